From an optimization exercise on the open Yosys and OpenROAD flow, aimed at small area; shortcuts taken in it are not production practice.
Function was checked by simulation only, so behaviour that the tests miss may differ from the original.
Runs are listed by start time; runs that overlapped did not see each other's results, and the first one shown may already differ from the original design.
Not every run is shown, and edits may drop behaviour that the tests do not exercise.
In runs 7 to 10 the design's own scripts or RTL, not TritonCTS, make the clock network.
The flow treats the clock pin as an ideal source. Dropping or thinning the clock tree relies on that and would not hold on a real chip.
Power is estimated from default activity; no workload was simulated.

**flow/run.sh**
```bash
#!/bin/bash
# synth_recipe.tcl (not shown) runs the flow's synth.tcl, then flattens the netlist and writes it again
# the make line also repeats each setting of config.mk as NAME=value (left out here)
make -C /OpenROAD-flow-scripts/flow DESIGN_CONFIG=/design/flow/config.mk WORK_HOME=/design/flow/orfs CLKGATE_MAP_FILE= SYNTH_SCRIPT=/design/flow/synth_recipe.tcl finish
```
**flow/design.v**
```verilog
`timescale 1ns / 1ps
module treyVictoryX(winx,occ_player);
  output winx;
  input [8:0] occ_player;
  assign winx = (occ_player[0] & occ_player[1] & occ_player[2])|(occ_player[5] & occ_player[4] & occ_player[3])|(occ_player[6] & occ_player[7] & occ_player[8])|(occ_player[6] & occ_player[0] & occ_player[3])|(occ_player[1] & occ_player[4] & occ_player[7])|(occ_player[5] & occ_player[8] & occ_player[2])|(occ_player[0] & occ_player[4] & occ_player[8])|(occ_player[6] & occ_player[4] & occ_player[2]);
endmodule
module treyVictoryO(wino,occ_square,occ_player);
  output wino;
  input [8:0] occ_square;
  input [8:0] occ_player;
  assign wino = (!occ_player[0] & !occ_player[1] & !occ_player[2] & (occ_square[0] & occ_square[1] & occ_square[2]))|(!occ_player[5] & !occ_player[4] & !occ_player[3] & (occ_square[5] & occ_square[4] & occ_square[3]))|(!occ_player[6] & !occ_player[7] & !occ_player[8] & (occ_square[6] & occ_square[7] & occ_square[8]))|(!occ_player[6] & !occ_player[0] & !occ_player[3] & (occ_square[0] & occ_square[3] & occ_square[6]))|(!occ_player[1] & !occ_player[4] & !occ_player[7] & (occ_square[4] & occ_square[1] & occ_square[7]))|(!occ_player[5] & !occ_player[8] & !occ_player[2] & (occ_square[5] & occ_square[8] & occ_square[2]))|(!occ_player[0] & !occ_player[4] & !occ_player[8] & (occ_square[0] & occ_square[4] & occ_square[8]))|(!occ_player[6] & !occ_player[4] & !occ_player[2] & (occ_square[6] & occ_square[4] & occ_square[2]));
endmodule
module catsGame(cats,occ_square,winx,wino);
  output reg cats;
  input [8:0] occ_square;
  input winx;
  input wino;
  always @(*)begin
    if(occ_square == 9'b111111111 && winx == 1'b0 && wino == 1'b0)begin
       cats <=1'b1;
    end else begin
       cats <= 1'b0;
    end
  end
endmodule
module tictactoe(turnX, turnO, occ_pos, occ_square, occ_player, game_st_ascii, reset, clk, flash_clk, flash_rise, sel_pos, buttonX, buttonO);
  output turnX;
  output turnO;
  output [8:0] occ_pos, occ_square, occ_player;
  output [7:0] game_st_ascii;
  input reset, clk, flash_clk;
  input flash_rise;  
  input [8:0] sel_pos;
  input buttonX, buttonO;
  reg [8:0] occ_square;
  reg [8:0] occ_player;
  reg [3:0] game_state;
  reg [8:0] occ_pos;
  reg [8:0] occ_squarenext;
  reg [8:0] occ_playernext;
  reg [3:0] nx_game_state;
  reg [7:0] game_st_ascii;
  reg [7:0] ascii_next;
  reg nextX;
  reg nextO;
  reg nextV;
  reg counter;
  reg turnX;
  reg turnO;
  reg valid;
  integer a;
  integer b;
  integer i;
  integer j;
  wire winx;
  wire wino;
  wire cat;
  wire wbX;
  wire wbO;
  reg rbX;
  reg rbO;
  wire bO;
  wire bX;
  reg [8:0] r_occ_pos;
  reg trig;
  treyVictoryX treyVictoryX(winx,occ_player);
  treyVictoryO treyVictoryO(wino,occ_square,occ_player);
  catsGame catsGame(cat,occ_square,winx,wino);
  always @(posedge clk) begin
    begin
        game_state <= nx_game_state;
        occ_square <= occ_squarenext;
        occ_player <= occ_playernext;
        game_st_ascii <= ascii_next;
        turnX <= nextX;
        turnO <= nextO;
        valid <= nextV;
	   end
  end
always @(posedge clk)begin
    if(reset)begin
        counter <= 1'b0;
    end else if(flash_rise)begin
        if(counter)begin
            counter <= 1'b0;
        end else begin
            counter <= 1'b1;
        end
    end
end
 always @(*)begin
        occ_pos = 9'b000000000;
        if(game_state != 4'b0101 && game_state != 4'b1010)begin
            if(counter)begin
                occ_pos = occ_square;
            end else begin
                occ_pos = occ_player;
            end
        end
    if(game_state == 4'b0101 || game_state == 4'b1010)begin
    if(!flash_clk)begin
              occ_pos[8:0] = 9'b000000000;
        end
    end
        if(game_state ==4'b0101)begin
      if(flash_clk)begin
            if(occ_player[0] & occ_player[1] & occ_player[2])begin
              occ_pos[8:0] = 9'b000000111;
            end
            if(occ_player[5] & occ_player[4] & occ_player[3])begin
              occ_pos[8:0] = 9'b000111000;
            end
            if(occ_player[6] & occ_player[7] & occ_player[8])begin
              occ_pos[8:0] = 9'b111000000;
            end
            if(occ_player[6] & occ_player[0] & occ_player[3])begin
              occ_pos[8:0] = 9'b001001001;
            end
            if(occ_player[1] & occ_player[4] & occ_player[7])begin
              occ_pos[8:0] = 9'b010010010;
            end
            if(occ_player[5] & occ_player[8] & occ_player[2])begin
              occ_pos[8:0] = 9'b100100100;
            end
            if(occ_player[0] & occ_player[4] & occ_player[8])begin
              occ_pos[8:0] = 9'b100010001;
            end
            if(occ_player[6] & occ_player[4] & occ_player[2])begin
              occ_pos[8:0] = 9'b001010100;
            end
          end 
    end else if(game_state == 4'b1010)begin
      if(flash_clk)begin
            if(!occ_player[0] & !occ_player[1] & !occ_player[2])begin
              occ_pos[8:0] = 9'b000000111;
            end
            if(!occ_player[5] & !occ_player[4] & !occ_player[3])begin
              occ_pos[8:0] = 9'b000111000;
            end
            if(!occ_player[6] & !occ_player[7] & !occ_player[8])begin
              occ_pos[8:0] = 9'b111000000;
            end
            if(!occ_player[6] & !occ_player[0] & !occ_player[3])begin
              occ_pos[8:0] = 9'b001001001;
            end
            if(!occ_player[1] & !occ_player[4] & !occ_player[7])begin
              occ_pos[8:0] = 9'b010010010;
            end
            if(!occ_player[5] & !occ_player[8] & !occ_player[2])begin
              occ_pos[8:0] = 9'b100100100;
            end
            if(!occ_player[0] & !occ_player[4] & !occ_player[8])begin
              occ_pos[8:0] = 9'b100010001;
            end
            if(!occ_player[6] & !occ_player[4] & !occ_player[2])begin
              occ_pos[8:0] = 9'b001010100;
            end
          end 
  end
        end
  always @(posedge clk)begin
      if((nx_game_state == 4'b0001 || nx_game_state == 4'b0010) && (buttonX))begin
        rbX <= 1'b1;
      end
      else begin
        rbX <= 1'b0;
      end
      if((nx_game_state == 4'b0110 || nx_game_state == 4'b0111) && (buttonO))begin
        rbO <= 1'b1;
      end
      else begin
        rbO <= 1'b0;
      end
      end
      assign bO = rbO;
      assign bX = rbX;
  always @(posedge clk) begin
     if (reset == 1) begin
      nx_game_state <= 4'b0000;
	  nextX <= 1'b1;
	  nextO <= 1'b0;
	  nextV <= 1'b1;
	  occ_squarenext <= 9'b000000000;
	  occ_playernext <= 9'b000000000;
    end
	else begin
		case(game_state) 
		  4'b0000: begin
			case (reset)
			  1'b1: begin nx_game_state <= 4'b0000; ascii_next <= 8'b00100000; nextX <= 1'b0; nextO <= 1'b0; nextV <= 1'b0;end
			  1'b0: begin nx_game_state <= 4'b0001; ascii_next <= 8'b00100000; nextX <= 1'b1; nextO <= 1'b0; nextV <= 1'b0;end
			endcase
		  end
		  4'b0001: begin
			case({bX, bO})
			  2'b10: begin 
			   if (((occ_square & sel_pos) != 9'b000000000 )||( sel_pos != 9'b000000001 && sel_pos != 9'b000000010 && sel_pos != 9'b000000100 && sel_pos != 9'b000001000 && sel_pos != 9'b000010000 && sel_pos != 9'b000100000 && sel_pos != 9'b001000000 && sel_pos != 9'b010000000 && sel_pos != 9'b100000000)) begin
				   nx_game_state <= 4'b0011; ascii_next <= 8'b00100000; nextX <= 1'b0; nextO <= 1'b0;nextV <= 1'b0;
			   end
			   else begin
				 nx_game_state <= 4'b0011; ascii_next <= 8'b00100000; nextX <= 1'b0; nextO <= 1'b0; nextV <= 1'b1;
				end
			  end
			  2'b01: begin nx_game_state <= 4'b0010; ascii_next <= 8'b10000000; nextX <= 1'b1; nextO <= 1'b0; nextV <= 1'b1;end
			  2'b00, 2'b11: begin nx_game_state <= 4'b0001; ascii_next <= 8'b00100000; nextX <= 1'b1; nextO <= 1'b0; nextV <= 1'b1;end
			endcase
		  end
		  4'b0010: begin
			case({bX, bO})
			  2'b10: begin 
				if (((occ_square & sel_pos) != 9'b000000000) ||(sel_pos != 9'b000000001 && sel_pos != 9'b000000010 && sel_pos != 9'b000000100 && sel_pos != 9'b000001000 && sel_pos != 9'b000010000 && sel_pos != 9'b000100000 && sel_pos != 9'b001000000 && sel_pos != 9'b010000000 && sel_pos != 9'b100000000)) begin
				  nx_game_state <= 4'b0011; ascii_next <= 8'b00100000; nextX <= 1'b0; nextO <= 1'b0;nextV <= 1'b0;
				end
				else begin
				  nx_game_state <= 4'b0011; ascii_next <= 8'b00100000; nextX <= 1'b0; nextO <= 1'b0; nextV <= 1'b1;
				end
			  end
			  2'b01, 2'b00, 2'b11: begin nx_game_state <= 4'b0010; ascii_next <= 8'b10000000; nextX <= 1'b1; nextO <= 1'b0; nextV <= 1'b1;end
			endcase
		  end
		  4'b0011: begin
			case(valid)
			  1'b1: begin
			    nextX <= 1'b0; nextO <= 1'b0; nextV <= 1'b0;
				nx_game_state <= 4'b0100; ascii_next <= 8'b00100000;
				occ_squarenext <= occ_square | sel_pos;
				occ_playernext <= occ_player | sel_pos;
			  end
			  1'b0: begin nx_game_state <= 4'b0010; ascii_next <= 8'b10000000; nextX <= 1'b1; nextO <= 1'b0; nextV <= 1'b1;end
			endcase
		  end
		  4'b0100: begin
			if (winx) begin
			  nx_game_state <= 4'b0101; ascii_next <= 8'b01000000; nextX <= 1'b0; nextO <= 1'b0; nextV <= 1'b0;
			end
			else if (occ_square == 9'b111111111) begin
			  nx_game_state <= 4'b1011; ascii_next <= 8'b00001000; nextX <= 1'b0; nextO <= 1'b0; nextV <= 1'b1;end
			else
			  begin nx_game_state <= 4'b0110; ascii_next <= 8'b00100000; nextX <= 1'b0; nextO <= 1'b1; nextV <= 1'b0;
   		    end
		  end
		  4'b0101: begin
			ascii_next <= 8'b01000000;
			nx_game_state <= 4'b0101;
			nextX <= 1'b0; nextO <= 1'b0; nextV <= 1'b1;
		  end
		  4'b0110: begin
			case({bO, bX})
			  2'b10: begin  
			   if (((occ_square & sel_pos) != 9'b000000000 ) ||( sel_pos != 9'b000000001 && sel_pos != 9'b000000010 && sel_pos != 9'b000000100 && sel_pos != 9'b000001000 && sel_pos != 9'b000010000 && sel_pos != 9'b000100000 && sel_pos != 9'b001000000 && sel_pos != 9'b010000000 && sel_pos != 9'b100000000)) begin
				  nx_game_state <= 4'b1000; ascii_next <= 8'b00100000; nextX <= 1'b0; nextO <= 1'b0;nextV <= 1'b0;
				end
				else begin
				 nx_game_state <= 4'b1000; ascii_next <= 8'b00100000; nextX <= 1'b0; nextO <= 1'b0; nextV <= 1'b1;
				end
			  end
			  2'b01: begin nx_game_state <= 4'b0111; ascii_next <= 8'b10000000; nextX <= 1'b0; nextO <= 1'b1; nextV <= 1'b1;end
			  2'b00, 2'b11: begin nx_game_state <= 4'b0110; ascii_next <= 8'b00100000; nextX <= 1'b0; nextO <= 1'b1; nextV <= 1'b1;end
			endcase
		  end
		  4'b0111: begin
			case({bO, bX})
			  2'b10: begin 
				if (((occ_square & sel_pos) != 9'b000000000 )||( sel_pos != 9'b000000001 && sel_pos != 9'b000000010 && sel_pos != 9'b000000100 && sel_pos != 9'b000001000 && sel_pos != 9'b000010000 && sel_pos != 9'b000100000 && sel_pos != 9'b001000000 && sel_pos != 9'b010000000 && sel_pos != 9'b100000000)) begin
				  nx_game_state <= 4'b1000; ascii_next <= 8'b00100000; nextX <= 1'b0; nextO <= 1'b0; nextV <= 1'b0;
				end
				else begin
				  nx_game_state <= 4'b1000; ascii_next <= 8'b00100000; nextX <= 1'b0; nextO <= 1'b0; nextV <= 1'b1;
				end
			  end
			  2'b01, 2'b00, 2'b11: begin nx_game_state <= 4'b0111; ascii_next <= 8'b10000000; nextX <= 1'b0; nextO <= 1'b1; end
			endcase
		  end
		  4'b1000: begin
			case(valid)
			  1'b1: begin 
			  nx_game_state <= 4'b1001; ascii_next <= 8'b00100000;
			  occ_squarenext <= (occ_square | sel_pos);
			  nextX <= 1'b0; nextO <= 1'b0; nextV <= 1'b1;
			  end
			  1'b0: begin nx_game_state <= 4'b0111; ascii_next <= 8'b10000000; nextX <= 1'b0; nextO <= 1'b1; nextV <= 1'b1;end
			endcase
		  end
		  4'b1001: begin
			if (wino) begin
			  nx_game_state <= 4'b1010; ascii_next <= 8'b00010000; nextX <= 1'b0; nextO <= 1'b0; nextV <= 1'b1;end
			else if (occ_square == 9'b111111111) begin
			  nx_game_state <= 4'b1011; ascii_next <= 8'b00001000; nextX <= 1'b0; nextO <= 1'b0; nextV <= 1'b1;end
			else  begin
			  nx_game_state <= 4'b0001; ascii_next <= 8'b00100000; nextX <= 1'b1; nextO <= 1'b0; nextV <= 1'b1; end
		  end
		  4'b1010: begin
		    nextX <= 1'b0; nextO <= 1'b0; nextV <= 1'b1;
			ascii_next <= 8'b00010000;
			nx_game_state <= 4'b1010;
		  end
		  4'b1011: begin
		    nextX <= 1'b0; nextO <= 1'b0; nextV <= 1'b1;
			ascii_next <= 8'b00001000;
			nx_game_state <= 4'b1011;
	      end
	    endcase
	end
  end
endmodule
module clock_div(
    input clk,
    input rst,
    input [28:0] speed,  
    output reg new_clk,
    output rise  
    );
    reg [27:0] count;
    assign rise = !rst && ({1'b0, count} == speed) && !new_clk;
    always @ (posedge(clk))
    begin
        if (rst == 1'b1)
        begin 
            count <= 28'b0;   
            new_clk <= 1'b0;            
        end
        else if (count == speed)
        begin
            count <= 28'b0;
            new_clk <= ~new_clk;
        end
        else
        begin
            count <= count + 1'b1;
            new_clk <= new_clk;
        end
    end
endmodule
module Charlieplexer(
   input clk,
   input rst,
   input step,  
   input [35:0] led_array_state,
   output reg [5:0] row,
   output reg [5:0] col,
   output reg emit 
   );
reg [5:0] i;
always @(posedge(clk))
begin
    if(rst) begin
        i = 0;
        row = 6'b000000;
        col = 6'b000000;
        emit = 1'b0;
    end else if(step) begin
    if(i >= 36) begin
        i = 0;
    end
    if(i <= 5)
    begin
        row[5:0] = 6'b000001;    
    end 
    else if(i >=6 && i <= 11)
    begin
        row[5:0] = 6'b000010;
    end 
    else if(i>=12 && i <=17)
    begin
        row[5:0] = 6'b000100;
    end 
    else if(i>=18 && i <=23)
    begin 
        row[5:0] = 6'b001000;
    end 
    else if(i>=23 && i <=29)
    begin
        row[5:0] = 6'b010000;
    end 
    else if(i>=30) 
    begin
        row[5:0] = 6'b100000;
    end
    if(i == 6 || i == 0 || i == 12 ||i == 18 || i == 24 || i == 30) 
    begin
        col[5:0] = 6'b000001;
    end
    else if(i == 7 || i == 1 || i == 13 ||i == 19 || i == 25 || i == 31) 
    begin
        col[5:0] = 6'b000010;
    end
    if(i == 8 || i == 2 || i == 14 ||i == 20 || i == 26 || i == 32) 
    begin
        col[5:0] = 6'b000100;
    end
    if(i == 9 || i == 3 || i == 15 ||i == 21 || i == 27 || i == 33) 
    begin
        col[5:0] = 6'b001000;
    end
    if(i == 10 || i == 4 || i == 16 ||i == 22 || i == 28 || i == 34) 
    begin
        col[5:0] = 6'b010000;
    end
    if(i == 11 || i == 5 || i == 17 ||i == 23 || i == 29 || i == 35) 
    begin
        col[5:0] = 6'b100000;
    end
    if(led_array_state[i])
    begin
        emit = 1'b1;    
    end else 
    begin
        emit = 1'b0;
    end
    i = i+1;
    end
end
endmodule
module buffer_translator(
    input [5:0] row,
    input [5:0] col,
    input emit,
    output reg [6:0] en,
    output reg [6:0] ctrl
);
always @ (*)
begin
if(emit == 1'b1)begin
    en[0] = row[0]|(col[0]&(row[1]|row[2]|row[3]|row[4]|row[5]));
    en[1] = (col[0]&row[0])|row[1]|(col[1]&(row[2]|row[3]|row[4]|row[5]));
    en[2] = (col[1]&(row[0]|row[1]))|row[2]|(col[2]&(row[3]|row[4]|row[5]));
    en[3] = (col[2]&(row[0]|row[1]|row[2]))|row[3]|(col[3]&(row[4]|row[5]));
    en[4] = (col[3]&(row[0]|row[1]|row[2]|row[3]))|row[4]|(col[4]&row[5]);
    en[5] = (col[4]&(row[0]|row[1]|row[2]|row[3]|row[4]))|row[5];
    en[6] = (col[5]&(row[0]|row[1]|row[2]|row[3]|row[4]|row[5]));
    ctrl[0] = ~row[0];
    ctrl[1] = ~row[1];
    ctrl[2] = ~row[2];
    ctrl[3] = ~row[3];
    ctrl[4] = ~row[4];
    ctrl[5] = ~row[5];
    ctrl[6] = col[5];
    end
 else begin
    en[6:0] = 7'b0000000;
    ctrl[6:0] = 7'b0000000; 
end
end
endmodule
module LED_Driver(
    input clk,
    input [8:0] sw,
    input btnC,
    input btnU,
    input btnD,
    output [15:0] led,
    output reg [6:0] seg,
    output [6:0] ja_oe,
    output [6:0] ja_out,
    output reg [3:0] an
    );
    wire sm_clk;
    wire tester_clk;
    wire sm_rise;
    wire tester_rise;
    reg [35:0] led_state;
    clock_div clock_Div(
    .clk(clk),
    .rst(btnC),
    .speed(29'd250000),
    .new_clk(tester_clk),
    .rise(tester_rise)
    );
    clock_div clock_Div2(
    .clk(clk),
    .rst(btnC),
    .speed(29'd2500),
    .new_clk(sm_clk),
    .rise(sm_rise)
    );
    wire x_turn;
    wire o_turn; 
    reg [35:0] grid_state;  
    wire [8:0] occ_position;
    wire [8:0] occ_square;
    wire [8:0] occ_player;
    wire [7:0] game_st_ascii;
    wire [5:0] arr_row;  
    wire [5:0] arr_col;
    wire led_emit;  
    wire [6:0] buffer_en;   
    wire [6:0] buffer_ctrl;
    tictactoe game(
    .turnX(x_turn),
    .turnO(o_turn),
    .occ_pos(occ_position),
    .occ_square(occ_square),
    .occ_player(occ_player),
    .game_st_ascii(game_st_ascii),
    .reset(btnC),
    .clk(clk),
    .flash_clk(tester_clk),
    .flash_rise(tester_rise),
    .sel_pos(sw),
    .buttonX(btnU),
    .buttonO(btnD)
    );
    Charlieplexer Charlie(
    .clk(clk),
    .rst(btnC),
    .step(sm_rise),
    .led_array_state(grid_state),
    .row(arr_row),
    .col(arr_col),
    .emit(led_emit)
    );
    buffer_translator BT(
    .row(arr_row),
    .col(arr_col),
    .emit(led_emit),
    .en(buffer_en),
    .ctrl(buffer_ctrl)
    );
    assign led[8:0] = (sw|occ_position);
    assign led[15] = x_turn;
    assign led[14] = o_turn;
    assign led[13:9] = 5'b00000;
    assign ja_oe = buffer_en;
    assign ja_out = buffer_en & buffer_ctrl;
    always @ (*)
    begin
    if(occ_position[8])begin
        if(occ_player[8])begin
            led_state[35:34] <= 2'b11;
            led_state[29:28] <= 2'b11;
        end else begin
            led_state[35:34] <= 2'b00;
            led_state[29:28] <= 2'b11;
        end 
    end else begin
            led_state[35:34] <= 2'b00;
            led_state[29:28] <= 2'b00;
    end
    if(occ_position[7])begin
        if(occ_player[7])begin
            led_state[33:32] <= 2'b11;
            led_state[27:26] <= 2'b11;
        end else begin
            led_state[33:32] <= 2'b00;
            led_state[27:26] <= 2'b11;
        end
    end else begin
            led_state[33:32] <= 2'b00;
            led_state[27:26] <= 2'b00;
    end
    if(occ_position[6])begin
        if(occ_player[6])begin
            led_state[31:30] <= 2'b11;
            led_state[25:24] <= 2'b11;
        end else begin
            led_state[31:30] <= 2'b00;
            led_state[25:24] <= 2'b11;
        end 
    end else begin
            led_state[31:30] <= 2'b00;
            led_state[25:24] <= 2'b00;
        end
    if(occ_position[5])begin
        if(occ_player[5])begin
            led_state[23:22] <= 2'b11;
            led_state[17:16] <= 2'b11;
        end else begin
            led_state[23:22] <= 2'b00;
            led_state[17:16] <= 2'b11;
        end 
    end else begin
            led_state[23:22] <= 2'b00;
            led_state[17:16] <= 2'b00;
        end
    if(occ_position[4])begin
        if(occ_player[4])begin
            led_state[21:20] <= 2'b11;
            led_state[15:14] <= 2'b11;
        end else begin
            led_state[21:20] <= 2'b00;
            led_state[15:14] <= 2'b11;
        end 
    end else begin
            led_state[21:20] <= 2'b00;
            led_state[15:14] <= 2'b00;
        end
    if(occ_position[3])begin
        if(occ_player[3])begin
            led_state[19:18] <= 2'b11;
            led_state[13:12] <= 2'b11;
        end else begin
            led_state[19:18] <= 2'b00;
            led_state[13:12] <= 2'b11;
        end 
    end else begin
            led_state[19:18] <= 2'b00;
            led_state[13:12] <= 2'b00;
        end 
    if(occ_position[2])begin
        if(occ_player[2])begin
                        led_state[11:10] <= 2'b11;
            led_state[5:4] <= 2'b11;
        end else begin
                        led_state[11:10] <= 2'b00;
            led_state[5:4] <= 2'b11;
        end 
    end else begin
            led_state[11:10] <= 2'b00;
            led_state[5:4] <= 2'b00;
        end
    if(occ_position[1])begin
        if(occ_player[1])begin
            led_state[9:8] <= 2'b11;
            led_state[3:2] <= 2'b11;
        end else begin
            led_state[9:8] <= 2'b00;
            led_state[3:2] <= 2'b11;
        end 
    end else begin
            led_state[9:8] <= 2'b00;
            led_state[3:2] <= 2'b00;
        end       
    if(occ_position[0])begin
        if(occ_player[0])begin
            led_state[7:6] <= 2'b11;
            led_state[1:0] <= 2'b11; 
        end else begin
            led_state[7:6] <= 2'b00;
            led_state[1:0] <= 2'b11; 
        end 
    end else begin
            led_state[7:6] <= 2'b00;
            led_state[1:0] <= 2'b00;
        end
    case(game_st_ascii)
            8'b10000000:
            begin
                seg <= 7'b0000110;
                an <= 4'b1110;
            end
            8'b00100000:
            begin
                seg <= 7'b0101011;
                an <= 4'b1110;
            end
            8'b00010000:
            begin
                seg <= 7'b1000000;
                an <= 4'b1110;
            end
            8'b01000000:
            begin
                seg <= 7'b0001001;
                an <= 4'b1110;
            end
            default:
            begin
                seg <= 7'b1111111;
                an <=4'b1111;
            end
    endcase
        end
    always @ (*)
    begin
        grid_state <= led_state;
    end
endmodule
```
**flow/config.mk**
```make
export PLATFORM = sky130hd
export DESIGN_NAME = LED_Driver
export DESIGN_NICKNAME = LED_Driver
export VERILOG_FILES = /design/flow/design.v
export SDC_FILE = /design/flow/constraint.sdc
export NUM_CORES = 4
export LEC_CHECK = 0
export CAP_MARGIN = 20
export CORE_MARGIN = 2
export CORE_UTILIZATION = 40
export SLEW_MARGIN = 20
```
**flow/constraint.sdc**
```tcl
create_clock -name core_clock -period 5.0 [get_ports {clk}]
set_input_delay 1.0000 -clock core_clock [delete_from_list [all_inputs] [get_ports {clk}]]
set_output_delay 1.0000 -clock core_clock [all_outputs]
set_load 0.01 [all_outputs]
```
==> reports/qor.log, run 1 <==
qor: yosys.synth.yosys.seq_area_share 0.355
qor: yosys.synthDistinctLibCells 86
qor: min_path.hold_depth 0
qor: setup_path.critPathSlowestCell sky130_fd_sc_hd__dfxtp_1
qor: power.clockPowerShare 0.467
qor: cts.tritoncts_clock_tree done
qor: power.powerDensity 313 nW/um^2
qor: min_path.timing.hold.worst_endpoint game.game_st_ascii[5]$_DFF_P_
qor: timing.finalSetupTns 0 ns
qor: timing.final_critical_path_setup_slack 0.654 ns
qor: cells_and_area.layout.cells.most_common sky130_fd_sc_hd__nor2_1
qor: routing.firstDrtPassIters 6
qor: yosys.synth-edff-count 5
qor: setup_path.start_kind register
qor: routing.drt_first_iter_violations 620
qor: timing.layout_worst_path_cycle_share 0.869
qor: routing.route.detailed.drc 0
qor: timing.holdWs 0.348 ns
qor: global_routing.grt_first_pass_wirelength 35100 um
qor: global_routing.number_of_antenna_violations_at_the_first_check_in_global_routing 0
qor: cts.cts.htree.levels 4
qor: min_path.holdCritStartpoint game.ascii_next[5]$_DFFE_PP_
qor: power.internal_portion_of_total_power 2100 uW
qor: timing.final_count_of_pins_violating_max_slew 0
qor: die.initial_utilization 0.410
qor: cells_and_area.area_growth_syn_to_fin 14.2%
qor: setup_path.worst_r2r_endpoint Charlie.col[4]$_SDFFE_PP0P_
qor: die.die-area 21200 um^2
qor: timing.period_minus_slack 4.35 ns
qor: yosys.synth_seq_cells 140
qor: power.leakage 0.00322 uW
qor: setup_path.worst_ep_required_time 4.00 ns
qor: setup_path.regToRegSetupSlack 1.62 ns
qor: run_status.outcome no timing/DRC/antenna violations
qor: cts.clk-insertion-delay-late 0.42 ns
qor: cts.clk_pin_slew 0.06 ns
qor: die.dieWidth 146 um
qor: timing.rsz0062_at_grt no
qor: job.max_cap_violations 0
qor: timing.relSlewSlack 0.316
qor: cells_and_area.diodes 0
qor: die.io-pin-count 54
qor: cts.ctsResizeCount 0
qor: cts.ctsRootBufferMaster sky130_fd_sc_hd__clkbuf_16
qor: global_routing.grt_use_total 0.201
qor: yosys.ys_dominant_reg_cell sky130_fd_sc_hd__dfxtp_1
qor: die.die_y 146 um
qor: timing.fin_skew 0.00944 ns
qor: timing.worstMarginPinSlew 1.02 ns
qor: global_routing.first_global_vias 6748
qor: routing.route.detailed.wl_per_inst 16.5 um
qor: cells_and_area.layout.cells.most_common_list sky130_fd_sc_hd__nor2_1, sky130_fd_sc_hd__dfxtp_1, sky130_fd_sc_hd__nand2_1
qor: die.std_cell_rows 51
qor: yosys.synthesis.area 8030 um^2
qor: min_path.hold_path.class reg -> reg
qor: placed_design.post-place-cells 1267
qor: setup_path.crit_family compound AO/OA/AOI/OAI gates
qor: cts.hold_buffers 0
qor: yosys.yosysWarningCount 6
qor: yosys.syn_avg_cell_area 7.89 um^2
qor: setup_path.crit_fanout 24
qor: yosys.post_synth_inst_count 1017
qor: power.power.share.combinational 0.104
qor: placed_design.detailed_placer_s_ending_hpwl 15000 um
qor: setup_path.worst-setup-path-type reg -> out
qor: setup_path.cp-end-kind output pin
qor: setup_path.critPathBufInv 1
qor: power.seqPwrFrac 0.429
qor: cells_and_area.fillCellCount 1992
qor: yosys.synth-async-reset-ratio 0
qor: timing.endpoints_failing_hold 0
qor: timing.clock.fmax 230 MHz
qor: setup_path.worst_r2r_path_depth 10
qor: routing.num_vias 7275
qor: global_routing.globalRoute.totalOverflow 0
qor: cells_and_area.nets 1047
qor: placed_design.preCtsSetupSlack 1.22 ns
qor: cts.cts.repair_timing.setup_buffer_count 0
qor: die.design.core.area 19600 um^2
qor: cells_and_area.post_route_cells_drive_above_1_share 0.0667
qor: power.ir_drop 212 uV
qor: setup_path.critical-path-max-stage-delay 0.84 ns
qor: cells_and_area.stdcell_count 1299
qor: cts.numCtsBuffers 17
qor: setup_path.cp_cell_sequence o22ai_1, a2111oi_0, nor3_1, o32ai_1, or2_2, clkdlybuf4s50_1
qor: setup_path.worstPathArrival 3.35 ns
qor: timing.timing.final.setup_violations 0
qor: power.power.share.switching 0.268
qor: routing.wirelength 21400 um
qor: routing.avgViaCountPerCell 5.60
qor: routing.ant_nets 0
qor: global_routing.grt_start_max_net_pins 47
qor: cts.clock_tree.buffer_depth 2
qor: placed_design.port_buffers 45
qor: placed_design.place_congestion 0.905
qor: setup_path.r2r-start Charlie.i[1]$_SDFFE_PP0P_
qor: power.p_sw 767 uW
qor: cts.cts.sinks 140
-- synthesized netlist by cell type (all sizes together), types with 13 or more instances --
| master | n | area share |
|---|---|---|
| inv | 33 | 0.015 |
| a211oi | 29 | 0.027 |
| nand2 | 86 | 0.041 |
| nor3 | 28 | 0.018 |
| nand2b | 13 | 0.010 |
| dfxtp | 135 | 0.34 |
| nor2b | 21 | 0.016 |
| ha | 13 | 0.020 |
| and3 | 13 | 0.010 |
| buf | 37 | 0.027 |
| clkbuf | 37 | 0.017 |
| or3 | 19 | 0.016 |
| nor2 | 156 | 0.074 |
| xor2 | 42 | 0.046 |
| a21oi | 37 | 0.023 |
| nand3 | 40 | 0.025 |
| xnor2 | 21 | 0.023 |
| o21ai | 48 | 0.030 |
| nor4 | 15 | 0.012 |
-- sequential cells by signal, summed over array words and instances, names as in the netlist, 6 cells and up --
register             cells
clock_Div2.count        28
Charlie.row              6
game.occ_squarenext      9
Charlie.col              6
game.occ_square          9
clock_Div.count         28
Charlie.i                6
game.occ_playernext      9
game.occ_player          9
-- layout make-up --
cell class                 instances  area (um^2)  area share
multi-input combinational        775         4720       0.515
sequential                       140         2850       0.311
timing repair buffer              53          505      0.0551
clock buffer                      20          478      0.0521
tap                              265          332      0.0362
clock inverter                    12          149      0.0162
inverter                          34          128      0.0139
-- logic make-up (layout without fill, tap and decap cells) --
group	Yosys count	after routing	share of synthesized area
and+or+nand+nor	455	455	0.285
AOI/OAI and AO/OA	224	224	0.194
DFF	140	140	0.355
buffers and inverters	108	119	0.0600
xor gates and xnor gates	63	63	0.0687
adders and majority gates	13	13	0.0203
muxes	12	12	0.0157
other	2	8	0.000936
-- worst register-to-register path: cells and delay by family (launching register included) --
family	cells	cell delay (ns)
AOI/OAI and AO/OA	4	0.89
DFF	1	0.88
adders and majority gates	1	0.27
and+or+nand+nor	3	0.86
muxes	1	0.18
buffers and inverters	1	0.18
-- worst max-delay path by stage --
stage                                           from                          end  cells after the start
after floorplan            Charlie.i[4]$_SDFFE_PP0P_  Charlie.row[3]$_SDFFE_PP0P_                     13
final                     game.occ_player[4]$_DFF_P_                       led[6]                      6
after global placement    game.occ_player[4]$_DFF_P_                       led[6]                      6
after global routing      game.occ_player[4]$_DFF_P_                       led[6]                      6
after detailed placement  game.occ_player[4]$_DFF_P_                       led[4]                      6
after CTS                 game.occ_player[4]$_DFF_P_                       led[6]                      6
-- per-layer routing --
layer	vias up	track usage	wire length (um)
met1	3377	0.271	10100
met4	0	0.0623	417
met3	32	0.0442	1020
met2	223	0.323	9900
li1	3643	-	-
met5	-	0	0
-- per-stage QoR --
stage / power (uW) / utilization / area [um^2]
floorplan: 1450 / - / 8050
global placement: 1550 / 0.436 / 8540
detailed placement: 1550 / 0.436 / 8540
CTS: 2890 / 0.468 / 9170
global route: 2990 / 0.468 / 9170
finish: 2870 / 0.468 / 9170
-- power groups by stage --
stage	combinational, uW	sequential (uW)	clock, uW
floorplan	240	1210	0
global placement	298	1250	0
detailed placement	296	1250	0
CTS	298	1230	1370
global route	332	1240	1420
finish	299	1230	1340
==> run 2, diff against run 1 <==
==> flow/design.v (replaced) <==
`timescale 1ns / 1ps
module LED_Driver(
    input clk,
    input [8:0] sw,
    input btnC,
    input btnU,
    input btnD,
    output [15:0] led,
    output reg [6:0] seg,
    output [6:0] ja_oe,
    output [6:0] ja_out,
    output reg [3:0] an
    );
    wire rst = btnC;
    localparam [17:0] FL_TERM = 18'b111111010011011110;
    reg  [17:0] fl;
    reg         flash;    
    reg         par;      
    wire        fl_tc = (fl == FL_TERM);
    always @(posedge clk) begin
        if (rst | fl_tc) fl <= 18'd0;
        else             fl <= {~fl[16:0], ~(fl[17] ^ fl[6])};
        if (rst) begin
            flash <= 1'b0;
            par   <= 1'b0;
        end else if (fl_tc) begin
            flash <= ~flash;
            if (!flash) par <= ~par;
        end
    end
    localparam [11:0] SC_TERM = 12'b011100100111;
    reg  [11:0] sc;
    reg         sc_clk;
    wire        sc_tc = (sc == SC_TERM);
    wire        step  = !rst && sc_tc && !sc_clk;
    always @(posedge clk) begin
        if (rst | sc_tc) sc <= 12'd0;
        else             sc <= {~sc[10:0], sc[11] ^ sc[0]};
        if (rst)        sc_clk <= 1'b0;
        else if (sc_tc) sc_clk <= ~sc_clk;
    end
    localparam [2:0] S_TURN = 3'b000, S_ERR = 3'b001, S_CHKV_OK = 3'b010,
                     S_CHKV_BAD = 3'b011, S_CHKW = 3'b100, S_WIN = 3'b101,
                     S_START = 3'b110, S_CATS = 3'b111;
    reg  [3:0] gs, nx;
    reg  [8:0] occ_sq_n, occ_pl_n;    
    reg  [8:0] occ_sq, occ_pl;        
    reg        rb;                    
    wire       p  = gs[3];
    wire [2:0] s  = gs[2:0];
    wire onehot = (sw == 9'h001) | (sw == 9'h002) | (sw == 9'h004) |
                  (sw == 9'h008) | (sw == 9'h010) | (sw == 9'h020) |
                  (sw == 9'h040) | (sw == 9'h080) | (sw == 9'h100);
    wire v = onehot && ((occ_sq & sw) == 9'd0);
    wire [8:0] q  = occ_sq;
    wire [8:0] qp = occ_pl;
    wire [8:0] qo = q & ~qp;
    wire winx = (qp[0]&qp[1]&qp[2]) | (qp[5]&qp[4]&qp[3]) | (qp[6]&qp[7]&qp[8]) |
                (qp[6]&qp[0]&qp[3]) | (qp[1]&qp[4]&qp[7]) | (qp[5]&qp[8]&qp[2]) |
                (qp[0]&qp[4]&qp[8]) | (qp[6]&qp[4]&qp[2]);
    wire wino = (qo[0]&qo[1]&qo[2]) | (qo[5]&qo[4]&qo[3]) | (qo[6]&qo[7]&qo[8]) |
                (qo[6]&qo[0]&qo[3]) | (qo[1]&qo[4]&qo[7]) | (qo[5]&qo[8]&qo[2]) |
                (qo[0]&qo[4]&qo[8]) | (qo[6]&qo[4]&qo[2]);
    wire full = &q;
    reg [3:0] nx_d;
    always @(*) begin
        case (s)
            S_TURN, S_ERR: nx_d = rb ? {p, 2'b01, ~v} : gs;
            S_CHKV_OK:     nx_d = {p, S_CHKW};
            S_CHKV_BAD:    nx_d = {p, S_ERR};
            S_CHKW:        nx_d = (p ? wino : winx) ? {p, S_WIN} :
                                  full ? {p, S_CATS} : {~p, S_TURN};
            S_START:       nx_d = {1'b0, S_TURN};
            default:       nx_d = gs;        
        endcase
    end
    wire upd = (s == S_CHKV_OK);
    always @(posedge clk) begin
        gs     <= nx;
        occ_sq <= occ_sq_n;
        occ_pl <= occ_pl_n;
        rb     <= nx[3] ? btnD : btnU;
        if (rst) begin
            nx       <= {1'b0, S_START};
            occ_sq_n <= 9'd0;
            occ_pl_n <= 9'd0;
        end else begin
            nx <= nx_d;
            if (upd)       occ_sq_n <= q | sw;
            if (upd && !p) occ_pl_n <= qp | sw;
        end
    end
    wire turnX = ((s == S_TURN) | (s == S_ERR)) & !p | (s == S_START);
    wire turnO = ((s == S_TURN) | (s == S_ERR)) & p;
    wire [8:0] t = p ? ~qp : qp;
    wire [7:0] m;
    assign m[0] = t[0] & t[1] & t[2];
    assign m[1] = t[5] & t[4] & t[3];
    assign m[2] = t[6] & t[7] & t[8];
    assign m[3] = t[6] & t[0] & t[3];
    assign m[4] = t[1] & t[4] & t[7];
    assign m[5] = t[5] & t[8] & t[2];
    assign m[6] = t[0] & t[4] & t[8];
    assign m[7] = t[6] & t[4] & t[2];
    wire [8:0] line = m[7] ? 9'b001010100 :
                      m[6] ? 9'b100010001 :
                      m[5] ? 9'b100100100 :
                      m[4] ? 9'b010010010 :
                      m[3] ? 9'b001001001 :
                      m[2] ? 9'b111000000 :
                      m[1] ? 9'b000111000 :
                      m[0] ? 9'b000000111 : 9'b000000000;
    wire [8:0] occ_pos = (s == S_WIN) ? (flash ? line : 9'd0)
                                      : (par ? q : qp);
    reg       cl, rl, emit;
    reg [1:0] ch, rh;
    wire [1:0] ch_inc = {ch[0], ~ch[1] & ~ch[0]};
    wire [1:0] rh_inc = {rh[0], ~rh[1] & ~rh[0]};
    wire       c1 = cl & ch[1];           
    wire       n_cl = ~cl;
    wire [1:0] n_ch = cl ? ch_inc : ch;
    wire       n_rl = rl ^ c1;
    wire [1:0] n_rh = (c1 & rl) ? rh_inc : rh;
    wire [8:0] e = occ_pos & (n_rl ? qp : 9'h1ff);
    reg        e_sel;
    always @(*) begin
        case ({n_rh, n_ch})
            4'b0000: e_sel = e[0];
            4'b0001: e_sel = e[1];
            4'b0010: e_sel = e[2];
            4'b0100: e_sel = e[3];
            4'b0101: e_sel = e[4];
            4'b0110: e_sel = e[5];
            4'b1000: e_sel = e[6];
            4'b1001: e_sel = e[7];
            default: e_sel = e[8];
        endcase
    end
    always @(posedge clk) begin
        if (rst) begin
            cl <= 1'b1; ch <= 2'd2; rl <= 1'b1; rh <= 2'd2;
            emit <= 1'b0;
        end else if (step) begin
            cl <= n_cl; ch <= n_ch; rl <= n_rl; rh <= n_rh;
            emit <= e_sel;
        end
    end
    wire [2:0] r = {rh, rl};              
    wire [2:0] c = {ch, cl};
    wire [2:0] colpin = (c < r) ? c : c + 3'd1;
    wire [6:0] rowhot = 7'd1 << r;
    wire [6:0] colhot = 7'd1 << colpin;
    assign ja_oe  = emit ? (rowhot | colhot) : 7'd0;
    assign ja_out = ~rowhot;              
    localparam [2:0] C_NONE = 3'd0, C_E = 3'd1, C_X = 3'd2, C_O = 3'd3, C_CATS = 3'd4;
    reg  [2:0] held;
    reg  [2:0] cls;
    always @(*) begin
        case (s)
            S_ERR:   cls = C_E;
            S_WIN:   cls = p ? C_O : C_X;
            S_CATS:  cls = C_CATS;
            S_START: cls = held;
            default: cls = C_NONE;
        endcase
    end
    always @(posedge clk) held <= cls;
    always @(*) begin
        case (cls)
            C_E:     begin seg = 7'b0000110; an = 4'b1110; end
            C_NONE:  begin seg = 7'b0101011; an = 4'b1110; end
            C_O:     begin seg = 7'b1000000; an = 4'b1110; end
            C_X:     begin seg = 7'b0001001; an = 4'b1110; end
            default: begin seg = 7'b1111111; an = 4'b1111; end
        endcase
    end
    assign led[8:0]  = sw | occ_pos;
    assign led[15]   = turnX;
    assign led[14]   = turnO;
    assign led[13:9] = 5'b00000;
endmodule
==> reports/qor.log, run 2 <==
qor: global_routing.number_of_antenna_violations_at_the_first_check_in_global_routing 0 [unchanged]
qor: yosys.synth-xor-area-share 0.0211 [-0.0476]
qor: timing.endpoints_failing_hold 0 [unchanged]
qor: yosys.portion_of_synthesized_cell_area_occupied_by_the_leading_cell_type 0.386 [+0.0494]
qor: setup_path.cp-end-kind output pin
qor: run_status.outcome no timing/DRC/antenna violations
qor: die.std_cell_rows 39 [-24%]
qor: cts.ctsRootBufferMaster sky130_fd_sc_hd__clkbuf_16
qor: setup_path.crit_fanout 29 [+21%]
qor: routing.avgViaCountPerCell 5.66 [+1.0%]
qor: setup_path.worst-setup-path-type reg -> out
qor: cts.tritoncts_clock_tree done
qor: power.leakage 0.00187 uW [-42%]
qor: timing.finalSetupTns 0 ns [unchanged]
qor: cells_and_area.fillCellCount 1098 [-45%]
qor: yosys.synthDistinctLibCells 76 [-12%]
qor: cells_and_area.nets 578 [-45%]
qor: routing.wirelength 11400 um [-47%]
qor: setup_path.worst_ep_required_time 4.00 ns [about the same]
qor: timing.final_critical_path_setup_slack 0.830 ns [+0.176 ns]
qor: yosys.synth-simple-area-share 0.270 [-0.0153]
qor: yosys.synth_area_leader_cell sky130_fd_sc_hd__dfxtp_1
qor: setup_path.regToRegSetupSlack 2.42 ns [+0.80 ns]
qor: global_routing.grt_first_pass_wirelength 18900 um [-46%]
qor: cts.cts.sinks 88 [-37%]
qor: cells_and_area.diodes 0 [unchanged]
qor: cts.clock_tree.buffer_depth 2 [unchanged]
qor: yosys.synth_top_cells_by_count sky130_fd_sc_hd__nor2_1, sky130_fd_sc_hd__dfxtp_1, sky130_fd_sc_hd__nand2_1, sky130_fd_sc_hd__o21ai_0, sky130_fd_sc_hd__a211oi_1
qor: global_routing.globalRoute.totalOverflow 0 [unchanged]
qor: die.dieWidth 111 um [-24%]
qor: routing.route.detailed.wl_per_inst 16.2 um [-2.0%]
qor: timing.worstMarginPinSlew 0.930 ns [-0.0923 ns]
qor: cts.clk_pin_slew 0.06 ns [about the same]
qor: routing.route.detailed.drc 0 [unchanged]
qor: setup_path.critical-path-max-stage-delay 0.91 ns [+0.07 ns]
qor: timing.clock.fmax 240 MHz [+4.2%]
qor: setup_path.worstSetupStartpoint gs[3]$_DFF_P_
qor: cts.cts.repair_timing.setup_buffer_count 0 [unchanged]
qor: yosys.yosysWarningCount 1 [-5]
qor: setup_path.worst_r2r_endpoint emit$_SDFFE_PP0P_
qor: timing.layout_worst_path_cycle_share 0.834 [-0.0351]
qor: cells_and_area.area_growth_syn_to_fin 14.3% [about the same]
qor: yosys.ys_dominant_reg_cell sky130_fd_sc_hd__dfxtp_1
qor: min_path.holdCritStartpoint nx[1]$_SDFF_PP1_
qor: min_path.hold_depth 0 [unchanged]
qor: cells_and_area.flip_flop_and_latch_area 1760 um^2 [-38%]
qor: setup_path.r2r-start gs[3]$_DFF_P_
qor: yosys.synth_top_family_by_area simple AND/OR/NAND/NOR gates
qor: die.design.core.area 11300 um^2 [-42%]
qor: min_path.timing.hold.worst_endpoint gs[1]$_DFF_P_
qor: cells_and_area.largest_reg_flops 18
qor: setup_path.cp_cell_sequence nor4b_2, o221ai_1, nor4_1, o21bai_1, o211ai_1, or2_2, clkdlybuf4s50_1
qor: placed_design.port_buffers 45 [unchanged]
qor: min_path.hold_path.class reg -> reg
qor: die.die_y 111 um [-24%]
qor: setup_path.critPathBufInv 1 [unchanged]
qor: timing.final_count_of_pins_violating_max_slew 0 [unchanged]
qor: routing.num_vias 4006 [-45%]
qor: cts.clk-insertion-delay-late 0.34 ns [-0.08 ns]
qor: timing.fin_skew 0.0112 ns [+0.00176 ns]
qor: global_routing.first_global_vias 3726 [-45%]
qor: timing.period_minus_slack 4.17 ns [-0.176 ns]
qor: timing.rsz0062_at_grt no
qor: placed_design.place_congestion 0.978 [+8.1%]
qor: global_routing.grt_start_max_net_pins 30 [-36%]
qor: power.powerDensity 354 nW/um^2 [+13%]
qor: yosys.muxShareOfSynthArea 0.0206 [+0.00482]
qor: power.ir_drop 163 uV [-23%]
qor: cells_and_area.top_regs fl: 18 flops, sc: 12 flops
qor: yosys.synth_seq_cells 88 [-37%]
qor: placed_design.preCtsSetupSlack 1.23 ns [+0.00924 ns]
qor: yosys.syn_avg_cell_area 8.39 um^2 [+6.3%]
qor: setup_path.critPathSlowestCell sky130_fd_sc_hd__dfxtp_1
qor: routing.ant_nets 0 [unchanged]
qor: global_routing.grt_use_total 0.189 [-0.0126]
qor: routing.drt_first_iter_violations 279 [-55%]
qor: yosys.synthesis.area 4560 um^2 [-43%]
qor: yosys.synth-async-reset-ratio 0 [unchanged]
qor: yosys.synth-edff-count 0 [-5]
qor: cells_and_area.multi_input_area 2470 um^2 [-48%]
qor: placed_design.detailed_placer_s_ending_hpwl 8130 um [-46%]
qor: cells_and_area.largest-register fl
qor: die.initial_utilization 0.405 [-0.00497]
qor: timing.timing.final.setup_violations 0 [unchanged]
qor: cts.ctsResizeCount 0 [unchanged]
qor: cts.numCtsBuffers 9 [-8]
qor: cts.cts.htree.levels 3 [-1]
qor: yosys.synth.yosys.seq_area_share 0.386 [+0.0307]
qor: yosys.post_synth_inst_count 544 [-47%]
qor: job.max_cap_violations 0 [unchanged]
qor: setup_path.worst_r2r_path_depth 7 [-3]
qor: yosys.synth.area.top_cells sky130_fd_sc_hd__dfxtp_1, sky130_fd_sc_hd__nor2_1, sky130_fd_sc_hd__a211oi_1
qor: yosys.synthMostInstantiatedCell sky130_fd_sc_hd__nor2_1
qor: setup_path.worstPathArrival 3.17 ns [-0.18 ns]
qor: setup_path.start_kind register
qor: timing.relSlewSlack 0.378 [+0.0626]
qor: cells_and_area.post_route_cells_drive_above_1_share 0.0673 [+0.000525]
qor: setup_path.crit_family flip-flops
qor: die.io-pin-count 54 [unchanged]
qor: yosys.synth_adder_area_share 0.0110 [-0.00929]
qor: yosys.post_synthesis_compound_gate_area_fraction 0.213 [+0.0189]
qor: cells_and_area.layout.cells.most_common_list sky130_fd_sc_hd__nor2_1, sky130_fd_sc_hd__dfxtp_1, sky130_fd_sc_hd__clkdlybuf4s50_1
qor: cts.hold_buffers 0 [unchanged]
qor: die.die-area 12300 um^2 [-42%]
qor: routing.firstDrtPassIters 5 [-1]
qor: timing.holdWs 0.330 ns [-0.0178 ns]
qor: cells_and_area.layout.cells.most_common sky130_fd_sc_hd__nor2_1
==> run 2: cell types whose count changed after synthesis, moves of 20 or more <==
| cell | delta |
|---|---|
| sky130_fd_sc_hd__a21oi_1 | -21 |
| sky130_fd_sc_hd__clkbuf_1 | -23 |
| sky130_fd_sc_hd__dfxtp_1 | -47 |
| sky130_fd_sc_hd__nand2_1 | -53 |
| sky130_fd_sc_hd__nand3_1 | -25 |
| sky130_fd_sc_hd__nor2_1 | -60 |
| sky130_fd_sc_hd__o21ai_0 | -20 |
| sky130_fd_sc_hd__xor2_1 | -34 |
==> run 2: cell families after synthesis <==
family / count (synthesis)
buffers and inverters: 65
other: 2
DFF: 88
adders and majority gates: 4
AOI/OAI and AO/OA: 130
and+or+nand+nor: 235
muxes: 9
xor gates and xnor gates: 11
==> run 2: power by group <==
part           internal [uW]  switching [uW]  leakage (uW)
combinational            164             186       0.00101
sequential               777             111      0.000727
clock                    332             274      0.000131
total                   1270             571       0.00187
==> run 2: stage by stage <==
stage,total power [uW],cell area [um^2],cells,utilization
floorplan,1140,4590,550,-
global placement,1240,4950,693,0.439
detailed placement,1250,4950,693,0.439
CTS,1850,5220,708,0.463
global route,1930,5220,708,0.463
finish,1840,5220,708,0.463
==> run 2: cell type report <==
cell class / count / share of cell area
multi-input combinational: 397 / 0.474
sequential: 88 / 0.338
timing repair buffer: 49 / 0.0921
clock buffer: 9 / 0.0432
tap: 143 / 0.0343
inverter: 16 / 0.0115
clock inverter: 6 / 0.00696
==> run 2: worst max-delay path by stage <==
stage / endpoint / cells past startpoint / slack (ns)
6_report: led[2] / 7 / 0.83
5_1_grt: ja_oe[3] / 9 / 0.61
4_1_cts: led[2] / 7 / 0.85
3_5_place_dp: led[2] / 7 / 1.23
3_3_place_gp: led[0] / 7 / 1.28
2_1_floorplan: ja_oe[3] / 9 / 1.90
==> run 2: per-layer routing <==
layer	vias to the layer above	global-route usage	part of all wire
met5	-	0	0
met4	0	0.0750	0.014
met3	11	0.0377	0.062
met2	146	0.282	0.44
li1	1966	-	-
met1	1883	0.267	0.49
==> run 3, diff against run 2 <==
--- a/flow/config.mk
+++ b/flow/config.mk
@@ -5,7 +5,9 @@
 export SDC_FILE = /design/flow/constraint.sdc
 export NUM_CORES = 4
 export LEC_CHECK = 0
+export ABC_AREA = 1
 export CAP_MARGIN = 20
 export CORE_MARGIN = 2
 export CORE_UTILIZATION = 40
+export CTS_BUF_LIST = sky130_fd_sc_hd__clkbuf_8
 export SLEW_MARGIN = 20
==> reports/qor.log, run 3 <==
qor: run_status.outcome no timing/DRC/antenna violations
qor: placed_design.postPlaceCellArea 4810 um^2 [-2.8%]
qor: timing.finalSetupTns 0 ns [unchanged]
qor: timing.rsz0062_at_grt no
qor: yosys.synthMostInstantiatedCell sky130_fd_sc_hd__nand2_1
qor: yosys.synth.yosys.seq_area_share 0.408 [+0.0223]
qor: timing.endpoints_failing_hold 0 [unchanged]
qor: timing.timing.final.setup_violations 0 [unchanged]
qor: routing.ant_nets 0 [unchanged]
qor: cts.ctsResizeCount 0 [unchanged]
qor: setup_path.cp_cell_sequence inv_1, nand2_1, nand2_2, nand2_2, nor2_4, nor2_1, nand3_1, nand2_1, nand2_1, nand2_1, nand2_1, nand3_1, clkdlybuf4s50_1
qor: yosys.yosysWarningCount 1 [unchanged]
qor: die.io-pin-count 54 [unchanged]
qor: cts.hold_buffers 0 [unchanged]
qor: yosys.synthesis.area 4310 um^2 [-5.5%]
qor: cells_and_area.largest-register fl
qor: die.std_cell_rows 37 [-5.1%]
qor: cts.clk_pin_slew 0.10 ns [+0.04 ns]
qor: power.leakage 0.00215 uW [+15%]
qor: setup_path.worst_ep_required_time 4.00 ns [about the same]
qor: routing.num_vias 4077 [+1.8%]
qor: global_routing.grt_start_max_net_pins 24 [-20%]
qor: routing.firstDrtPassIters 6 [+1]
qor: min_path.hold_path.class reg -> reg
qor: cts.cts.sinks 88 [unchanged]
qor: placed_design.port_buffers 45 [unchanged]
qor: yosys.post_synth_inst_count 608 [+12%]
qor: cts.ctsRootBufferMaster sky130_fd_sc_hd__clkbuf_8
qor: setup_path.critPathSlowestCell sky130_fd_sc_hd__dfxtp_1
qor: yosys.synth-async-reset-ratio 0 [unchanged]
qor: global_routing.first_global_vias 3785 [+1.6%]
qor: timing.clock.fmax 250 MHz [+4.2%]
qor: timing.holdWs 0.333 ns [+0.00315 ns]
qor: setup_path.critical-path-max-stage-delay 0.94 ns [+0.03 ns]
qor: die.dieWidth 108 um [-2.7%]
qor: setup_path.cell_seen_most_often_among_critical_path_stages sky130_fd_sc_hd__nand2_1
qor: yosys.ys_dominant_reg_cell sky130_fd_sc_hd__dfxtp_1
qor: yosys.synth-edff-count 0 [unchanged]
qor: routing.avgViaCountPerCell 5.18 [-8.4%]
qor: cells_and_area.area_growth_syn_to_fin 16.2%
qor: cells_and_area.layout.cells.most_common sky130_fd_sc_hd__nand2_1
qor: power.power.total 1560 uW [-16%]
qor: cts.clk-insertion-delay-late 0.37 ns [+0.03 ns]
qor: timing.fin_skew 0.0119 ns [+0.000744 ns]
qor: placed_design.place_congestion 0.949 [-3.0%]
qor: cts.tritoncts_clock_tree done
qor: global_routing.grt_first_pass_wirelength 18500 um [-2.1%]
qor: timing.relSlewSlack 0.293 [-0.0850]
qor: cells_and_area.nets 663 [+15%]
qor: global_routing.globalRoute.totalOverflow 0 [unchanged]
qor: cts.cts.repair_timing.setup_buffer_count 0 [unchanged]
qor: routing.wirelength 11400 um [about the same]
qor: power.seqPwrFrac 0.518 [+0.037]
qor: power.p_sw 505 uW [-12%]
qor: placed_design.detailed_placer_s_ending_hpwl 8830 um [+8.6%]
qor: cells_and_area.top_regs fl: 18 flops, sc: 12 flops
qor: die.design.core.area 10400 um^2 [-7.6%]
qor: power.powerDensity 310 nW/um^2 [-12%]
qor: die.die_y 108 um [-2.7%]
qor: power.internal_portion_of_total_power 1050 uW [-17%]
qor: setup_path.cp-end-kind output pin
qor: routing.route.detailed.wl_per_inst 14.5 um [-10%]
qor: yosys.portion_of_synthesized_cell_area_occupied_by_the_leading_cell_type 0.408 [+0.0223]
qor: yosys.syn_avg_cell_area 7.10 um^2 [-15%]
qor: die.die-area 11600 um^2 [-5.3%]
qor: yosys.synthDistinctLibCells 38 [-50%]
qor: cells_and_area.post_route_cells_drive_above_1_share 0.0722 [+0.00494]
qor: routing.drt_first_iter_violations 290 [+3.9%]
qor: global_routing.grt_use_total 0.205 [+0.0163]
qor: timing.period_minus_slack 4.00 ns [-0.170 ns]
qor: cells_and_area.largest_reg_flops 18 [unchanged]
qor: yosys.synth_seq_cells 88 [unchanged]
qor: job.max_cap_violations 0 [unchanged]
qor: power.ir_drop 177 uV [+8.1%]
qor: cts.numCtsBuffers 9 [unchanged]
qor: routing.route.detailed.drc 0 [unchanged]
qor: timing.layout_worst_path_cycle_share 0.800 [-0.0340]
qor: cts.cts.htree.levels 3 [unchanged]
qor: setup_path.crit_fanout 23 [-21%]
qor: die.initial_utilization 0.414 [+0.00936]
qor: cells_and_area.finalInstanceArea 5010 um^2 [-3.9%]
qor: cells_and_area.layout.cells.most_common_list sky130_fd_sc_hd__nand2_1, sky130_fd_sc_hd__dfxtp_1, sky130_fd_sc_hd__inv_1
qor: yosys.synth.area.top_cells sky130_fd_sc_hd__dfxtp_1, sky130_fd_sc_hd__nand2_1, sky130_fd_sc_hd__inv_1
qor: power.power.share.combinational 0.167 [-0.023]
qor: cells_and_area.diodes 0 [unchanged]
qor: setup_path.start_kind register
qor: yosys.synth_top_cells_by_count sky130_fd_sc_hd__nand2_1, sky130_fd_sc_hd__dfxtp_1, sky130_fd_sc_hd__inv_1, sky130_fd_sc_hd__nor2_1, sky130_fd_sc_hd__o21ai_0
qor: power.clockPowerShare 0.315 [-0.014]
qor: cts.clock_tree.buffer_depth 2 [unchanged]
qor: power.power.share.switching 0.324 [+0.0147]
qor: setup_path.worstPathArrival 3.00 ns [-0.17 ns]
qor: setup_path.worst-setup-path-type reg -> out
qor: timing.worstMarginPinSlew 1.06 ns [+0.126 ns]
qor: global_routing.number_of_antenna_violations_at_the_first_check_in_global_routing 0 [unchanged]
qor: timing.final_count_of_pins_violating_max_slew 0 [unchanged]
qor: yosys.synth_area_leader_cell sky130_fd_sc_hd__dfxtp_1
## run 3: cell types whose count changed after synthesis, moves of 8 or more
cell                       before  now
sky130_fd_sc_hd__inv_1         15   70
sky130_fd_sc_hd__nor2b_1        9    0
sky130_fd_sc_hd__nand2b_1      12    0
sky130_fd_sc_hd__o21ai_0       21   35
sky130_fd_sc_hd__buf_2         11    0
sky130_fd_sc_hd__nor2_1        95   64
sky130_fd_sc_hd__a211oi_1      19    9
sky130_fd_sc_hd__nand3_1       15   34
sky130_fd_sc_hd__a31oi_1        7   15
sky130_fd_sc_hd__a21oi_1       16   25
sky130_fd_sc_hd__nand2_1       32  149
## run 3: cell type report
| type | instances | area [um^2] |
|---|---|---|
| Tap cell | 136 | 170 |
| Fill cell | 1069 | 5400 |
| Clock inverter | 7 | 73.8 |
| Multi-Input combinational cell | 425 | 2140 |
| Timing Repair Buffer | 46 | 458 |
| Clock buffer | 9 | 124 |
| Inverter | 76 | 285 |
| Sequential cell | 88 | 1760 |
## run 3: per-layer routing
layer	up-vias	GRT usage	wire, um
li1	2053	-	-
met1	1894	0.266	5290
met2	115	0.343	5450
met3	15	0.0357	527
met4	0	0.0678	166
met5	-	0	0
## run 3: logic make-up (layout without fill, tap and decap cells)
group                      after synthesis  after routing  synth area share
xor gates and xnor gates                 4              4           0.00812
adders and majority gates                4              4            0.0116
AOI/OAI and AO/OA                      110            110             0.150
buffers and inverters                  101            138             0.101
DFF                                     88             88             0.408
and+or+nand+nor                        298            298             0.316
muxes                                    1              1           0.00261
other                                    2              8           0.00174
## run 3: power by group through the flow
| stage | Combinational [uW] | Sequential, uW | Clock (uW) |
|---|---|---|---|
| floorplan | 189 | 804 | 0 |
| global placement | 257 | 819 | 0 |
| detailed placement | 259 | 821 | 0 |
| CTS | 259 | 805 | 502 |
| global route | 286 | 814 | 535 |
| finish | 260 | 806 | 490 |
## run 3: path summary, 6_finish.rpt
kind	startpoint	to	slack [ns]	cells past startpoint
max reg2reg	gs[3]$_DFF_P_	emit$_SDFFE_PP0P_	2.45	15
min reg2reg	nx[0]$_SDFF_PP0_	gs[0]$_DFF_P_	0.33	0
min	nx[0]$_SDFF_PP0_	gs[0]$_DFF_P_	0.33	0
max	gs[3]$_DFF_P_	led[2]	1.00	13
## run 3: worst max-delay path: cells and delay by family, from the launching register on
| family | cells | cell delay (ns) |
|---|---|---|
| buffers and inverters | 2 | 0.78 |
| DFF | 1 | 0.94 |
| and+or+nand+nor | 11 | 0.89 |
## run 3: per-stage QoR
stage	instances	utilization	worst slack, ns
after floorplan	614	-	2.32
after global placement	771	0.462	1.52
after detailed placement	771	0.462	1.44
after CTS	787	0.481	1.02
after global routing	787	0.481	0.777
final	787	0.481	1.00
==> run 4, diff against run 3 <==
==> flow/flow/run.sh (new file) <==
#!/bin/bash
# Standard ORFS layout with two changes:
#  - synthesis maps the logic with an area-oriented ABC script (flow/abc_min.script);
#    everything else in the standard flow's synthesis script is unchanged;
#  - the port buffers use the smallest buffer cell.
set -euo pipefail
here=$(pwd)
export FLOW_ABC_SCRIPT=$here/flow/abc_min.script
{ echo "source $here/flow/abc_override.tcl"; cat synth_recipe.tcl; } > my_synth.tcl
sed "s#SYNTH_SCRIPT=[^ ]*#SYNTH_SCRIPT=$here/my_synth.tcl#" standard.sh > my_standard.sh
export BUFFER_PORTS_ARGS="-buffer_cell sky130_fd_sc_hd__buf_1"
bash my_standard.sh > standard.log 2>&1
==> flow/flow/abc_min.script (new file) <==
strash
ifraig
scorr
dc2
strash
dch -f
map -a
amap
==> flow/flow/abc_override.tcl (new file) <==
# Replaces the ABC script of ORFS's technology-mapping call with
# flow/abc_min.script and gives ABC the clock period in ps.
proc abc {args} {
  set out {}
  for {set i 0} {$i < [llength $args]} {incr i} {
    set a [lindex $args $i]
    if {$a eq "-script"} {
      incr i
      lappend out -script $::env(FLOW_ABC_SCRIPT)
    } elseif {$a eq "-D"} {
      incr i
      lappend out -D [expr {int($::env(FLOW_PERIOD_NS) * 1000)}]
    } else {
      lappend out $a
    }
  }
  yosys abc {*}$out
}
==> flow/standard.sh (new file) <==
#!/bin/bash
# synth_recipe.tcl (not shown) runs the flow's synth.tcl, then flattens the netlist and writes it again
# the make line also repeats each setting of config.mk as NAME=value (left out here)
make -C /OpenROAD-flow-scripts/flow DESIGN_CONFIG=/design/flow/config.mk WORK_HOME=/design/flow/orfs CLKGATE_MAP_FILE= SYNTH_SCRIPT=/design/flow/synth_recipe.tcl "${@:-finish}"
removed: flow/run.sh
==> reports/qor.log, run 4 <==
qor: run_status.outcome no timing/DRC/antenna violations
qor: routing.ant_nets 0 [unchanged]
qor: cells_and_area.largest-register fl
qor: min_path.hold_path.class reg -> reg
qor: yosys.synth-edff-count 0 [unchanged]
qor: cells_and_area.finalInstanceArea 4370 um^2 [-13%]
qor: timing.layout_worst_path_cycle_share 0.878 [+0.0779]
qor: yosys.ys_dominant_reg_cell sky130_fd_sc_hd__dfxtp_1
qor: setup_path.critPathSlowestCell sky130_fd_sc_hd__dfxtp_1
qor: cts.numCtsBuffers 9 [unchanged]
qor: routing.avgViaCountPerCell 5.47 [+5.6%]
qor: placed_design.postPlaceCellArea 4180 um^2 [-13%]
qor: cts.clk-insertion-delay-late 0.37 ns [about the same]
qor: job.max_cap_violations 0 [unchanged]
qor: die.initial_utilization 0.405 [-0.00932]
qor: yosys.synthesis.area 3900 um^2 [-9.5%]
qor: cells_and_area.layout.cells.most_common sky130_fd_sc_hd__nor2_1
qor: timing.worstMarginPinSlew 0.703 ns [-0.353 ns]
qor: global_routing.number_of_antenna_violations_at_the_first_check_in_global_routing 0 [unchanged]
qor: setup_path.critical_path_cell_count 9 [-4]
qor: cts.ctsResizeCount 0 [unchanged]
qor: power.leakage 0.00148 uW [-31%]
qor: setup_path.critical-path-max-stage-delay 0.64 ns [-0.30 ns]
qor: power.powerDensity 334 nW/um^2 [+7.8%]
qor: global_routing.globalRoute.totalOverflow 0 [unchanged]
qor: setup_path.regToRegSetupSlack 1.19 ns [-1.26 ns]
qor: timing.period_minus_slack 4.39 ns [+0.389 ns]
qor: timing.clock.fmax 228 MHz [-8.9%]
qor: setup_path.worstPathArrival 3.39 ns [+0.39 ns]
qor: setup_path.crit_fanout 14 [-39%]
qor: yosys.portion_of_synthesized_cell_area_occupied_by_the_leading_cell_type 0.451 [+0.0431]
qor: yosys.syn_avg_cell_area 7.96 um^2 [+12%]
qor: yosys.synthMostInstantiatedCell sky130_fd_sc_hd__nor2_1
qor: routing.drt_first_iter_violations 371 [+28%]
qor: timing.finalSetupTns 0 ns [unchanged]
qor: timing.final_count_of_pins_violating_max_slew 0 [unchanged]
qor: power.ir_drop 188 uV [+6.7%]
qor: routing.route.detailed.drc 0 [unchanged]
qor: yosys.synthDistinctLibCells 40 [+5.3%]
qor: timing.relSlewSlack 0.531 [+0.238]
qor: cells_and_area.area_growth_syn_to_fin 12.0%
qor: yosys.post_synth_inst_count 490 [-19%]
qor: routing.route.detailed.wl_per_inst 15.1 um [+4.2%]
qor: die.dieWidth 103 um [-4.7%]
qor: routing.num_vias 3713 [-8.9%]
qor: cts.clock_tree.buffer_depth 2 [unchanged]
qor: cells_and_area.post_route_cells_drive_above_1_share 0.0348 [-0.0374]
qor: die.io-pin-count 54 [unchanged]
qor: yosys.synth_seq_cells 88 [unchanged]
qor: global_routing.grt_start_max_net_pins 23 [-4.2%]
qor: cts.cts.sinks 88 [unchanged]
qor: setup_path.cell_seen_most_often_among_critical_path_stages sky130_fd_sc_hd__or2_0
qor: yosys.synth.area.top_cells sky130_fd_sc_hd__dfxtp_1, sky130_fd_sc_hd__nor2_1, sky130_fd_sc_hd__clkinv_1
qor: placed_design.place_congestion 0.919 [-3.1%]
qor: cells_and_area.diodes 0 [unchanged]
qor: placed_design.detailed_placer_s_ending_hpwl 7770 um [-12%]
qor: timing.rsz0062_at_grt no
qor: routing.wirelength 10300 um [-10%]
qor: die.die_y 103 um [-4.7%]
qor: cells_and_area.nets 558 [-16%]
qor: placed_design.port_buffers 45 [unchanged]
qor: cts.hold_buffers 0 [unchanged]
qor: timing.endpoints_failing_hold 0 [unchanged]
qor: global_routing.grt_use_total 0.202 [-0.00302]
qor: cts.tritoncts_clock_tree done
qor: cts.cts.htree.levels 3 [unchanged]
qor: setup_path.worst_ep_required_time 4.00 ns [about the same]
qor: cts.cts.repair_timing.setup_buffer_count 0 [unchanged]
qor: timing.fin_skew 0.00807 ns [-0.00388 ns]
qor: setup_path.crit_family compound AO/OA/AOI/OAI gates
qor: routing.firstDrtPassIters 5 [-1]
qor: setup_path.cp-end-kind output pin
qor: setup_path.critPathBufInv 2 [unchanged]
qor: global_routing.grt_first_pass_wirelength 16300 um [-12%]
qor: yosys.synth.yosys.seq_area_share 0.451 [+0.0431]
qor: cells_and_area.top_regs fl: 18 flops, sc: 12 flops
qor: yosys.synth-async-reset-ratio 0 [unchanged]
qor: setup_path.worst-setup-path-type reg -> out
qor: cells_and_area.largest_reg_flops 18 [unchanged]
qor: cells_and_area.layout.cells.most_common_list sky130_fd_sc_hd__nor2_1, sky130_fd_sc_hd__dfxtp_1, sky130_fd_sc_hd__clkinv_1
qor: setup_path.start_kind register
qor: global_routing.first_global_vias 3296 [-13%]
qor: die.std_cell_rows 36 [-2.7%]
qor: yosys.yosysWarningCount 1 [unchanged]
qor: setup_path.cp_cell_sequence clkinv_1, a22oi_1, nor3_1, or2_0, nor4_1, a21oi_1, o32ai_1, or2_0, buf_1
qor: setup_path.worst_r2r_path_depth 15 [unchanged]
qor: yosys.synth_area_leader_cell sky130_fd_sc_hd__dfxtp_1
qor: die.die-area 10600 um^2 [-9.2%]
qor: timing.timing.final.setup_violations 0 [unchanged]
qor: yosys.synth_top_cells_by_count sky130_fd_sc_hd__nor2_1, sky130_fd_sc_hd__dfxtp_1, sky130_fd_sc_hd__clkinv_1, sky130_fd_sc_hd__o21ai_0, sky130_fd_sc_hd__nand2_1
qor: min_path.hold_depth 0 [unchanged]
qor: die.design.core.area 9640 um^2 [-7.5%]
qor: cts.clk_pin_slew 0.09 ns [about the same]
qor: cts.ctsRootBufferMaster sky130_fd_sc_hd__clkbuf_8
[run 4: report_power, final]
part / switching, uW / internal (uW)
Clock: 267 / 200
Combinational: 121 / 60.5
Sequential: 55.6 / 758
[run 4: final timing paths]
kind	start	endpoint
worst max register to register	gs[3]$_DFF_P_	emit$_SDFFE_PP0P_
worst min-delay path	nx[0]$_SDFF_PP0_	gs[0]$_DFF_P_
worst min register to register	nx[0]$_SDFF_PP0_	gs[0]$_DFF_P_
worst max-delay path	gs[3]$_DFF_P_	led[5]
[run 4: cell type report]
type,instances,area [um^2]
Clock buffer,10,138
Sequential cell,88,1760
Fill cell,1018,5270
Timing Repair Buffer,47,184
Tap cell,133,166
Multi-Input combinational cell,335,1850
Inverter,60,225
Clock inverter,6,47.5
[run 4: cell families (layout without fill, tap and decap cells)]
group / count (synthesis) / count (layout) / synth area share
and+or+nand+nor: 179 / 179 / 0.209
buffers and inverters: 73 / 123 / 0.0818
DFF: 88 / 88 / 0.451
other: 2 / 8 / 0.00192
AOI/OAI and AO/OA: 144 / 144 / 0.243
adders and majority gates: 4 / 4 / 0.0128
[run 4: routing by layer]
metal	part of all wire	vias to the layer above	GRT usage	routed length, um
met4	0.025	0	0.101	256
met1	0.48	1713	0.279	4900
met5	0	-	0	0
li1	-	1838	-	-
met3	0.060	26	0.0319	617
met2	0.44	136	0.307	4500
[run 4: metrics by stage]
stage / total power (uW) / utilization / setup slack, ns / std cells / hold WS (ns)
6_report: 1460 / 0.453 / 0.611 / 679 / 0.327
4_1_cts: 1470 / 0.453 / 0.676 / 679 / 0.330
2_1_floorplan: 938 / - / 1.68 / 496 / 0.310
5_1_grt: 1530 / 0.453 / 0.293 / 679 / 0.330
3_3_place_gp: 1010 / 0.434 / 1.13 / 663 / 0.311
3_5_place_dp: 1010 / 0.434 / 1.11 / 663 / 0.318
==> run 5, diff against run 4 <==
--- a/flow/design.v
+++ b/flow/design.v
@@ -112,46 +112,42 @@
                       m[0] ? 9'b000000111 : 9'b000000000;
     wire [8:0] occ_pos = (s == S_WIN) ? (flash ? line : 9'd0)
                                       : (par ? q : qp);
-    reg       cl, rl, emit;
-    reg [1:0] ch, rh;
-    wire [1:0] ch_inc = {ch[0], ~ch[1] & ~ch[0]};
-    wire [1:0] rh_inc = {rh[0], ~rh[1] & ~rh[0]};
-    wire       c1 = cl & ch[1];           
-    wire       n_cl = ~cl;
-    wire [1:0] n_ch = cl ? ch_inc : ch;
-    wire       n_rl = rl ^ c1;
-    wire [1:0] n_rh = (c1 & rl) ? rh_inc : rh;
-    wire [8:0] e = occ_pos & (n_rl ? qp : 9'h1ff);
-    reg        e_sel;
-    always @(*) begin
-        case ({n_rh, n_ch})
-            4'b0000: e_sel = e[0];
-            4'b0001: e_sel = e[1];
-            4'b0010: e_sel = e[2];
-            4'b0100: e_sel = e[3];
-            4'b0101: e_sel = e[4];
-            4'b0110: e_sel = e[5];
-            4'b1000: e_sel = e[6];
-            4'b1001: e_sel = e[7];
-            default: e_sel = e[8];
-        endcase
-    end
+    reg  [2:0] jr, jc;
+    reg        emit;
+    wire       c5   = jc[2] & ~jc[1];
+    wire [2:0] n_jc = {jc[1:0], ~jc[2]};
+    wire [2:0] n_jr = c5 ? {jr[1:0], ~jr[2]} : jr;
+    wire [2:0] rsel = {n_jr[2] & ~n_jr[0], n_jr[1] & n_jr[0], ~n_jr[2] & ~n_jr[1]};
+    wire [2:0] csel = {n_jc[2] & ~n_jc[0], n_jc[1] & n_jc[0], ~n_jc[2] & ~n_jc[1]};
+    wire       n_rodd = n_jr[2] ^ n_jr[1] ^ n_jr[0];
+    wire [8:0] e = occ_pos & (n_rodd ? qp : 9'h1ff);
+    wire       e_sel = |({rsel[2] & csel[2], rsel[2] & csel[1], rsel[2] & csel[0],
+                          rsel[1] & csel[2], rsel[1] & csel[1], rsel[1] & csel[0],
+                          rsel[0] & csel[2], rsel[0] & csel[1], rsel[0] & csel[0]} & e);
     always @(posedge clk) begin
         if (rst) begin
-            cl <= 1'b1; ch <= 2'd2; rl <= 1'b1; rh <= 2'd2;
+            jr <= 3'b100; jc <= 3'b100;
             emit <= 1'b0;
         end else if (step) begin
-            cl <= n_cl; ch <= n_ch; rl <= n_rl; rh <= n_rh;
+            jr <= n_jr; jc <= n_jc;
             emit <= e_sel;
         end
     end
-    wire [2:0] r = {rh, rl};              
-    wire [2:0] c = {ch, cl};
-    wire [2:0] colpin = (c < r) ? c : c + 3'd1;
-    wire [6:0] rowhot = 7'd1 << r;
-    wire [6:0] colhot = 7'd1 << colpin;
-    assign ja_oe  = emit ? (rowhot | colhot) : 7'd0;
-    assign ja_out = ~rowhot;              
+    wire [5:0] rh = {jr[2] & ~jr[1], jr[1] & ~jr[0], jr[2] & jr[0],
+                     ~jr[2] & jr[1], ~jr[1] & jr[0], ~jr[2] & ~jr[0]};
+    wire [5:0] ch = {jc[2] & ~jc[1], jc[1] & ~jc[0], jc[2] & jc[0],
+                     ~jc[2] & jc[1], ~jc[1] & jc[0], ~jc[2] & ~jc[0]};
+    wire [4:0] rgt = {rh[5], |rh[5:4], |rh[5:3], |rh[5:2], |rh[5:1]};
+    wire [6:0] cp;
+    assign cp[0] = ch[0] & rgt[0];
+    assign cp[1] = ch[1] & rgt[1] | ch[0] & ~rgt[0];
+    assign cp[2] = ch[2] & rgt[2] | ch[1] & ~rgt[1];
+    assign cp[3] = ch[3] & rgt[3] | ch[2] & ~rgt[2];
+    assign cp[4] = ch[4] & rgt[4] | ch[3] & ~rgt[3];
+    assign cp[5] =                  ch[4] & ~rgt[4];
+    assign cp[6] = ch[5];
+    assign ja_oe  = emit ? ({1'b0, rh} | cp) : 7'd0;
+    assign ja_out = ~{1'b0, rh};          
     localparam [2:0] C_NONE = 3'd0, C_E = 3'd1, C_X = 3'd2, C_O = 3'd3, C_CATS = 3'd4;
     reg  [2:0] held;
     reg  [2:0] cls;
--- a/flow/flow/run.sh
+++ b/flow/flow/run.sh
@@ -1,6 +1,6 @@
 #!/bin/bash
 # Standard ORFS layout with two changes:
-#  - synthesis maps the logic with an area-oriented ABC script (flow/abc_min.script);
+#  - synthesis maps the logic with an area-oriented ABC script (flow/abc_min.script: deepsyn, then &nf);
 #    everything else in the standard flow's synthesis script is unchanged;
 #  - the port buffers use the smallest buffer cell.
 set -euo pipefail
==> flow/flow/abc_min.script (replaced) <==
strash
&get -n
&deepsyn -I 10 -J 20
&put
strash
&get -n
&dch -f
&nf -p -R 1000
&put
==> reports/qor.log, run 5 <==
qor: routing.route.detailed.drc 0 [unchanged]
qor: routing.avgViaCountPerCell 5.45 [-0.40%]
qor: cts.tritoncts_clock_tree done
qor: timing.final_count_of_pins_violating_max_slew 0 [unchanged]
qor: power.ir_drop 200 uV [+6.3%]
qor: cts.clk_pin_slew 0.10 ns [about the same]
qor: timing.worstMarginPinSlew 0.800 ns [+0.0963 ns]
qor: cells_and_area.layout.cells.most_common sky130_fd_sc_hd__dfxtp_1
qor: timing.timing.final.setup_violations 0 [unchanged]
qor: timing.holdWs 0.333 ns [+0.00588 ns]
qor: die.die_y 99.3 um [-3.4%]
qor: setup_path.cp-end-kind output pin
qor: cts.cts.htree.levels 3 [unchanged]
qor: die.dieWidth 99.3 um [-3.4%]
qor: setup_path.critPathBufInv 1 [-1]
qor: routing.ant_nets 0 [unchanged]
qor: placed_design.place_congestion 0.927 [+0.88%]
qor: timing.layout_worst_path_cycle_share 0.784 [-0.0938]
qor: die.die-area 9860 um^2 [-6.6%]
qor: cells_and_area.largest-register fl
qor: global_routing.grt_first_pass_wirelength 15500 um [-5.1%]
qor: timing.finalSetupTns 0 ns [unchanged]
qor: cts.ctsResizeCount 0 [unchanged]
qor: yosys.portion_of_synthesized_cell_area_occupied_by_the_leading_cell_type 0.485 [+0.0334]
qor: cells_and_area.top_regs fl: 18 flops, sc: 12 flops
qor: die.io-pin-count 54 [unchanged]
qor: yosys.synthDistinctLibCells 50 [+25%]
qor: power.internal_portion_of_total_power 1230 uW [+20%]
qor: run_status.outcome no timing/DRC/antenna violations
qor: power.power.share.combinational 0.270 [+0.146]
qor: timing.rsz0062_at_grt no
qor: yosys.synthMostInstantiatedCell sky130_fd_sc_hd__dfxtp_1
qor: yosys.synth_seq_cells 88 [unchanged]
qor: cells_and_area.area_growth_syn_to_fin 11.2%
qor: timing.fin_skew 0.0104 ns [+0.00237 ns]
qor: routing.drt_first_iter_violations 262 [-29%]
qor: global_routing.first_global_vias 3145 [-4.6%]
qor: routing.firstDrtPassIters 6 [+1]
qor: power.seqPwrFrac 0.501 [-0.056]
qor: power.leakage 0.00149 uW [+0.79%]
qor: cts.clock_tree.buffer_depth 2 [unchanged]
qor: setup_path.cp_cell_sequence nor2b_1, a32oi_1, and2_0, nand2_1, nor4_1, nand3b_1, nor3b_1, a221oi_1, nand2b_1, buf_1
qor: die.std_cell_rows 34 [-5.6%]
qor: timing.clock.fmax 255 MHz [+12%]
qor: yosys.synth.area.top_cells sky130_fd_sc_hd__dfxtp_1, sky130_fd_sc_hd__nor2_1, sky130_fd_sc_hd__o21ai_0
qor: global_routing.grt_use_total 0.197 [-0.00534]
qor: routing.num_vias 3257 [-12%]
qor: cts.hold_buffers 0 [unchanged]
qor: timing.period_minus_slack 3.92 ns [-0.469 ns]
qor: cts.clk-insertion-delay-late 0.36 ns [about the same]
qor: setup_path.start_kind register
qor: cells_and_area.stdcell_count 598 [-12%]
qor: yosys.ys_dominant_reg_cell sky130_fd_sc_hd__dfxtp_1
qor: power.clockPowerShare 0.230 [-0.090]
qor: power.power.share.switching 0.382 [+0.0787]
qor: setup_path.worst-setup-path-type reg -> out
qor: setup_path.critPathSlowestCell sky130_fd_sc_hd__dfxtp_1
qor: global_routing.grt_start_max_net_pins 24 [+4.3%]
qor: setup_path.worstPathArrival 2.92 ns [-0.47 ns]
qor: setup_path.crit_fanout 13 [-1]
qor: setup_path.critical-path-max-stage-delay 0.57 ns [-0.07 ns]
qor: setup_path.critical_path_cell_count 10 [+1]
qor: setup_path.worst_r2r_path_depth 12 [-3]
qor: yosys.post_synth_inst_count 436 [-11%]
qor: global_routing.number_of_antenna_violations_at_the_first_check_in_global_routing 0 [unchanged]
qor: min_path.hold_depth 0 [unchanged]
qor: setup_path.crit_family simple AND/OR/NAND/NOR gates
qor: power.p_sw 757 uW [+71%]
qor: power.powerDensity 491 nW/um^2 [+47%]
qor: cells_and_area.nets 499 [-11%]
qor: yosys.syn_avg_cell_area 8.33 um^2 [+4.6%]
qor: routing.wirelength 9370 um [-8.9%]
qor: cts.cts.sinks 88 [unchanged]
qor: yosys.synth-async-reset-ratio 0 [unchanged]
qor: cells_and_area.post_route_cells_drive_above_1_share 0.0347 [-0.000105]
qor: global_routing.globalRoute.totalOverflow 0 [unchanged]
qor: cts.ctsRootBufferMaster sky130_fd_sc_hd__clkbuf_8
qor: timing.endpoints_failing_hold 0 [unchanged]
qor: cells_and_area.diodes 0 [unchanged]
qor: cts.numCtsBuffers 9 [unchanged]
qor: yosys.yosysWarningCount 1 [unchanged]
qor: yosys.synth-edff-count 0 [unchanged]
qor: job.max_cap_violations 0 [unchanged]
qor: yosys.synth_top_cells_by_count sky130_fd_sc_hd__dfxtp_1, sky130_fd_sc_hd__nor2_1, sky130_fd_sc_hd__nand2_1, sky130_fd_sc_hd__o21ai_0, sky130_fd_sc_hd__nor3_1
qor: min_path.hold_path.class reg -> reg
qor: die.initial_utilization 0.415 [+0.00977]
qor: placed_design.port_buffers 44 [-2.2%]
qor: timing.relSlewSlack 0.467 [-0.0642]
qor: cts.cts.repair_timing.setup_buffer_count 0 [unchanged]
qor: cells_and_area.layout.cells.most_common_list sky130_fd_sc_hd__dfxtp_1, sky130_fd_sc_hd__nor2_1, sky130_fd_sc_hd__nand2_1
qor: yosys.synthesis.area 3630 um^2 [-6.9%]
qor: yosys.synth.yosys.seq_area_share 0.485 [+0.0334]
qor: placed_design.post-place-cells 582 [-12%]
qor: setup_path.worst_ep_required_time 4.00 ns [about the same]
qor: yosys.synth_area_leader_cell sky130_fd_sc_hd__dfxtp_1
qor: routing.route.detailed.wl_per_inst 15.7 um [+3.5%]
qor: placed_design.detailed_placer_s_ending_hpwl 6750 um [-13%]
qor: die.design.core.area 8760 um^2 [-9.1%]
qor: cells_and_area.largest_reg_flops 18 [unchanged]
[run 5: final cells by class]
type	count	area [um^2]
clock inverters	7	53.8
inverters	12	45.0
repair buffers	45	173
multi-input cells	329	1750
well taps	108	135
flip-flops and latches	88	1760
clock buffers	9	124
fillers	893	4720
[run 5: metal layers]
| metal | up-vias | wire length (um) | GRT usage |
|---|---|---|---|
| met5 | - | 0 | 0 |
| met3 | 16 | 601 | 0.0457 |
| met4 | 0 | 188 | 0.0748 |
| li1 | 1625 | - | - |
| met1 | 1503 | 4490 | 0.270 |
| met2 | 113 | 4080 | 0.301 |
[run 5: final timing paths]
path	slack (ns)	end	from
setup / recovery	1.08	led[0]	gs[3]$_DFF_P_
hold / removal	0.33	gs[0]$_DFF_P_	nx[0]$_SDFF_PP0_
setup reg to reg	1.65	nx[1]$_SDFF_PP1_	occ_pl[4]$_DFF_P_
hold reg to reg	0.33	gs[0]$_DFF_P_	nx[0]$_SDFF_PP0_
[run 5: logic make-up after synthesis]
group / count (synthesis) / synth area share
AO/OA/AOI/OAI: 94 / 0.169
XOR/XNOR: 4 / 0.00964
adder cells (fa/ha/maj): 1 / 0.00344
buffers and inverters: 26 / 0.0413
flip-flops: 88 / 0.485
multiplexers: 2 / 0.00585
other: 2 / 0.00207
AND/OR/NAND/NOR: 219 / 0.283
[run 5: power by group through the flow]
stage	logic [uW]	registers [uW]	clock network (uW)
after floorplan	416	948	0
after global placement	529	1000	0
after detailed placement	528	1000	0
after CTS	532	988	467
after global routing	608	1020	492
final	535	993	456
[run 5: metrics by stage]
step	cell area [um^2]	setup slack, ns	power, uW	util
2_1_floorplan	3660	2.02	1360	-
3_3_place_gp	3860	1.59	1530	0.441
3_5_place_dp	3860	1.50	1530	0.441
4_1_cts	4040	1.10	1990	0.461
5_1_grt	4040	0.841	2120	0.461
6_report	4040	1.08	1980	0.461
[run 5: worst register-to-register path, cell delays in order (launching register included)]
cell and delay (ns):
sky130_fd_sc_hd__dfxtp_1 0.51, sky130_fd_sc_hd__nand2b_1 0.21, sky130_fd_sc_hd__nor3_1 0.06, sky130_fd_sc_hd__a31oi_1 0.35, sky130_fd_sc_hd__clkinv_1 0.21, sky130_fd_sc_hd__o21ai_0 0.23
sky130_fd_sc_hd__nand3_1 0.15, sky130_fd_sc_hd__o32a_1 0.39, sky130_fd_sc_hd__or3_1 0.35, sky130_fd_sc_hd__a41oi_1 0.28, sky130_fd_sc_hd__nand2b_1 0.20, sky130_fd_sc_hd__a21oi_1 0.05
sky130_fd_sc_hd__a211o_1 0.26
==> run 6, diff against run 5 <==
--- a/flow/design.v
+++ b/flow/design.v
@@ -54,13 +54,26 @@
     wire v = onehot && ((occ_sq & sw) == 9'd0);
     wire [8:0] q  = occ_sq;
     wire [8:0] qp = occ_pl;
-    wire [8:0] qo = q & ~qp;
-    wire winx = (qp[0]&qp[1]&qp[2]) | (qp[5]&qp[4]&qp[3]) | (qp[6]&qp[7]&qp[8]) |
-                (qp[6]&qp[0]&qp[3]) | (qp[1]&qp[4]&qp[7]) | (qp[5]&qp[8]&qp[2]) |
-                (qp[0]&qp[4]&qp[8]) | (qp[6]&qp[4]&qp[2]);
-    wire wino = (qo[0]&qo[1]&qo[2]) | (qo[5]&qo[4]&qo[3]) | (qo[6]&qo[7]&qo[8]) |
-                (qo[6]&qo[0]&qo[3]) | (qo[1]&qo[4]&qo[7]) | (qo[5]&qo[8]&qo[2]) |
-                (qo[0]&qo[4]&qo[8]) | (qo[6]&qo[4]&qo[2]);
+    wire [8:0] t = p ? ~qp : qp;
+    wire [7:0] m;
+    assign m[0] = t[0] & t[1] & t[2];
+    assign m[1] = t[5] & t[4] & t[3];
+    assign m[2] = t[6] & t[7] & t[8];
+    assign m[3] = t[6] & t[0] & t[3];
+    assign m[4] = t[1] & t[4] & t[7];
+    assign m[5] = t[5] & t[8] & t[2];
+    assign m[6] = t[0] & t[4] & t[8];
+    assign m[7] = t[6] & t[4] & t[2];
+    wire [7:0] qline;
+    assign qline[0] = q[0] & q[1] & q[2];
+    assign qline[1] = q[5] & q[4] & q[3];
+    assign qline[2] = q[6] & q[7] & q[8];
+    assign qline[3] = q[6] & q[0] & q[3];
+    assign qline[4] = q[1] & q[4] & q[7];
+    assign qline[5] = q[5] & q[8] & q[2];
+    assign qline[6] = q[0] & q[4] & q[8];
+    assign qline[7] = q[6] & q[4] & q[2];
+    wire win = |(m & (p ? qline : 8'hff));    
     wire full = &q;
     reg [3:0] nx_d;
     always @(*) begin
@@ -68,7 +81,7 @@
             S_TURN, S_ERR: nx_d = rb ? {p, 2'b01, ~v} : gs;
             S_CHKV_OK:     nx_d = {p, S_CHKW};
             S_CHKV_BAD:    nx_d = {p, S_ERR};
-            S_CHKW:        nx_d = (p ? wino : winx) ? {p, S_WIN} :
+            S_CHKW:        nx_d = win ? {p, S_WIN} :
                                   full ? {p, S_CATS} : {~p, S_TURN};
             S_START:       nx_d = {1'b0, S_TURN};
             default:       nx_d = gs;        
@@ -92,16 +105,6 @@
     end
     wire turnX = ((s == S_TURN) | (s == S_ERR)) & !p | (s == S_START);
     wire turnO = ((s == S_TURN) | (s == S_ERR)) & p;
-    wire [8:0] t = p ? ~qp : qp;
-    wire [7:0] m;
-    assign m[0] = t[0] & t[1] & t[2];
-    assign m[1] = t[5] & t[4] & t[3];
-    assign m[2] = t[6] & t[7] & t[8];
-    assign m[3] = t[6] & t[0] & t[3];
-    assign m[4] = t[1] & t[4] & t[7];
-    assign m[5] = t[5] & t[8] & t[2];
-    assign m[6] = t[0] & t[4] & t[8];
-    assign m[7] = t[6] & t[4] & t[2];
     wire [8:0] line = m[7] ? 9'b001010100 :
                       m[6] ? 9'b100010001 :
                       m[5] ? 9'b100100100 :
==> flow/flow/run.sh (replaced) <==
#!/bin/bash
# Standard ORFS layout with two changes:
#  - synthesis maps the logic with an area-oriented ABC script (flow/abc_min.script: deepsyn, then &nf);
#    everything else in the standard flow's synthesis script is unchanged;
#  - the port buffers use the smallest buffer cell;
#  - clock tree synthesis inserts no dummy loads.
set -euo pipefail
here=$(pwd)
export FLOW_ABC_SCRIPT=$here/flow/abc_min.script
{ echo "source $here/flow/abc_override.tcl"; cat synth_recipe.tcl; } > my_synth.tcl
sed "s#SYNTH_SCRIPT=[^ ]*#SYNTH_SCRIPT=$here/my_synth.tcl#" standard.sh > my_standard.sh
export CTS_ARGS="-sink_clustering_enable -repair_clock_nets -buf_list sky130_fd_sc_hd__clkbuf_8 -dont_use_dummy_load"
export BUFFER_PORTS_ARGS="-buffer_cell sky130_fd_sc_hd__buf_1"
bash my_standard.sh > standard.log 2>&1
==> reports/qor.log, run 6 <==
qor: cts.cts.repair_timing.setup_buffer_count 0 [unchanged]
qor: placed_design.port_buffers 44 [unchanged]
qor: yosys.portion_of_synthesized_cell_area_occupied_by_the_leading_cell_type 0.486 [+0.000669]
qor: yosys.synthesis.area 3630 um^2 [-0.14%]
qor: cells_and_area.top_regs fl: 18 flops, sc: 12 flops
qor: yosys.muxShareOfSynthArea 0.00586 [+0.00000807]
qor: cts.clock_tree.buffer_depth 2 [unchanged]
qor: die.die_y 99.2 um [about the same]
qor: setup_path.cp-end-kind output pin
qor: placed_design.detailed_placer_s_ending_hpwl 6600 um [-2.3%]
qor: timing.clock.fmax 260 MHz [+1.9%]
qor: global_routing.first_global_vias 3022 [-3.9%]
qor: timing.fin_skew 0.0385 ns [+0.0280 ns]
qor: setup_path.cell_seen_most_often_among_critical_path_stages sky130_fd_sc_hd__nand2_1
qor: routing.firstDrtPassIters 5 [-1]
qor: yosys.synthDistinctLibCells 45 [-10%]
qor: global_routing.grt_use_total 0.188 [-0.00819]
qor: cells_and_area.diodes 0 [unchanged]
qor: setup_path.regToRegSetupSlack 1.94 ns [+0.29 ns]
qor: yosys.synth.area.top_cells sky130_fd_sc_hd__dfxtp_1, sky130_fd_sc_hd__nor2_1, sky130_fd_sc_hd__nand2_1
qor: yosys.ys_dominant_reg_cell sky130_fd_sc_hd__dfxtp_1
qor: cells_and_area.stdcell_count 593 [-0.84%]
qor: yosys.synth_area_leader_cell sky130_fd_sc_hd__dfxtp_1
qor: power.power.share.combinational 0.294 [+0.024]
qor: cells_and_area.flip_flop_and_latch_area 1760 um^2 [unchanged]
qor: global_routing.grt_first_pass_wirelength 14900 um [-3.7%]
qor: power.ir_drop 286 uV [+43%]
qor: cells_and_area.post_route_cells_drive_above_1_share 0.0227 [-0.0120]
qor: cts.clk-insertion-delay-late 0.36 ns [about the same]
qor: global_routing.grt_start_max_net_pins 24 [unchanged]
qor: die.die-area 9850 um^2 [-0.14%]
qor: timing.timing.final.setup_violations 0 [unchanged]
qor: power.seqPwrFrac 0.515 [+0.014]
qor: die.design.core.area 8760 um^2 [unchanged]
qor: yosys.synthMostInstantiatedCell sky130_fd_sc_hd__dfxtp_1
qor: yosys.synth_top_family_by_area simple AND/OR/NAND/NOR gates
qor: min_path.hold_path.class reg -> reg
qor: job.max_cap_violations 0 [unchanged]
qor: routing.drt_first_iter_violations 214 [-18%]
qor: global_routing.number_of_antenna_violations_at_the_first_check_in_global_routing 0 [unchanged]
qor: yosys.synth-simple-area-share 0.284 [+0.000391]
qor: placed_design.post-place-cells 584 [+0.34%]
qor: yosys.post_synth_inst_count 437 [+0.23%]
qor: yosys.post_synthesis_compound_gate_area_fraction 0.174 [+0.00437]
qor: timing.rsz0062_at_grt no
qor: power.leakage 0.00148 uW [-1.1%]
qor: yosys.yosysWarningCount 1 [unchanged]
qor: die.initial_utilization 0.414 [-0.000571]
qor: cells_and_area.largest-register fl
qor: yosys.syn_avg_cell_area 8.30 um^2 [-0.37%]
qor: power.internal_portion_of_total_power 1200 uW [-2.1%]
qor: timing.layout_worst_path_cycle_share 0.769 [-0.0148]
qor: power.power.share.switching 0.371 [-0.0104]
qor: cells_and_area.layout.core_utilization 0.455 [-0.00585]
qor: cells_and_area.layout.cells.most_common sky130_fd_sc_hd__dfxtp_1
qor: timing.relSlewSlack 0.541 [+0.0739]
qor: power.p_sw 710 uW [-6.3%]
qor: routing.route.detailed.wl_per_inst 14.9 um [-4.6%]
qor: cells_and_area.area_growth_syn_to_fin 9.93%
qor: timing.period_minus_slack 3.85 ns [-0.0742 ns]
qor: die.io-pin-count 54 [unchanged]
qor: global_routing.globalRoute.totalOverflow 0 [unchanged]
qor: yosys.synth_seq_cells 88 [unchanged]
qor: die.std_cell_rows 34 [unchanged]
qor: timing.final_critical_path_setup_slack 1.15 ns [+0.0742 ns]
qor: run_status.outcome no timing/DRC/antenna violations
qor: cts.cts.sinks 88 [unchanged]
qor: setup_path.worst_ep_required_time 4.00 ns [about the same]
qor: setup_path.worst-setup-path-type reg -> out
qor: power.clockPowerShare 0.191 [-0.039]
qor: cells_and_area.fillCellCount 885 [-0.90%]
qor: cells_and_area.nets 501 [+0.40%]
qor: cts.numCtsBuffers 9 [unchanged]
qor: routing.route.detailed.drc 0 [unchanged]
qor: yosys.synth_top_cells_by_count sky130_fd_sc_hd__dfxtp_1, sky130_fd_sc_hd__nor2_1, sky130_fd_sc_hd__nand2_1, sky130_fd_sc_hd__o21ai_0, sky130_fd_sc_hd__nand2b_1
qor: cts.ctsRootBufferMaster sky130_fd_sc_hd__clkbuf_8
qor: routing.ant_nets 0 [unchanged]
qor: routing.num_vias 3262 [+0.15%]
qor: cts.hold_buffers 0 [unchanged]
qor: timing.worstMarginPinSlew 0.687 ns [-0.112 ns]
qor: setup_path.critical-path-max-stage-delay 0.56 ns [about the same]
qor: placed_design.place_congestion 0.880 [-5.1%]
qor: placed_design.preCtsSetupSlack 1.56 ns [+0.0559 ns]
qor: setup_path.critPathSlowestCell sky130_fd_sc_hd__dfxtp_1
qor: routing.wirelength 8860 um [-5.4%]
qor: yosys.synth-async-reset-ratio 0 [unchanged]
qor: yosys.synth_adder_area_share 0.00345 [+0.00000475]
qor: cells_and_area.layout.cells.most_common_list sky130_fd_sc_hd__dfxtp_1, sky130_fd_sc_hd__nor2_1, sky130_fd_sc_hd__nand2_1
qor: routing.avgViaCountPerCell 5.50 [+1.0%]
qor: cells_and_area.largest_reg_flops 18 [unchanged]
qor: timing.holdWs 0.329 ns [-0.00403 ns]
qor: cts.tritoncts_clock_tree done
qor: cells_and_area.multi_input_area 1750 um^2 [+0.36%]
qor: timing.finalSetupTns 0 ns [unchanged]
qor: timing.endpoints_failing_hold 0 [unchanged]
qor: cts.cts.htree.levels 3 [unchanged]
qor: cts.clk_pin_slew 0.06 ns [-0.04 ns]
qor: yosys.synth-edff-count 0 [unchanged]
qor: timing.final_count_of_pins_violating_max_slew 0 [unchanged]
qor: setup_path.start_kind register
qor: power.powerDensity 479 nW/um^2 [-2.4%]
qor: setup_path.worstPathArrival 2.85 ns [-0.07 ns]
qor: yosys.synth-xor-area-share 0.00724 [-0.00240]
qor: setup_path.crit_fanout 12 [-1]
qor: yosys.synth.yosys.seq_area_share 0.486 [+0.000669]
qor: die.dieWidth 99.2 um [about the same]
qor: cts.ctsResizeCount 0 [unchanged]
qor: setup_path.cp_cell_sequence nor2b_1, a31oi_1, nand2_1, or3_1, nand2_1, nor2_1, o21ai_0, a222oi_1, nand2b_1, buf_1
run 6: cell count changes in the layout (fill, tap and decap cells not counted), sizes merged, moves of 3 or more:
cell | before | now
clkinv | 14 | 9
nand2 | 47 | 50
inv | 3 | 0
nand2b | 18 | 21
nor4 | 3 | 0
a31oi | 7 | 10
a32oi | 4 | 0
nand4 | 0 | 3
a21oi | 10 | 14
run 6: area by class of cell:
cell class | instances | share of cell area
Tap cell | 108 | 0.0339
Sequential cell | 88 | 0.442
Multi-Input combinational cell | 333 | 0.440
Timing Repair Buffer | 46 | 0.0452
Inverter | 9 | 0.00847
Clock buffer | 9 | 0.0311
run 6: power by group through the flow:
| stage | Sequential, uW | Clock, uW | Combinational [uW] |
|---|---|---|---|
| floorplan | 943 | 0 | 431 |
| global placement | 994 | 0 | 573 |
| detailed placement | 996 | 0 | 558 |
| CTS | 979 | 379 | 562 |
| global route | 1000 | 408 | 639 |
| finish | 984 | 365 | 561 |
run 6: path summary, 6_finish.rpt:
check	start	endpoint	cells past startpoint
worst max register to register	gs[3]$_DFF_P_	emit$_SDFFE_PP0P_	11
worst max-delay path	gs[3]$_DFF_P_	led[0]	10
worst min register to register	nx[2]$_SDFF_PP1_	gs[2]$_DFF_P_	0
worst min-delay path	nx[2]$_SDFF_PP1_	gs[2]$_DFF_P_	0
run 6: per-layer routing:
metal  vias up  part of all wire  GRT usage
li1       1620                 -          -
met1      1503              0.48      0.262
met2       119              0.44      0.280
met3        20             0.062     0.0422
met4         0             0.024     0.0854
met5         -                 0          0
run 6: logic make-up (layout without fill, tap and decap cells):
kind of cell               count (synthesis)  count (layout)
and+or+nand+nor                          219             219
muxes                                      2               2
other                                      2               9
DFF                                       88              88
buffers and inverters                     23              64
adders and majority gates                  1               1
xor gates and xnor gates                   3               3
AOI/OAI and AO/OA                         99              99
run 6: worst max-delay path: cells and delay by family (launching register included):
kind | cells | cell delay, ns
buffers and inverters | 1 | 0.15
AND/OR/NAND/NOR | 6 | 1.03
flip-flops | 1 | 0.56
AO/OA/AOI/OAI | 3 | 0.79
run 6: metrics by stage:
stage          area (um^2)  total power (uW)
2_1_floorplan         3650              1370
6_report              3990              1910
3_5_place_dp          3860              1550
3_3_place_gp          3860              1570
4_1_cts               3990              1920
5_1_grt               3990              2050
==> run 7, diff against run 6 <==
--- a/flow/design.v
+++ b/flow/design.v
@@ -48,6 +48,8 @@
     reg        rb;                    
     wire       p  = gs[3];
     wire [2:0] s  = gs[2:0];
+    localparam [2:0] C_NONE = 3'd0, C_E = 3'd1, C_X = 3'd2, C_O = 3'd3, C_CATS = 3'd4;
+    reg  [2:0] cls;
     wire onehot = (sw == 9'h001) | (sw == 9'h002) | (sw == 9'h004) |
                   (sw == 9'h008) | (sw == 9'h010) | (sw == 9'h020) |
                   (sw == 9'h040) | (sw == 9'h080) | (sw == 9'h100);
@@ -87,6 +89,16 @@
             default:       nx_d = gs;        
         endcase
     end
+    reg [2:0] cls_nx;    
+    always @(*) begin
+        case (nx[2:0])
+            S_ERR:   cls_nx = C_E;
+            S_WIN:   cls_nx = nx[3] ? C_O : C_X;
+            S_CATS:  cls_nx = C_CATS;
+            S_START: cls_nx = occ_sq_n[2:0];
+            default: cls_nx = C_NONE;
+        endcase
+    end
     wire upd = (s == S_CHKV_OK);
     always @(posedge clk) begin
         gs     <= nx;
@@ -95,11 +107,12 @@
         rb     <= nx[3] ? btnD : btnU;
         if (rst) begin
             nx       <= {1'b0, S_START};
-            occ_sq_n <= 9'd0;
+            occ_sq_n <= {6'd0, cls_nx};
             occ_pl_n <= 9'd0;
         end else begin
             nx <= nx_d;
-            if (upd)       occ_sq_n <= q | sw;
+            if (upd)                   occ_sq_n      <= q | sw;
+            else if (nx[2:0] == S_START) occ_sq_n[2:0] <= 3'd0;
             if (upd && !p) occ_pl_n <= qp | sw;
         end
     end
@@ -151,19 +164,15 @@
     assign cp[6] = ch[5];
     assign ja_oe  = emit ? ({1'b0, rh} | cp) : 7'd0;
     assign ja_out = ~{1'b0, rh};          
-    localparam [2:0] C_NONE = 3'd0, C_E = 3'd1, C_X = 3'd2, C_O = 3'd3, C_CATS = 3'd4;
-    reg  [2:0] held;
-    reg  [2:0] cls;
     always @(*) begin
         case (s)
             S_ERR:   cls = C_E;
             S_WIN:   cls = p ? C_O : C_X;
             S_CATS:  cls = C_CATS;
-            S_START: cls = held;
+            S_START: cls = q[2:0];    
             default: cls = C_NONE;
         endcase
     end
-    always @(posedge clk) held <= cls;
     always @(*) begin
         case (cls)
             C_E:     begin seg = 7'b0000110; an = 4'b1110; end
==> flow/flow/run.sh (replaced) <==
#!/bin/bash
# Standard ORFS layout (standard.sh) with these changes:
#  - synthesis maps the logic with an area-oriented ABC script (flow/abc_min.script:
#    deepsyn, then &nf); everything else in the standard flow's synthesis script is unchanged,
#    except that no buffers are inserted for outputs that share a net
#    (SYNTH_INSBUF=0; every port still gets its own port buffer later);
#  - the port buffers use the smallest buffer cell;
#  - the clock tree is one level: the clock port drives 4 clkbuf_16, each
#    placed at the centre of the quarter of the registers it drives
#    (flow/manual_cts.tcl, run in place of clock_tree_synthesis).
set -euo pipefail
here=$(pwd)
export FLOW_ABC_SCRIPT=$here/flow/abc_min.script
{ echo "source $here/flow/abc_override.tcl"; cat synth_recipe.tcl; } > my_synth.tcl
sed "s#SYNTH_SCRIPT=[^ ]*#SYNTH_SCRIPT=$here/my_synth.tcl SYNTH_INSBUF=0#" standard.sh > my_standard.sh
export PRE_CTS_TCL=$here/flow/manual_cts.tcl MANUAL_CTS_NET=clk MANUAL_CTS_N=4 MANUAL_CTS_CELL=sky130_fd_sc_hd__clkbuf_16
export BUFFER_PORTS_ARGS="-buffer_cell sky130_fd_sc_hd__buf_1"
bash my_standard.sh > standard.log 2>&1
==> flow/flow/manual_cts.tcl (new file) <==
# PRE_CTS_TCL hook: replaces clock_tree_synthesis with a one-level clock
# tree: the clock port drives $::env(MANUAL_CTS_N) buffers of cell
# $::env(MANUAL_CTS_CELL), each placed at the centre of the registers it
# drives (registers split into groups by position).
rename clock_tree_synthesis __orfs_clock_tree_synthesis
proc clock_tree_synthesis {args} {
  set block [ord::get_db_block]
  set dbu [$block getDbUnitsPerMicron]
  set cell $::env(MANUAL_CTS_CELL)
  set n $::env(MANUAL_CTS_N)
  set clk_net [$block findNet $::env(MANUAL_CTS_NET)]
  set sinks {}
  foreach it [$clk_net getITerms] {
    if {[$it isInputSignal] || [$it getIoType] eq "INPUT"} {
      set inst [$it getInst]
      set bb [$inst getBBox]
      lappend sinks [list [expr {([$bb xMin] + [$bb xMax]) / 2.0 / double($dbu)}] [expr {([$bb yMin] + [$bb yMax]) / 2.0 / double($dbu)}] "[$inst getName]/[[$it getMTerm] getName]"]
    }
  }
  set m [llength $sinks]
  puts "manual CTS: $m sinks, $n buffers of $cell"
  # split into n groups: by x for n = 2, by x then y for n = 4
  set groups [list $sinks]
  set axis 0
  while {[llength $groups] < $n} {
    set ng {}
    foreach g $groups {
      set s [lsort -real -index $axis $g]
      set h [expr {[llength $s] / 2}]
      lappend ng [lrange $s 0 [expr {$h - 1}]] [lrange $s $h end]
    }
    set groups $ng
    set axis [expr {1 - $axis}]
  }
  set i 0
  foreach g $groups {
    set sx 0.0; set sy 0.0; set pins {}
    foreach s $g { set sx [expr {$sx + [lindex $s 0]}]; set sy [expr {$sy + [lindex $s 1]}]; lappend pins [get_pins [lindex $s 2]] }
    set cx [expr {$sx / [llength $g]}]; set cy [expr {$sy / [llength $g]}]
    insert_buffer -buffer_cell $cell -net $::env(MANUAL_CTS_NET) -load_pins $pins -location [list $cx $cy] -buffer_name clkbuf_man_$i -net_name clk_man_$i
    puts "manual CTS: buffer $i drives [llength $g] sinks at ($cx, $cy)"
    incr i
  }
  foreach net [$block getNets] {
    if {[string match clk_man_* [$net getName]] || [$net getName] eq $::env(MANUAL_CTS_NET)} { $net setSigType CLOCK }
  }
  set_propagated_clock [all_clocks]
}
==> reports/qor.log, run 7 <==
qor: routing.route.detailed.wl_per_inst 15.5 um [+4.0%]
qor: setup_path.worst-setup-path-type reg -> out
qor: routing.firstDrtPassIters 4 [-1]
qor: cells_and_area.diodes 0 [unchanged]
qor: timing.worstMarginPinSlew 0.877 ns [+0.189 ns]
qor: cts.clk-insertion-delay-late 0.15 ns [-0.21 ns]
qor: routing.ant_nets 0 [unchanged]
qor: setup_path.start_kind register
qor: yosys.synth-edff-count 3 [+3]
qor: die.io-pin-count 54 [unchanged]
qor: global_routing.grt_use_total 0.183 [-0.00534]
qor: cells_and_area.post_route_cells_drive_above_1_share 0.0106 [-0.0121]
qor: timing.fin_skew 0.0105 ns [-0.0280 ns]
qor: timing.timing.final.setup_violations 0 [unchanged]
qor: routing.num_vias 3219 [-1.3%]
qor: yosys.synthMostInstantiatedCell sky130_fd_sc_hd__dfxtp_1
qor: timing.endpoints_failing_hold 0 [unchanged]
qor: cells_and_area.top_regs fl: 18 flops, sc: 12 flops
qor: cts.cts.repair_timing.setup_buffer_count 0 [unchanged]
qor: cts.clk_pin_slew 0.09 ns [+0.03 ns]
qor: power.internal_portion_of_total_power 1190 uW [-0.62%]
qor: yosys.synthDistinctLibCells 49 [+8.9%]
qor: die.initial_utilization 0.408 [-0.00592]
qor: global_routing.number_of_antenna_violations_at_the_first_check_in_global_routing 0 [unchanged]
qor: global_routing.first_global_vias 2892 [-4.3%]
qor: cells_and_area.largest_reg_flops 18 [unchanged]
qor: placed_design.place_congestion 0.943 [+7.2%]
qor: cells_and_area.fillCellCount 883 [-0.23%]
qor: setup_path.critical-path-max-stage-delay 0.57 ns [about the same]
qor: job.max_cap_violations 0 [unchanged]
qor: power.power.share.switching 0.372 [about the same]
qor: global_routing.grt_first_pass_wirelength 14700 um [-1.5%]
qor: setup_path.cp_cell_sequence nand2b_1, o31ai_1, nor2b_1, o211ai_1, nand2_1, a31oi_1, nor2_1, a221oi_1, nand2b_1, buf_1
qor: die.std_cell_rows 34 [unchanged]
qor: die.dieWidth 97.6 um [-1.6%]
qor: timing.clock.fmax 259 MHz [-0.43%]
qor: power.clockPowerShare 0.162 [-0.029]
qor: die.die-area 9530 um^2 [-3.2%]
qor: min_path.hold_path.class reg -> reg
qor: cells_and_area.nets 489 [-2.4%]
qor: placed_design.detailed_placer_s_ending_hpwl 6710 um [+1.7%]
qor: yosys.syn_avg_cell_area 8.41 um^2 [+1.3%]
qor: timing.finalSetupTns 0 ns [unchanged]
qor: power.p_sw 706 uW [-0.53%]
qor: cells_and_area.layout.cells.most_common_list sky130_fd_sc_hd__dfxtp_1, sky130_fd_sc_hd__nor2_1, sky130_fd_sc_hd__nand2_1
qor: global_routing.grt_start_max_net_pins 26 [+8.3%]
qor: timing.relSlewSlack 0.416 [-0.125]
qor: routing.route.detailed.drc 0 [unchanged]
qor: yosys.synth_top_cells_by_count sky130_fd_sc_hd__dfxtp_1, sky130_fd_sc_hd__nor2_1, sky130_fd_sc_hd__nand2_1, sky130_fd_sc_hd__o21ai_0, sky130_fd_sc_hd__nand2b_1
qor: yosys.synth-async-reset-ratio 0 [unchanged]
qor: routing.wirelength 9030 um [+1.9%]
qor: die.die_y 97.6 um [-1.6%]
qor: placed_design.port_buffers 44 [unchanged]
qor: timing.rsz0062_at_grt no
qor: setup_path.worstPathArrival 2.86 ns [about the same]
qor: yosys.yosysWarningCount 1 [unchanged]
qor: timing.period_minus_slack 3.86 ns [+0.0166 ns]
qor: cells_and_area.layout.cells.most_common sky130_fd_sc_hd__dfxtp_1
qor: power.ir_drop 301 uV [+5.3%]
qor: yosys.synth_seq_cells 85 [-3.4%]
qor: placed_design.preCtsSetupSlack 1.41 ns [-0.152 ns]
qor: yosys.synth_area_leader_cell sky130_fd_sc_hd__dfxtp_1
qor: yosys.synthesis.area 3510 um^2 [-3.3%]
qor: timing.layout_worst_path_cycle_share 0.773 [+0.00333]
qor: timing.final_count_of_pins_violating_max_slew 0 [unchanged]
qor: power.powerDensity 482 nW/um^2 [+0.61%]
qor: yosys.synth.area.top_cells sky130_fd_sc_hd__dfxtp_1, sky130_fd_sc_hd__nor2_1, sky130_fd_sc_hd__o21ai_0
qor: routing.drt_first_iter_violations 190 [-11%]
qor: run_status.outcome no timing/DRC/antenna violations
qor: setup_path.crit_fanout 12 [unchanged]
qor: cts.ctsResizeCount 0 [unchanged]
qor: die.design.core.area 8590 um^2 [-1.9%]
qor: global_routing.globalRoute.totalOverflow 0 [unchanged]
qor: power.seqPwrFrac 0.518 [+0.003]
qor: cells_and_area.largest-register fl
qor: power.leakage 0.00144 uW [-2.4%]
qor: cells_and_area.area_growth_syn_to_fin 12.4%
qor: cells_and_area.flip_flop_and_latch_area 1730 um^2 [-1.7%]
qor: yosys.synth.yosys.seq_area_share 0.494 [+0.00824]
qor: yosys.ys_dominant_reg_cell sky130_fd_sc_hd__dfxtp_1
qor: cts.hold_buffers 0 [unchanged]
qor: setup_path.critPathSlowestCell sky130_fd_sc_hd__dfxtp_1
qor: power.power.total 1900 uW [-0.59%]
qor: routing.avgViaCountPerCell 5.54 [+0.72%]
qor: timing.final_critical_path_setup_slack 1.14 ns [-0.0166 ns]
qor: yosys.portion_of_synthesized_cell_area_occupied_by_the_leading_cell_type 0.468 [-0.0174]
qor: cells_and_area.multi_input_area 1770 um^2 [+0.78%]
qor: setup_path.cell_seen_most_often_among_critical_path_stages sky130_fd_sc_hd__nand2b_1
qor: power.power.share.combinational 0.321 [+0.027]
qor: setup_path.cp-end-kind output pin
qor: setup_path.worst_ep_required_time 4.00 ns [about the same]
qor: yosys.post_synth_inst_count 417 [-4.6%]
run 7: cell count changes after synthesis, moves of 3 or more:
cell | before | now
sky130_fd_sc_hd__nor3_1 | 19 | 10
sky130_fd_sc_hd__nand3_1 | 9 | 15
sky130_fd_sc_hd__nor2b_1 | 12 | 9
sky130_fd_sc_hd__or3_1 | 7 | 2
sky130_fd_sc_hd__buf_4 | 14 | 0
sky130_fd_sc_hd__nor4_1 | 0 | 4
sky130_fd_sc_hd__o21ai_0 | 37 | 41
sky130_fd_sc_hd__and2_0 | 1 | 4
sky130_fd_sc_hd__dfxtp_1 | 88 | 82
sky130_fd_sc_hd__o211ai_1 | 2 | 5
sky130_fd_sc_hd__edfxtp_1 | 0 | 3
sky130_fd_sc_hd__nand2_1 | 50 | 45
run 7: stage by stage:
stage / util / hold slack [ns] / cell area [um^2] / instances
after floorplan: - / 0.323 / 3530 / 424
after CTS: 0.459 / 0.349 / 3940 / 581
final: 0.459 / 0.343 / 3940 / 581
after detailed placement: 0.447 / 0.330 / 3840 / 577
after global routing: 0.459 / 0.353 / 3940 / 581
after global placement: 0.447 / 0.324 / 3840 / 577
run 7: logic make-up after synthesis:
logic type | share of synthesized area
flip-flops | 0.494
XOR/XNOR | 0.00999
AO/OA/AOI/OAI | 0.191
multiplexers | 0.00892
other | 0.00214
buffers and inverters | 0.00963
AND/OR/NAND/NOR | 0.281
adder cells (fa/ha/maj) | 0.00357
run 7: path summary, 6_finish.rpt:
path	startpoint	end	slack, ns	cells after the start
max reg2reg	gs[3]$_DFF_P_	nx[3]$_SDFF_PP0_	1.61	11
max	gs[3]$_DFF_P_	led[0]	1.14	10
min	occ_pl_n[0]$_SDFFE_PP0P_	occ_pl[0]$_DFF_P_	0.34	0
min reg2reg	occ_pl_n[0]$_SDFFE_PP0P_	occ_pl[0]$_DFF_P_	0.34	0
run 7: power groups by stage:
stage	logic, uW	clock network [uW]	registers (uW)
after global routing	679	340	1000
after global placement	592	0	994
after floorplan	436	0	935
after detailed placement	596	0	995
after CTS	602	320	979
final	609	307	983
run 7: layout make-up, without the clock buffers:
type                       instances  area share
inverter                           9     0.00857
tap                              108      0.0343
sequential                        85       0.439
timing repair buffer              45      0.0438
multi-input combinational        330       0.449
run 7: routing by layer:
| metal | share of wire | GRT usage | up-vias |
|---|---|---|---|
| met2 | 0.45 | 0.295 | 109 |
| met5 | 0 | 0 | - |
| met4 | 0.013 | 0.0235 | 0 |
| met1 | 0.47 | 0.274 | 1500 |
| li1 | - | - | 1601 |
| met3 | 0.066 | 0.0173 | 9 |
run 7: critical path, delay by kind of cell, from the launching register on:
kind            cells  cell delay, ns
buf+inv             1            0.15
simple gates        5            0.58
compound gates      4            1.42
flops               1            0.57
==> run 8, diff against run 7 <==
--- a/flow/flow/run.sh
+++ b/flow/flow/run.sh
@@ -5,6 +5,7 @@
 #    except that no buffers are inserted for outputs that share a net
 #    (SYNTH_INSBUF=0; every port still gets its own port buffer later);
 #  - the port buffers use the smallest buffer cell;
+#  - constant outputs share one tie cell per value (SKIP_REPAIR_TIE_FANOUT=1);
 #  - the clock tree is one level: the clock port drives 4 clkbuf_16, each
 #    placed at the centre of the quarter of the registers it drives
 #    (flow/manual_cts.tcl, run in place of clock_tree_synthesis).
@@ -12,7 +13,7 @@
 here=$(pwd)
 export FLOW_ABC_SCRIPT=$here/flow/abc_min.script
 { echo "source $here/flow/abc_override.tcl"; cat synth_recipe.tcl; } > my_synth.tcl
-sed "s#SYNTH_SCRIPT=[^ ]*#SYNTH_SCRIPT=$here/my_synth.tcl SYNTH_INSBUF=0#" standard.sh > my_standard.sh
+sed "s#SYNTH_SCRIPT=[^ ]*#SYNTH_SCRIPT=$here/my_synth.tcl SYNTH_INSBUF=0 SKIP_REPAIR_TIE_FANOUT=1#" standard.sh > my_standard.sh
 export PRE_CTS_TCL=$here/flow/manual_cts.tcl MANUAL_CTS_NET=clk MANUAL_CTS_N=4 MANUAL_CTS_CELL=sky130_fd_sc_hd__clkbuf_16
 export BUFFER_PORTS_ARGS="-buffer_cell sky130_fd_sc_hd__buf_1"
 bash my_standard.sh > standard.log 2>&1
==> reports/qor.log, run 8 <==
qor: setup_path.critPathSlowestCell sky130_fd_sc_hd__dfxtp_1
qor: cells_and_area.layout.cells.most_common_list sky130_fd_sc_hd__dfxtp_1, sky130_fd_sc_hd__nor2_1, sky130_fd_sc_hd__nand2_1
qor: yosys.synth_area_leader_cell sky130_fd_sc_hd__dfxtp_1
qor: cts.hold_buffers 0 [unchanged]
qor: yosys.ys_dominant_reg_cell sky130_fd_sc_hd__dfxtp_1
qor: timing.worstMarginPinSlew 0.778 ns [-0.0989 ns]
qor: die.initial_utilization 0.408 [unchanged]
qor: setup_path.cp_cell_sequence nand2b_1, o31ai_1, nand2b_1, nor2_1, nor2_1, o21a_1, nand3_1, a222oi_1, nand2b_1, buf_1
qor: yosys.yosysWarningCount 1 [unchanged]
qor: yosys.synth_seq_cells 85 [unchanged]
qor: cts.clk-insertion-delay-late 0.15 ns [about the same]
qor: timing.period_minus_slack 3.79 ns [-0.0729 ns]
qor: placed_design.port_buffers 44 [unchanged]
qor: placed_design.detailed_placer_s_ending_hpwl 6630 um [-1.2%]
qor: setup_path.crit_fanout 12 [unchanged]
qor: timing.final_critical_path_setup_slack 1.21 ns [+0.0729 ns]
qor: yosys.syn_avg_cell_area 8.41 um^2 [unchanged]
qor: timing.endpoints_failing_hold 0 [unchanged]
qor: yosys.synth.yosys.seq_area_share 0.494 [unchanged]
qor: global_routing.grt_first_pass_wirelength 14900 um [+1.8%]
qor: setup_path.worstPathArrival 2.79 ns [-0.07 ns]
qor: die.design.core.area 8590 um^2 [unchanged]
qor: die.dieWidth 97.6 um [unchanged]
qor: min_path.hold_path.class reg -> reg
qor: yosys.synthesis.area 3510 um^2 [unchanged]
qor: cells_and_area.post_route_cells_drive_above_1_share 0.0107 [+0.000159]
qor: timing.fin_skew 0.0125 ns [+0.00207 ns]
qor: routing.wirelength 8950 um [-0.96%]
qor: die.die_y 97.6 um [unchanged]
qor: setup_path.worstSetupStartpoint gs[3]$_DFF_P_
qor: setup_path.worst-setup-path-type reg -> out
qor: die.die-area 9530 um^2 [unchanged]
qor: cells_and_area.largest-register fl
qor: yosys.portion_of_synthesized_cell_area_occupied_by_the_leading_cell_type 0.468 [unchanged]
qor: routing.route.detailed.wl_per_inst 15.6 um [+0.24%]
qor: die.std_cell_rows 34 [unchanged]
qor: setup_path.cell_seen_most_often_among_critical_path_stages sky130_fd_sc_hd__nand2b_1
qor: die.io-pin-count 54 [unchanged]
qor: yosys.synthMostInstantiatedCell sky130_fd_sc_hd__dfxtp_1
qor: yosys.synth-async-reset-ratio 0 [unchanged]
qor: setup_path.regToRegSetupSlack 1.56 ns [-0.05 ns]
qor: global_routing.first_global_vias 2997 [+3.6%]
qor: yosys.synth.area.top_cells sky130_fd_sc_hd__dfxtp_1, sky130_fd_sc_hd__nor2_1, sky130_fd_sc_hd__o21ai_0
qor: cells_and_area.top_regs fl: 18 flops, sc: 12 flops
qor: global_routing.globalRoute.totalOverflow 0 [unchanged]
qor: timing.relSlewSlack 0.481 [+0.0659]
qor: cells_and_area.area_growth_syn_to_fin 11.6%
qor: timing.clock.fmax 264 MHz [+1.9%]
qor: routing.route.detailed.drc 0 [unchanged]
qor: routing.drt_first_iter_violations 208 [+9.5%]
qor: power.powerDensity 486 nW/um^2 [+0.83%]
qor: cells_and_area.layout.core_utilization 0.456 [-0.00306]
qor: cells_and_area.largest_reg_flops 18 [unchanged]
qor: global_routing.number_of_antenna_violations_at_the_first_check_in_global_routing 0 [unchanged]
qor: global_routing.grt_start_max_net_pins 26 [unchanged]
qor: placed_design.place_congestion 1.08 [+15%]
qor: cells_and_area.nets 482 [-1.4%]
qor: yosys.synth-edff-count 3 [unchanged]
qor: timing.layout_worst_path_cycle_share 0.758 [-0.0146]
qor: setup_path.cp-end-kind output pin
qor: timing.rsz0062_at_grt no
qor: routing.num_vias 3217 [-0.062%]
qor: yosys.synthDistinctLibCells 49 [unchanged]
qor: cells_and_area.diodes 0 [unchanged]
qor: setup_path.worst_ep_required_time 4.00 ns [about the same]
qor: setup_path.worst_r2r_endpoint nx[3]$_SDFF_PP0_
qor: cells_and_area.layout.cells.most_common sky130_fd_sc_hd__dfxtp_1
qor: cells_and_area.finalInstanceArea 3920 um^2 [-0.67%]
qor: routing.ant_nets 0 [unchanged]
qor: yosys.post_synth_inst_count 417 [unchanged]
qor: power.leakage 0.00142 uW [-1.6%]
qor: job.max_cap_violations 0 [unchanged]
qor: placed_design.preCtsSetupSlack 1.44 ns [+0.0312 ns]
qor: power.ir_drop 290 uV [-3.7%]
qor: routing.avgViaCountPerCell 5.60 [+1.2%]
qor: placed_design.postPlaceCellArea 3810 um^2 [-0.68%]
qor: timing.final_count_of_pins_violating_max_slew 0 [unchanged]
qor: cts.cts.repair_timing.setup_buffer_count 0 [unchanged]
qor: timing.finalSetupTns 0 ns [unchanged]
qor: setup_path.worst_r2r_path_depth 12 [+1]
qor: setup_path.critical-path-max-stage-delay 0.57 ns [about the same]
qor: yosys.synth_top_cells_by_count sky130_fd_sc_hd__dfxtp_1, sky130_fd_sc_hd__nor2_1, sky130_fd_sc_hd__nand2_1, sky130_fd_sc_hd__o21ai_0, sky130_fd_sc_hd__nand2b_1
qor: run_status.outcome no timing/DRC/antenna violations
qor: cts.clk_pin_slew 0.09 ns [about the same]
qor: global_routing.grt_use_total 0.184 [+0.00136]
qor: setup_path.critPathCapture led[3]
qor: setup_path.start_kind register
qor: routing.firstDrtPassIters 5 [+1]
qor: timing.timing.final.setup_violations 0 [unchanged]
qor: cts.ctsResizeCount 0 [unchanged]
qor: setup_path.r2r-start gs[3]$_DFF_P_
-- run 8: stage by stage --
stage / hold WS [ns] / total power, uW / instances
after floorplan: 0.323 / 1370 / 417
after global placement: 0.325 / 1590 / 570
after detailed placement: 0.330 / 1580 / 570
after CTS: 0.338 / 1900 / 574
after global routing: 0.341 / 2020 / 574
final: 0.339 / 1900 / 574
-- run 8: how the worst min path moves through the flow --
stage                        startpoint                 to  depth (start not counted)
6_report       occ_pl_n[0]$_SDFFE_PP0P_  occ_pl[0]$_DFF_P_                          0
5_1_grt        occ_sq_n[4]$_SDFFE_PP0P_  occ_sq[4]$_DFF_P_                          0
4_1_cts        occ_pl_n[1]$_SDFFE_PP0P_  occ_pl[1]$_DFF_P_                          0
3_5_place_dp      occ_sq_n[1]$_DFFE_PP_  occ_sq[1]$_DFF_P_                          0
3_3_place_gp      occ_sq_n[0]$_DFFE_PP_  occ_sq[0]$_DFF_P_                          0
2_1_floorplan     occ_sq_n[0]$_DFFE_PP_  occ_sq[0]$_DFF_P_                          0
-- run 8: critical path, delay by kind of cell (launching register included) --
kind | cells | cell delay, ns
buffers and inverters | 1 | 0.15
AND/OR/NAND/NOR | 6 | 0.80
flip-flops | 1 | 0.57
AO/OA/AOI/OAI | 3 | 1.12
-- run 8: metal layers --
| layer | global-route usage | up-vias | share of wire |
|---|---|---|---|
| met5 | 0 | - | 0 |
| met4 | 0.0385 | 0 | 0.012 |
| met3 | 0.0194 | 11 | 0.060 |
| met2 | 0.289 | 123 | 0.44 |
| met1 | 0.276 | 1492 | 0.48 |
| li1 | - | 1591 | - |
-- run 8: cells by family after synthesis --
logic type                 after synthesis  synth area share
buffers and inverters                    9           0.00963
adders and majority gates                1           0.00357
and+or+nand+nor                        208             0.281
AOI/OAI and AO/OA                      105             0.191
xor gates and xnor gates                 4           0.00999
DFF                                     85             0.494
other                                    2           0.00214
muxes                                    3           0.00892
-- run 8: cell type report, without the clock buffers --
cell class	instances	area (um^2)
fillers	878	4680
flip-flops and latches	85	1730
well taps	108	135
inverters	9	33.8
multi-input cells	323	1740
repair buffers	45	173
-- run 8: where the power goes --
part / internal [uW] / switching [uW]
combinational: 227 / 380
clock: 146 / 167
sequential: 821 / 161
==> run 9, diff against run 8 <==
==> flow/flow/run.sh (replaced) <==
#!/bin/bash
# Standard ORFS layout (standard.sh) with these changes:
#  - synthesis maps the logic with an area-oriented ABC script (flow/abc_min.script:
#    deepsyn, then &nf); everything else in the standard flow's synthesis script is unchanged,
#    except that no buffers are inserted for outputs that share a net
#    (SYNTH_INSBUF=0; every port still gets its own port buffer later);
#  - the port buffers use the smallest buffer cell;
#  - constant outputs share one tie cell per value (SKIP_REPAIR_TIE_FANOUT=1);
#  - the clock tree is one level: the clock port drives 3 clkbuf_16, each
#    placed at the centre of the third of the registers it drives
#    (flow/manual_cts.tcl, run in place of clock_tree_synthesis).
set -euo pipefail
here=$(pwd)
export FLOW_ABC_SCRIPT=$here/flow/abc_min.script
{ echo "source $here/flow/abc_override.tcl"; cat synth_recipe.tcl; } > my_synth.tcl
sed "s#SYNTH_SCRIPT=[^ ]*#SYNTH_SCRIPT=$here/my_synth.tcl SYNTH_INSBUF=0 SKIP_REPAIR_TIE_FANOUT=1#" standard.sh > my_standard.sh
export PRE_CTS_TCL=$here/flow/manual_cts.tcl MANUAL_CTS_NET=clk MANUAL_CTS_N=3 MANUAL_CTS_CELL=sky130_fd_sc_hd__clkbuf_16
export BUFFER_PORTS_ARGS="-buffer_cell sky130_fd_sc_hd__buf_1"
bash my_standard.sh > standard.log 2>&1
--- a/flow/flow/manual_cts.tcl
+++ b/flow/flow/manual_cts.tcl
@@ -22,6 +22,14 @@
   # split into n groups: by x for n = 2, by x then y for n = 4
   set groups [list $sinks]
   set axis 0
+  if {$n == 3} {
+    set s [lsort -real -index 0 $sinks]
+    set a [expr {$m / 3}]
+    set b [expr {2 * $m / 3}]
+    set rest [lsort -real -index 1 [lrange $s $a end]]
+    set h [expr {[llength $rest] / 2}]
+    set groups [list [lrange $s 0 [expr {$a - 1}]] [lrange $rest 0 [expr {$h - 1}]] [lrange $rest $h end]]
+  }
   while {[llength $groups] < $n} {
     set ng {}
     foreach g $groups {
==> reports/qor.log, run 9 <==
qor: timing.timing.final.setup_violations 0 [unchanged]
qor: cells_and_area.nets 481 [-0.21%]
qor: power.ir_drop 352 uV [+21%]
qor: job.max_cap_violations 0 [unchanged]
qor: global_routing.number_of_antenna_violations_at_the_first_check_in_global_routing 0 [unchanged]
qor: cells_and_area.area_growth_syn_to_fin 10.9%
qor: global_routing.first_global_vias 3004 [+0.23%]
qor: yosys.post_synth_inst_count 417 [unchanged]
qor: yosys.synth.yosys.seq_area_share 0.494 [unchanged]
qor: cts.clk_pin_slew 0.11 ns [+0.02 ns]
qor: yosys.ys_dominant_reg_cell sky130_fd_sc_hd__dfxtp_1
qor: die.std_cell_rows 34 [unchanged]
qor: timing.worstMarginPinSlew 0.852 ns [+0.0739 ns]
qor: yosys.portion_of_synthesized_cell_area_occupied_by_the_leading_cell_type 0.468 [unchanged]
qor: routing.firstDrtPassIters 5 [unchanged]
qor: timing.endpoints_failing_hold 0 [unchanged]
qor: setup_path.start_kind register
qor: setup_path.critPathSlowestCell sky130_fd_sc_hd__dfxtp_1
qor: global_routing.grt_start_max_net_pins 30 [+15%]
qor: routing.route.detailed.wl_per_inst 15.8 um [+1.2%]
qor: min_path.hold_path.class reg -> reg
qor: cells_and_area.top_regs fl: 18 flops, sc: 12 flops
qor: global_routing.grt_use_total 0.187 [+0.00275]
qor: die.io-pin-count 54 [unchanged]
qor: routing.ant_nets 0 [unchanged]
qor: die.initial_utilization 0.408 [unchanged]
qor: cts.cts.repair_timing.setup_buffer_count 0 [unchanged]
qor: timing.period_minus_slack 3.79 ns [-0.00328 ns]
qor: cells_and_area.flip_flop_and_latch_area 1730 um^2 [unchanged]
qor: timing.clock.fmax 264 MHz [about the same]
qor: setup_path.cell_seen_most_often_among_critical_path_stages sky130_fd_sc_hd__nand2b_1
qor: yosys.synthesis.area 3510 um^2 [unchanged]
qor: cells_and_area.diodes 0 [unchanged]
qor: setup_path.worst_ep_required_time 4.00 ns [about the same]
qor: die.die-area 9530 um^2 [unchanged]
qor: setup_path.worstPathArrival 2.79 ns [about the same]
qor: power.leakage 0.00141 uW [-0.87%]
qor: die.dieWidth 97.6 um [unchanged]
qor: yosys.yosysWarningCount 1 [unchanged]
qor: placed_design.port_buffers 44 [unchanged]
qor: cells_and_area.largest_reg_flops 18 [unchanged]
qor: yosys.synthDistinctLibCells 49 [unchanged]
qor: setup_path.crit_fanout 12 [unchanged]
qor: timing.final_count_of_pins_violating_max_slew 0 [unchanged]
qor: setup_path.cp_cell_sequence nand2b_1, o31ai_1, nand2b_1, nor2_1, nor2_1, o21a_1, nand3_1, a222oi_1, nand2b_1, buf_1
qor: timing.finalSetupTns 0 ns [unchanged]
qor: yosys.synth_area_leader_cell sky130_fd_sc_hd__dfxtp_1
qor: setup_path.crit_family compound AO/OA/AOI/OAI gates
qor: routing.wirelength 9040 um [+1.1%]
qor: timing.layout_worst_path_cycle_share 0.757 [about the same]
qor: cts.hold_buffers 0 [unchanged]
qor: cells_and_area.multi_input_area 1740 um^2 [unchanged]
qor: timing.relSlewSlack 0.432 [-0.0493]
qor: cts.ctsResizeCount 0 [unchanged]
qor: placed_design.place_congestion 1.08 [unchanged]
qor: timing.fin_skew 0.0179 ns [+0.00533 ns]
qor: setup_path.critPathBufInv 1 [unchanged]
qor: cells_and_area.fillCellCount 887 [+1.0%]
qor: timing.final_critical_path_setup_slack 1.21 ns [+0.00328 ns]
qor: yosys.syn_avg_cell_area 8.41 um^2 [unchanged]
qor: yosys.synthMostInstantiatedCell sky130_fd_sc_hd__dfxtp_1
qor: power.powerDensity 480 nW/um^2 [-1.2%]
qor: global_routing.grt_first_pass_wirelength 15200 um [+1.5%]
qor: run_status.outcome no timing/DRC/antenna violations
qor: setup_path.cp-end-kind output pin
qor: placed_design.preCtsSetupSlack 1.44 ns [unchanged]
qor: routing.drt_first_iter_violations 259 [+25%]
qor: routing.num_vias 3242 [+0.78%]
qor: cells_and_area.post_route_cells_drive_above_1_share 0.00860 [-0.00213]
qor: yosys.synth-edff-count 3 [unchanged]
qor: global_routing.globalRoute.totalOverflow 0 [unchanged]
qor: setup_path.worst-setup-path-type reg -> out
qor: timing.rsz0062_at_grt no
qor: cells_and_area.layout.cells.most_common sky130_fd_sc_hd__dfxtp_1
qor: cells_and_area.layout.cells.most_common_list sky130_fd_sc_hd__dfxtp_1, sky130_fd_sc_hd__nor2_1, sky130_fd_sc_hd__nand2_1
qor: yosys.synth.area.top_cells sky130_fd_sc_hd__dfxtp_1, sky130_fd_sc_hd__nor2_1, sky130_fd_sc_hd__o21ai_0
qor: routing.route.detailed.drc 0 [unchanged]
qor: setup_path.critical-path-max-stage-delay 0.57 ns [about the same]
qor: cts.clk-insertion-delay-late 0.17 ns [+0.02 ns]
qor: cells_and_area.largest-register fl
qor: yosys.synth_top_cells_by_count sky130_fd_sc_hd__dfxtp_1, sky130_fd_sc_hd__nor2_1, sky130_fd_sc_hd__nand2_1, sky130_fd_sc_hd__o21ai_0, sky130_fd_sc_hd__nand2b_1
qor: routing.avgViaCountPerCell 5.66 [+0.95%]
qor: placed_design.detailed_placer_s_ending_hpwl 6630 um [unchanged]
qor: yosys.synth-async-reset-ratio 0 [unchanged]
qor: yosys.synth_seq_cells 85 [unchanged]
qor: die.die_y 97.6 um [unchanged]
qor: die.design.core.area 8590 um^2 [unchanged]
qor: cells_and_area.layout.core_utilization 0.453 [-0.00291]
## run 9: cell counts after synthesis
No cell type changed its count.
## run 9: where the power goes
group,internal [uW],switching [uW],total [uW]
Clock,111,168,280
Sequential,821,160,981
Combinational,227,380,607
Total,1160,708,1870
## run 9: layer usage
metal	share of wire	GRT usage
met2	0.44	0.291
met3	0.057	0.0180
met5	0	0
met4	0.022	0.0417
met1	0.48	0.282
## run 9: through the flow
| step | hold slack (ns) | cells | power (uW) | cell area [um^2] |
|---|---|---|---|---|
| 3_5_place_dp | 0.330 | 570 | 1580 | 3810 |
| 4_1_cts | 0.340 | 573 | 1860 | 3890 |
| 2_1_floorplan | 0.323 | 417 | 1370 | 3510 |
| 6_report | 0.336 | 573 | 1870 | 3890 |
| 5_1_grt | 0.340 | 573 | 1990 | 3890 |
| 3_3_place_gp | 0.325 | 570 | 1590 | 3810 |
## run 9: final cells by class, without the clock buffers
type / instances / share of cell area
multi-input cells: 323 / 0.448
flip-flops and latches: 85 / 0.445
repair buffers: 45 / 0.0444
well taps: 108 / 0.0347
inverters: 9 / 0.00868
## run 9: path summary, 6_finish.rpt
path	startpoint	to	slack [ns]	cells after the start
hold / removal	occ_sq_n[0]$_DFFE_PP_	occ_sq[0]$_DFF_P_	0.34	0
hold reg to reg	occ_sq_n[0]$_DFFE_PP_	occ_sq[0]$_DFF_P_	0.34	0
setup / recovery	gs[3]$_DFF_P_	led[3]	1.21	10
setup reg to reg	gs[3]$_DFF_P_	nx[3]$_SDFF_PP0_	1.60	12
## run 9: logic make-up (layout without fill, tap and decap cells)
group | Yosys count | count (layout) | synth area share
simple gates | 208 | 208 | 0.281
compound gates | 105 | 105 | 0.191
flops | 85 | 85 | 0.494
buf+inv | 9 | 57 | 0.00963
xor+xnor | 4 | 4 | 0.00999
mux | 3 | 3 | 0.00892
other cells | 2 | 2 | 0.00214
fa+ha+maj | 1 | 1 | 0.00357
## run 9: worst register-to-register path, cell delays in order (launching register included)
cell	delay, ns
sky130_fd_sc_hd__dfxtp_1	0.57
sky130_fd_sc_hd__nand2b_1	0.16
sky130_fd_sc_hd__o31ai_1	0.53
sky130_fd_sc_hd__nand2b_1	0.23
sky130_fd_sc_hd__nor2_1	0.07
sky130_fd_sc_hd__nor2_1	0.10
sky130_fd_sc_hd__o21a_1	0.15
sky130_fd_sc_hd__nand3_1	0.12
sky130_fd_sc_hd__a221oi_1	0.45
sky130_fd_sc_hd__o41ai_1	0.22
sky130_fd_sc_hd__or3b_1	0.42
sky130_fd_sc_hd__xor2_1	0.16
sky130_fd_sc_hd__nor3_1	0.15
==> run 10, diff against run 9 <==
--- a/flow/design.v
+++ b/flow/design.v
@@ -56,16 +56,15 @@
     wire v = onehot && ((occ_sq & sw) == 9'd0);
     wire [8:0] q  = occ_sq;
     wire [8:0] qp = occ_pl;
-    wire [8:0] t = p ? ~qp : qp;
     wire [7:0] m;
-    assign m[0] = t[0] & t[1] & t[2];
-    assign m[1] = t[5] & t[4] & t[3];
-    assign m[2] = t[6] & t[7] & t[8];
-    assign m[3] = t[6] & t[0] & t[3];
-    assign m[4] = t[1] & t[4] & t[7];
-    assign m[5] = t[5] & t[8] & t[2];
-    assign m[6] = t[0] & t[4] & t[8];
-    assign m[7] = t[6] & t[4] & t[2];
+    assign m[0] = p ? ~(qp[0] | qp[1] | qp[2]) : (qp[0] & qp[1] & qp[2]);
+    assign m[1] = p ? ~(qp[5] | qp[4] | qp[3]) : (qp[5] & qp[4] & qp[3]);
+    assign m[2] = p ? ~(qp[6] | qp[7] | qp[8]) : (qp[6] & qp[7] & qp[8]);
+    assign m[3] = p ? ~(qp[6] | qp[0] | qp[3]) : (qp[6] & qp[0] & qp[3]);
+    assign m[4] = p ? ~(qp[1] | qp[4] | qp[7]) : (qp[1] & qp[4] & qp[7]);
+    assign m[5] = p ? ~(qp[5] | qp[8] | qp[2]) : (qp[5] & qp[8] & qp[2]);
+    assign m[6] = p ? ~(qp[0] | qp[4] | qp[8]) : (qp[0] & qp[4] & qp[8]);
+    assign m[7] = p ? ~(qp[6] | qp[4] | qp[2]) : (qp[6] & qp[4] & qp[2]);
     wire [7:0] qline;
     assign qline[0] = q[0] & q[1] & q[2];
     assign qline[1] = q[5] & q[4] & q[3];
@@ -118,14 +117,25 @@
     end
     wire turnX = ((s == S_TURN) | (s == S_ERR)) & !p | (s == S_START);
     wire turnO = ((s == S_TURN) | (s == S_ERR)) & p;
-    wire [8:0] line = m[7] ? 9'b001010100 :
-                      m[6] ? 9'b100010001 :
-                      m[5] ? 9'b100100100 :
-                      m[4] ? 9'b010010010 :
-                      m[3] ? 9'b001001001 :
-                      m[2] ? 9'b111000000 :
-                      m[1] ? 9'b000111000 :
-                      m[0] ? 9'b000000111 : 9'b000000000;
+    wire [7:0] w;
+    assign w[7] = m[7];
+    assign w[6] = m[6] & ~m[7];
+    assign w[5] = m[5] & ~|m[7:6];
+    assign w[4] = m[4] & ~|m[7:5];
+    assign w[3] = m[3] & ~|m[7:4];
+    assign w[2] = m[2] & ~|m[7:3];
+    assign w[1] = m[1] & ~|m[7:2];
+    assign w[0] = m[0] & ~|m[7:1];
+    wire [8:0] line;
+    assign line[0] = w[0] | w[3] | w[6];
+    assign line[1] = w[0] | w[4];
+    assign line[2] = w[0] | w[5] | w[7];
+    assign line[3] = w[1] | w[3];
+    assign line[4] = w[1] | w[4] | w[6] | w[7];
+    assign line[5] = w[1] | w[5];
+    assign line[6] = w[2] | w[3] | w[7];
+    assign line[7] = w[2] | w[4];
+    assign line[8] = w[2] | w[5] | w[6];
     wire [8:0] occ_pos = (s == S_WIN) ? (flash ? line : 9'd0)
                                       : (par ? q : qp);
     reg  [2:0] jr, jc;
==> reports/qor.log, run 10 <==
qor: run_status.outcome no timing/DRC/antenna violations
qor: yosys.ys_dominant_reg_cell sky130_fd_sc_hd__dfxtp_1
qor: routing.firstDrtPassIters 6 [+1]
qor: setup_path.worst_r2r_endpoint emit$_SDFFE_PP0P_
qor: cells_and_area.layout.cells.most_common_list sky130_fd_sc_hd__dfxtp_1, sky130_fd_sc_hd__nor2_1, sky130_fd_sc_hd__nand2_1
qor: die.std_cell_rows 34 [unchanged]
qor: setup_path.r2r-start gs[3]$_DFF_P_
qor: timing.period_minus_slack 3.83 ns [+0.0418 ns]
qor: placed_design.detailed_placer_s_ending_hpwl 6880 um [+3.8%]
qor: global_routing.grt_start_max_net_pins 30 [unchanged]
qor: global_routing.grt_first_pass_wirelength 15300 um [+0.77%]
qor: yosys.synth.yosys.seq_area_share 0.496 [+0.00177]
qor: setup_path.cp-end-kind output pin
qor: timing.rsz0062_at_grt no
qor: yosys.synth-async-reset-ratio 0 [unchanged]
qor: yosys.synth-edff-count 3 [unchanged]
qor: yosys.synthMostInstantiatedCell sky130_fd_sc_hd__dfxtp_1
qor: job.max_cap_violations 0 [unchanged]
qor: routing.route.detailed.wl_per_inst 16.0 um [+1.2%]
qor: power.powerDensity 522 nW/um^2 [+8.7%]
qor: placed_design.postPlaceCellArea 3810 um^2 [-0.13%]
qor: die.io-pin-count 54 [unchanged]
qor: yosys.synth_area_leader_cell sky130_fd_sc_hd__dfxtp_1
qor: timing.final_critical_path_setup_slack 1.17 ns [-0.0417 ns]
qor: yosys.portion_of_synthesized_cell_area_occupied_by_the_leading_cell_type 0.470 [+0.00168]
qor: min_path.hold_depth 0 [unchanged]
qor: timing.finalSetupTns 0 ns [unchanged]
qor: yosys.synth_top_cells_by_count sky130_fd_sc_hd__dfxtp_1, sky130_fd_sc_hd__nor2_1, sky130_fd_sc_hd__nand2_1, sky130_fd_sc_hd__o21ai_0, sky130_fd_sc_hd__nand3_1
qor: setup_path.regToRegSetupSlack 1.87 ns [+0.27 ns]
qor: die.design.core.area 8590 um^2 [unchanged]
qor: setup_path.worst_ep_required_time 4.00 ns [about the same]
qor: routing.avgViaCountPerCell 5.60 [-0.97%]
qor: yosys.yosysWarningCount 1 [unchanged]
qor: timing.fin_skew 0.0123 ns [-0.00558 ns]
qor: min_path.hold_path.class reg -> reg
qor: timing.timing.final.setup_violations 0 [unchanged]
qor: cells_and_area.layout.cells.most_common sky130_fd_sc_hd__dfxtp_1
qor: routing.drt_first_iter_violations 213 [-18%]
qor: cts.ctsResizeCount 0 [unchanged]
qor: global_routing.globalRoute.totalOverflow 0 [unchanged]
qor: timing.clock.fmax 261 MHz [-1.1%]
qor: timing.endpoints_failing_hold 0 [unchanged]
qor: global_routing.grt_use_total 0.189 [+0.00165]
qor: die.dieWidth 97.5 um [-0.17%]
qor: placed_design.place_congestion 1.01 [-7.3%]
qor: setup_path.crit_fanout 14 [+2]
qor: min_path.timing.hold.worst_endpoint occ_pl[0]$_DFF_P_
qor: timing.layout_worst_path_cycle_share 0.766 [+0.00835]
qor: cts.clk_pin_slew 0.11 ns [about the same]
qor: timing.worstMarginPinSlew 0.921 ns [+0.0694 ns]
qor: cts.hold_buffers 0 [unchanged]
qor: die.initial_utilization 0.407 [-0.00146]
qor: placed_design.port_buffers 44 [unchanged]
qor: cells_and_area.finalInstanceArea 3880 um^2 [-0.13%]
qor: global_routing.number_of_antenna_violations_at_the_first_check_in_global_routing 0 [unchanged]
qor: cts.clk-insertion-delay-late 0.17 ns [about the same]
qor: routing.num_vias 3216 [-0.80%]
qor: setup_path.worst-setup-path-type reg -> out
qor: setup_path.start_kind register
qor: setup_path.worstPathArrival 2.83 ns [+0.04 ns]
qor: global_routing.first_global_vias 3056 [+1.7%]
qor: power.leakage 0.00140 uW [-0.78%]
qor: placed_design.preCtsSetupSlack 1.43 ns [-0.00718 ns]
qor: timing.relSlewSlack 0.381 [-0.0515]
qor: routing.wirelength 9170 um [+1.4%]
qor: cells_and_area.post_route_cells_drive_above_1_share 0.0107 [+0.00213]
qor: routing.route.detailed.drc 0 [unchanged]
qor: routing.ant_nets 0 [unchanged]
qor: die.die_y 97.5 um [-0.17%]
qor: yosys.synthDistinctLibCells 48 [-2.0%]
qor: cells_and_area.fillCellCount 888 [+0.11%]
qor: power.ir_drop 255 uV [-28%]
qor: cells_and_area.top_regs fl: 18 flops, sc: 12 flops
qor: yosys.synthesis.area 3490 um^2 [-0.36%]
qor: yosys.post_synth_inst_count 417 [unchanged]
qor: cells_and_area.largest_reg_flops 18 [unchanged]
qor: yosys.syn_avg_cell_area 8.38 um^2 [-0.36%]
qor: yosys.synth_seq_cells 85 [unchanged]
qor: setup_path.worstSetupStartpoint gs[3]$_DFF_P_
qor: cells_and_area.area_growth_syn_to_fin 11.2%
qor: yosys.synth.area.top_cells sky130_fd_sc_hd__dfxtp_1, sky130_fd_sc_hd__nor2_1, sky130_fd_sc_hd__nand2_1
qor: cells_and_area.largest-register fl
qor: cells_and_area.nets 482 [+0.21%]
qor: cells_and_area.diodes 0 [unchanged]
qor: timing.final_count_of_pins_violating_max_slew 0 [unchanged]
qor: die.die-area 9500 um^2 [-0.34%]
qor: setup_path.worst_r2r_path_depth 13 [+1]
qor: min_path.holdCritStartpoint occ_pl_n[0]$_SDFFE_PP0P_
qor: power.power.total 2030 uW [+8.5%]
qor: cts.cts.repair_timing.setup_buffer_count 0 [unchanged]
-- run 10: logic make-up (layout without fill, tap and decap cells) --
group	after synthesis	after routing	synth area share
and+or+nand+nor	222	222	0.305
other	2	2	0.00215
buffers and inverters	11	60	0.0118
adders and majority gates	1	1	0.00358
xor gates and xnor gates	3	3	0.00752
DFF	85	85	0.496
muxes	3	3	0.00895
AOI/OAI and AO/OA	90	90	0.166
-- run 10: worst max-delay path by stage --
stage | endpoint | slack (ns) | cells past startpoint
after global placement | led[7] | 1.41 | 10
after detailed placement | led[7] | 1.43 | 10
after floorplan | led[7] | 1.87 | 9
final | led[7] | 1.17 | 10
after CTS | led[7] | 1.22 | 10
after global routing | led[7] | 0.92 | 10
-- run 10: power by group --
group / internal (uW) / switching, uW
sequential: 877 / 241
clock: 111 / 166
combinational: 250 / 381
-- run 10: metal layers --
metal	routed length [um]	global-route usage	part of all wire
met5	0	0	0
met4	188	0.0256	0.021
met3	524	0.0158	0.057
met2	4290	0.321	0.47
met1	4160	0.269	0.45
-- run 10: worst max-delay path, cell delays in order (launching register included) --
cell                       delay [ns]
sky130_fd_sc_hd__dfxtp_1         0.59
sky130_fd_sc_hd__nand2b_1        0.16
sky130_fd_sc_hd__nor3_1          0.15
sky130_fd_sc_hd__a31oi_1         0.10
sky130_fd_sc_hd__a211o_1         0.33
sky130_fd_sc_hd__nor3b_1         0.38
sky130_fd_sc_hd__o21ai_0         0.20
sky130_fd_sc_hd__nor3b_1         0.26
sky130_fd_sc_hd__nand3b_1        0.18
sky130_fd_sc_hd__or2_0           0.15
sky130_fd_sc_hd__buf_1           0.16
-- run 10: layout make-up, without the clock buffers --
type	count	area (um^2)	area share
repair buffers	46	180	0.0464
inverters	11	41.3	0.0106
multi-input cells	321	1720	0.443
flip-flops and latches	85	1730	0.446
well taps	108	135	0.0348
-- run 10: metrics by stage --
step                std cells   util  hold WS (ns)
global placement          571  0.443         0.331
finish                    574  0.452         0.345
CTS                       574  0.452         0.348
detailed placement        571  0.443         0.329
floorplan                 417      -         0.323
global route              574  0.452         0.358

## port drivers added, routing unchanged
Ports are ideal in the flow. The routed layouts listed here were re-timed in OpenROAD. Step 1, drivers: a clkbuf_16 drives clk and a buf_2 each remaining input, both assumed. Step 2 adds t to the input delays and takes it off the output delays; t is the mean of the earliest and latest rising clock arrival at the registers after step 1. Input paths then give back, and output paths get back, about the clock's delay inside the block. Slacks: ideal / step 1 / step 2; pairs: ideal / step 1.
| run | t, ns | slack for setup (ns) | hold slack, ns | worst register clock-pin slew, ns |
|---|---|---|---|---|
| run 1 | 0.464 | 0.654 / 0.607 / 1.071 | 0.348 / 0.348 / 0.348 | 0.07 / 0.07 |
| run 2 | 0.376 | 0.830 / 0.788 / 1.163 | 0.330 / 0.330 / 0.330 | 0.07 / 0.07 |
| run 3 | 0.399 | 1.000 / 0.963 / 1.362 | 0.333 / 0.333 / 0.333 | 0.10 / 0.10 |
| run 4 | 0.398 | 0.611 / 0.578 / 0.976 | 0.327 / 0.327 / 0.327 | 0.09 / 0.09 |
| run 5 | 0.384 | 1.080 / 1.048 / 1.432 | 0.333 / 0.333 / 0.333 | 0.10 / 0.10 |
| run 6 | 0.370 | 1.154 / 1.125 / 1.495 | 0.329 / 0.329 / 0.329 | 0.11 / 0.11 |
| run 7 | 0.225 | 1.137 / 1.059 / 1.283 | 0.343 / 0.343 / 0.343 | 0.09 / 0.09 |
| run 8 | 0.222 | 1.210 / 1.135 / 1.357 | 0.339 / 0.339 / 0.339 | 0.09 / 0.09 |
| run 9 | 0.227 | 1.213 / 1.150 / 1.378 | 0.336 / 0.336 / 0.336 | 0.11 / 0.11 |
| run 10 | 0.229 | 1.171 / 1.105 / 1.334 | 0.345 / 0.345 / 0.345 | 0.11 / 0.11 |
After both steps every run listed still meets setup and hold.
